From an optimization exercise on the open Yosys and OpenROAD flow, aimed at a short achievable clock period and few clock cycles; shortcuts taken in it are not production practice. At most, simulation tests tie the RTL to the original design; equivalence was not proved. Runs are listed by start time; runs that overlapped did not see each other's results, and the first one shown may already differ from the original design. Some runs may be left out. An edit can pass the tests and still lose a function that they never use. Only the layout flow was run in runs 2 and 4; the RTL was not checked for function there. Power figures rest on the tool's default switching activity, not on a simulated workload.

`flow/design.v`:
```
module ALU (
   input wire [2:0]  ALU_control,
   input wire [31:0] ScrA,
   input wire [31:0] ScrB,
   output reg [31:0] ALUResult,
   output reg        Zero
);
always @(*) 
    begin
        Zero=1'b0;
        case (ALU_control)
            3'b000:
                begin
                 ALUResult=ScrA&ScrB;
                 Zero=(ALUResult) ? 1'b0 :1'b1;
                end    
            3'b001:
                begin
                 ALUResult=ScrA|ScrB;
                 Zero=(ALUResult) ? 1'b0 :1'b1;
                end    
            3'b010:
                begin
                 ALUResult=ScrA+ScrB;
                end   
            3'b100:
                begin
                 ALUResult=ScrA-ScrB;
                 Zero=(ALUResult) ? 1'b0 :1'b1;
                end
            3'b101:
                begin
                 ALUResult=ScrA*ScrB;
                 Zero=(ALUResult) ? 1'b0 :1'b1;
                end
            3'b110:
                begin
                 ALUResult=(ScrA<ScrB) ? 32'b1 : 32'b0;
                end
            default: 
                begin
                 ALUResult=32'b0;
                 Zero=1'b0;
                end
        endcase
    end
endmodule
module Alu_decoder (
    input wire [5:0] funct,
    input wire [1:0] Alu_op,
    output reg [2:0] Alu_control
);
always @(*)
    begin
        case (Alu_op)
            2'b00: Alu_control=3'b010;
            2'b01: Alu_control=3'b100;
            2'b10:
                begin
                    case (funct)
                        6'b100000: Alu_control=3'b010;
                        6'b100010: Alu_control=3'b100;
                        6'b101010: Alu_control=3'b110;
                        6'b011100: Alu_control=3'b101;
                        default: Alu_control=3'b010;
                    endcase
                end
            default: Alu_control=3'b010;
        endcase
    end
endmodule
module Main_decoder (
    input wire [5:0] opcode,
    output reg       jmp,
    output reg       mem_to_reg,
    output reg       mem_write,
    output reg       branch,
    output reg       Alu_src,
    output reg       reg_dst,
    output reg       reg_write,
    output reg [1:0] Alu_op
);
always @(*)
    begin
        case (opcode)
            6'b100011:
                begin
                    jmp=1'b0;
                    Alu_op=2'b0;
                    mem_write=1'b0;
                    reg_write=1'b1;
                    reg_dst=1'b0;
                    Alu_src=1'b1;
                    mem_to_reg=1'b1;
                    branch=1'b0;
                end 
            6'b101011:
                begin
                    jmp=1'b0;
                    Alu_op=2'b0;
                    mem_write=1'b1;
                    reg_write=1'b0;
                    reg_dst=1'b0;
                    Alu_src=1'b1;
                    mem_to_reg=1'b1;
                    branch=1'b0;
                end
            6'b000000:
                begin
                    jmp=1'b0;
                    Alu_op=2'b10;
                    mem_write=1'b0;
                    reg_write=1'b1;
                    reg_dst=1'b1;
                    Alu_src=1'b0;
                    mem_to_reg=1'b0;
                    branch=1'b0;
                end
            6'b001000:
                begin
                    jmp=1'b0;
                    Alu_op=2'b0;
                    mem_write=1'b0;
                    reg_write=1'b1;
                    reg_dst=1'b0;
                    Alu_src=1'b1;
                    mem_to_reg=1'b0;
                    branch=1'b0;
                end
            6'b000100:
                begin
                    jmp=1'b0;
                    Alu_op=2'b01;
                    mem_write=1'b0;
                    reg_write=1'b0;
                    reg_dst=1'b0;
                    Alu_src=1'b0;
                    mem_to_reg=1'b0;
                    branch=1'b1;
                end
            6'b000010:
                begin
                    jmp=1'b1;
                    Alu_op=2'b0;
                    mem_write=1'b0;
                    reg_write=1'b0;
                    reg_dst=1'b0;
                    Alu_src=1'b0;
                    mem_to_reg=1'b0;
                    branch=1'b0;
                end
            default:
                begin
                    jmp=1'b0;
                    Alu_op=2'b0;
                    mem_write=1'b0;
                    reg_write=1'b0;
                    reg_dst=1'b0;
                    Alu_src=1'b0;
                    mem_to_reg=1'b0;
                    branch=1'b0;
                end
        endcase
    end 
endmodule
module control_unit (
    input wire [5:0] opcode,
    input wire [5:0] funct,
    output wire       jmp,
    output wire       mem_to_reg,
    output wire       mem_write,
    output wire       branch,
    output wire       Alu_src,
    output wire       reg_dst,
    output wire       reg_write,
    output wire [2:0] Alu_control
);
wire [1:0] alu_op;
Main_decoder dec (
    .opcode(opcode),
    .jmp(jmp),
    .mem_to_reg(mem_to_reg),
    .mem_write(mem_write),
    .branch(branch),
    .Alu_src(Alu_src),
    .reg_dst(reg_dst),
    .reg_write(reg_write),
    .Alu_op(alu_op)
);
Alu_decoder alu_dec (
    .funct(funct),
    .Alu_op(alu_op),
    .Alu_control(Alu_control)
);
endmodule
module PC (
    input wire [31:0] PC_i,
    input wire        clk,
    input wire        rst,
    output reg [31:0] PC_o
);
always @(posedge clk or negedge rst) 
    begin
        if (!rst) 
            begin
               PC_o<=32'b0;   
            end
        else 
            begin
                PC_o<=PC_i;
            end  
    end
endmodule
module adder (
    input wire [31:0] A,
    input wire [31:0] B,
    output wire [31:0] C
);
assign C=A+B;    
endmodule
module mux #(
    parameter Length_in=32,
    parameter Length_out=32
 )(
    input wire [Length_in-1:0] mux_i1,
    input wire [Length_in-1:0] mux_i2,
    input wire        sel,
    output reg [Length_out-1:0] mux_o
);
always @(*)
    begin
        if (!sel)
        begin
            mux_o=mux_i1;
        end
        else
            mux_o=mux_i2;
    end
endmodule
module register_file (
    input wire [4:0]  A1,
    input wire [4:0]  A2,
    input wire [4:0]  A3,
    input wire [31:0] wd3,
    input wire        clk,
    input wire        rst,
    input wire        we3,
    output wire [31:0] rd1,
    output wire [31:0] rd2
);
reg [31:0] reg_f [0:31];
integer i;
always @(posedge clk or negedge rst)
    begin
        if (!rst)
            begin
                for (i=0; i<32; i=i+1)
                    begin
                        reg_f [i] <= { (32) {1'b0} };
                    end
            end
        else if (we3)
            begin
                reg_f [A3] <= wd3;
            end
    end
assign rd1 = reg_f[A1];
assign rd2 = reg_f[A2];
endmodule
module shift_Lft_2 #(
    parameter IN_length=32,
    parameter Out_length=32
) ( 
    input wire [IN_length-1:0] shift_i,
    output wire [Out_length-1:0] shift_o
);
assign shift_o=shift_i<<2;   
endmodule
module sign_e (
    input wire [15:0] sign_i,
    output reg [31:0] sign_o
);
reg [15:0] extra;
always @(*)
    begin
        extra={16 {sign_i[15]}};
        sign_o={extra,sign_i};   
    end    
endmodule
module mips (
    input wire clk,
    input wire rst,
    output wire [31:0] imem_addr,
    input  wire [31:0] imem_rdata,
    output wire [31:0] dmem_addr,
    output wire [31:0] dmem_wdata,
    output wire        dmem_we,
    input  wire [31:0] dmem_rdata
);
wire [31:0] instr ;
wire sel_1 ;
wire sel_2 ;
wire sel_3 ;
wire sel_4 ;
wire sel_5 ;
wire [27:0] sh1_i;
wire [27:0] sh1_o;
wire [31:0] sh2_i;
wire [31:0] sh2_o;
wire [31:0] adr1_o;
wire [31:0] adr2_o;
wire [31:0] pc_ot;
wire [31:0] PCJump;
wire [4:0] mux1_o;  
wire [31:0] mux2_o;
wire [31:0] mux3_o;
wire [31:0] mux4_o;
wire [31:0] mux5_o;
wire [31:0] R_RD1;   
wire [31:0] R_RD2;
wire Memwrite_wire;
wire Branch_wire;
wire  [2:0] Alucontrol_wire;
wire RegWrite_wire;
wire zero_wire;
wire [31:0] alu_o_wire;
wire [31:0] ReadData;  
assign sh1_i=instr[25:0];
assign PCJump={adr2_o[31:28],sh1_o};
assign sel_4=Branch_wire&zero_wire;
control_unit CU(
    .opcode(instr[31:26]),
    .funct(instr[5:0]),
    .jmp(sel_3),
    .mem_to_reg(sel_5),
    .mem_write(Memwrite_wire),
    .branch(Branch_wire), 
    .Alu_src(sel_2),
    .reg_dst(sel_1),
    .reg_write(RegWrite_wire),
    .Alu_control(Alucontrol_wire)
);
register_file RF(
    .A1(instr[25:21]),
    .A2(instr[20:16]),
    .A3(mux1_o),
    .wd3(mux5_o),
    .clk(clk),
    .rst(rst),
    .we3(RegWrite_wire),
    .rd1(R_RD1),
    .rd2(R_RD2)
);
assign imem_addr = pc_ot;
assign instr     = imem_rdata;
mux #(.Length_in(5), .Length_out(5)) M1(
    .mux_i1(instr[20:16]),
    .mux_i2(instr[15:11]),
    .sel(sel_1),
    .mux_o(mux1_o)
);
sign_e si_ex(
    .sign_i(instr[15:0]),
    .sign_o(sh2_i)
);
shift_Lft_2 #(.IN_length(28), .Out_length(28)) shift_U1 (
   .shift_i(sh1_i),
   .shift_o(sh1_o)
);
shift_Lft_2 #(.IN_length(32), .Out_length(32)) shift_U2 (
    .shift_i(sh2_i),
    .shift_o(sh2_o)
);
adder adU1(
    .A(sh2_o),
    .B(adr2_o),
    .C(adr1_o)
);
adder adU2(
    .A(pc_ot),
    .B(32'd4),
    .C(adr2_o)
);
PC pc(
    .PC_i(mux3_o),
    .clk(clk),
    .rst(rst),
    .PC_o(pc_ot)
);
mux M3(
    .mux_i1(mux4_o),
    .mux_i2(PCJump),
    .sel(sel_3),
    .mux_o(mux3_o)
);
mux M4(
    .mux_i1(adr2_o),
    .mux_i2(adr1_o),
    .sel(sel_4),
    .mux_o(mux4_o)
);
mux M2(
    .mux_i1(R_RD2),
    .mux_i2(sh2_i),  
    .sel(sel_2),  
    .mux_o(mux2_o)
);
ALU alu(
    .ALU_control(Alucontrol_wire),
    .ScrA(R_RD1),
    .ScrB(mux2_o),
    .ALUResult(alu_o_wire),
    .Zero(zero_wire)
);
assign dmem_addr  = alu_o_wire;
assign dmem_wdata = R_RD2;
assign dmem_we    = Memwrite_wire;
assign ReadData   = dmem_rdata;
mux M5(
    .mux_i1(alu_o_wire),
    .mux_i2(ReadData),  
    .sel(sel_5),  
    .mux_o(mux5_o)
);
endmodule
```
`flow/run.sh`:
```
#!/bin/bash
# synth_recipe.tcl (not shown) runs the flow's synth.tcl, then flattens the netlist and writes it again
# the make line also repeats each setting of config.mk as NAME=value (left out here)
make -C /OpenROAD-flow-scripts/flow DESIGN_CONFIG=/design/flow/config.mk WORK_HOME=/design/flow/orfs CLKGATE_MAP_FILE= SYNTH_SCRIPT=/design/flow/synth_recipe.tcl finish
```
`flow/config.mk`:
```
export PLATFORM = sky130hd
export DESIGN_NAME = mips
export DESIGN_NICKNAME = mips
export VERILOG_FILES = /design/flow/design.v
export SDC_FILE = /design/flow/constraint.sdc
export NUM_CORES = 4
export LEC_CHECK = 0
export CAP_MARGIN = 20
export CORE_MARGIN = 2
export CORE_UTILIZATION = 40
export SLEW_MARGIN = 20
```
`flow/constraint.sdc`:
```
create_clock -name core_clock -period 23.0 [get_ports {clk}]
set_input_delay 4.6000 -clock core_clock [delete_from_list [all_inputs] [get_ports {clk}]]
set_output_delay 4.6000 -clock core_clock [all_outputs]
set_load 0.01 [all_outputs]
```
==> impl_metrics.csv, run 1 <==
group,metric,value,unit
clock_network,cts.htree.levels,3,
synthesis,syn_area,0.0739,sq mm
setup_path,path_max_fanout,27,
grt,grt_first_pass_wirelength,570,mm
routing,drt_iter0_markers,13548,
timing,hold_slack,0.507,ns
clock_network,clk_latency,0.80,ns
placed_design,hpwl,284,mm
synthesis,netlist_instances,8549,
clock_network,clockBufferDepth,3,
power,clkPwrFrac,42.9,%
power,internal_power,3.23,mW
setup_path,cpMostUsedCell,"fa_1",
cells_and_area,syn2layout_area_growth,13.0,%
routing,detail-route-antenna-nets,0,
synthesis,avgSynthCellArea,8.64,sq um
synthesis,ys_ff_latch,1054,
synthesis,synth_edf_count,0,
synthesis,yosysWarnings,9,
clock_network,numCtsBuffers,111,
synthesis,ys_seq_area_share,35.7,%
routing,wl_per_cell,37.3,microns
routing,vias,74660,
worst_hold_path,hold_class,"flip-flop to flip-flop",
routing,drtPass1Iterations,15,
grt,grt-ovfl-total,0,
cells_and_area,nets,9215,
timing,tightest_slew,1.28,ns
timing,fin_tns_setup,0,ns
placed_design,gp_congestion,1.07,
timing,grt_setup_unrepaired,"no",
power,pwr-share-comb,15.1,%
synthesis,synth.distinct_cells,102,
clock_network,cts.sinks,1054,
setup_path,worstSetupPathType,"input port to output pin",
timing,slew_violations,0,
timing,fmax,0.0454,GHz
setup_path,r2r_setup_slack,10.48,ns
synthesis,ys_async_sr_fraction,100,%
clock_network,cts.reportedPaths.clkPinSlew,0.07,ns
floorplanning,num_rows,157,
routing,wirelength,413,mm
clock_network,ctsResizeCount,0,
clock_network,cts_hold_buf,0,
grt,grt_max_degree,171,
timing,hold_violations,0,
placed_design,portBuffers,160,
floorplanning,ios,163,
cells_and_area,nFillCells,17826,
cells_and_area,final_cell_mix,"nand2_1, dfrtp_1, o21ai_0, a22oi_1, inv_1",
grt,grt_pass1_vias,70774,
cells_and_area,layout_commonest_cell,"nand2_1",
setup_path,crit_required,18.40,ns
timing,fin_crit,22.01,ns
routing,viasPerCell,6.75,
routing,drc_errors,0,
synthesis,synthFlopType,"dfrtp_1",
timing,fin_skew,0.0515,ns
grt,grtUsageTotal,43.3,%
power,p_switching,1.37,mW
setup_path,slowest_delay,1.05,ns
job,maxCapViolCount,0,
timing,relSlewSlack,14.6,%
floorplanning,die-area,0.188,sq mm
timing,fin_crit_sh,95.7,%
grt,grt_antenna_before_repair,21,
setup_path,crit_path_end_kind,"output pin",
power,p_sw_share,29.8,%
clock_network,cts_root_buf,"clkbuf_16",
setup_path,start_kind,"input port",
floorplanning,dieHeight,434,microns
power,power.leakage,37.4,nW
cells_and_area,drive_above_1_share,9.50,%
floorplanning,start_util,40.3,%
outcome,status,"complete, no violations",
timing,setup_viol,0,
power,peakVddDrop,0.0515,mV
floorplanning,coreArea,0.183,sq mm
floorplanning,die_x,434,microns
clock_network,cts_tree,"built",
setup_path,arrival,17.41,ns
power,power_frac_seq,42.0,%
power,power.density,55.1,mW/mm^2
setup_path,slowest_stage,"nor2_4",
clock_network,postCtsSetupBuffers,0,
==> synthesized netlist by cell type, drive strengths merged, types with 28 or more instances <==
master	number	area share [%]
mux2i	66	0.92
and3	34	0.29
nand3	133	0.90
clkbuf	447	2.3
nor3	86	0.58
nor2	574	2.9
buf	200	1.3
a221oi	89	1.1
nand3b	29	0.32
xnor2	106	1.3
o21ai	1044	7.1
nand4	111	0.94
a21o	30	0.30
nor4	65	0.55
a22oi	732	7.4
a21oi	217	1.5
xor2	41	0.49
dfrtp	1054	36
mux2	111	1.7
fa	411	11
nand2b	36	0.30
ha	250	4.2
a22o	79	0.94
nand2	1515	7.7
inv	642	3.3
nor2b	28	0.24
==> registers in the layout (all words and copies together) (netlist names) <==
register / cells
RF.reg_f: 1024
pc.PC_o: 30
==> cells by family after synthesis <==
| family | Yosys count | share of synthesized area, % |
|---|---|---|
| compound gates | 2497 | 21.7 |
| xor+xnor | 154 | 1.96 |
| fa+ha+maj | 661 | 15.4 |
| buf+inv | 1307 | 6.96 |
| flops | 1054 | 35.7 |
| mux | 177 | 2.61 |
| other cells | 1 | 0.00508 |
| simple gates | 2698 | 15.6 |
==> power by group through the flow <==
stage	Sequential [mW]	Combinational [mW]	Clock, mW
4_1_cts	1.93	0.662	1.97
3_3_place_gp	1.96	0.652	0
5_1_grt	1.93	0.726	2.05
3_5_place_dp	1.96	0.659	0
2_1_floorplan	1.96	0.341	0
6_report	1.93	0.694	1.98
==> through the flow <==
step                cell area, sq um  power [mW]  cells  setup slack (ns)  util, %
floorplan                      73900        2.30   8550              4.56        -
finish                         83500        4.60  11055             0.992     45.6
global route                   83500        4.71  11042             0.980     45.5
CTS                            83300        4.56  11034              1.61     45.4
detailed placement             79400        2.62  10832              1.64     43.3
global placement               79400        2.62  10831              1.64     43.3
==> worst paths after layout <==
path | cells after the start | from | endpoint
max | 41 | imem_rdata[18] | dmem_addr[30]
min | 2 | RF.reg_f[19][29] | RF.reg_f[19][29]
max reg2reg | 40 | RF.reg_f[6][11] | pc.PC_o[26]
min reg2reg | 2 | RF.reg_f[19][29] | RF.reg_f[19][29]
max in group asynchronous | 4 | rst | RF.reg_f[10][23]
min in group asynchronous | 1 | rst | RF.reg_f[8][12]
==> final cells by class <==
cell class                 count  area (sq um)  area share [%]
timing repair buffer         472          4140            4.96
sequential                  1054         26400            31.6
multi-input combinational   6189         43500            52.1
tap                         2464          3080            3.69
clock inverter                50           709           0.850
inverter                     660          2480            2.97
clock buffer                 152          3180            3.81
antenna                       14          35.0          0.0420
==> critical path, delay by kind of cell <==
family          cells  cell delay [ns]
compound gates     14             2.98
mux                 2             0.82
buf+inv             9             2.18
fa+ha+maj           9             4.25
xor+xnor            1             0.30
simple gates        6             2.17
==> routing by layer <==
layer  global-route usage, %  part of all wire, %  vias up
li1                        -                    -    29525
met3                    18.8                   16     1967
met1                    56.3                   37    36519
met2                    57.8                   38     6625
met4                    28.4                  8.6       24
met5                   0.442                0.056        -
Testbench counts, summed over its fixed seeds: cycles 35,409.
==> run 2: too many edits to list; what changed since run 1 <==
flow/design.v: 425 -> 2333 lines; modules unchanged: 8
  mul_cs: new, 1931 lines, shown in part
  register_file: edited, 30 -> 28 lines
  mips: edited, 136 -> 162 lines
  removed: ALU
==> module mul_cs as of run 2, first 168 of 1931 lines <==
module mul_cs (
    input  wire [31:0] a,
    input  wire [31:0] b,
    output wire [31:0] s,
    output wire [31:0] c
);
wire w1;
wire w2;
wire w3;
wire w4;
wire w5;
wire w6;
wire w7;
wire w8;
wire w9;
wire w10;
wire w11;
wire w12;
wire w13;
wire w14;
wire w15;
wire w16;
wire w17;
wire w18;
wire w19;
wire w20;
wire w21;
wire w22;
wire w23;
wire w24;
wire w25;
wire w26;
wire w27;
wire w28;
wire w29;
wire w30;
wire w31;
wire w32;
wire w33;
wire w34;
wire w35;
wire w36;
wire w37;
wire w38;
wire w39;
wire w40;
wire w41;
wire w42;
wire w43;
wire w44;
wire w45;
wire w46;
wire w47;
wire w48;
wire w49;
wire w50;
wire w51;
wire w52;
wire w53;
wire w54;
wire w55;
wire w56;
wire w57;
wire w58;
wire w59;
wire w60;
wire w61;
wire w62;
wire w63;
wire w64;
wire w65;
wire w66;
wire w67;
wire w68;
wire w69;
wire w70;
wire w71;
wire w72;
wire w73;
wire w74;
wire w75;
wire w76;
wire w77;
wire w78;
wire w79;
wire w80;
wire w81;
wire w82;
wire w83;
wire w84;
wire w85;
wire w86;
wire w87;
wire w88;
wire w89;
wire w90;
wire w91;
wire w92;
wire w93;
wire w94;
wire w95;
wire w96;
wire w97;
wire w98;
wire w99;
wire w100;
wire w101;
wire w102;
wire w103;
wire w104;
wire w105;
wire w106;
wire w107;
wire w108;
wire w109;
wire w110;
wire w111;
wire w112;
wire w113;
wire w114;
wire w115;
wire w116;
wire w117;
wire w118;
wire w119;
wire w120;
wire w121;
wire w122;
wire w123;
wire w124;
wire w125;
wire w126;
wire w127;
wire w128;
wire w129;
wire w130;
wire w131;
wire w132;
wire w133;
wire w134;
wire w135;
wire w136;
wire w137;
wire w138;
wire w139;
wire w140;
wire w141;
wire w142;
wire w143;
wire w144;
wire w145;
wire w146;
wire w147;
wire w148;
wire w149;
wire w150;
wire w151;
wire w152;
wire w153;
wire w154;
wire w155;
wire w156;
wire w157;
wire w158;
wire w159;
wire w160;
wire w161;
wire w162;
==> module register_file as of run 2 <==
module register_file (
    input wire [4:0]  A1,
    input wire [4:0]  A2,
    input wire [4:0]  A3,
    input wire [31:0] wd3,
    input wire        clk,
    input wire        rst,
    input wire        we3,
    output wire [31:0] rd1,
    output wire [31:0] rd2
);
reg [31:0] reg_f [0:31];
reg [31:0] wv;
always @(posedge clk)
    begin
        if (we3)
            reg_f [A3] <= wd3;
    end
always @(posedge clk or negedge rst)
    begin
        if (!rst)
            wv <= 32'd0;
        else if (we3)
            wv[A3] <= 1'b1;
    end
assign rd1 = wv[A1] ? reg_f[A1] : 32'd0;
assign rd2 = wv[A2] ? reg_f[A2] : 32'd0;
endmodule
==> module mips as of run 2 <==
module mips (
    input wire clk,
    input wire rst,
    output wire [31:0] imem_addr,
    input  wire [31:0] imem_rdata,
    output wire [31:0] dmem_addr,
    output wire [31:0] dmem_wdata,
    output wire        dmem_we,
    input  wire [31:0] dmem_rdata
);
reg  [31:0] pc_f;
wire [31:0] pc4_f = pc_f + 32'd4;
wire [31:0] inst_f = imem_rdata;
wire        j_f = (inst_f[31:26] == 6'b000010);
wire [31:0] jt_f = {pc4_f[31:28], inst_f[25:0], 2'b00};
assign imem_addr = pc_f;
reg         v_d;
reg  [31:0] ir_d;
reg  [31:0] pc4_d;
wire [5:0] op_d  = ir_d[31:26];
wire [4:0] rs_d  = ir_d[25:21];
wire [4:0] rt_d  = ir_d[20:16];
wire [4:0] rd_d  = ir_d[15:11];
wire [5:0] fn_d  = ir_d[5:0];
wire [31:0] imm_d = {{16{ir_d[15]}}, ir_d[15:0]};
wire is_r_d    = (op_d == 6'b000000);
wire is_addi_d = (op_d == 6'b001000);
wire is_lw_d   = (op_d == 6'b100011);
wire is_sw_d   = (op_d == 6'b101011);
wire is_beq_d  = (op_d == 6'b000100);
wire is_mul_d  = is_r_d & (fn_d == 6'b011100);
wire is_sub_d  = is_r_d & (fn_d == 6'b100010);
wire is_slt_d  = is_r_d & (fn_d == 6'b101010);
wire wr_d      = is_r_d | is_addi_d | is_lw_d;
wire [4:0] wdst_d = is_r_d ? rd_d : rt_d;
wire use_rs_d  = is_r_d | is_addi_d | is_lw_d | is_sw_d | is_beq_d;
wire use_rt_d  = is_r_d | is_sw_d | is_beq_d;
wire isel_d    = is_addi_d | is_lw_d | is_sw_d;
reg         wr_e, ld_e, mul_e, sw_e, sub_e, slt_e;
reg  [4:0]  wdst_e;
reg  [31:0] a_e, b_e, st_e, ma_e, mb_e;
wire [31:0] alu_e;
reg         wr_m, ld_m, mul_m, we_m;
reg  [4:0]  wdst_m;
reg  [31:0] res_m, std_m, s_m, c_m;
wire [31:0] val_m;
reg         wr_w;
reg  [4:0]  wdst_w;
reg  [31:0] res_w;
wire [31:0] rf_rs, rf_rt;
register_file RF (
    .A1(rs_d), .A2(rt_d), .A3(wdst_w), .wd3(res_w),
    .clk(clk), .rst(rst), .we3(wr_w),
    .rd1(rf_rs), .rd2(rf_rt)
);
wire he_rs = wr_e & (wdst_e == rs_d);
wire hm_rs = wr_m & (wdst_m == rs_d);
wire hw_rs = wr_w & (wdst_w == rs_d);
wire he_rt = wr_e & (wdst_e == rt_d);
wire hm_rt = wr_m & (wdst_m == rt_d);
wire hw_rt = wr_w & (wdst_w == rt_d);
wire [31:0] fwd_rs = he_rs ? alu_e : hm_rs ? val_m : hw_rs ? res_w : rf_rs;
wire [31:0] fwd_rt = he_rt ? alu_e : hm_rt ? val_m : hw_rt ? res_w : rf_rt;
wire late_e = ld_e | mul_e;
wire late_m = ld_m | mul_m;
wire stall_d = v_d & (
      (use_rs_d & he_rs & late_e)
    | (use_rt_d & he_rt & late_e)
    | (is_beq_d & ~he_rs & hm_rs & late_m)
    | (is_beq_d & ~he_rt & hm_rt & late_m));
wire [31:0] cmp_rs = he_rs ? alu_e : hm_rs ? res_m : hw_rs ? res_w : rf_rs;
wire [31:0] cmp_rt = he_rt ? alu_e : hm_rt ? res_m : hw_rt ? res_w : rf_rt;
wire        taken_d = v_d & is_beq_d & ~stall_d & (cmp_rs == cmp_rt);
wire [31:0] bt_d    = pc4_d + {imm_d[29:0], 2'b00};
wire go_d = v_d & ~stall_d;
always @(posedge clk or negedge rst) begin
    if (!rst) begin
        pc_f <= 32'd0;
        v_d  <= 1'b0;
    end else begin
        if (taken_d)
            pc_f <= bt_d;
        else if (!stall_d)
            pc_f <= j_f ? jt_f : pc4_f;
        if (!stall_d)
            v_d <= ~taken_d;
    end
end
always @(posedge clk) begin
    if (!stall_d) begin
        ir_d  <= inst_f;
        pc4_d <= pc4_f;
    end
end
always @(posedge clk or negedge rst) begin
    if (!rst) begin
        wr_e  <= 1'b0;
        ld_e  <= 1'b0;
        mul_e <= 1'b0;
        sw_e  <= 1'b0;
    end else begin
        wr_e  <= go_d & wr_d;
        ld_e  <= go_d & is_lw_d;
        mul_e <= go_d & is_mul_d;
        sw_e  <= go_d & is_sw_d;
    end
end
always @(posedge clk) begin
    wdst_e <= wdst_d;
    sub_e  <= is_sub_d;
    slt_e  <= is_slt_d;
    a_e    <= fwd_rs;
    b_e    <= isel_d ? imm_d : fwd_rt;
    st_e   <= fwd_rt;
    if (go_d & is_mul_d) begin
        ma_e <= fwd_rs;
        mb_e <= fwd_rt;
    end
end
wire [31:0] add_e = a_e + b_e;
wire [32:0] sub_e33 = {1'b0, a_e} - {1'b0, b_e};
assign alu_e = slt_e ? {31'd0, sub_e33[32]} : sub_e ? sub_e33[31:0] : add_e;
wire [31:0] ms_e, mc_e;
mul_cs MUL (.a(ma_e), .b(mb_e), .s(ms_e), .c(mc_e));
always @(posedge clk or negedge rst) begin
    if (!rst) begin
        wr_m <= 1'b0;
        ld_m <= 1'b0;
        mul_m <= 1'b0;
        we_m <= 1'b0;
    end else begin
        wr_m <= wr_e;
        ld_m <= ld_e;
        mul_m <= mul_e;
        we_m <= sw_e;
    end
end
always @(posedge clk) begin
    wdst_m <= wdst_e;
    res_m  <= alu_e;
    std_m  <= st_e;
    if (mul_e) begin
        s_m <= ms_e;
        c_m <= mc_e;
    end
end
assign dmem_addr  = res_m;
assign dmem_wdata = std_m;
assign dmem_we    = we_m;
wire [31:0] mulsum_m = s_m + c_m;
assign val_m = ld_m ? dmem_rdata : mul_m ? mulsum_m : res_m;
always @(posedge clk or negedge rst) begin
    if (!rst)
        wr_w <= 1'b0;
    else
        wr_w <= wr_m;
end
always @(posedge clk) begin
    wdst_w <= wdst_m;
    res_w  <= val_m;
end
endmodule
removed: flow/run.sh
==> flow/flow/run.sh (new file) <==
#!/bin/bash
set -euo pipefail
MARGIN=${MARGIN:-17}
sed -e "s|CLKGATE_MAP_FILE= |CLKGATE_MAP_FILE= SETUP_SLACK_MARGIN=${MARGIN} |" standard.sh > standard_margin.sh
bash standard_margin.sh > make_flow.log 2>&1 || { tail -50 make_flow.log; exit 1; }
tail -5 make_flow.log
==> flow/standard.sh (new file) <==
#!/bin/bash
# synth_recipe.tcl (not shown) runs the flow's synth.tcl, then flattens the netlist and writes it again
# the make line also repeats each setting of config.mk as NAME=value (left out here)
make -C /OpenROAD-flow-scripts/flow DESIGN_CONFIG=/design/flow/config.mk WORK_HOME=/design/flow/orfs CLKGATE_MAP_FILE= SYNTH_SCRIPT=/design/flow/synth_recipe.tcl "${@:-finish}"
==> run 2 against run 1 <==
Non-clock buffer count shrank 50. Clock skew grew 0.012 ns. Cell area grew 19%. Critical path type is now flip-flop to flip-flop. Critical endpoint is now pc_f[23].
==> impl_metrics.csv, run 2 <==
group,metric,value,unit
routing,drc_errors,0,
synthesis,netlist_top_cells_area,"edfxtp_1, mux4_2, fa_1, dfxtp_1, mux2i_1",
grt,grt_antenna_before_repair,18,
cells_and_area,nFillCells,19212,
grt,grt_first_pass_wirelength,449,mm
timing,relSlewSlack,19.9,%
cells_and_area,post-route-util,45.8,%
setup_path,worstSetupPathType,"flip-flop to flip-flop",
placed_design,dp.cells,9427,
synthesis,ys_seq_area_share,48.8,%
synthesis,synthFlopType,"edfxtp_1",
timing,hold_slack,0.325,ns
setup_path,path_max_fanout,58,
cells_and_area,nets,7465,
cells_and_area,regArea,0.0429,sq mm
job,maxCapViolCount,0,
cells_and_area,largest_register,"RF.reg_f",
cells_and_area,drive_above_1_share,19.4,%
timing,fin_crit_sh,26.4,%
clock_network,cts.sinks,1508,
cells_and_area,final_cell_area,0.0997,sq mm
synthesis,netlist_instances,6639,
setup_path,crit_path_end_kind,"flip-flop",
cells_and_area,multi_input_area,0.0415,sq mm
synthesis,syn_area,0.0876,sq mm
setup_path,arrival,6.79,ns
floorplanning,die-area,0.223,sq mm
synthesis,avgSynthCellArea,13.2,sq um
synthesis,synth_compound_area_share,7.96,%
floorplanning,start_util,40.3,%
power,power.leakage,37.3,nW
clock_network,cts_root_buf,"clkbuf_16",
timing,fmax,0.164,GHz
worst_hold_path,hp-start,"st_e[17]",
setup_path,r2r_cells,15,
placed_design,hpwl,204,mm
routing,detail-route-antenna-nets,0,
worst_hold_path,hold_class,"flip-flop to flip-flop",
timing,setup_viol,0,
outcome,status,"complete, no violations",
synthesis,ys_async_sr_fraction,4.91,%
floorplanning,coreArea,0.217,sq mm
clock_network,cts.htree.levels,4,
synthesis,ys_ff_latch,1508,
routing,drtPass1Iterations,6,
clock_network,cts_tree,"built",
timing,hold_violations,0,
clock_network,cts.reportedPaths.clkPinSlew,0.06,ns
clock_network,numCtsBuffers,170,
synthesis,synth_top_area_share,41.7,%
placed_design,placed_area,0.0928,sq mm
timing,fin_crit,6.08,ns
cells_and_area,layout_commonest_cell,"edfxtp_1",
synthesis,synth_fa_ha_area_share,11.6,%
synthesis,ys_top_cells_by_count,"edfxtp_1, inv_1, nand2_1",
routing,vias,60953,
synthesis,yosysTopAreaCell,"edfxtp_1",
power,peakVddDrop,0.0781,mV
timing,fin_skew,0.0634,ns
floorplanning,num_rows,171,
cells_and_area,final_cells,9842,
timing,worst_slack,16.92,ns
grt,grt-ovfl-total,0,
synthesis,yosys-mux-area-fraction,16.6,%
synthesis,synth_simple_gate_area_share,8.78,%
cells_and_area,syn2layout_area_growth,13.8,%
synthesis,synth_top_family_by_area,"multiplexers",
floorplanning,ios,163,
placed_design,dp_slack,15.11,ns
setup_path,start_kind,"flip-flop",
timing,slew_violations,0,
routing,viasPerCell,6.19,
placed_design,portBuffers,162,
routing,wl_per_cell,32.2,microns
timing,tightest_slew,1.20,ns
cells_and_area,largest_reg_flops,1024,
floorplanning,dieHeight,472,microns
grt,grt_max_degree,71,
synthesis,synth_edf_count,1215,
synthesis,yosysWarnings,2,
grt,grt_pass1_vias,61269,
power,fin_total_pwr,6.98,mW
floorplanning,die_x,472,microns
setup_path,crit_required,23.71,ns
grt,grtUsageTotal,28.1,%
worst_hold_path,min_path_cells,0,
power,power.density,70.1,mW/mm^2
cells_and_area,final_cell_mix,"edfxtp_1, inv_1, nand2_1, mux4_2, fa_1",
clock_network,clockBufferDepth,3,
routing,drt_iter0_markers,7788,
timing,fin_tns_setup,0,ns
placed_design,gp_congestion,0.966,
routing,wirelength,317,mm
synthesis,synth_most_common_cell,"edfxtp_1",
synthesis,synth.distinct_cells,88,
timing,grt_setup_unrepaired,"yes",
clock_network,clk_latency,0.86,ns
synthesis,synth_xor_area_share,2.00,%
clock_network,cts_hold_buf,0,
run 2: changes by cell type after synthesis, moves of 195 or more:
| cell | before | now |
|---|---|---|
| edfxtp_1 | 0 | 1215 |
| dfrtp_1 | 1054 | 74 |
| nand2_1 | 1514 | 538 |
| o21ai_0 | 1030 | 204 |
| a22oi_1 | 732 | 43 |
| mux4_2 | 0 | 516 |
| and2_1 | 10 | 354 |
| nor2_1 | 571 | 302 |
| dfxtp_1 | 0 | 219 |
| clkbuf_1 | 447 | 252 |
run 2: what timing repair did:
action,CTS,global route
pin swaps,0,2
setup buffers,59,23
gates resized for setup,575,27
cloned,4,0
setup endpoints to repair,133,72
run 2: cell families after synthesis:
logic type,after synthesis
flip-flops,1508
XOR/XNOR,200
adder cells (fa/ha/maj),567
AND/OR/NAND/NOR,1580
multiplexers,800
AO/OA/AOI/OAI,1035
buffers and inverters,949
run 2: power breakdown:
| group | switching (mW) | internal [mW] | total (mW) |
|---|---|---|---|
| Sequential | 0.131 | 3.08 | 3.21 |
| Clock | 1.23 | 1.57 | 2.80 |
| Combinational | 0.563 | 0.411 | 0.975 |
| Total | 1.92 | 5.06 | 6.98 |
run 2: final timing paths:
| kind | endpoint | slack (ns) |
|---|---|---|
| worst min-delay path | std_m[17] | 0.32 |
| min in group asynchronous | pc_f[5] | 3.61 |
| max in group asynchronous | pc_f[30] | 18.17 |
| worst max register to register | pc_f[23] | 16.92 |
| worst min register to register | std_m[17] | 0.32 |
| worst max-delay path | pc_f[23] | 16.92 |
run 2: critical path, stage by stage (launching register included):
cell	delay (ns)
dfxtp_4	0.91
buf_16	0.39
mux2_2	0.39
o211ai_1	0.32
nand4_1	0.35
and3_1	0.33
o211a_1	0.21
or4_1	0.55
nor4_2	0.42
and4b_1	0.33
and4_1	0.24
nand4_1	0.24
a2111oi_4	0.32
nand4_4	0.13
buf_6	0.22
mux2_4	0.39
run 2: layer usage:
layer / track usage (%) / vias up / part of all wire [%] / wire length (microns)
met4: 18.3 / 10 / 7.7 / 24300
met3: 5.95 / 936 / 10 / 31900
met2: 42.6 / 3758 / 44 / 141000
met5: 0.346 / - / 0.050 / 159
li1: - / 24855 / - / -
met1: 36.7 / 31394 / 38 / 120000
run 2: cell type report:
class | instances | share of cell area, %
inverter | 548 | 2.08
antenna | 8 | 0.0201
clock buffer | 218 | 4.55
clock inverter | 102 | 1.20
timing repair buffer | 422 | 3.87
sequential | 1508 | 43.1
tap | 2854 | 3.58
multi-input combinational | 4182 | 41.6
==> run 3, diff against run 2 <==
--- a/flow/design.v
+++ b/flow/design.v
@@ -2184,6 +2184,14 @@
 wire [31:0] inst_f = imem_rdata;
 wire        j_f = (inst_f[31:26] == 6'b000010);
 wire [31:0] jt_f = {pc4_f[31:28], inst_f[25:0], 2'b00};
+wire        bs_f = (inst_f[31:26] == 6'b000100) & (inst_f[25:21] == inst_f[20:16]);
+wire [16:0] blo_f = {1'b0, pc4_f[17:2]} + {1'b0, inst_f[15:0]};
+wire [13:0] bhi0_f = pc4_f[31:18];
+wire [13:0] bhip_f = pc4_f[31:18] + 14'd1;
+wire [13:0] bhim_f = pc4_f[31:18] - 14'd1;
+wire [13:0] bhi_f  = (inst_f[15] == blo_f[16]) ? bhi0_f : blo_f[16] ? bhip_f : bhim_f;
+wire [31:0] bt_f = {bhi_f, blo_f[15:0], 2'b00};
+wire [31:0] pcn_f = j_f ? jt_f : bs_f ? bt_f : pc4_f;
 assign imem_addr = pc_f;
 reg         v_d;
 reg  [31:0] ir_d;
@@ -2198,7 +2206,7 @@
 wire is_addi_d = (op_d == 6'b001000);
 wire is_lw_d   = (op_d == 6'b100011);
 wire is_sw_d   = (op_d == 6'b101011);
-wire is_beq_d  = (op_d == 6'b000100);
+wire is_beq_d  = (op_d == 6'b000100) & (rs_d != rt_d);    
 wire is_mul_d  = is_r_d & (fn_d == 6'b011100);
 wire is_sub_d  = is_r_d & (fn_d == 6'b100010);
 wire is_slt_d  = is_r_d & (fn_d == 6'b101010);
@@ -2252,7 +2260,7 @@
         if (taken_d)
             pc_f <= bt_d;
         else if (!stall_d)
-            pc_f <= j_f ? jt_f : pc4_f;
+            pc_f <= pcn_f;
         if (!stall_d)
             v_d <= ~taken_d;
     end
==> run 3 against run 2 <==
Critical path depth increased by 4. Utilization up 0.13 points. Sequential power grew 2%. Fmax decreased by 23%. Worst hold slack better by 0.0015 ns. Clock skew down 0.027 ns. Cell area up 3.6%. Global-route usage down 0.14 points. Sequential cell count did not move. Wire length grew 3.4%. Largest cell class is now multi-input gates.
==> impl_metrics.csv, run 3 <==
group,metric,value,unit
outcome,status,"complete, no violations",
power,power_frac_seq,42.1,%
synthesis,synth_fa_ha_area_share,11.6,%
clock_network,cts_tree,"built",
cells_and_area,drive_above_1_share,18.7,%
worst_hold_path,hold_class,"flip-flop to flip-flop",
floorplanning,die_x,479,microns
synthesis,netlist_top_cells_area,"edfxtp_1, mux4_2, fa_1, dfxtp_1, mux2i_1",
grt,grt_first_pass_wirelength,465,mm
routing,vias,65256,
clock_network,cts_root_buf,"clkbuf_16",
routing,viasPerCell,6.20,
power,p_switching,2.34,mW
cells_and_area,largest_reg_flops,1024,
floorplanning,dieHeight,479,microns
timing,fin_skew,0.0360,ns
synthesis,synth_most_common_cell,"edfxtp_1",
timing,hold_slack,0.326,ns
clock_network,clk_latency,0.85,ns
grt,grt-ovfl-total,0,
placed_design,hpwl,213,mm
routing,wirelength,328,mm
synthesis,avgSynthCellArea,12.6,sq um
timing,fin_crit_sh,34.4,%
synthesis,synth_top_area_share,40.5,%
synthesis,ys_async_sr_fraction,4.91,%
clock_network,numCtsBuffers,169,
synthesis,synth_simple_gate_area_share,9.60,%
cells_and_area,nFillCells,19943,
synthesis,yosysTopAreaCell,"edfxtp_1",
grt,grt_antenna_before_repair,16,
routing,drt_iter0_markers,8671,
synthesis,yosysWarnings,2,
power,power.density,75.4,mW/mm^2
cells_and_area,layout_commonest_cell,"edfxtp_1",
synthesis,synth_edf_count,1215,
routing,wl_per_cell,31.2,microns
synthesis,synthFlopType,"edfxtp_1",
setup_path,path_max_fanout,4,
setup_path,crit_path_end_kind,"flip-flop",
clock_network,cts.reportedPaths.clkPinSlew,0.06,ns
grt,grtUsageMet2,43.0,%
clock_network,clockBufferDepth,3,
placed_design,gp_congestion,0.962,
power,pwr-share-comb,22.3,%
placed_design,portBuffers,162,
timing,setup_viol,0,
routing,drtPass1Iterations,6,
synthesis,ys_top_cells_by_count,"edfxtp_1, inv_1, nand2_1",
cells_and_area,syn2layout_area_growth,14.5,%
routing,drc_errors,0,
floorplanning,start_util,40.2,%
synthesis,netlist_instances,7156,
power,clkPwrFrac,35.5,%
synthesis,synth_top_family_by_area,"multiplexers",
floorplanning,die-area,0.229,sq mm
routing,detail-route-antenna-nets,0,
floorplanning,ios,163,
clock_network,cts.sinks,1508,
floorplanning,coreArea,0.224,sq mm
grt,met3_usage,6.14,%
cells_and_area,nets,8044,
floorplanning,num_rows,174,
synthesis,synth_compound_area_share,9.44,%
synthesis,syn_area,0.0902,sq mm
timing,grt_setup_unrepaired,"yes",
setup_path,worstSetupPathType,"input port to flip-flop",
cells_and_area,final_cell_mix,"edfxtp_1, inv_1, nand2_1, mux4_2, and2_1",
grt,grtUsageTotal,28.0,%
setup_path,crit_required,23.69,ns
power,internal_power,5.45,mW
timing,fin_crit,7.92,ns
job,maxCapViolCount,0,
clock_network,cts.htree.levels,4,
timing,fin_tns_setup,0,ns
timing,fmax,0.126,GHz
synthesis,yosys-mux-area-fraction,15.2,%
timing,tightest_slew,1.20,ns
setup_path,start_kind,"input port",
timing,relSlewSlack,19.4,%
grt,grt_pass1_vias,64781,
grt,use_met1,37.7,%
cells_and_area,largest_register,"RF.reg_f",
synthesis,ys_ff_latch,1508,
setup_path,arrival,8.61,ns
timing,hold_violations,0,
grt,grt_busiest_layer,"met2",
power,peakVddDrop,0.0628,mV
synthesis,synth_xor_area_share,2.19,%
synthesis,ys_seq_area_share,47.4,%
grt,grt_max_degree,111,
synthesis,synth.distinct_cells,92,
power,power.leakage,39.1,nW
power,p_sw_share,30.0,%
timing,slew_violations,0,
==> run 3: area by class of cell <==
class | count | area, sq um | share of cell area (%)
multi-input cells | 4609 | 44200 | 42.8
flip-flops and latches | 1508 | 42900 | 41.6
clock buffers | 209 | 4510 | 4.37
repair buffers | 487 | 4420 | 4.29
well taps | 2992 | 3740 | 3.63
inverters | 612 | 2310 | 2.24
clock inverters | 102 | 1070 | 1.03
diodes | 5 | 12.5 | 0.0121
==> run 3: cells by family after synthesis <==
kind of cell	after synthesis
and+or+nand+nor	1724
buffers and inverters	1039
muxes	842
DFF	1508
xor gates and xnor gates	225
adders and majority gates	591
AOI/OAI and AO/OA	1227
==> run 3: final timing paths <==
path / to / startpoint / cells after the start / slack, ns
max in group asynchronous: ld_m / rst / 2 / 18.19
hold reg to reg: std_m[0] / st_e[0] / 0 / 0.33
setup / recovery: pc_f[30] / imem_rdata[11] / 19 / 15.08
hold / removal: std_m[0] / st_e[0] / 0 / 0.33
min in group asynchronous: pc_f[8] / rst / 1 / 3.71
setup reg to reg: pc_f[17] / b_e[10] / 16 / 16.91
==> run 3: stage by stage <==
step / util (%) / setup WS (ns) / total power, mW / cell area [sq um] / cells
floorplan: - / 14.50 / 4.24 / 90400 / 7156
global route: 46.0 / 14.93 / 8.04 / 103000 / 10520
finish: 46.0 / 15.08 / 7.79 / 103000 / 10524
detailed placement: 42.6 / 13.10 / 4.80 / 95700 / 10064
global placement: 42.6 / 13.15 / 4.80 / 95700 / 10064
CTS: 45.6 / 15.16 / 7.70 / 102000 / 10467
==> run 3: metal layers <==
metal	part of all wire, %	vias to the layer above
met4	5.7	6
met3	11	753
met5	0.013	-
met2	45	3975
met1	39	33639
li1	-	26883
==> run 3: critical path, stage by stage <==
cell and delay (ns):
clkdlybuf4s50_1 0.60, ha_4 0.26, o21ai_0 0.23, a21oi_2 0.07
o211a_2 0.29, or2_4 0.28, buf_8 0.13, fa_2 0.39
inv_2 0.05, a21o_1 0.12, nor2_1 0.04, o31a_1 0.30
o21ai_2 0.14, o211a_1 0.23, o41ai_2 0.09, xnor2_1 0.14
or3_1 0.38, a31oi_1 0.17, mux2i_1 0.09
==> run 3: what timing repair did <==
action | in CTS | in global routing
endpoints found under the setup margin | 131 | 76
endpoints found under the hold margin | 0 | 0
pin swaps | 41 | 24
cloned | 1 | 2
hold buffers | 0 | 0
setup buffers | 91 | 49
resized for setup | 661 | 82
==> run 3: power groups by stage <==
stage | sequential, mW | clock (mW) | combinational, mW
after CTS | 3.28 | 2.79 | 1.63
after global routing | 3.29 | 2.90 | 1.85
after global placement | 3.35 | 0 | 1.44
after floorplan | 3.30 | 0 | 0.938
after detailed placement | 3.36 | 0 | 1.45
final | 3.28 | 2.77 | 1.74
Testbench counts for the RTL of run 3, summed over its fixed seeds: cycles 36,772.
==> run 4, diff against run 3 <==
--- a/flow/design.v
+++ b/flow/design.v
@@ -2192,7 +2192,8 @@
 wire [13:0] bhi_f  = (inst_f[15] == blo_f[16]) ? bhi0_f : blo_f[16] ? bhip_f : bhim_f;
 wire [31:0] bt_f = {bhi_f, blo_f[15:0], 2'b00};
 wire [31:0] pcn_f = j_f ? jt_f : bs_f ? bt_f : pc4_f;
-assign imem_addr = pc_f;
+reg  [31:0] pc_o;
+assign imem_addr = pc_o;
 reg         v_d;
 reg  [31:0] ir_d;
 reg  [31:0] pc4_d;
@@ -2221,7 +2222,7 @@
 wire [31:0] alu_e;
 reg         wr_m, ld_m, mul_m, we_m;
 reg  [4:0]  wdst_m;
-reg  [31:0] res_m, std_m, s_m, c_m;
+reg  [31:0] res_m, std_m, s_m, c_m, da_m;
 wire [31:0] val_m;
 reg         wr_w;
 reg  [4:0]  wdst_w;
@@ -2241,32 +2242,32 @@
 wire [31:0] fwd_rs = he_rs ? alu_e : hm_rs ? val_m : hw_rs ? res_w : rf_rs;
 wire [31:0] fwd_rt = he_rt ? alu_e : hm_rt ? val_m : hw_rt ? res_w : rf_rt;
 wire late_e = ld_e | mul_e;
-wire late_m = ld_m | mul_m;
 wire stall_d = v_d & (
       (use_rs_d & he_rs & late_e)
-    | (use_rt_d & he_rt & late_e)
-    | (is_beq_d & ~he_rs & hm_rs & late_m)
-    | (is_beq_d & ~he_rt & hm_rt & late_m));
-wire [31:0] cmp_rs = he_rs ? alu_e : hm_rs ? res_m : hw_rs ? res_w : rf_rs;
-wire [31:0] cmp_rt = he_rt ? alu_e : hm_rt ? res_m : hw_rt ? res_w : rf_rt;
-wire        taken_d = v_d & is_beq_d & ~stall_d & (cmp_rs == cmp_rt);
+    | (use_rt_d & he_rt & late_e));
+reg         beq_e;
+reg  [31:0] bt_e;
+wire        taken_e = beq_e & (a_e == b_e);
 wire [31:0] bt_d    = pc4_d + {imm_d[29:0], 2'b00};
-wire go_d = v_d & ~stall_d;
+wire stall_f = stall_d & ~taken_e;
+wire go_d = v_d & ~stall_d & ~taken_e;
+wire [31:0] pcx_f = taken_e ? bt_e : stall_d ? pc_f : pcn_f;
 always @(posedge clk or negedge rst) begin
     if (!rst) begin
         pc_f <= 32'd0;
         v_d  <= 1'b0;
     end else begin
-        if (taken_d)
-            pc_f <= bt_d;
+        pc_f <= pcx_f;
+        if (taken_e)
+            v_d <= 1'b0;
         else if (!stall_d)
-            pc_f <= pcn_f;
-        if (!stall_d)
-            v_d <= ~taken_d;
+            v_d <= 1'b1;
     end
 end
+always @(posedge clk)
+    pc_o <= rst ? pcx_f : 32'd0;
 always @(posedge clk) begin
-    if (!stall_d) begin
+    if (!stall_f) begin
         ir_d  <= inst_f;
         pc4_d <= pc4_f;
     end
@@ -2277,7 +2278,9 @@
         ld_e  <= 1'b0;
         mul_e <= 1'b0;
         sw_e  <= 1'b0;
+        beq_e <= 1'b0;
     end else begin
+        beq_e <= go_d & is_beq_d;
         wr_e  <= go_d & wr_d;
         ld_e  <= go_d & is_lw_d;
         mul_e <= go_d & is_mul_d;
@@ -2286,6 +2289,7 @@
 end
 always @(posedge clk) begin
     wdst_e <= wdst_d;
+    bt_e   <= bt_d;
     sub_e  <= is_sub_d;
     slt_e  <= is_slt_d;
     a_e    <= fwd_rs;
@@ -2317,13 +2321,16 @@
 always @(posedge clk) begin
     wdst_m <= wdst_e;
     res_m  <= alu_e;
-    std_m  <= st_e;
+    if (ld_e | sw_e)
+        da_m <= alu_e;
+    if (sw_e)
+        std_m <= st_e;
     if (mul_e) begin
         s_m <= ms_e;
         c_m <= mc_e;
     end
 end
-assign dmem_addr  = res_m;
+assign dmem_addr  = da_m;
 assign dmem_wdata = std_m;
 assign dmem_we    = we_m;
 wire [31:0] mulsum_m = s_m + c_m;
==> run 4 against run 3 <==
Critical path depth rose by 4. Area after synthesis decreased by 0.47%. Combinational power fell by about 20%. Sequential cell count is 97 higher. Count of clock-buffer cells in the layout rose by 14. Still clean. Non-clock buffer count fell by 137. Sequential share of layout area is 3.1 points higher. Fmax up 1.4%.
==> impl_metrics.csv, run 4 <==
group,metric,value,unit
outcome,status,"complete, no violations",
synthesis,netlist_instances,6334,
setup_path,slowest_delay,0.33,ns
clock_network,cts_hold_buf,0,
routing,viasPerCell,5.90,
routing,drt_iter0_markers,6071,
cells_and_area,nets,7153,
timing,slew_violations,0,
timing,fmax,0.128,GHz
timing,fin_skew,0.0477,ns
placed_design,portBuffers,162,
routing,vias,56775,
setup_path,crit_buf_inv,4,
synthesis,syn_area,0.0897,sq mm
routing,dr_wl_met2,140,mm
setup_path,cp_top_family,"compound AO/OA/AOI/OAI gates",
clock_network,numCtsBuffers,173,
grt,grt_first_pass_wirelength,418,mm
synthesis,synth_most_common_cell,"edfxtp_1",
grt,grt-ovfl-total,0,
grt,grt_pass1_vias,58443,
synthesis,ys_ff_latch,1605,
setup_path,r2r_setup_slack,17.27,ns
clock_network,clockBufferDepth,3,
power,power.density,76.2,mW/mm^2
placed_design,gp_congestion,0.948,
floorplanning,num_rows,173,
setup_path,crit_required,23.77,ns
routing,highest_layer,"met5",
cells_and_area,largest_reg_flops,1024,
synthesis,yosysWarnings,2,
job,maxCapViolCount,0,
grt,grt_antenna_before_repair,10,
synthesis,netlist_top_cells_area,"edfxtp_1, mux4_2, fa_1, dfxtp_1, and2_1",
setup_path,crit_path_end_kind,"flip-flop",
clock_network,cts_tree,"built",
cells_and_area,final_cells,9623,
cells_and_area,final_cell_mix,"edfxtp_1, mux4_2, inv_1, and2_1, fa_1",
clock_network,cts.sinks,1605,
cells_and_area,layout_commonest_cell,"edfxtp_1",
clock_network,cts_root_buf,"clkbuf_16",
floorplanning,start_util,40.3,%
routing,wirelength,290,mm
synthesis,synth.distinct_cells,99,
timing,grt_setup_unrepaired,"yes",
routing,drtPass1Iterations,6,
synthesis,synthFlopType,"edfxtp_1",
power,peakVddDrop,0.0774,mV
timing,fin_crit_sh,34.0,%
floorplanning,die_x,478,microns
synthesis,avgSynthCellArea,14.2,sq um
placed_design,dp.cells,9237,
floorplanning,ios,163,
timing,hold_violations,0,
setup_path,slowest_stage,"fa_2",
synthesis,ys_top_cells_by_count,"edfxtp_1, mux4_2, inv_1",
synthesis,ys_seq_area_share,50.5,%
setup_path,path_cells,"buf_8, ha_4, inv_2, fa_2, nand2b_4, a21oi_4, o2111ai_4, o21a_4, nor2_4, clkinv_8, ha_4, and2_4, o41a_1, a211o_1, a31oi_4, buf_6, a21oi_2, a32o_2, and3_4, o311ai_2, o21ai_1, o21ai_1, and2_1",
clock_network,cts.reportedPaths.clkPinSlew,0.06,ns
power,power.leakage,37.5,nW
setup_path,start_kind,"input port",
synthesis,yosysTopAreaCell,"edfxtp_1",
timing,setup_viol,0,
timing,relSlewSlack,12.1,%
routing,detail-route-antenna-nets,0,
grt,grt_max_degree,113,
setup_path,path_max_fanout,4,
setup_path,arrival,8.58,ns
timing,fin_tns_setup,0,ns
synthesis,synth_top_area_share,42.8,%
cells_and_area,largest_register,"RF.reg_f",
floorplanning,dieHeight,478,microns
timing,fin_crit,7.81,ns
cells_and_area,drive_above_1_share,22.2,%
routing,drc_errors,0,
grt,grtUsageTotal,25.2,%
cells_and_area,syn2layout_area_growth,13.1,%
floorplanning,coreArea,0.223,sq mm
synthesis,synth_edf_count,1279,
placed_design,hpwl,187,mm
routing,wl_met3,21.0,mm
clock_network,cts.htree.levels,4,
synthesis,ys_async_sr_fraction,4.67,%
worst_hold_path,hold_class,"flip-flop to flip-flop",
setup_path,worstSetupPathType,"input port to flip-flop",
timing,tightest_slew,1.31,ns
routing,routedLengthMet1,114,mm
clock_network,clk_latency,0.84,ns
floorplanning,die-area,0.228,sq mm
routing,wl_per_cell,30.1,microns
run 4: power by group:
part	switching (mW)	total, mW	leakage (nW)	internal [mW]
sequential	0.187	3.52	14.9	3.34
combinational	0.781	1.40	19.9	0.624
clock	1.20	2.81	2.74	1.61
total	2.16	7.74	37.5	5.57
run 4: path summary, 6_finish.rpt:
kind	endpoint	from	cells past startpoint
max	pc_o[25]	imem_rdata[0]	23
min in group asynchronous	pc_f[1]	rst	1
min	bt_e[1]	pc4_d[1]	0
max reg2reg	c_m[31]	mb_e[2]	19
min reg2reg	bt_e[1]	pc4_d[1]	0
max in group asynchronous	mul_e	rst	2
run 4: stage by stage:
| stage | instance area (sq um) | utilization (%) | power, mW | setup slack [ns] | hold slack, ns |
|---|---|---|---|---|---|
| after floorplan | 90000 | - | 4.35 | 14.74 | 0.323 |
| after global placement | 95200 | 42.8 | 4.78 | 13.16 | 0.326 |
| after detailed placement | 95200 | 42.8 | 4.79 | 13.17 | 0.330 |
| after CTS | 101000 | 45.4 | 7.67 | 15.27 | 0.335 |
| after global routing | 102000 | 45.6 | 8.00 | 15.12 | 0.343 |
| final | 102000 | 45.6 | 7.74 | 15.19 | 0.334 |
run 4: final cells by class:
type                       count  area, sq um
fill                       19738       121000
sequential                  1605        45400
multi-input combinational   3745        41700
clock buffer                 223         4650
tap                         2975         3720
timing repair buffer         350         2670
inverter                     621         2340
clock inverter                96          966
antenna                        8         20.0
run 4: cell families (layout without fill, tap and decap cells):
group,Yosys count,count (layout),synth area share (%)
and+or+nand+nor,1324,1324,7.51
adders and majority gates,592,592,11.7
xor gates and xnor gates,218,218,2.14
other,0,8,0
DFF,1605,1605,50.5
buffers and inverters,984,1290,4.19
muxes,770,770,17.8
AOI/OAI and AO/OA,841,841,6.14
run 4: what timing repair did:
item | in CTS | in global routing
pin swaps | 49 | 59
gates resized for setup | 535 | 80
setup buffers | 28 | 31
endpoints found under the setup margin | 166 | 89
run 4: metal layers:
metal	track usage [%]	vias to the layer above
met5	0	-
met4	11.6	4
met3	4.44	575
met2	41.2	2485
met1	32.9	30002
li1	-	23709
==> run 5, diff against run 4 <==
--- a/flow/design.v
+++ b/flow/design.v
@@ -2077,23 +2077,51 @@
     .Alu_control(Alu_control)
 );
 endmodule
-module PC (
-    input wire [31:0] PC_i,
-    input wire        clk,
-    input wire        rst,
-    output reg [31:0] PC_o
+module fetch_next (
+    input  wire [31:0] inst,    
+    input  wire [31:0] pc4,     
+    input  wire [23:0] hip,     
+    input  wire [23:0] him,     
+    input  wire [31:0] pcs,     
+    input  wire        hold,    
+    output wire [31:0] pcx
 );
-always @(posedge clk or negedge rst) 
-    begin
-        if (!rst) 
-            begin
-               PC_o<=32'b0;   
-            end
-        else 
-            begin
-                PC_o<=PC_i;
-            end  
-    end
+wire j  = (inst[31:26] == 6'b000010);
+wire bs = (inst[31:26] == 6'b000100) & (inst[25:21] == inst[20:16])
+        & ((inst[15:5] == {11{1'b0}}) | (inst[15:5] == {11{1'b1}}));
+wire [5:0] a = pc4[7:2];
+wire [5:0] b = inst[5:0];
+wire [5:0] p0 = a ^ b;
+wire [5:0] g0 = a & b;
+wire g1_1 = g0[1] | (p0[1] & g0[0]);
+wire g1_2 = g0[2] | (p0[2] & g0[1]);
+wire p1_2 = p0[2] & p0[1];
+wire g1_3 = g0[3] | (p0[3] & g0[2]);
+wire p1_3 = p0[3] & p0[2];
+wire g1_4 = g0[4] | (p0[4] & g0[3]);
+wire p1_4 = p0[4] & p0[3];
+wire g1_5 = g0[5] | (p0[5] & g0[4]);
+wire p1_5 = p0[5] & p0[4];
+wire g2_2 = g1_2 | (p1_2 & g0[0]);
+wire g2_3 = g1_3 | (p1_3 & g1_1);
+wire g2_4 = g1_4 | (p1_4 & g1_2);
+wire p2_4 = p1_4 & p1_2;
+wire g2_5 = g1_5 | (p1_5 & g1_3);
+wire p2_5 = p1_5 & p1_3;
+wire g3_4 = g2_4 | (p2_4 & g0[0]);
+wire g3_5 = g2_5 | (p2_5 & g1_1);
+wire [5:0] lo;
+assign lo[0] = p0[0];
+assign lo[1] = p0[1] ^ g0[0];
+assign lo[2] = p0[2] ^ g1_1;
+assign lo[3] = p0[3] ^ g2_2;
+assign lo[4] = p0[4] ^ g2_3;
+assign lo[5] = p0[5] ^ g3_4;
+wire co = g3_5;
+wire [23:0] hi = (b[5] == co) ? pc4[31:8] : co ? hip : him;
+wire [31:0] bt = {hi, lo, 2'b00};
+wire [31:0] jt = {pc4[31:28], inst[25:0], 2'b00};
+assign pcx = (j & ~hold) ? jt : (bs & ~hold) ? bt : pcs;
 endmodule
 module adder (
     input wire [31:0] A,
@@ -2182,16 +2210,6 @@
 reg  [31:0] pc_f;
 wire [31:0] pc4_f = pc_f + 32'd4;
 wire [31:0] inst_f = imem_rdata;
-wire        j_f = (inst_f[31:26] == 6'b000010);
-wire [31:0] jt_f = {pc4_f[31:28], inst_f[25:0], 2'b00};
-wire        bs_f = (inst_f[31:26] == 6'b000100) & (inst_f[25:21] == inst_f[20:16]);
-wire [16:0] blo_f = {1'b0, pc4_f[17:2]} + {1'b0, inst_f[15:0]};
-wire [13:0] bhi0_f = pc4_f[31:18];
-wire [13:0] bhip_f = pc4_f[31:18] + 14'd1;
-wire [13:0] bhim_f = pc4_f[31:18] - 14'd1;
-wire [13:0] bhi_f  = (inst_f[15] == blo_f[16]) ? bhi0_f : blo_f[16] ? bhip_f : bhim_f;
-wire [31:0] bt_f = {bhi_f, blo_f[15:0], 2'b00};
-wire [31:0] pcn_f = j_f ? jt_f : bs_f ? bt_f : pc4_f;
 reg  [31:0] pc_o;
 assign imem_addr = pc_o;
 reg         v_d;
@@ -2207,7 +2225,9 @@
 wire is_addi_d = (op_d == 6'b001000);
 wire is_lw_d   = (op_d == 6'b100011);
 wire is_sw_d   = (op_d == 6'b101011);
-wire is_beq_d  = (op_d == 6'b000100) & (rs_d != rt_d);    
+wire is_beq_d  = (op_d == 6'b000100) & (rs_d != rt_d);
+wire bsl_d     = (op_d == 6'b000100) & (rs_d == rt_d)
+               & ~((ir_d[15:5] == 11'd0) | (ir_d[15:5] == 11'h7FF));
 wire is_mul_d  = is_r_d & (fn_d == 6'b011100);
 wire is_sub_d  = is_r_d & (fn_d == 6'b100010);
 wire is_slt_d  = is_r_d & (fn_d == 6'b101010);
@@ -2251,14 +2271,22 @@
 wire [31:0] bt_d    = pc4_d + {imm_d[29:0], 2'b00};
 wire stall_f = stall_d & ~taken_e;
 wire go_d = v_d & ~stall_d & ~taken_e;
-wire [31:0] pcx_f = taken_e ? bt_e : stall_d ? pc_f : pcn_f;
+wire        tkd_d  = v_d & bsl_d;
+wire        hold_f = taken_e | tkd_d | stall_d;
+wire [31:0] pcs_f  = taken_e ? bt_e : tkd_d ? bt_d : stall_d ? pc_f : pc4_f;
+wire [31:0] pcx_f;
+fetch_next FN (
+    .inst(inst_f), .pc4(pc4_f),
+    .hip(pc4_f[31:8] + 24'd1), .him(pc4_f[31:8] - 24'd1),
+    .pcs(pcs_f), .hold(hold_f), .pcx(pcx_f)
+);
 always @(posedge clk or negedge rst) begin
     if (!rst) begin
         pc_f <= 32'd0;
         v_d  <= 1'b0;
     end else begin
         pc_f <= pcx_f;
-        if (taken_e)
+        if (taken_e | tkd_d)
             v_d <= 1'b0;
         else if (!stall_d)
             v_d <= 1'b1;
@@ -2310,21 +2338,19 @@
         wr_m <= 1'b0;
         ld_m <= 1'b0;
         mul_m <= 1'b0;
-        we_m <= 1'b0;
     end else begin
         wr_m <= wr_e;
         ld_m <= ld_e;
         mul_m <= mul_e;
-        we_m <= sw_e;
     end
 end
+always @(posedge clk)
+    we_m <= sw_e;
 always @(posedge clk) begin
     wdst_m <= wdst_e;
     res_m  <= alu_e;
-    if (ld_e | sw_e)
-        da_m <= alu_e;
-    if (sw_e)
-        std_m <= st_e;
+    da_m   <= add_e;
+    std_m  <= st_e;
     if (mul_e) begin
         s_m <= ms_e;
         c_m <= mc_e;
==> flow/flow/run.sh (replaced) <==
#!/bin/bash
set -euo pipefail
MARGIN=${MARGIN:-17}
sed -e "s|CLKGATE_MAP_FILE= |CLKGATE_MAP_FILE= SETUP_SLACK_MARGIN=${MARGIN} 'BUFFER_PORTS_ARGS=-buffer_cell sky130_fd_sc_hd__buf_4' |" standard.sh > standard_margin.sh
bash standard_margin.sh > make_flow.log 2>&1 || { tail -50 make_flow.log; exit 1; }
tail -5 make_flow.log
--- a/flow/config.mk
+++ b/flow/config.mk
@@ -9,3 +9,4 @@
 export CORE_MARGIN = 2
 export CORE_UTILIZATION = 40
 export SLEW_MARGIN = 20
+export SYNTH_HIERARCHICAL = 1
==> run 5 against run 4 <==
Via count is 15% higher. Sequential cell count is 9 lower. First-iteration DRC count grew 31%. Wire length increased by 9.4%.
==> impl_metrics.csv, run 5 <==
group,metric,value,unit
outcome,status,"complete, no violations",
floorplanning,die_x,485,microns
placed_design,gp_congestion,0.943,
routing,drc_errors,0,
cells_and_area,regArea,0.0445,sq mm
routing,drt_iter0_markers,7965,
synthesis,synth_most_common_cell,"edfxtp_1",
routing,viasPerCell,6.14,
synthesis,yosysWarnings,8,
timing,fin_tns_setup,0,ns
routing,drtPass1Iterations,5,
synthesis,synthFlopType,"edfxtp_1",
synthesis,netlist_instances,7489,
timing,fin_crit_sh,26.7,%
setup_path,cp.depth,7,
timing,slew_violations,0,
clock_network,cts_hold_buf,0,
routing,wl_per_cell,29.7,microns
routing,vias,65471,
synthesis,avgSynthCellArea,12.3,sq um
setup_path,r2r-start,"ma_e[5]",
timing,fmax,0.163,GHz
routing,detail-route-antenna-nets,0,
setup_path,reg2reg_to,"c_m[31]",
synthesis,ys_ff_latch,1596,
routing,wirelength,317,mm
floorplanning,start_util,40.2,%
setup_path,r2r_setup_slack,17.21,ns
grt,grt_antenna_before_repair,10,
clock_network,cts.htree.levels,4,
clock_network,numCtsBuffers,172,
floorplanning,ios,163,
worst_hold_path,min_to,"we_m",
clock_network,clk_latency,0.84,ns
setup_path,r2r_cells,14,
setup_path,worstSetupPathType,"input port to flip-flop",
timing,relSlewSlack,24.7,%
worst_hold_path,hp-start,"sw_e",
synthesis,yosysTopAreaCell,"edfxtp_1",
timing,hold_violations,0,
floorplanning,die-area,0.235,sq mm
synthesis,synth_top_area_share,39.5,%
clock_network,cts.sinks,1596,
setup_path,path_max_fanout,7,
timing,fin_crit,6.13,ns
setup_path,start_kind,"input port",
timing,tightest_slew,1.12,ns
cells_and_area,largest_register,"RF.reg_f",
placed_design,dp_slack,15.75,ns
grt,grt-ovfl-total,0,
synthesis,synth_edf_count,1216,
synthesis,ys_async_sr_fraction,4.64,%
synthesis,ys_seq_area_share,48.1,%
setup_path,crit_path_end_kind,"flip-flop",
setup_path,cpMostUsedCell,"or4_4",
clock_network,clockBufferDepth,3,
cells_and_area,nets,8143,
clock_network,cts_root_buf,"clkbuf_16",
timing,fin_skew,0.0517,ns
floorplanning,num_rows,176,
cells_and_area,nFillCells,20857,
floorplanning,coreArea,0.230,sq mm
setup_path,critPathLaunch,"imem_rdata[31]",
power,power.leakage,38.8,nW
timing,worst_slack,16.87,ns
grt,grt_max_degree,99,
timing,grt_setup_unrepaired,"yes",
setup_path,slowest_delay,0.55,ns
worst_hold_path,hold_class,"flip-flop to flip-flop",
worst_hold_path,min_path_cells,0,
setup_path,slowest_stage,"or4_4",
synthesis,synth.distinct_cells,109,
setup_path,arrival,6.91,ns
synthesis,netlist_top_cells_area,"edfxtp_1, fa_1, dfxtp_1, mux2i_1, mux4_2",
grt,grt_first_pass_wirelength,453,mm
grt,grtUsageTotal,26.3,%
synthesis,syn_area,0.0924,sq mm
cells_and_area,drive_above_1_share,14.6,%
clock_network,cts.reportedPaths.clkPinSlew,0.06,ns
cells_and_area,largest_reg_flops,1024,
synthesis,ys_top_cells_by_count,"edfxtp_1, mux2i_1, inv_1",
cells_and_area,layout_commonest_cell,"edfxtp_1",
grt,grt_pass1_vias,65636,
cells_and_area,final_cell_mix,"edfxtp_1, mux2i_1, inv_1, nand2_1, fa_1",
job,maxCapViolCount,0,
floorplanning,dieHeight,485,microns
setup_path,path_cells,"buf_6, or4_4, or4_4, a211o_4, buf_12, o41ai_4, buf_4",
cells_and_area,multi_input_area,0.0438,sq mm
placed_design,hpwl,200,mm
setup_path,crit_buf_inv,3,
placed_design,portBuffers,162,
setup_path,cp_top_family,"simple AND/OR/NAND/NOR gates",
timing,setup_viol,0,
clock_network,cts_tree,"built",
power,peakVddDrop,0.0845,mV
power,power.density,72.5,mW/mm^2
cells_and_area,syn2layout_area_growth,11.1,%
setup_path,crit_required,23.77,ns
[run 5: through the flow]
stage | hold WS [ns] | util (%) | power [mW] | instances | area (sq um)
floorplan | 0.310 | - | 4.19 | 7489 | 92500
global placement | 0.318 | 41.9 | 4.57 | 10319 | 96400
detailed placement | 0.314 | 41.9 | 4.59 | 10319 | 96400
CTS | 0.329 | 44.5 | 7.37 | 10645 | 102000
global route | 0.333 | 44.7 | 7.67 | 10666 | 103000
finish | 0.327 | 44.7 | 7.44 | 10668 | 103000
[run 5: worst max-delay path by stage]
stage | endpoint | slack [ns]
5_1_grt | pc_o[26] | 16.85
6_report | pc_f[18] | 16.87
3_5_place_dp | pc_o[31] | 15.75
2_1_floorplan | pc_o[8] | 16.31
4_1_cts | pc_o[16] | 16.91
3_3_place_gp | pc_o[17] | 15.64
[run 5: what timing repair did]
item / CTS / global route
gates resized for setup: 38 / 48
pin swaps: 9 / 14
setup buffers: 10 / 15
setup endpoints to repair: 65 / 64
cloned: 4 / 5
[run 5: cells by family after synthesis]
family	after synthesis	synth area share, %
adders and majority gates	576	11.1
xor gates and xnor gates	292	2.84
other	1	0.00406
AOI/OAI and AO/OA	1323	9.74
and+or+nand+nor	1708	9.29
muxes	914	13.6
buffers and inverters	1079	5.28
DFF	1596	48.1
[run 5: report_power, final]
part	switching [mW]	total, mW	internal, mW
combinational	0.784	1.24	0.457
clock	1.19	2.78	1.59
sequential	0.136	3.42	3.28
[run 5: per-layer routing]
layer  part of all wire, %  GRT usage, %  up-vias
li1                      -             -    27454
met1                    40          36.0    33734
met2                    45          40.3     3492
met3                   9.0          4.68      789
met4                   5.8          13.2        2
met5                 0.011         0.102        -
[run 5: worst register-to-register path, delay by kind of cell (launching register included)]
family | cells | cell delay (ns)
and+or+nand+nor | 1 | 0.30
DFF | 1 | 1.01
adders and majority gates | 6 | 2.83
xor gates and xnor gates | 6 | 1.28
buffers and inverters | 1 | 0.09
[run 5: area by class of cell]
class / count / share of cell area [%]
antenna: 3 / 0.00731
multi-input combinational: 4820 / 42.7
inverter: 538 / 1.97
sequential: 1596 / 43.4
clock inverter: 79 / 0.697
clock buffer: 233 / 4.69
timing repair buffer: 373 / 2.89
tap: 3026 / 3.69
[run 5: per-module statistics from Yosys (local to each module, per instance)]
module	cells inside	flip-flops and latches
fetch_next	222	0
mips	2685	540
mul_cs	1568	0
register_file	3014	1056
Testbench counts for the RTL of run 5, summed over its fixed seeds: cycles 37,594.
==> run 6, diff against run 5 <==
--- a/flow/design.v
+++ b/flow/design.v
@@ -2,7 +2,8 @@
     input  wire [31:0] a,
     input  wire [31:0] b,
     output wire [31:0] s,
-    output wire [31:0] c
+    output wire [31:0] c,
+    output wire [31:0] d
 );
 wire w1;
 wire w2;
@@ -874,66 +875,6 @@
 wire w868;
 wire w869;
 wire w870;
-wire w871;
-wire w872;
-wire w873;
-wire w874;
-wire w875;
-wire w876;
-wire w877;
-wire w878;
-wire w879;
-wire w880;
-wire w881;
-wire w882;
-wire w883;
-wire w884;
-wire w885;
-wire w886;
-wire w887;
-wire w888;
-wire w889;
-wire w890;
-wire w891;
-wire w892;
-wire w893;
-wire w894;
-wire w895;
-wire w896;
-wire w897;
-wire w898;
-wire w899;
-wire w900;
-wire w901;
-wire w902;
-wire w903;
-wire w904;
-wire w905;
-wire w906;
-wire w907;
-wire w908;
-wire w909;
-wire w910;
-wire w911;
-wire w912;
-wire w913;
-wire w914;
-wire w915;
-wire w916;
-wire w917;
-wire w918;
-wire w919;
-wire w920;
-wire w921;
-wire w922;
-wire w923;
-wire w924;
-wire w925;
-wire w926;
-wire w927;
-wire w928;
-wire w929;
-wire w930;
 assign w1 = (a[28]&b[0]) ^ (a[27]&b[1]);
 assign w2 = (a[28]&b[0]) & (a[27]&b[1]);
 assign w3 = (a[29]&b[0]) ^ (a[28]&b[1]) ^ (a[27]&b[2]);
@@ -1804,130 +1745,102 @@
 assign w868 = (w802 & w804) | (w802 & w805) | (w804 & w805);
 assign w869 = w806 ^ w808 ^ w809;
 assign w870 = (w806 & w808) | (w806 & w809) | (w808 & w809);
-assign w871 = (a[2]&b[0]) ^ (a[1]&b[1]);
-assign w872 = (a[2]&b[0]) & (a[1]&b[1]);
-assign w873 = w813 ^ (a[1]&b[2]) ^ (a[0]&b[3]);
-assign w874 = (w813 & (a[1]&b[2])) | (w813 & (a[0]&b[3])) | ((a[1]&b[2]) & (a[0]&b[3]));
-assign w875 = w814 ^ w815 ^ (a[0]&b[4]);
-assign w876 = (w814 & w815) | (w814 & (a[0]&b[4])) | (w815 & (a[0]&b[4]));
-assign w877 = w816 ^ w817 ^ (a[0]&b[5]);
-assign w878 = (w816 & w817) | (w816 & (a[0]&b[5])) | (w817 & (a[0]&b[5]));
-assign w879 = w818 ^ w819 ^ w711;
-assign w880 = (w818 & w819) | (w818 & w711) | (w819 & w711);
-assign w881 = w820 ^ w821 ^ w715;
-assign w882 = (w820 & w821) | (w820 & w715) | (w821 & w715);
-assign w883 = w822 ^ w823 ^ w719;
-assign w884 = (w822 & w823) | (w822 & w719) | (w823 & w719);
-assign w885 = w824 ^ w825 ^ w723;
-assign w886 = (w824 & w825) | (w824 & w723) | (w825 & w723);
-assign w887 = w826 ^ w827 ^ w727;
-assign w888 = (w826 & w827) | (w826 & w727) | (w827 & w727);
-assign w889 = w828 ^ w829 ^ w731;
-assign w890 = (w828 & w829) | (w828 & w731) | (w829 & w731);
-assign w891 = w830 ^ w831 ^ w735;
-assign w892 = (w830 & w831) | (w830 & w735) | (w831 & w735);
-assign w893 = w832 ^ w833 ^ w739;
-assign w894 = (w832 & w833) | (w832 & w739) | (w833 & w739);
-assign w895 = w834 ^ w835 ^ w743;
-assign w896 = (w834 & w835) | (w834 & w743) | (w835 & w743);
-assign w897 = w836 ^ w837 ^ w747;
-assign w898 = (w836 & w837) | (w836 & w747) | (w837 & w747);
-assign w899 = w838 ^ w839 ^ w751;
-assign w900 = (w838 & w839) | (w838 & w751) | (w839 & w751);
-assign w901 = w840 ^ w841 ^ w755;
-assign w902 = (w840 & w841) | (w840 & w755) | (w841 & w755);
-assign w903 = w842 ^ w843 ^ w759;
-assign w904 = (w842 & w843) | (w842 & w759) | (w843 & w759);
-assign w905 = w844 ^ w845 ^ w763;
-assign w906 = (w844 & w845) | (w844 & w763) | (w845 & w763);
-assign w907 = w846 ^ w847 ^ w767;
-assign w908 = (w846 & w847) | (w846 & w767) | (w847 & w767);
-assign w909 = w848 ^ w849 ^ w771;
-assign w910 = (w848 & w849) | (w848 & w771) | (w849 & w771);
-assign w911 = w850 ^ w851 ^ w775;
-assign w912 = (w850 & w851) | (w850 & w775) | (w851 & w775);
-assign w913 = w852 ^ w853 ^ w779;
-assign w914 = (w852 & w853) | (w852 & w779) | (w853 & w779);
-assign w915 = w854 ^ w855 ^ w783;
-assign w916 = (w854 & w855) | (w854 & w783) | (w855 & w783);
-assign w917 = w856 ^ w857 ^ w787;
-assign w918 = (w856 & w857) | (w856 & w787) | (w857 & w787);
-assign w919 = w858 ^ w859 ^ w791;
-assign w920 = (w858 & w859) | (w858 & w791) | (w859 & w791);
-assign w921 = w860 ^ w861 ^ w795;
-assign w922 = (w860 & w861) | (w860 & w795) | (w861 & w795);
-assign w923 = w862 ^ w863 ^ w799;
-assign w924 = (w862 & w863) | (w862 & w799) | (w863 & w799);
-assign w925 = w864 ^ w865 ^ w803;
-assign w926 = (w864 & w865) | (w864 & w803) | (w865 & w803);
-assign w927 = w866 ^ w867 ^ w807;
-assign w928 = (w866 & w867) | (w866 & w807) | (w867 & w807);
-assign w929 = w868 ^ w869 ^ w811;
-assign w930 = (w868 & w869) | (w868 & w811) | (w869 & w811);
 assign s[0] = (a[0]&b[0]);
 assign c[0] = 1'b0;
+assign d[0] = 1'b0;
 assign s[1] = (a[1]&b[0]);
 assign c[1] = (a[0]&b[1]);
-assign s[2] = w871;
-assign c[2] = (a[0]&b[2]);
-assign s[3] = w872;
-assign c[3] = w873;
-assign s[4] = w874;
-assign c[4] = w875;
-assign s[5] = w876;
-assign c[5] = w877;
-assign s[6] = w878;
-assign c[6] = w879;
-assign s[7] = w880;
-assign c[7] = w881;
-assign s[8] = w882;
-assign c[8] = w883;
-assign s[9] = w884;
-assign c[9] = w885;
-assign s[10] = w886;
-assign c[10] = w887;
-assign s[11] = w888;
-assign c[11] = w889;
-assign s[12] = w890;
-assign c[12] = w891;
-assign s[13] = w892;
-assign c[13] = w893;
-assign s[14] = w894;
-assign c[14] = w895;
-assign s[15] = w896;
-assign c[15] = w897;
-assign s[16] = w898;
-assign c[16] = w899;
-assign s[17] = w900;
-assign c[17] = w901;
-assign s[18] = w902;
-assign c[18] = w903;
-assign s[19] = w904;
-assign c[19] = w905;
-assign s[20] = w906;
-assign c[20] = w907;
-assign s[21] = w908;
-assign c[21] = w909;
-assign s[22] = w910;
-assign c[22] = w911;
-assign s[23] = w912;
-assign c[23] = w913;
-assign s[24] = w914;
-assign c[24] = w915;
-assign s[25] = w916;
-assign c[25] = w917;
-assign s[26] = w918;
-assign c[26] = w919;
-assign s[27] = w920;
-assign c[27] = w921;
-assign s[28] = w922;
-assign c[28] = w923;
-assign s[29] = w924;
-assign c[29] = w925;
-assign s[30] = w926;
-assign c[30] = w927;
-assign s[31] = w928;
-assign c[31] = w929;
+assign d[1] = 1'b0;
+assign s[2] = (a[2]&b[0]);
+assign c[2] = (a[1]&b[1]);
+assign d[2] = (a[0]&b[2]);
+assign s[3] = w813;
+assign c[3] = (a[1]&b[2]);
+assign d[3] = (a[0]&b[3]);
+assign s[4] = w814;
+assign c[4] = w815;
+assign d[4] = (a[0]&b[4]);
+assign s[5] = w816;
+assign c[5] = w817;
+assign d[5] = (a[0]&b[5]);
+assign s[6] = w818;
+assign c[6] = w819;
+assign d[6] = w711;
+assign s[7] = w820;
+assign c[7] = w821;
+assign d[7] = w715;
+assign s[8] = w822;
+assign c[8] = w823;
+assign d[8] = w719;
+assign s[9] = w824;
+assign c[9] = w825;
+assign d[9] = w723;
+assign s[10] = w826;
+assign c[10] = w827;
+assign d[10] = w727;
+assign s[11] = w828;
+assign c[11] = w829;
+assign d[11] = w731;
+assign s[12] = w830;
+assign c[12] = w831;
+assign d[12] = w735;
+assign s[13] = w832;
+assign c[13] = w833;
+assign d[13] = w739;
+assign s[14] = w834;
+assign c[14] = w835;
+assign d[14] = w743;
+assign s[15] = w836;
+assign c[15] = w837;
+assign d[15] = w747;
+assign s[16] = w838;
+assign c[16] = w839;
+assign d[16] = w751;
+assign s[17] = w840;
+assign c[17] = w841;
+assign d[17] = w755;
+assign s[18] = w842;
+assign c[18] = w843;
+assign d[18] = w759;
+assign s[19] = w844;
+assign c[19] = w845;
+assign d[19] = w763;
+assign s[20] = w846;
+assign c[20] = w847;
+assign d[20] = w767;
+assign s[21] = w848;
+assign c[21] = w849;
+assign d[21] = w771;
+assign s[22] = w850;
+assign c[22] = w851;
+assign d[22] = w775;
+assign s[23] = w852;
+assign c[23] = w853;
+assign d[23] = w779;
+assign s[24] = w854;
+assign c[24] = w855;
+assign d[24] = w783;
+assign s[25] = w856;
+assign c[25] = w857;
+assign d[25] = w787;
+assign s[26] = w858;
+assign c[26] = w859;
+assign d[26] = w791;
+assign s[27] = w860;
+assign c[27] = w861;
+assign d[27] = w795;
+assign s[28] = w862;
+assign c[28] = w863;
+assign d[28] = w799;
+assign s[29] = w864;
+assign c[29] = w865;
+assign d[29] = w803;
+assign s[30] = w866;
+assign c[30] = w867;
+assign d[30] = w807;
+assign s[31] = w868;
+assign c[31] = w869;
+assign d[31] = w811;
 endmodule
 module Alu_decoder (
     input wire [5:0] funct,
@@ -2118,7 +2031,9 @@
 assign lo[4] = p0[4] ^ g2_3;
 assign lo[5] = p0[5] ^ g3_4;
 wire co = g3_5;
-wire [23:0] hi = (b[5] == co) ? pc4[31:8] : co ? hip : him;
+wire [23:0] hi1 = b[5] ? pc4[31:8] : hip;
+wire [23:0] hi0 = b[5] ? him : pc4[31:8];
+wire [23:0] hi = co ? hi1 : hi0;
 wire [31:0] bt = {hi, lo, 2'b00};
 wire [31:0] jt = {pc4[31:28], inst[25:0], 2'b00};
 assign pcx = (j & ~hold) ? jt : (bs & ~hold) ? bt : pcs;
@@ -2242,7 +2157,7 @@
 wire [31:0] alu_e;
 reg         wr_m, ld_m, mul_m, we_m;
 reg  [4:0]  wdst_m;
-reg  [31:0] res_m, std_m, s_m, c_m, da_m;
+reg  [31:0] res_m, std_m, s_m, c_m, d_m, da_m;
 wire [31:0] val_m;
 reg         wr_w;
 reg  [4:0]  wdst_w;
@@ -2272,8 +2187,9 @@
 wire stall_f = stall_d & ~taken_e;
 wire go_d = v_d & ~stall_d & ~taken_e;
 wire        tkd_d  = v_d & bsl_d;
-wire        hold_f = taken_e | tkd_d | stall_d;
-wire [31:0] pcs_f  = taken_e ? bt_e : tkd_d ? bt_d : stall_d ? pc_f : pc4_f;
+reg         booted;
+wire        hold_f = taken_e | tkd_d | stall_d | ~booted;
+wire [31:0] pcs_f  = ~booted ? 32'd0 : taken_e ? bt_e : tkd_d ? bt_d : stall_d ? pc_f : pc4_f;
 wire [31:0] pcx_f;
 fetch_next FN (
     .inst(inst_f), .pc4(pc4_f),
@@ -2282,18 +2198,20 @@
 );
 always @(posedge clk or negedge rst) begin
     if (!rst) begin
-        pc_f <= 32'd0;
-        v_d  <= 1'b0;
+        pc_f   <= 32'd0;
+        v_d    <= 1'b0;
+        booted <= 1'b0;
     end else begin
+        booted <= 1'b1;
         pc_f <= pcx_f;
-        if (taken_e | tkd_d)
+        if (taken_e | tkd_d | ~booted)
             v_d <= 1'b0;
         else if (!stall_d)
             v_d <= 1'b1;
     end
 end
 always @(posedge clk)
-    pc_o <= rst ? pcx_f : 32'd0;
+    pc_o <= pcx_f;
 always @(posedge clk) begin
     if (!stall_f) begin
         ir_d  <= inst_f;
@@ -2331,8 +2249,8 @@
 wire [31:0] add_e = a_e + b_e;
 wire [32:0] sub_e33 = {1'b0, a_e} - {1'b0, b_e};
 assign alu_e = slt_e ? {31'd0, sub_e33[32]} : sub_e ? sub_e33[31:0] : add_e;
-wire [31:0] ms_e, mc_e;
-mul_cs MUL (.a(ma_e), .b(mb_e), .s(ms_e), .c(mc_e));
+wire [31:0] ms_e, mc_e, md_e;
+mul_cs MUL (.a(ma_e), .b(mb_e), .s(ms_e), .c(mc_e), .d(md_e));
 always @(posedge clk or negedge rst) begin
     if (!rst) begin
         wr_m <= 1'b0;
@@ -2354,12 +2272,15 @@
     if (mul_e) begin
         s_m <= ms_e;
         c_m <= mc_e;
+        d_m <= md_e;
     end
 end
 assign dmem_addr  = da_m;
 assign dmem_wdata = std_m;
 assign dmem_we    = we_m;
-wire [31:0] mulsum_m = s_m + c_m;
+wire [31:0] mx_m = s_m ^ c_m ^ d_m;
+wire [31:0] my_m = (s_m & c_m) | (s_m & d_m) | (c_m & d_m);
+wire [31:0] mulsum_m = mx_m + {my_m[30:0], 1'b0};
 assign val_m = ld_m ? dmem_rdata : mul_m ? mulsum_m : res_m;
 always @(posedge clk or negedge rst) begin
     if (!rst)
==> flow/flow/run.sh (replaced) <==
#!/bin/bash
set -euo pipefail
MARGIN=${MARGIN:-17.4}
sed -e "s|CLKGATE_MAP_FILE= |CLKGATE_MAP_FILE= SETUP_SLACK_MARGIN=${MARGIN} 'BUFFER_PORTS_ARGS=-buffer_cell sky130_fd_sc_hd__buf_4' |" standard.sh > standard_margin.sh
bash standard_margin.sh > make_flow.log 2>&1 || { tail -50 make_flow.log; exit 1; }
tail -5 make_flow.log
--- a/flow/config.mk
+++ b/flow/config.mk
@@ -7,6 +7,8 @@
 export LEC_CHECK = 0
 export CAP_MARGIN = 20
 export CORE_MARGIN = 2
-export CORE_UTILIZATION = 40
+export CORE_UTILIZATION = 70
+export CTS_CLUSTER_DIAMETER = 100
+export CTS_CLUSTER_SIZE = 25
 export SLEW_MARGIN = 20
 export SYNTH_HIERARCHICAL = 1
==> run 6 against run 5 <==
Synthesized cell count rose by 0.72%. Highest routed layer unchanged. Largest cell class unchanged. Global-route usage rose by 17 points. Die area shrank 42%. Area after synthesis increased by 1.5%. Largest power group unchanged.
==> impl_metrics.csv, run 6 <==
group,metric,value,unit
outcome,status,"complete, no violations",
timing,fin_crit_sh,25.8,%
synthesis,yosysTopAreaCell,"edfxtp_1",
floorplanning,ios,163,
synthesis,ys_ff_latch,1629,
timing,fin_tns_setup,0,ns
setup_path,start_kind,"input port",
floorplanning,num_rows,134,
routing,detail-route-antenna-nets,0,
floorplanning,die-area,0.137,sq mm
synthesis,synth_top_area_share,39.9,%
routing,dr_wl_met2,132,mm
synthesis,synth_most_common_cell,"edfxtp_1",
clock_network,clk_latency,0.76,ns
timing,relSlewSlack,25.2,%
clock_network,cts_tree,"built",
clock_network,cts.reportedPaths.clkPinSlew,0.10,ns
floorplanning,die_x,370,microns
setup_path,worstSetupPathType,"input port to flip-flop",
grt,grt_antenna_before_repair,8,
cells_and_area,post-route-util,74.8,%
floorplanning,coreArea,0.133,sq mm
grt,grt_max_degree,111,
clock_network,cts.htree.levels,3,
clock_network,cts.sinks,1629,
synthesis,ys_seq_area_share,48.5,%
power,power.leakage,38.3,nW
power,fin_total_pwr,5.62,mW
routing,wl_per_cell,32.4,microns
timing,hold_slack,0.371,ns
power,power.density,56.3,mW/mm^2
synthesis,synthFlopType,"edfxtp_1",
clock_network,cts_root_buf,"clkbuf_16",
grt,grt-ovfl-total,0,
cells_and_area,nets,8045,
cells_and_area,layout_commonest_cell,"edfxtp_1",
cells_and_area,drive_above_1_share,13.8,%
setup_path,cpMostUsedCell,"buf_6",
synthesis,ys_top_cells_by_count,"edfxtp_1, mux2i_1, inv_1",
floorplanning,dieHeight,370,microns
routing,vias,66822,
placed_design,dp_slack,15.56,ns
routing,drtPass1Iterations,6,
clock_network,cts_hold_buf,0,
cells_and_area,regArea,0.0456,sq mm
synthesis,avgSynthCellArea,12.4,sq um
job,maxCapViolCount,0,
setup_path,arrival,6.51,ns
routing,wl_met3,42.7,mm
timing,worst_slack,17.07,ns
timing,grt_setup_unrepaired,"yes",
timing,hold_violations,0,
placed_design,portBuffers,162,
cells_and_area,multi_input_area,0.0440,sq mm
grt,grt_first_pass_wirelength,434,mm
routing,viasPerCell,7.25,
timing,fin_skew,0.0605,ns
floorplanning,start_util,70.4,%
cells_and_area,syn2layout_area_growth,6.25,%
synthesis,syn_area,0.0938,sq mm
routing,drt_iter0_markers,10303,
placed_design,gp_congestion,0.981,
routing,routedLengthMet1,104,mm
synthesis,yosysWarnings,8,
timing,fin_crit,5.93,ns
power,peakVddDrop,0.0972,mV
timing,fmax,0.169,GHz
setup_path,crit_path_end_kind,"flip-flop",
setup_path,path_max_fanout,5,
timing,slew_violations,0,
grt,grtUsageTotal,43.6,%
synthesis,ys_async_sr_fraction,4.60,%
synthesis,synth.distinct_cells,114,
setup_path,path_cells,"buf_6, or4_4, buf_6, or4b_4, buf_8, clkbuf_16, nand3_1, o211ai_1",
cells_and_area,largest_register,"RF.reg_f",
timing,setup_viol,0,
clock_network,numCtsBuffers,78,
routing,drc_errors,0,
cells_and_area,nFillCells,8553,
synthesis,netlist_top_cells_area,"edfxtp_1, fa_1, mux2i_1, dfxtp_1, mux4_2",
timing,tightest_slew,1.12,ns
synthesis,synth_edf_count,1248,
setup_path,crit_required,23.58,ns
cells_and_area,final_cell_mix,"edfxtp_1, mux2i_1, inv_1, nand2_1, fa_1",
routing,wirelength,299,mm
placed_design,hpwl,188,mm
synthesis,netlist_instances,7543,
setup_path,r2r_setup_slack,17.31,ns
grt,grt_pass1_vias,66741,
setup_path,slowest_stage,"or4_4",
clock_network,clockBufferDepth,3,
routing,highest_layer,"met5",
cells_and_area,largest_reg_flops,1024,
worst_hold_path,hold_class,"flip-flop to flip-flop",
setup_path,slowest_delay,0.56,ns
## run 6: cell count changes after synthesis, moves of 22 or more
| cell | change |
|---|---|
| a221oi_1 | -22 |
| buf_4 | +25 |
| edfxtp_1 | +32 |
| mux2i_1 | +41 |
| nor2_1 | -29 |
| o21ai_0 | -30 |
| o2bb2ai_1 | -22 |
## run 6: per-module statistics from Yosys (local to each module, per instance)
module / cell area [sq um] / copies in the design / cells inside / flops+latches
register_file: 50100 / 1 / 3014 / 1056
mul_cs: 13500 / 1 / 1526 / 0
fetch_next: 1760 / 1 / 235 / 0
mips: 28500 / 1 / 2768 / 573
## run 6: power by group
part	switching, mW	internal, mW
clock	0.974	0.657
combinational	0.397	0.237
sequential	0.0903	3.26
## run 6: worst max-delay path: cells and delay by family
| kind | cells | cell delay [ns] |
|---|---|---|
| AND/OR/NAND/NOR | 3 | 1.19 |
| buffers and inverters | 4 | 0.60 |
| AO/OA/AOI/OAI | 1 | 0.10 |
## run 6: cells by family after synthesis
family | count (synthesis) | share of synthesized area (%)
AND/OR/NAND/NOR | 1671 | 8.91
XOR/XNOR | 296 | 2.79
flip-flops | 1629 | 48.5
multiplexers | 975 | 14.0
AO/OA/AOI/OAI | 1304 | 9.45
adder cells (fa/ha/maj) | 577 | 11.0
buffers and inverters | 1089 | 5.33
other | 2 | 0.00800
## run 6: final timing paths
path                                start      end  depth (start not counted)
max                        imem_rdata[31]  pc_o[4]                          8
min                                  sw_e     we_m                          0
max reg2reg                      ir_d[16]  pc_o[4]                         18
min reg2reg                          sw_e     we_m                          0
max in group asynchronous             rst    mul_e                          2
min in group asynchronous             rst  pc_f[6]                          1
## run 6: layer usage
| metal | vias to the layer above | track usage (%) |
|---|---|---|
| li1 | 27195 | - |
| met1 | 33168 | 59.0 |
| met2 | 5347 | 64.8 |
| met3 | 1108 | 11.7 |
| met4 | 4 | 24.2 |
| met5 | - | 0 |
## run 6: cell type report
cell class	count	share of cell area, %
multi-input combinational	4828	44.2
timing repair buffer	352	3.56
antenna	4	0.0100
clock inverter	16	0.252
tap	1768	2.22
inverter	513	1.93
sequential	1629	45.8
clock buffer	113	2.09
## run 6: through the flow
stage                     std cells  cell area [sq um]
after detailed placement       9053              95800
after CTS                      9209              99400
after global placement         9053              95800
after floorplan                7545              93900
after global routing           9219              99700
final                          9223              99700
## run 6: timing repair
action | 4_1_cts | 5_1_grt
gates resized for setup | 251 | 31
gates cloned | 14 | 3
pin swaps | 7 | 3
setup buffers | 13 | 6
setup endpoints to repair | 202 | 177
Testbench counts for the RTL of run 6, summed over its fixed seeds: cycles 37,690.
==> run 7, diff against run 6 <==
--- a/flow/config.mk
+++ b/flow/config.mk
@@ -7,7 +7,7 @@
 export LEC_CHECK = 0
 export CAP_MARGIN = 20
 export CORE_MARGIN = 2
-export CORE_UTILIZATION = 70
+export CORE_UTILIZATION = 60
 export CTS_CLUSTER_DIAMETER = 100
 export CTS_CLUSTER_SIZE = 25
 export SLEW_MARGIN = 20
==> run 7 against run 6 <==
Critical path depth did not move. Sequential power barely moved. Via count is 1.8% lower. Combinational power up 3%. Utilization down 10 points. Cell area is 0.72% higher. Count of clock-buffer cells in the layout decreased by 5. Register-to-register slack improved by 0.18 ns. First-iteration DRC count is 16% lower. Wire length increased by 4.2%. Largest power group unchanged.
==> impl_metrics.csv, run 7 <==
group,metric,value,unit
cells_and_area,post-route-util,64.4,%
timing,relSlewSlack,17.2,%
setup_path,arrival,6.55,ns
synthesis,ys_ff_latch,1629,
setup_path,crit_path_end_kind,"flip-flop",
grt,grt_max_degree,112,
timing,tightest_slew,1.24,ns
setup_path,worstSetupPathType,"input port to flip-flop",
setup_path,r2r_setup_slack,17.49,ns
floorplanning,ios,163,
placed_design,placed_area,0.0962,sq mm
clock_network,cts.sinks,1629,
routing,viasPerCell,6.90,
placed_design,hpwl,194,mm
floorplanning,die_x,399,microns
synthesis,synth_top_family_by_area,"multiplexers",
routing,wirelength,311,mm
power,fin_total_pwr,5.64,mW
cells_and_area,drive_above_1_share,14.1,%
setup_path,r2r_cells,18,
clock_network,cts_hold_buf,0,
placed_design,portBuffers,162,
synthesis,synth_top_area_share,39.9,%
synthesis,synth_compound_area_share,9.45,%
floorplanning,start_util,60.2,%
setup_path,start_kind,"input port",
setup_path,crit_required,23.63,ns
worst_hold_path,min_to,"std_m[15]",
synthesis,yosysTopAreaCell,"edfxtp_1",
timing,fin_skew,0.0521,ns
timing,hold_violations,0,
grt,grt_first_pass_wirelength,446,mm
job,maxCapViolCount,0,
synthesis,ys_top_cells_by_count,"edfxtp_1, mux2i_1, inv_1",
clock_network,numCtsBuffers,78,
cells_and_area,nets,8054,
synthesis,yosysWarnings,8,
timing,grt_setup_unrepaired,"yes",
synthesis,yosys-mux-area-fraction,14.0,%
clock_network,cts.htree.levels,3,
power,internal_power,4.17,mW
timing,setup_viol,0,
clock_network,clockBufferDepth,3,
floorplanning,dieHeight,399,microns
timing,slew_violations,0,
cells_and_area,final_cell_mix,"edfxtp_1, mux2i_1, inv_1, nand2_1, fa_1",
worst_hold_path,hold_class,"flip-flop to flip-flop",
placed_design,gp_congestion,0.956,
power,pwr-share-comb,11.6,%
power,p_switching,1.47,mW
floorplanning,num_rows,145,
synthesis,synth_simple_gate_area_share,8.91,%
clock_network,clk_latency,0.76,ns
worst_hold_path,min_path_cells,0,
synthesis,avgSynthCellArea,12.4,sq um
power,peakVddDrop,0.0675,mV
grt,grt-ovfl-total,0,
synthesis,synth.distinct_cells,114,
timing,fin_tns_setup,0,ns
setup_path,path_max_fanout,7,
worst_hold_path,hp-start,"st_e[15]",
cells_and_area,layout_commonest_cell,"edfxtp_1",
synthesis,netlist_top_cells_area,"edfxtp_1, fa_1, mux2i_1, dfxtp_1, mux4_2",
cells_and_area,syn2layout_area_growth,7.01,%
routing,detail-route-antenna-nets,0,
clock_network,cts.reportedPaths.clkPinSlew,0.11,ns
synthesis,synth_xor_area_share,2.79,%
routing,drtPass1Iterations,8,
clock_network,cts_tree,"built",
routing,vias,65606,
synthesis,ys_async_sr_fraction,4.60,%
power,p_sw_share,26.1,%
floorplanning,die-area,0.160,sq mm
routing,drt_iter0_markers,8637,
timing,fin_crit_sh,25.7,%
routing,wl_per_cell,32.7,microns
power,power.density,56.2,mW/mm^2
synthesis,synth_most_common_cell,"edfxtp_1",
routing,drc_errors,0,
floorplanning,coreArea,0.156,sq mm
synthesis,netlist_instances,7543,
cells_and_area,multi_input_area,0.0443,sq mm
power,power_frac_seq,59.2,%
power,clkPwrFrac,29.2,%
timing,fmax,0.169,GHz
setup_path,r2r-start,"ir_d[22]",
outcome,status,"complete, no violations",
cells_and_area,final_cell_area,0.100,sq mm
timing,fin_crit,5.92,ns
grt,grtUsageTotal,38.8,%
synthesis,synthFlopType,"edfxtp_1",
clock_network,cts_root_buf,"clkbuf_16",
setup_path,reg2reg_to,"pc_f[21]",
cells_and_area,nFillCells,11882,
synthesis,syn_area,0.0938,sq mm
synthesis,synth_fa_ha_area_share,11.0,%
synthesis,synth_edf_count,1248,
power,power.leakage,38.4,nW
synthesis,ys_seq_area_share,48.5,%
grt,grt_antenna_before_repair,11,
cells_and_area,regArea,0.0456,sq mm
grt,grt_pass1_vias,65009,
cells_and_area,largest_register,"RF.reg_f",
cells_and_area,largest_reg_flops,1024,
==> run 7: worst max-delay path: stages <==
cell	delay [ns]
buf_6	0.09
or4_4	0.56
nor4_4	0.35
o2111ai_4	0.16
buf_12	0.19
buf_12	0.15
or3_1	0.30
o211ai_1	0.12
==> run 7: power groups by stage <==
stage	Sequential (mW)	Clock (mW)	Combinational, mW
after detailed placement	3.40	0	0.616
final	3.34	1.65	0.652
after global placement	3.40	0	0.611
after floorplan	3.38	0	0.388
after global routing	3.35	1.75	0.687
after CTS	3.34	1.66	0.634
==> run 7: worst max-delay path by stage <==
stage	from	to	slack (ns)	depth (start not counted)
global route	imem_rdata[31]	pc_o[3]	17.07	8
finish	imem_rdata[31]	pc_o[3]	17.08	8
global placement	imem_rdata[5]	pc_f[3]	15.13	7
CTS	pc_o[2]	imem_addr[2]	17.12	1
floorplan	imem_rdata[31]	pc_f[10]	16.75	6
detailed placement	imem_rdata[5]	pc_f[3]	15.19	7
==> run 7: Yosys stat by module (local to each module, per instance) <==
module	times used	flops+latches
register_file	1	1056
mips	1	573
mul_cs	1	0
fetch_next	1	0
==> run 7: area by class of cell <==
| class | instances | area share, % |
|---|---|---|
| clock buffers | 108 | 2.12 |
| well taps | 2058 | 2.56 |
| inverters | 513 | 1.92 |
| clock inverters | 11 | 0.179 |
| repair buffers | 357 | 3.64 |
| diodes | 7 | 0.0174 |
| multi-input cells | 4832 | 44.1 |
| flip-flops and latches | 1629 | 45.4 |
==> run 7: kinds of logic after synthesis <==
logic type | Yosys count
and+or+nand+nor | 1671
DFF | 1629
AOI/OAI and AO/OA | 1304
buffers and inverters | 1089
muxes | 975
adders and majority gates | 577
xor gates and xnor gates | 296
other | 2
==> run 7: repair_timing <==
| item | 4_1_cts | 5_1_grt |
|---|---|---|
| gates resized for setup | 272 | 52 |
| pin swaps | 19 | 20 |
| gates cloned | 14 | 5 |
| endpoints found under the setup margin | 176 | 174 |
| setup buffers | 18 | 7 |
==> run 7: metrics by stage <==
| step | instances | setup WS, ns | hold WS [ns] |
|---|---|---|---|
| finish | 9515 | 17.08 | 0.332 |
| floorplan | 7545 | 16.75 | 0.310 |
| global route | 9509 | 17.07 | 0.342 |
| detailed placement | 9344 | 15.19 | 0.312 |
| CTS | 9495 | 17.12 | 0.332 |
| global placement | 9344 | 15.13 | 0.312 |
==> run 7: per-layer routing <==
| metal | wire [microns] | global-route usage, % |
|---|---|---|
| met3 | 34900 | 7.84 |
| met1 | 121000 | 54.6 |
| met5 | 38 | 0 |
| met2 | 140000 | 59.0 |
| met4 | 15700 | 16.8 |
==> run 8, diff against run 7 <==
--- a/flow/design.v
+++ b/flow/design.v
@@ -2122,11 +2122,10 @@
     output wire        dmem_we,
     input  wire [31:0] dmem_rdata
 );
-reg  [31:0] pc_f;
+reg  [31:0] pc_f;       
 wire [31:0] pc4_f = pc_f + 32'd4;
 wire [31:0] inst_f = imem_rdata;
-reg  [31:0] pc_o;
-assign imem_addr = pc_o;
+assign imem_addr = pc_f;
 reg         v_d;
 reg  [31:0] ir_d;
 reg  [31:0] pc4_d;
@@ -2198,12 +2197,10 @@
 );
 always @(posedge clk or negedge rst) begin
     if (!rst) begin
-        pc_f   <= 32'd0;
         v_d    <= 1'b0;
         booted <= 1'b0;
     end else begin
         booted <= 1'b1;
-        pc_f <= pcx_f;
         if (taken_e | tkd_d | ~booted)
             v_d <= 1'b0;
         else if (!stall_d)
@@ -2211,7 +2208,7 @@
     end
 end
 always @(posedge clk)
-    pc_o <= pcx_f;
+    pc_f <= pcx_f;
 always @(posedge clk) begin
     if (!stall_f) begin
         ir_d  <= inst_f;
--- a/flow/config.mk
+++ b/flow/config.mk
@@ -7,7 +7,7 @@
 export LEC_CHECK = 0
 export CAP_MARGIN = 20
 export CORE_MARGIN = 2
-export CORE_UTILIZATION = 60
+export CORE_UTILIZATION = 70
 export CTS_CLUSTER_DIAMETER = 100
 export CTS_CLUSTER_SIZE = 25
 export SLEW_MARGIN = 20
==> run 8 against run 7 <==
Cell count is 3.5% lower. Register-to-register slack lost 0.18 ns. First-iteration DRC count is 11% higher. Via count up 1.1%. Count of clock-buffer cells in the layout down 4. Sequential power shrank 1%. Largest cell class unchanged. Wire length fell by 4.1%. Total power decreased by 2.0%. Non-clock buffer count grew 13. Clock power decreased by 2%.
==> impl_metrics.csv, run 8 <==
group,metric,value,unit
outcome,status,"complete, no violations",
timing,fin_crit_sh,25.7,%
synthesis,syn_area,0.0931,sq mm
clock_network,cts.sinks,1597,
placed_design,dp.cells,9012,
synthesis,yosysWarnings,8,
floorplanning,die-area,0.136,sq mm
routing,wirelength,298,mm
power,p_sw_share,25.9,%
synthesis,netlist_top_cells_area,"edfxtp_1, fa_1, mux2i_1, dfxtp_1, mux4_2",
timing,relSlewSlack,21.9,%
grt,grt_first_pass_wirelength,435,mm
power,peakVddDrop,0.0606,mV
routing,drtPass1Iterations,8,
synthesis,synth_edf_count,1248,
synthesis,yosysTopAreaCell,"edfxtp_1",
clock_network,cts_hold_buf,0,
power,internal_power,4.09,mW
cells_and_area,post-route-util,74.9,%
routing,wl_per_cell,32.5,microns
setup_path,crit_required,23.65,ns
placed_design,dp_slack,15.39,ns
synthesis,netlist_instances,7513,
synthesis,ys_top_cells_by_count,"edfxtp_1, mux2i_1, inv_1",
placed_design,portBuffers,162,
setup_path,path_max_fanout,21,
grt,grt-ovfl-total,0,
cells_and_area,largest_reg_flops,1024,
floorplanning,coreArea,0.132,sq mm
worst_hold_path,min_to,"std_m[13]",
setup_path,arrival,6.56,ns
synthesis,avgSynthCellArea,12.4,sq um
cells_and_area,final_cell_area,0.0986,sq mm
clock_network,cts_root_buf,"clkbuf_16",
setup_path,worstSetupPathType,"input port to flip-flop",
placed_design,gp_congestion,0.997,
placed_design,placed_area,0.0950,sq mm
timing,grt_setup_unrepaired,"yes",
timing,worst_slack,17.09,ns
timing,hold_violations,0,
timing,fin_tns_setup,0,ns
setup_path,crit_path_end_kind,"flip-flop",
synthesis,synth_top_area_share,40.3,%
worst_hold_path,hp-start,"st_e[13]",
power,power.density,56.1,mW/mm^2
clock_network,numCtsBuffers,77,
setup_path,start_kind,"input port",
cells_and_area,final_cell_mix,"edfxtp_1, mux2i_1, inv_1, nand2_1, fa_1",
routing,drc_errors,0,
timing,slew_violations,0,
setup_path,reg2reg_to,"pc_f[3]",
synthesis,synth_most_common_cell,"edfxtp_1",
setup_path,r2r-start,"ir_d[25]",
routing,viasPerCell,7.22,
clock_network,clk_latency,0.74,ns
cells_and_area,largest_register,"RF.reg_f",
floorplanning,start_util,70.7,%
cells_and_area,syn2layout_area_growth,5.98,%
clock_network,cts.htree.levels,3,
grt,grt_pass1_vias,66707,
routing,drt_iter0_markers,9548,
grt,grt_antenna_before_repair,8,
floorplanning,num_rows,133,
grt,grtUsageTotal,44.0,%
timing,tightest_slew,1.16,ns
power,p_switching,1.43,mW
clock_network,clockBufferDepth,3,
timing,fin_crit,5.91,ns
power,clkPwrFrac,29.1,%
power,power.leakage,37.8,nW
synthesis,synthFlopType,"edfxtp_1",
floorplanning,dieHeight,369,microns
power,power_frac_seq,59.7,%
routing,detail-route-antenna-nets,0,
cells_and_area,nets,8031,
grt,grt_max_degree,114,
cells_and_area,drive_above_1_share,13.8,%
synthesis,synth.distinct_cells,114,
clock_network,cts.reportedPaths.clkPinSlew,0.10,ns
cells_and_area,layout_commonest_cell,"edfxtp_1",
setup_path,r2r_cells,16,
floorplanning,ios,163,
synthesis,ys_async_sr_fraction,2.69,%
synthesis,ys_ff_latch,1597,
timing,hold_slack,0.337,ns
routing,vias,66315,
worst_hold_path,hold_class,"flip-flop to flip-flop",
job,maxCapViolCount,0,
worst_hold_path,min_path_cells,0,
cells_and_area,final_cells,9182,
clock_network,cts_tree,"built",
timing,setup_viol,0,
power,fin_total_pwr,5.53,mW
floorplanning,die_x,369,microns
placed_design,hpwl,187,mm
setup_path,r2r_setup_slack,17.31,ns
power,pwr-share-comb,11.2,%
timing,fin_skew,0.0390,ns
timing,fmax,0.169,GHz
synthesis,ys_seq_area_share,48.0,%
==> run 8: worst max-delay path, cell delays in order <==
cell and delay, ns:
buf_6 0.09, or4_4 0.56, nor4_4 0.37, o2111ai_4 0.27
buf_12 0.24, or3_1 0.31, o211ai_1 0.09
==> run 8: logic make-up after synthesis <==
family | count (synthesis) | synth area share, %
AOI/OAI and AO/OA | 1304 | 9.53
xor gates and xnor gates | 296 | 2.81
adders and majority gates | 577 | 11.1
buffers and inverters | 1091 | 5.39
DFF | 1597 | 48.0
muxes | 975 | 14.2
other | 2 | 0.00807
and+or+nand+nor | 1671 | 8.98
==> run 8: cell type report <==
class	count	area (sq um)
clock buffers	104	2080
fillers	8468	33000
repair buffers	370	3440
multi-input cells	4829	43800
well taps	1755	2200
inverters	513	1930
flip-flops and latches	1597	44900
diodes	1	2.50
clock inverters	13	218
==> run 8: worst max path at each step <==
stage                              start        endpoint  cells past startpoint
after floorplan           imem_rdata[31]        pc_f[15]                      6
after global placement     imem_rdata[5]         pc_f[3]                      7
after detailed placement   imem_rdata[5]         pc_f[3]                      7
after CTS                      std_m[13]  dmem_wdata[13]                      1
after global routing      imem_rdata[31]         pc_f[3]                      7
final                     imem_rdata[31]         pc_f[3]                      7
==> run 8: power by group through the flow <==
stage | clock network, mW | logic, mW | registers [mW]
detailed placement | 0 | 0.583 | 3.36
global route | 1.70 | 0.649 | 3.31
CTS | 1.60 | 0.600 | 3.29
global placement | 0 | 0.576 | 3.36
finish | 1.61 | 0.619 | 3.30
floorplan | 0 | 0.388 | 3.33
==> run 8: timing repair <==
action	CTS	global route
endpoints found under the setup margin	162	137
gates resized for setup	243	29
cloned	8	0
setup buffers	41	3
pin swaps	8	3
==> run 8: Yosys stat by module, one instance, submodules excluded <==
module	times used	cells	flip-flops and latches
mips	1	2738	541
register_file	1	3014	1056
mul_cs	1	1526	0
fetch_next	1	235	0
==> run 8: per-layer routing <==
layer | GRT usage [%] | share of wire (%) | wire length [microns]
met5 | 0 | 0.025 | 76
met4 | 25.3 | 6.9 | 20500
met3 | 12.2 | 15 | 43600
met2 | 66.1 | 44 | 132000
met1 | 58.2 | 34 | 102000
Testbench counts for the RTL of run 8, summed over its fixed seeds: cycles 37,690.
==> run 9, diff against run 8 <==
--- a/flow/design.v
+++ b/flow/design.v
@@ -1995,9 +1995,7 @@
     input  wire [31:0] pc4,     
     input  wire [23:0] hip,     
     input  wire [23:0] him,     
-    input  wire [31:0] pcs,     
-    input  wire        hold,    
-    output wire [31:0] pcx
+    output wire [31:0] nf       
 );
 wire j  = (inst[31:26] == 6'b000010);
 wire bs = (inst[31:26] == 6'b000100) & (inst[25:21] == inst[20:16])
@@ -2036,7 +2034,15 @@
 wire [23:0] hi = co ? hi1 : hi0;
 wire [31:0] bt = {hi, lo, 2'b00};
 wire [31:0] jt = {pc4[31:28], inst[25:0], 2'b00};
-assign pcx = (j & ~hold) ? jt : (bs & ~hold) ? bt : pcs;
+assign nf = j ? jt : bs ? bt : pc4;
+endmodule
+module pc_mux (
+    input  wire [31:0] nf,
+    input  wire [31:0] early,
+    input  wire        use_f,
+    output wire [31:0] pcx
+);
+assign pcx = use_f ? nf : early;
 endmodule
 module adder (
     input wire [31:0] A,
@@ -2179,29 +2185,41 @@
 wire stall_d = v_d & (
       (use_rs_d & he_rs & late_e)
     | (use_rt_d & he_rt & late_e));
+wire late_m = ld_m | mul_m;
+wire [31:0] cmp_rs = hm_rs ? res_m : hw_rs ? res_w : rf_rs;
+wire [31:0] cmp_rt = hm_rt ? res_m : hw_rt ? res_w : rf_rt;
+wire        dres_d = is_beq_d & ~(hm_rs & ~he_rs & late_m) & ~(hm_rt & ~he_rt & late_m)
+                   & ~((he_rs | he_rt) & slt_e);
+wire [31:0] k_d    = he_rs ? cmp_rt : cmp_rs;
+wire [31:0] bx_e   = b_e ^ {32{sub_e}};
+wire [31:0] cfs_d  = a_e ^ bx_e ^ k_d;
+wire [31:0] cfc_d  = {(a_e[30:0] & bx_e[30:0]) | ((a_e[30:0] | bx_e[30:0]) & ~k_d[30:0]), sub_e};
+wire        eq_d   = (he_rs | he_rt) ? (cfs_d == cfc_d) : (cmp_rs == cmp_rt);
+wire        taken_d = v_d & dres_d & ~stall_d & eq_d;
 reg         beq_e;
 reg  [31:0] bt_e;
 wire        taken_e = beq_e & (a_e == b_e);
 wire [31:0] bt_d    = pc4_d + {imm_d[29:0], 2'b00};
 wire stall_f = stall_d & ~taken_e;
 wire go_d = v_d & ~stall_d & ~taken_e;
-wire        tkd_d  = v_d & bsl_d;
+wire        redir_d = (v_d & bsl_d) | taken_d;
 reg         booted;
-wire        hold_f = taken_e | tkd_d | stall_d | ~booted;
-wire [31:0] pcs_f  = ~booted ? 32'd0 : taken_e ? bt_e : tkd_d ? bt_d : stall_d ? pc_f : pc4_f;
-wire [31:0] pcx_f;
+wire        use_f   = booted & ~taken_e & ~redir_d & ~stall_d;
+wire [31:0] early_f = ~booted ? 32'd0 : taken_e ? bt_e : redir_d ? bt_d : pc_f;
+wire [31:0] nf_f, pcx_f;
 fetch_next FN (
     .inst(inst_f), .pc4(pc4_f),
     .hip(pc4_f[31:8] + 24'd1), .him(pc4_f[31:8] - 24'd1),
-    .pcs(pcs_f), .hold(hold_f), .pcx(pcx_f)
+    .nf(nf_f)
 );
+pc_mux PM (.nf(nf_f), .early(early_f), .use_f(use_f), .pcx(pcx_f));
 always @(posedge clk or negedge rst) begin
     if (!rst) begin
         v_d    <= 1'b0;
         booted <= 1'b0;
     end else begin
         booted <= 1'b1;
-        if (taken_e | tkd_d | ~booted)
+        if (taken_e | redir_d | ~booted)
             v_d <= 1'b0;
         else if (!stall_d)
             v_d <= 1'b1;
@@ -2223,7 +2241,7 @@
         sw_e  <= 1'b0;
         beq_e <= 1'b0;
     end else begin
-        beq_e <= go_d & is_beq_d;
+        beq_e <= go_d & is_beq_d & ~dres_d;
         wr_e  <= go_d & wr_d;
         ld_e  <= go_d & is_lw_d;
         mul_e <= go_d & is_mul_d;
==> run 9 against run 8 <==
Global-route usage is 4.6 points higher. Worst hold slack worse by 0.026 ns. Cell count is 5.7% higher. Via count is 12% higher. Non-clock buffer count is 171 higher. Critical path type unchanged. Largest power group unchanged.
==> impl_metrics.csv, run 9 <==
group,metric,value,unit
synthesis,ys_seq_area_share,46.5,%
cells_and_area,largest_register,"RF.reg_f",
routing,drt_iter0_markers,13091,
routing,viasPerCell,7.62,
clock_network,cts_tree,"built",
floorplanning,ios,163,
routing,wirelength,354,mm
routing,drtPass1Iterations,9,
timing,worst_slack,16.85,ns
clock_network,cts.htree.levels,3,
cells_and_area,nFillCells,7839,
synthesis,netlist_instances,7828,
setup_path,arrival,6.79,ns
placed_design,dp_slack,13.76,ns
floorplanning,die_x,374,microns
timing,relSlewSlack,14.2,%
floorplanning,num_rows,135,
timing,fin_skew,0.113,ns
setup_path,crit_path_end_kind,"flip-flop",
routing,wl_per_cell,36.5,microns
placed_design,dp.cells,9324,
setup_path,r2r-start,"ir_d[23]",
routing,vias,73984,
synthesis,synth_most_common_cell,"edfxtp_1",
grt,grtUsageTotal,48.6,%
synthesis,avgSynthCellArea,12.3,sq um
placed_design,portBuffers,162,
job,maxCapViolCount,0,
clock_network,cts.reportedPaths.clkPinSlew,0.11,ns
synthesis,yosysTopAreaCell,"edfxtp_1",
cells_and_area,syn2layout_area_growth,11.3,%
clock_network,clockBufferDepth,3,
synthesis,synthFlopType,"edfxtp_1",
floorplanning,coreArea,0.136,sq mm
setup_path,worstSetupPathType,"input port to flip-flop",
setup_path,reg2reg_to,"pc_f[12]",
timing,slew_violations,0,
floorplanning,start_util,70.7,%
setup_path,path_max_fanout,4,
setup_path,crit_required,23.65,ns
grt,grt_pass1_vias,72985,
clock_network,numCtsBuffers,78,
worst_hold_path,hp-start,"st_e[0]",
grt,grt_max_degree,74,
power,power.density,56.0,mW/mm^2
setup_path,r2r_cells,27,
floorplanning,dieHeight,374,microns
outcome,status,"complete, no violations",
cells_and_area,nets,8530,
timing,grt_setup_unrepaired,"yes",
timing,tightest_slew,1.28,ns
cells_and_area,final_cells,9705,
synthesis,ys_top_cells_by_count,"edfxtp_1, mux2i_1, inv_1",
synthesis,netlist_top_cells_area,"edfxtp_1, fa_1, mux2i_1, dfxtp_1, mux4_2",
synthesis,ys_ff_latch,1597,
worst_hold_path,min_to,"std_m[0]",
worst_hold_path,min_path_cells,0,
cells_and_area,drive_above_1_share,18.9,%
synthesis,syn_area,0.0960,sq mm
power,peakVddDrop,0.0879,mV
timing,fin_crit,6.15,ns
synthesis,synth.distinct_cells,103,
floorplanning,die-area,0.140,sq mm
timing,fmax,0.163,GHz
cells_and_area,final_cell_mix,"edfxtp_1, mux2i_1, inv_1, nand2_1, fa_1",
clock_network,clk_latency,0.84,ns
timing,fin_crit_sh,26.7,%
clock_network,cts_root_buf,"clkbuf_16",
timing,hold_violations,0,
clock_network,cts.sinks,1597,
synthesis,synth_top_area_share,39.0,%
timing,setup_viol,0,
setup_path,start_kind,"input port",
routing,detail-route-antenna-nets,0,
setup_path,r2r_setup_slack,16.95,ns
placed_design,hpwl,203,mm
power,power.leakage,41.2,nW
grt,grt_antenna_before_repair,37,
placed_design,gp_congestion,1.02,
synthesis,yosysWarnings,8,
routing,drc_errors,0,
cells_and_area,layout_commonest_cell,"edfxtp_1",
worst_hold_path,hold_class,"flip-flop to flip-flop",
synthesis,ys_async_sr_fraction,2.69,%
cells_and_area,largest_reg_flops,1024,
grt,grt-ovfl-total,0,
synthesis,synth_edf_count,1248,
timing,fin_tns_setup,0,ns
timing,hold_slack,0.311,ns
grt,grt_first_pass_wirelength,490,mm
==> run 9: cell count changes in the layout (fill, tap and decap cells not counted), sizes merged, moves of 29 or more <==
cell	previous run	this run
o221ai	2	31
xor2	96	135
nand4	35	70
mux2	55	84
a22oi	72	120
fa	414	445
buf	369	499
inv	518	552
nand3	147	184
==> run 9: cells by family (layout without fill, tap and decap cells) <==
| group | after synthesis | after routing | share of synthesized area, % |
|---|---|---|---|
| other cells | 2 | 27 | 0.00782 |
| compound gates | 1430 | 1430 | 10.3 |
| flops | 1597 | 1597 | 46.5 |
| simple gates | 1692 | 1699 | 8.76 |
| fa+ha+maj | 608 | 608 | 11.4 |
| buf+inv | 1150 | 1214 | 5.60 |
| xor+xnor | 360 | 360 | 3.31 |
| mux | 989 | 989 | 14.0 |
==> run 9: how the worst max path moves through the flow <==
stage,from,cells past startpoint,end
floorplan,imem_rdata[0],11,pc_f[17]
global placement,ir_d[16],23,pc_f[29]
detailed placement,ir_d[16],23,pc_f[31]
CTS,imem_rdata[0],12,pc_f[27]
global route,imem_rdata[0],13,pc_f[8]
finish,imem_rdata[0],13,pc_f[8]
==> run 9: power by group <==
part           switching, mW  internal [mW]
logic                  0.559          0.391
clock network           1.02          0.659
registers              0.136           3.22
total                   1.72           4.27
==> run 9: stage by stage <==
| step | util [%] | cell area, sq um | power, mW |
|---|---|---|---|
| floorplan | - | 96100 | 3.86 |
| global placement | 72.0 | 97700 | 4.13 |
| detailed placement | 72.0 | 97800 | 4.15 |
| CTS | 77.1 | 105000 | 5.83 |
| global route | 78.6 | 107000 | 6.07 |
| finish | 78.7 | 107000 | 5.98 |
==> run 9: worst max-delay path, cell delays in order <==
cell and delay [ns]:
buf_8 0.11, ha_4 0.15, inv_2 0.05, fa_2 0.20
and2b_2 0.25, o31ai_4 0.28, a21o_4 0.23, buf_6 0.11
buf_6 0.12, mux2i_1 0.19, mux2_4 0.18, o21ai_2 0.06
mux2_4 0.25
==> run 9: Yosys stat by module (local to each module, per instance) <==
module | cells inside | cell area [sq um]
fetch_next | 221 | 1770
mips | 3031 | 30100
mul_cs | 1526 | 13500
pc_mux | 36 | 544
register_file | 3014 | 50100
==> run 9: metal layers <==
layer / up-vias / track usage, % / wire [microns]
met5: - / 0 / 244
met3: 2024 / 17.6 / 62300
met2: 7375 / 70.2 / 149000
met4: 32 / 32.4 / 30600
li1: 28792 / - / -
met1: 35761 / 61.9 / 112000
==> run 9: layout make-up <==
cell class | count | area, sq um | share of cell area, %
antenna | 23 | 57.6 | 0.0539
clock buffer | 106 | 2060 | 1.93
clock inverter | 19 | 322 | 0.301
inverter | 548 | 2070 | 1.94
multi-input combinational | 5090 | 48300 | 45.2
sequential | 1597 | 44900 | 42.0
tap | 1781 | 2230 | 2.09
timing repair buffer | 541 | 6950 | 6.50
==> run 9: timing repair <==
action | in CTS | in global routing
buffers inserted | 103 | 60
gates resized for setup | 559 | 266
setup endpoints to repair | 179 | 134
hold buffers | 0 | 0
pin swaps | 33 | 47
cloned | 54 | 15
Testbench counts for the RTL of run 9, summed over its fixed seeds: cycles 36,926.
==> run 10, diff against run 9 <==
--- a/flow/design.v
+++ b/flow/design.v
@@ -1995,11 +1995,12 @@
     input  wire [31:0] pc4,     
     input  wire [23:0] hip,     
     input  wire [23:0] him,     
-    output wire [31:0] nf       
+    input  wire [31:0] pcs,     
+    input  wire        hold,    
+    output wire [31:0] pcx
 );
 wire j  = (inst[31:26] == 6'b000010);
-wire bs = (inst[31:26] == 6'b000100) & (inst[25:21] == inst[20:16])
-        & ((inst[15:5] == {11{1'b0}}) | (inst[15:5] == {11{1'b1}}));
+wire bs = (inst[31:26] == 6'b000100) & (inst[25:21] == inst[20:16]);
 wire [5:0] a = pc4[7:2];
 wire [5:0] b = inst[5:0];
 wire [5:0] p0 = a ^ b;
@@ -2034,15 +2035,7 @@
 wire [23:0] hi = co ? hi1 : hi0;
 wire [31:0] bt = {hi, lo, 2'b00};
 wire [31:0] jt = {pc4[31:28], inst[25:0], 2'b00};
-assign nf = j ? jt : bs ? bt : pc4;
-endmodule
-module pc_mux (
-    input  wire [31:0] nf,
-    input  wire [31:0] early,
-    input  wire        use_f,
-    output wire [31:0] pcx
-);
-assign pcx = use_f ? nf : early;
+assign pcx = (j & ~hold) ? jt : (bs & ~hold) ? bt : pcs;
 endmodule
 module adder (
     input wire [31:0] A,
@@ -2185,41 +2178,29 @@
 wire stall_d = v_d & (
       (use_rs_d & he_rs & late_e)
     | (use_rt_d & he_rt & late_e));
-wire late_m = ld_m | mul_m;
-wire [31:0] cmp_rs = hm_rs ? res_m : hw_rs ? res_w : rf_rs;
-wire [31:0] cmp_rt = hm_rt ? res_m : hw_rt ? res_w : rf_rt;
-wire        dres_d = is_beq_d & ~(hm_rs & ~he_rs & late_m) & ~(hm_rt & ~he_rt & late_m)
-                   & ~((he_rs | he_rt) & slt_e);
-wire [31:0] k_d    = he_rs ? cmp_rt : cmp_rs;
-wire [31:0] bx_e   = b_e ^ {32{sub_e}};
-wire [31:0] cfs_d  = a_e ^ bx_e ^ k_d;
-wire [31:0] cfc_d  = {(a_e[30:0] & bx_e[30:0]) | ((a_e[30:0] | bx_e[30:0]) & ~k_d[30:0]), sub_e};
-wire        eq_d   = (he_rs | he_rt) ? (cfs_d == cfc_d) : (cmp_rs == cmp_rt);
-wire        taken_d = v_d & dres_d & ~stall_d & eq_d;
 reg         beq_e;
 reg  [31:0] bt_e;
 wire        taken_e = beq_e & (a_e == b_e);
 wire [31:0] bt_d    = pc4_d + {imm_d[29:0], 2'b00};
 wire stall_f = stall_d & ~taken_e;
 wire go_d = v_d & ~stall_d & ~taken_e;
-wire        redir_d = (v_d & bsl_d) | taken_d;
+wire        tkd_d  = v_d & bsl_d;
 reg         booted;
-wire        use_f   = booted & ~taken_e & ~redir_d & ~stall_d;
-wire [31:0] early_f = ~booted ? 32'd0 : taken_e ? bt_e : redir_d ? bt_d : pc_f;
-wire [31:0] nf_f, pcx_f;
+wire        hold_f = taken_e | tkd_d | stall_d | ~booted;
+wire [31:0] pcs_f  = ~booted ? 32'd0 : taken_e ? bt_e : tkd_d ? bt_d : stall_d ? pc_f : pc4_f;
+wire [31:0] pcx_f;
 fetch_next FN (
     .inst(inst_f), .pc4(pc4_f),
     .hip(pc4_f[31:8] + 24'd1), .him(pc4_f[31:8] - 24'd1),
-    .nf(nf_f)
+    .pcs(pcs_f), .hold(hold_f), .pcx(pcx_f)
 );
-pc_mux PM (.nf(nf_f), .early(early_f), .use_f(use_f), .pcx(pcx_f));
 always @(posedge clk or negedge rst) begin
     if (!rst) begin
         v_d    <= 1'b0;
         booted <= 1'b0;
     end else begin
         booted <= 1'b1;
-        if (taken_e | redir_d | ~booted)
+        if (taken_e | tkd_d | ~booted)
             v_d <= 1'b0;
         else if (!stall_d)
             v_d <= 1'b1;
@@ -2241,7 +2222,7 @@
         sw_e  <= 1'b0;
         beq_e <= 1'b0;
     end else begin
-        beq_e <= go_d & is_beq_d & ~dres_d;
+        beq_e <= go_d & is_beq_d;
         wr_e  <= go_d & wr_d;
         ld_e  <= go_d & is_lw_d;
         mul_e <= go_d & is_mul_d;
--- a/flow/config.mk
+++ b/flow/config.mk
@@ -7,7 +7,7 @@
 export LEC_CHECK = 0
 export CAP_MARGIN = 20
 export CORE_MARGIN = 2
-export CORE_UTILIZATION = 70
+export CORE_UTILIZATION = 80
 export CTS_CLUSTER_DIAMETER = 100
 export CTS_CLUSTER_SIZE = 25
 export SLEW_MARGIN = 20
==> run 10 against run 9 <==
Sequential cell count unchanged. Worst hold slack better by 0.029 ns. Cell area down 8.3%. Combinational power down 33%. Largest power group unchanged. Highest routed layer unchanged.
==> impl_metrics.csv, run 10 <==
group,metric,value,unit
setup_path,crit_required,18.40,ns
cells_and_area,syn2layout_area_growth,5.49,%
power,power.density,56.6,mW/mm^2
timing,hold_slack,0.340,ns
cells_and_area,final_cell_mix,"edfxtp_1, mux2i_1, nand2_1, inv_1, fa_1",
outcome,status,"complete, no violations",
placed_design,portBuffers,162,
cells_and_area,largest_reg_flops,1024,
timing,fin_crit,5.85,ns
synthesis,synthFlopType,"edfxtp_1",
synthesis,ys_async_sr_fraction,2.69,%
power,peakVddDrop,0.118,mV
job,maxCapViolCount,0,
floorplanning,ios,163,
floorplanning,die_x,345,microns
worst_hold_path,hold_class,"flip-flop to flip-flop",
setup_path,cp_top_family,"flip-flops",
grt,grt_first_pass_wirelength,456,mm
placed_design,gp_congestion,1.01,
synthesis,avgSynthCellArea,12.4,sq um
placed_design,hpwl,194,mm
grt,grtUsageTotal,53.1,%
clock_network,cts_tree,"built",
grt,grt_antenna_before_repair,19,
timing,fin_crit_sh,25.4,%
cells_and_area,multi_input_area,0.0438,sq mm
synthesis,syn_area,0.0929,sq mm
routing,drtPass1Iterations,7,
timing,tightest_slew,1.18,ns
synthesis,netlist_instances,7479,
clock_network,cts_root_buf,"clkbuf_16",
setup_path,slowest_stage,"dfxtp_4",
synthesis,ys_seq_area_share,48.1,%
synthesis,ys_ff_latch,1597,
timing,worst_slack,17.15,ns
setup_path,crit_buf_inv,1,
setup_path,worstSetupPathType,"flip-flop to output pin",
floorplanning,num_rows,125,
placed_design,dp_slack,15.61,ns
routing,drc_errors,0,
setup_path,arrival,1.25,ns
setup_path,slowest_delay,0.42,ns
cells_and_area,largest_register,"RF.reg_f",
clock_network,cts.sinks,1597,
synthesis,ys_top_cells_by_count,"edfxtp_1, mux2i_1, nand2_1",
clock_network,cts.htree.levels,3,
timing,hold_violations,0,
timing,relSlewSlack,21.3,%
floorplanning,start_util,80.3,%
grt,grt-ovfl-total,0,
routing,drt_iter0_markers,13312,
synthesis,yosysWarnings,8,
routing,wirelength,317,mm
routing,detail-route-antenna-nets,0,
routing,viasPerCell,7.86,
cells_and_area,nets,7990,
synthesis,netlist_top_cells_area,"edfxtp_1, fa_1, mux2i_1, dfxtp_1, mux4_2",
timing,fin_skew,0.0388,ns
setup_path,path_max_fanout,2,
synthesis,synth_most_common_cell,"edfxtp_1",
setup_path,crit_path_end_kind,"output pin",
clock_network,clk_latency,0.74,ns
timing,grt_setup_unrepaired,"yes",
synthesis,synth_top_area_share,40.3,%
grt,grt_pass1_vias,71450,
clock_network,clockBufferDepth,3,
cells_and_area,drive_above_1_share,14.0,%
routing,vias,70165,
routing,wl_per_cell,35.5,microns
synthesis,synth.distinct_cells,109,
setup_path,path_cells,"buf_6",
floorplanning,die-area,0.119,sq mm
timing,slew_violations,0,
timing,fmax,0.171,GHz
floorplanning,dieHeight,345,microns
timing,fin_tns_setup,0,ns
cells_and_area,regArea,0.0449,sq mm
synthesis,synth_edf_count,1248,
cells_and_area,layout_commonest_cell,"edfxtp_1",
cells_and_area,nFillCells,5603,
grt,grt_max_degree,115,
clock_network,numCtsBuffers,75,
setup_path,start_kind,"flip-flop",
floorplanning,coreArea,0.116,sq mm
power,power.leakage,37.4,nW
synthesis,yosysTopAreaCell,"edfxtp_1",
clock_network,cts_hold_buf,0,
clock_network,cts.reportedPaths.clkPinSlew,0.10,ns
timing,setup_viol,0,
[run 10: area by class of cell]
| cell class | instances | area share (%) |
|---|---|---|
| Antenna cell | 16 | 0.0408 |
| Clock buffer | 102 | 2.04 |
| Clock inverter | 13 | 0.212 |
| Inverter | 512 | 1.96 |
| Multi-Input combinational cell | 4805 | 44.6 |
| Sequential cell | 1597 | 45.8 |
| Tap cell | 1524 | 1.95 |
| Timing Repair Buffer | 356 | 3.33 |
[run 10: what timing repair did]
action	in CTS	in global routing
setup buffers	37	9
pin swaps	5	3
gates cloned	3	2
resized for setup	240	31
setup endpoints to repair	127	133
[run 10: logic make-up after synthesis]
kind of cell | Yosys count | synth area share, %
adders and majority gates | 577 | 11.1
buffers and inverters | 1080 | 5.38
AOI/OAI and AO/OA | 1293 | 9.53
DFF | 1597 | 48.1
other | 2 | 0.00808
xor gates and xnor gates | 299 | 2.90
muxes | 975 | 14.2
and+or+nand+nor | 1656 | 8.80
[run 10: power breakdown]
group	total (mW)	switching (mW)	internal, mW	leakage, nW
sequential	3.32	0.114	3.21	14.7
clock	1.59	0.948	0.645	1.07
combinational	0.634	0.398	0.236	21.6
[run 10: per-module statistics from Yosys (local to each module, per instance)]
| module | flops+latches | area, sq um | times used |
|---|---|---|---|
| mips | 541 | 27500 | 1 |
| fetch_next | 0 | 1810 | 1 |
| register_file | 1056 | 50100 | 1 |
| mul_cs | 0 | 13500 | 1 |
[run 10: final timing paths]
path                                from             to  slack, ns  cells after the start
worst min register to register   st_e[5]       std_m[5]       0.34                      0
worst min-delay path             st_e[5]       std_m[5]       0.34                      0
worst max register to register  ir_d[21]       ma_e[23]      17.45                     12
worst max-delay path            pc_f[29]  imem_addr[29]      17.15                      1
max in group asynchronous            rst          mul_e      18.66                      1
min in group asynchronous            rst      RF.wv[17]       3.85                      1
[run 10: per-stage QoR]
step	utilization [%]	area [sq um]	power, mW	cells
detailed placement	81.6	94500	3.95	8742
floorplan	-	93000	3.72	7481
CTS	84.4	97700	5.47	8897
global route	84.7	98000	5.62	8912
finish	84.7	98000	5.55	8925
global placement	81.6	94500	3.93	8742
[run 10: routing by layer]
metal  vias to the layer above  wire length (microns)  track usage [%]
met5                         -                    101            0.881
met4                        14                  30400             37.6
met3                      2226                  58500             22.7
met2                      7659                 134000             76.9
met1                     33258                  93400             64.5
li1                      27008                      -                -
Testbench counts for the RTL of run 10, summed over its fixed seeds: cycles 37,690.
==> run 11, diff against run 10 <==
--- a/flow/design.v
+++ b/flow/design.v
@@ -2037,6 +2037,14 @@
 wire [31:0] jt = {pc4[31:28], inst[25:0], 2'b00};
 assign pcx = (j & ~hold) ? jt : (bs & ~hold) ? bt : pcs;
 endmodule
+module pc_fin (
+    input  wire [31:0] pn,
+    input  wire [31:0] bt,
+    input  wire        td,
+    output wire [31:0] pcx
+);
+assign pcx = td ? bt : pn;
+endmodule
 module adder (
     input wire [31:0] A,
     input wire [31:0] B,
@@ -2178,6 +2186,17 @@
 wire stall_d = v_d & (
       (use_rs_d & he_rs & late_e)
     | (use_rt_d & he_rt & late_e));
+wire late_m = ld_m | mul_m;
+wire [31:0] cmp_rs = hm_rs ? res_m : hw_rs ? res_w : rf_rs;
+wire [31:0] cmp_rt = hm_rt ? res_m : hw_rt ? res_w : rf_rt;
+wire        dres_d = is_beq_d & ~(hm_rs & ~he_rs & late_m) & ~(hm_rt & ~he_rt & late_m)
+                   & ~((he_rs | he_rt) & slt_e);
+wire [31:0] k_d    = he_rs ? cmp_rt : cmp_rs;
+wire [31:0] bx_e   = b_e ^ {32{sub_e}};
+wire [31:0] cfs_d  = a_e ^ bx_e ^ k_d;
+wire [31:0] cfc_d  = {(a_e[30:0] & bx_e[30:0]) | ((a_e[30:0] | bx_e[30:0]) & ~k_d[30:0]), sub_e};
+wire        eq_d   = (he_rs | he_rt) ? (cfs_d == cfc_d) : (cmp_rs == cmp_rt);
+wire        taken_d = v_d & dres_d & ~stall_d & eq_d;
 reg         beq_e;
 reg  [31:0] bt_e;
 wire        taken_e = beq_e & (a_e == b_e);
@@ -2188,19 +2207,20 @@
 reg         booted;
 wire        hold_f = taken_e | tkd_d | stall_d | ~booted;
 wire [31:0] pcs_f  = ~booted ? 32'd0 : taken_e ? bt_e : tkd_d ? bt_d : stall_d ? pc_f : pc4_f;
-wire [31:0] pcx_f;
+wire [31:0] pcn_f, pcx_f;
 fetch_next FN (
     .inst(inst_f), .pc4(pc4_f),
     .hip(pc4_f[31:8] + 24'd1), .him(pc4_f[31:8] - 24'd1),
-    .pcs(pcs_f), .hold(hold_f), .pcx(pcx_f)
+    .pcs(pcs_f), .hold(hold_f), .pcx(pcn_f)
 );
+pc_fin PF (.pn(pcn_f), .bt(bt_d), .td(taken_d & ~taken_e), .pcx(pcx_f));
 always @(posedge clk or negedge rst) begin
     if (!rst) begin
         v_d    <= 1'b0;
         booted <= 1'b0;
     end else begin
         booted <= 1'b1;
-        if (taken_e | tkd_d | ~booted)
+        if (taken_e | tkd_d | taken_d | ~booted)
             v_d <= 1'b0;
         else if (!stall_d)
             v_d <= 1'b1;
@@ -2222,7 +2242,7 @@
         sw_e  <= 1'b0;
         beq_e <= 1'b0;
     end else begin
-        beq_e <= go_d & is_beq_d;
+        beq_e <= go_d & is_beq_d & ~dres_d;
         wr_e  <= go_d & wr_d;
         ld_e  <= go_d & is_lw_d;
         mul_e <= go_d & is_mul_d;
--- a/flow/config.mk
+++ b/flow/config.mk
@@ -7,7 +7,7 @@
 export LEC_CHECK = 0
 export CAP_MARGIN = 20
 export CORE_MARGIN = 2
-export CORE_UTILIZATION = 80
+export CORE_UTILIZATION = 70
 export CTS_CLUSTER_DIAMETER = 100
 export CTS_CLUSTER_SIZE = 25
 export SLEW_MARGIN = 20
==> run 11 against run 10 <==
Cell area increased by 6.3%. Worst hold slack worse by 0.017 ns. Combinational power up 31%. Count of clock-buffer cells in the layout up 20. Largest cell class is now multi-input gates. Register-to-register slack lost 0.37 ns. Die area is 18% higher. Utilization down 7.9 points. Sequential power about the same.
==> impl_metrics.csv, run 11 <==
group,metric,value,unit
cells_and_area,final_cell_area,0.104,sq mm
synthesis,netlist_instances,7880,
timing,grt_setup_unrepaired,"yes",
floorplanning,die_x,374,microns
synthesis,yosysTopAreaCell,"edfxtp_1",
timing,fin_crit,5.92,ns
synthesis,syn_area,0.0960,sq mm
synthesis,synth.distinct_cells,114,
setup_path,crit_path_end_kind,"flip-flop",
setup_path,path_max_fanout,6,
synthesis,synth_most_common_cell,"edfxtp_1",
grt,grt_max_degree,73,
routing,wl_per_cell,34.5,microns
cells_and_area,final_cell_mix,"edfxtp_1, mux2i_1, nand2_1, inv_1, fa_1",
synthesis,ys_seq_area_share,46.5,%
setup_path,arrival,6.62,ns
grt,grt_antenna_before_repair,12,
floorplanning,die-area,0.140,sq mm
timing,tightest_slew,1.19,ns
cells_and_area,largest_register,"RF.reg_f",
timing,relSlewSlack,20.1,%
timing,fin_skew,0.0415,ns
routing,drc_errors,0,
setup_path,start_kind,"input port",
synthesis,avgSynthCellArea,12.2,sq um
timing,slew_violations,0,
synthesis,netlist_top_cells_area,"edfxtp_1, fa_1, mux2i_1, dfxtp_1, mux4_2",
routing,viasPerCell,7.41,
worst_hold_path,min_path_cells,0,
grt,grtUsageTotal,46.4,%
setup_path,worstSetupPathType,"input port to flip-flop",
grt,grt_pass1_vias,71156,
floorplanning,coreArea,0.136,sq mm
power,peakVddDrop,0.0726,mV
placed_design,portBuffers,162,
synthesis,yosysWarnings,8,
synthesis,synthFlopType,"edfxtp_1",
synthesis,synth_top_area_share,39.0,%
timing,fin_crit_sh,25.8,%
timing,fmax,0.169,GHz
routing,detail-route-antenna-nets,0,
clock_network,numCtsBuffers,76,
power,power.density,55.6,mW/mm^2
clock_network,cts_tree,"built",
cells_and_area,syn2layout_area_growth,8.58,%
power,power.leakage,40.5,nW
cells_and_area,nets,8511,
clock_network,cts.htree.levels,3,
timing,hold_violations,0,
routing,drt_iter0_markers,12256,
placed_design,hpwl,197,mm
floorplanning,ios,163,
clock_network,cts_hold_buf,0,
cells_and_area,drive_above_1_share,15.9,%
outcome,status,"complete, no violations",
cells_and_area,regArea,0.0449,sq mm
synthesis,ys_ff_latch,1597,
clock_network,cts_root_buf,"clkbuf_16",
synthesis,ys_top_cells_by_count,"edfxtp_1, mux2i_1, nand2_1",
floorplanning,dieHeight,374,microns
setup_path,crit_required,23.70,ns
placed_design,gp_congestion,1.02,
floorplanning,num_rows,135,
setup_path,r2r_cells,20,
clock_network,cts.reportedPaths.clkPinSlew,0.10,ns
routing,wirelength,334,mm
timing,hold_slack,0.323,ns
clock_network,clk_latency,0.75,ns
synthesis,synth_edf_count,1248,
cells_and_area,nFillCells,8346,
job,maxCapViolCount,0,
clock_network,cts.sinks,1597,
synthesis,ys_async_sr_fraction,2.69,%
routing,drtPass1Iterations,8,
cells_and_area,multi_input_area,0.0473,sq mm
clock_network,clockBufferDepth,3,
routing,vias,71764,
timing,fin_tns_setup,0,ns
cells_and_area,largest_reg_flops,1024,
placed_design,placed_area,0.0979,sq mm
cells_and_area,layout_commonest_cell,"edfxtp_1",
grt,grt_first_pass_wirelength,470,mm
grt,grt-ovfl-total,0,
timing,setup_viol,0,
floorplanning,start_util,70.7,%
worst_hold_path,hold_class,"flip-flop to flip-flop",
-- run 11: critical path, cell delays in order --
cell,delay (ns)
buf_8,0.08
ha_4,0.12
inv_2,0.04
fa_2,0.34
nand2b_4,0.16
a21oi_4,0.17
a31oi_4,0.12
buf_12,0.16
clkbuf_16,0.17
mux2_4,0.31
o21ai_2,0.16
mux2_4,0.17
-- run 11: final timing paths --
check	start	to	slack [ns]
worst max-delay path	imem_rdata[0]	pc_f[27]	17.08
worst min-delay path	st_e[16]	std_m[16]	0.32
worst max register to register	ir_d[18]	pc_f[27]	17.08
worst min register to register	st_e[16]	std_m[16]	0.32
max in group asynchronous	rst	mul_e	18.65
min in group asynchronous	rst	sw_e	3.84
-- run 11: power breakdown --
group / switching [mW] / internal, mW
combinational: 0.511 / 0.319
clock: 0.969 / 0.669
sequential: 0.114 / 3.22
total: 1.59 / 4.21
-- run 11: what timing repair did --
item / CTS / global route
pin swaps: 6 / 18
endpoints found under the setup margin: 138 / 133
gates resized for setup: 332 / 157
setup buffers: 59 / 45
cloned: 36 / 17
-- run 11: cell families after synthesis --
family,share of synthesized area [%]
xor+xnor,3.63
fa+ha+maj,11.4
simple gates,9.23
other cells,0.00782
compound gates,9.73
mux,14.0
buf+inv,5.40
flops,46.5
-- run 11: layer usage --
| metal | part of all wire (%) | GRT usage, % | wire length [microns] | up-vias |
|---|---|---|---|---|
| met2 | 44 | 68.7 | 146000 | 6648 |
| met4 | 7.4 | 27.7 | 24800 | 8 |
| li1 | - | - | - | 28551 |
| met5 | 0.019 | 0 | 62 | - |
| met3 | 16 | 14.6 | 53700 | 1577 |
| met1 | 33 | 60.3 | 110000 | 34980 |
-- run 11: stage by stage --
step                      setup WS (ns)  total power [mW]  utilization, %  std cells
final                             17.08              5.80            76.7       9685
after detailed placement          14.90              4.09            72.1       9381
after global placement            14.95              4.08            72.1       9381
after CTS                         17.11              5.70            75.7       9610
after global routing              17.08              5.90            76.7       9675
after floorplan                   16.63              3.81               -       7882
-- run 11: modules after synthesis (local to each module, per instance) --
module | copies in the design | flops+latches | cells inside
mips | 1 | 541 | 3074
fetch_next | 1 | 0 | 230
mul_cs | 1 | 0 | 1526
register_file | 1 | 1056 | 3014
pc_fin | 1 | 0 | 36
-- run 11: area by class of cell --
class | count | area share, %
antenna | 11 | 0.0264
clock buffer | 122 | 2.07
clock inverter | 12 | 0.181
inverter | 516 | 1.86
multi-input combinational | 5185 | 45.4
sequential | 1597 | 43.1
tap | 1781 | 2.14
timing repair buffer | 461 | 5.25
Testbench counts for the RTL of run 11, summed over its fixed seeds: cycles 36,926.
==> run 12, diff against run 11 <==
--- a/flow/config.mk
+++ b/flow/config.mk
@@ -7,7 +7,7 @@
 export LEC_CHECK = 0
 export CAP_MARGIN = 20
 export CORE_MARGIN = 2
-export CORE_UTILIZATION = 70
+export CORE_UTILIZATION = 80
 export CTS_CLUSTER_DIAMETER = 100
 export CTS_CLUSTER_SIZE = 25
 export SLEW_MARGIN = 20
==> run 12 against run 11 <==
The flow now stops in global routing (5_1_grt). Synthesized cell count stayed put. Area after synthesis stayed put.
==> impl_metrics.csv, run 12 <==
group,metric,value,unit
outcome,status,"did not finish",
outcome,haltStage,"global routing (5_1_grt)",
outcome,firstError,"[ERROR GRT-0232] Routing congestion too high. Check the congestion heatmap in the GUI.",
synthesis,synthFlopType,"edfxtp_1",
synthesis,synth.distinct_cells,114,
synthesis,ys_async_sr_fraction,2.69,%
grt,grt_max_degree,68,
placed_design,portBuffers,162,
grt,grt-ovfl-total,192,
clock_network,cts_root_buf,"clkbuf_16",
clock_network,cts.htree.levels,3,
clock_network,numCtsBuffers,76,
placed_design,dp_slack,14.95,ns
timing,grt-worst-endpoint,"pc_f[26]$_DFF_P_/D",
placed_design,gp_congestion,1.05,
clock_network,cts_hold_buf,0,
synthesis,syn_area,0.0960,sq mm
synthesis,synth_most_common_cell,"edfxtp_1",
synthesis,ys_seq_area_share,46.5,%
grt,grt_antenna_before_repair,59,
placed_design,hpwl,206,mm
grt,grtUsageTotal,79.2,%
synthesis,ys_ff_latch,1597,
placed_design,placed_area,0.0977,sq mm
synthesis,synth_top_area_share,39.0,%
synthesis,netlist_top_cells_area,"edfxtp_1, fa_1, mux2i_1, dfxtp_1, mux4_2",
synthesis,yosysWarnings,8,
floorplanning,num_rows,127,
floorplanning,start_util,80.3,%
synthesis,avgSynthCellArea,12.2,sq um
synthesis,netlist_instances,7880,
timing,worstEpCategory,"register input",
floorplanning,die_x,350,microns
clock_network,cts.sinks,1597,
synthesis,yosysTopAreaCell,"edfxtp_1",
clock_network,clockBufferDepth,3,
placed_design,dp.cells,9213,
synthesis,ys_top_cells_by_count,"edfxtp_1, mux2i_1, nand2_1",
floorplanning,ios,163,
synthesis,synth_edf_count,1248,
floorplanning,dieHeight,350,microns
## run 12: cell counts after synthesis
No cell type changed its count.
## run 12: cell families after synthesis
| group | Yosys count | share of synthesized area [%] |
|---|---|---|
| and+or+nand+nor | 1815 | 9.23 |
| DFF | 1597 | 46.5 |
| AOI/OAI and AO/OA | 1369 | 9.73 |
| buffers and inverters | 1107 | 5.40 |
| muxes | 988 | 14.0 |
| adders and majority gates | 608 | 11.4 |
| xor gates and xnor gates | 394 | 3.63 |
| other | 2 | 0.00782 |
## run 12: power by group through the flow
stage	registers, mW	clock network, mW	logic [mW]
detailed placement	3.40	0	0.686
global placement	3.39	0	0.669
CTS	3.34	1.59	0.770
floorplan	3.35	0	0.455
## run 12: worst max-delay path by stage
stage	end	slack [ns]	startpoint
CTS	imem_addr[30]	17.15	pc_f[30]
detailed placement	pc_f[29]	14.95	ir_d[21]
global placement	pc_f[31]	15.09	ir_d[21]
floorplan	pc_f[28]	16.63	imem_rdata[0]
## run 12: per-stage QoR
step                util, %  hold WS (ns)
CTS                    86.6         0.323
detailed placement     81.7         0.313
global placement       81.7         0.314
floorplan                 -         0.310
## run 12: Yosys stat by module, one instance, submodules excluded
module / cell area, sq um / times used / cells / flops+latches
fetch_next: 1810 / 1 / 230 / 0
mips: 30100 / 1 / 3074 / 541
mul_cs: 13400 / 1 / 1526 / 0
pc_fin: 544 / 1 / 36 / 0
register_file: 50100 / 1 / 3014 / 1056
## run 12: repair_timing
action	CTS
gates cloned	37
setup buffers	71
gates resized for setup	538
pin swaps	23
endpoints found under the setup margin	136
## run 12: metal layers
| metal | GRT overflow | global-route usage, % |
|---|---|---|
| met2 | 82 | 92.3 |
| met1 | 9 | 80.8 |
| met4 | 99 | 75.6 |
| met3 | 2 | 67.4 |
| met5 | 0 | 38.2 |
==> run 13, diff against run 12 <==
--- a/flow/design.v
+++ b/flow/design.v
@@ -2037,14 +2037,6 @@
 wire [31:0] jt = {pc4[31:28], inst[25:0], 2'b00};
 assign pcx = (j & ~hold) ? jt : (bs & ~hold) ? bt : pcs;
 endmodule
-module pc_fin (
-    input  wire [31:0] pn,
-    input  wire [31:0] bt,
-    input  wire        td,
-    output wire [31:0] pcx
-);
-assign pcx = td ? bt : pn;
-endmodule
 module adder (
     input wire [31:0] A,
     input wire [31:0] B,
@@ -2186,17 +2178,6 @@
 wire stall_d = v_d & (
       (use_rs_d & he_rs & late_e)
     | (use_rt_d & he_rt & late_e));
-wire late_m = ld_m | mul_m;
-wire [31:0] cmp_rs = hm_rs ? res_m : hw_rs ? res_w : rf_rs;
-wire [31:0] cmp_rt = hm_rt ? res_m : hw_rt ? res_w : rf_rt;
-wire        dres_d = is_beq_d & ~(hm_rs & ~he_rs & late_m) & ~(hm_rt & ~he_rt & late_m)
-                   & ~((he_rs | he_rt) & slt_e);
-wire [31:0] k_d    = he_rs ? cmp_rt : cmp_rs;
-wire [31:0] bx_e   = b_e ^ {32{sub_e}};
-wire [31:0] cfs_d  = a_e ^ bx_e ^ k_d;
-wire [31:0] cfc_d  = {(a_e[30:0] & bx_e[30:0]) | ((a_e[30:0] | bx_e[30:0]) & ~k_d[30:0]), sub_e};
-wire        eq_d   = (he_rs | he_rt) ? (cfs_d == cfc_d) : (cmp_rs == cmp_rt);
-wire        taken_d = v_d & dres_d & ~stall_d & eq_d;
 reg         beq_e;
 reg  [31:0] bt_e;
 wire        taken_e = beq_e & (a_e == b_e);
@@ -2207,20 +2188,19 @@
 reg         booted;
 wire        hold_f = taken_e | tkd_d | stall_d | ~booted;
 wire [31:0] pcs_f  = ~booted ? 32'd0 : taken_e ? bt_e : tkd_d ? bt_d : stall_d ? pc_f : pc4_f;
-wire [31:0] pcn_f, pcx_f;
+wire [31:0] pcx_f;
 fetch_next FN (
     .inst(inst_f), .pc4(pc4_f),
     .hip(pc4_f[31:8] + 24'd1), .him(pc4_f[31:8] - 24'd1),
-    .pcs(pcs_f), .hold(hold_f), .pcx(pcn_f)
+    .pcs(pcs_f), .hold(hold_f), .pcx(pcx_f)
 );
-pc_fin PF (.pn(pcn_f), .bt(bt_d), .td(taken_d & ~taken_e), .pcx(pcx_f));
 always @(posedge clk or negedge rst) begin
     if (!rst) begin
         v_d    <= 1'b0;
         booted <= 1'b0;
     end else begin
         booted <= 1'b1;
-        if (taken_e | tkd_d | taken_d | ~booted)
+        if (taken_e | tkd_d | ~booted)
             v_d <= 1'b0;
         else if (!stall_d)
             v_d <= 1'b1;
@@ -2242,7 +2222,7 @@
         sw_e  <= 1'b0;
         beq_e <= 1'b0;
     end else begin
-        beq_e <= go_d & is_beq_d & ~dres_d;
+        beq_e <= go_d & is_beq_d;
         wr_e  <= go_d & wr_d;
         ld_e  <= go_d & is_lw_d;
         mul_e <= go_d & is_mul_d;
--- a/flow/config.mk
+++ b/flow/config.mk
@@ -7,7 +7,7 @@
 export LEC_CHECK = 0
 export CAP_MARGIN = 20
 export CORE_MARGIN = 2
-export CORE_UTILIZATION = 80
+export CORE_UTILIZATION = 85
 export CTS_CLUSTER_DIAMETER = 100
 export CTS_CLUSTER_SIZE = 25
 export SLEW_MARGIN = 20
==> run 13 against run 12 <==
The flow again stops in global routing (5_1_grt). Synthesized cell count shrank 5.1%. Area after synthesis shrank 3.2%.
==> impl_metrics.csv, run 13 <==
group,metric,value,unit
synthesis,yosys-mux-area-fraction,14.2,%
floorplanning,die_x,335,microns
clock_network,cts.htree.levels,3,
synthesis,ys_top_cells_by_count,"edfxtp_1, mux2i_1, nand2_1",
synthesis,synth.distinct_cells,109,
synthesis,synth_top_family_by_area,"multiplexers",
synthesis,yosysTopAreaCell,"edfxtp_1",
clock_network,numCtsBuffers,76,
grt,grt_max_degree,114,
outcome,status,"did not finish",
grt,grtUsageTotal,78.2,%
timing,worstEpCategory,"top-level output",
outcome,firstError,"[ERROR GRT-0232] Routing congestion too high. Check the congestion heatmap in the GUI.",
timing,grt-worst-endpoint,"imem_addr[30]",
synthesis,ys_async_sr_fraction,2.69,%
synthesis,netlist_instances,7479,
placed_design,hpwl,211,mm
synthesis,synth_most_common_cell,"edfxtp_1",
placed_design,gp_congestion,1.03,
synthesis,yosysWarnings,8,
grt,grt-ovfl-total,7,
synthesis,synth_simple_gate_area_share,8.80,%
placed_design,placed_area,0.0944,sq mm
floorplanning,start_util,85.5,%
synthesis,synth_xor_area_share,2.90,%
synthesis,syn_area,0.0929,sq mm
synthesis,synth_compound_area_share,9.53,%
floorplanning,dieHeight,335,microns
synthesis,netlist_top_cells_area,"edfxtp_1, fa_1, mux2i_1, dfxtp_1, mux4_2",
clock_network,cts.sinks,1597,
floorplanning,num_rows,121,
synthesis,synth_edf_count,1248,
synthesis,avgSynthCellArea,12.4,sq um
placed_design,dp.cells,8626,
synthesis,ys_ff_latch,1597,
synthesis,synth_top_area_share,40.3,%
synthesis,synth_fa_ha_area_share,11.1,%
placed_design,portBuffers,162,
floorplanning,ios,163,
synthesis,ys_seq_area_share,48.1,%
synthesis,synthFlopType,"edfxtp_1",
clock_network,clockBufferDepth,3,
outcome,haltStage,"global routing (5_1_grt)",
clock_network,cts_root_buf,"clkbuf_16",
## run 13: cell count changes after synthesis, sizes merged, moves of 12 or more
cell / before / now
nand2: 593 / 508
xor2: 163 / 93
a21oi: 281 / 230
fa: 445 / 414
mux2: 81 / 50
buf: 305 / 275
xnor2: 230 / 205
nand3: 168 / 144
o21a: 47 / 24
nor2: 330 / 309
mux2i: 639 / 657
nor3: 129 / 114
a211oi: 31 / 43
## run 13: cell families after synthesis
family	count (synthesis)
flops	1597
buf+inv	1080
other cells	2
compound gates	1293
fa+ha+maj	577
xor+xnor	299
simple gates	1656
mux	975
## run 13: power groups by stage
stage	Combinational, mW	Sequential, mW	Clock (mW)
global placement	0.556	3.37	0
detailed placement	0.584	3.38	0
floorplan	0.386	3.33	0
CTS	0.625	3.32	1.60
## run 13: per-module statistics from Yosys (local to each module, per instance)
module | flops+latches | copies in the design
fetch_next | 0 | 1
mips | 541 | 1
mul_cs | 0 | 1
register_file | 1056 | 1
## run 13: stage by stage
| stage | util, % | power [mW] | hold slack (ns) | worst slack [ns] |
|---|---|---|---|---|
| after detailed placement | 86.8 | 3.96 | 0.313 | 15.61 |
| after CTS | 89.9 | 5.55 | 0.332 | 17.17 |
| after global placement | 86.8 | 3.92 | 0.313 | 15.69 |
| after floorplan | - | 3.72 | 0.310 | 16.86 |
## run 13: how the worst max path moves through the flow
stage | slack (ns) | start | cells after the start | end
2_1_floorplan | 16.86 | imem_rdata[0] | 9 | pc_f[10]
4_1_cts | 17.17 | pc_f[29] | 1 | imem_addr[29]
3_3_place_gp | 15.69 | imem_rdata[5] | 6 | pc_f[31]
3_5_place_dp | 15.61 | imem_rdata[5] | 6 | pc_f[31]
## run 13: routing by layer
metal | GRT overflow | global-route usage [%]
met5 | 0 | 38.6
met1 | 0 | 78.3
met3 | 2 | 66.5
met4 | 4 | 73.6
met2 | 1 | 93.0
## run 13: repair_timing
action | in CTS
hold buffers | 0
buffers inserted | 42
pin swaps | 3
gates cloned | 4
gates resized for setup | 249
endpoints found under the setup margin | 162
Testbench counts for the RTL of run 13, summed over its fixed seeds: cycles 37,690.
==> run 14, diff against run 13 <==
--- a/flow/design.v
+++ b/flow/design.v
@@ -2037,6 +2037,14 @@
 wire [31:0] jt = {pc4[31:28], inst[25:0], 2'b00};
 assign pcx = (j & ~hold) ? jt : (bs & ~hold) ? bt : pcs;
 endmodule
+module pc_fin (
+    input  wire [31:0] pn,
+    input  wire [31:0] bt,
+    input  wire        td,
+    output wire [31:0] pcx
+);
+assign pcx = td ? bt : pn;
+endmodule
 module adder (
     input wire [31:0] A,
     input wire [31:0] B,
@@ -2178,6 +2186,17 @@
 wire stall_d = v_d & (
       (use_rs_d & he_rs & late_e)
     | (use_rt_d & he_rt & late_e));
+wire late_m = ld_m | mul_m;
+wire [31:0] cmp_rs = hm_rs ? res_m : hw_rs ? res_w : rf_rs;
+wire [31:0] cmp_rt = hm_rt ? res_m : hw_rt ? res_w : rf_rt;
+wire        dres_d = is_beq_d & ~(hm_rs & ~he_rs & late_m) & ~(hm_rt & ~he_rt & late_m)
+                   & ~((he_rs | he_rt) & slt_e);
+wire [31:0] k_d    = he_rs ? cmp_rt : cmp_rs;
+wire [31:0] bx_e   = b_e ^ {32{sub_e}};
+wire [31:0] cfs_d  = a_e ^ bx_e ^ k_d;
+wire [31:0] cfc_d  = {(a_e[30:0] & bx_e[30:0]) | ((a_e[30:0] | bx_e[30:0]) & ~k_d[30:0]), sub_e};
+wire        eq_d   = (he_rs | he_rt) ? (cfs_d == cfc_d) : (cmp_rs == cmp_rt);
+wire        taken_d = v_d & dres_d & ~stall_d & eq_d;
 reg         beq_e;
 reg  [31:0] bt_e;
 wire        taken_e = beq_e & (a_e == b_e);
@@ -2188,19 +2207,20 @@
 reg         booted;
 wire        hold_f = taken_e | tkd_d | stall_d | ~booted;
 wire [31:0] pcs_f  = ~booted ? 32'd0 : taken_e ? bt_e : tkd_d ? bt_d : stall_d ? pc_f : pc4_f;
-wire [31:0] pcx_f;
+wire [31:0] pcn_f, pcx_f;
 fetch_next FN (
     .inst(inst_f), .pc4(pc4_f),
     .hip(pc4_f[31:8] + 24'd1), .him(pc4_f[31:8] - 24'd1),
-    .pcs(pcs_f), .hold(hold_f), .pcx(pcx_f)
+    .pcs(pcs_f), .hold(hold_f), .pcx(pcn_f)
 );
+pc_fin PF (.pn(pcn_f), .bt(bt_d), .td(taken_d & ~taken_e), .pcx(pcx_f));
 always @(posedge clk or negedge rst) begin
     if (!rst) begin
         v_d    <= 1'b0;
         booted <= 1'b0;
     end else begin
         booted <= 1'b1;
-        if (taken_e | tkd_d | ~booted)
+        if (taken_e | tkd_d | taken_d | ~booted)
             v_d <= 1'b0;
         else if (!stall_d)
             v_d <= 1'b1;
@@ -2222,7 +2242,7 @@
         sw_e  <= 1'b0;
         beq_e <= 1'b0;
     end else begin
-        beq_e <= go_d & is_beq_d;
+        beq_e <= go_d & is_beq_d & ~dres_d;
         wr_e  <= go_d & wr_d;
         ld_e  <= go_d & is_lw_d;
         mul_e <= go_d & is_mul_d;
--- a/flow/config.mk
+++ b/flow/config.mk
@@ -7,7 +7,7 @@
 export LEC_CHECK = 0
 export CAP_MARGIN = 20
 export CORE_MARGIN = 2
-export CORE_UTILIZATION = 85
+export CORE_UTILIZATION = 75
 export CTS_CLUSTER_DIAMETER = 100
 export CTS_CLUSTER_SIZE = 25
 export SLEW_MARGIN = 20
==> run 14 against run 13 <==
Now clean on timing, DRC and antenna. Area after synthesis up 3.3%. Synthesized cell count grew 5.4%.
==> impl_metrics.csv, run 14 <==
group,metric,value,unit
setup_path,path_max_fanout,6,
floorplanning,die_x,362,microns
timing,grt_setup_unrepaired,"yes",
setup_path,worstSetupPathType,"input port to flip-flop",
cells_and_area,largest_register,"RF.reg_f",
synthesis,yosys-mux-area-fraction,14.0,%
placed_design,gp_congestion,1.07,
power,fin_total_pwr,5.81,mW
cells_and_area,nets,8526,
synthesis,yosysWarnings,8,
synthesis,ys_async_sr_fraction,2.69,%
timing,tightest_slew,1.21,ns
cells_and_area,regArea,0.0449,sq mm
floorplanning,num_rows,131,
synthesis,synth_compound_area_share,9.73,%
cells_and_area,multi_input_area,0.0475,sq mm
power,peakVddDrop,0.110,mV
synthesis,ys_top_cells_by_count,"edfxtp_1, mux2i_1, nand2_1",
placed_design,hpwl,198,mm
synthesis,synth_top_family_by_area,"multiplexers",
setup_path,reg2reg_to,"pc_f[29]",
cells_and_area,final_cell_mix,"edfxtp_1, mux2i_1, nand2_1, inv_1, fa_1",
grt,grtUsageTotal,50.3,%
floorplanning,coreArea,0.127,sq mm
routing,wl_per_cell,35.8,microns
cells_and_area,layout_commonest_cell,"edfxtp_1",
synthesis,netlist_instances,7880,
cells_and_area,nFillCells,6829,
grt,grt_max_degree,70,
timing,fin_tns_setup,0,ns
power,power.density,55.6,mW/mm^2
setup_path,worstSetupEndpoint,"pc_f[27]",
timing,fin_crit,5.92,ns
setup_path,critPathLaunch,"imem_rdata[0]",
timing,hold_violations,0,
placed_design,portBuffers,162,
routing,drtPass1Iterations,17,
synthesis,synth_edf_count,1248,
cells_and_area,largest_reg_flops,1024,
floorplanning,start_util,75.4,%
timing,slew_violations,0,
synthesis,synth_top_area_share,39.0,%
grt,grt_antenna_before_repair,25,
routing,vias,73507,
clock_network,clk_latency,0.80,ns
job,maxCapViolCount,0,
clock_network,numCtsBuffers,76,
routing,drt_iter0_markers,14167,
grt,grt-ovfl-total,0,
power,power.leakage,40.6,nW
clock_network,cts_tree,"built",
setup_path,crit_path_end_kind,"flip-flop",
clock_network,cts.sinks,1597,
setup_path,r2r_setup_slack,17.27,ns
setup_path,r2r-start,"ir_d[23]",
synthesis,synth_fa_ha_area_share,11.4,%
clock_network,clockBufferDepth,3,
setup_path,start_kind,"input port",
timing,relSlewSlack,19.5,%
routing,wirelength,343,mm
cells_and_area,syn2layout_area_growth,8.86,%
routing,drc_errors,0,
setup_path,r2r_cells,21,
cells_and_area,drive_above_1_share,16.4,%
synthesis,ys_ff_latch,1597,
synthesis,yosysTopAreaCell,"edfxtp_1",
floorplanning,die-area,0.131,sq mm
clock_network,cts.reportedPaths.clkPinSlew,0.10,ns
clock_network,cts_hold_buf,0,
synthesis,syn_area,0.0960,sq mm
timing,fin_crit_sh,25.8,%
timing,fmax,0.169,GHz
synthesis,avgSynthCellArea,12.2,sq um
synthesis,synthFlopType,"edfxtp_1",
synthesis,synth_simple_gate_area_share,9.23,%
timing,setup_viol,0,
synthesis,netlist_top_cells_area,"edfxtp_1, fa_1, mux2i_1, dfxtp_1, mux4_2",
clock_network,cts.htree.levels,3,
setup_path,crit_required,23.69,ns
synthesis,synth_most_common_cell,"edfxtp_1",
setup_path,arrival,6.61,ns
clock_network,cts_root_buf,"clkbuf_16",
routing,viasPerCell,7.68,
outcome,status,"complete, no violations",
grt,grt_first_pass_wirelength,473,mm
synthesis,ys_seq_area_share,46.5,%
synthesis,synth_xor_area_share,3.63,%
synthesis,synth.distinct_cells,114,
worst_hold_path,hold_class,"flip-flop to flip-flop",
routing,detail-route-antenna-nets,0,
floorplanning,dieHeight,362,microns
floorplanning,ios,163,
timing,fin_skew,0.0662,ns
grt,grt_pass1_vias,71991,
[run 14: metrics by stage]
step | util [%] | instances | setup slack [ns] | cell area (sq um) | hold WS, ns
6_report | 82.0 | 9566 | 17.08 | 104000 | 0.329
5_1_grt | 82.0 | 9559 | 17.08 | 104000 | 0.334
4_1_cts | 80.7 | 9478 | 17.09 | 103000 | 0.331
3_5_place_dp | 76.8 | 9271 | 15.01 | 97800 | 0.312
3_3_place_gp | 76.8 | 9271 | 15.04 | 97800 | 0.312
2_1_floorplan | - | 7882 | 16.63 | 96100 | 0.310
[run 14: timing repair]
| action | 4_1_cts | 5_1_grt |
|---|---|---|
| setup endpoints to repair | 146 | 134 |
| gates cloned | 31 | 22 |
| setup buffers | 54 | 54 |
| pin swaps | 13 | 16 |
| gates resized for setup | 420 | 160 |
[run 14: cell families (layout without fill, tap and decap cells)]
kind of cell	Yosys count	after routing
other	2	12
AO/OA/AOI/OAI	1369	1369
XOR/XNOR	394	394
adder cells (fa/ha/maj)	608	608
AND/OR/NAND/NOR	1815	1820
buffers and inverters	1107	1116
multiplexers	988	988
flip-flops	1597	1597
[run 14: routing by layer]
layer	vias to the layer above	part of all wire (%)	global-route usage [%]
li1	28563	-	-
met1	35231	31	63.0
met2	7500	41	72.7
met3	2182	19	19.7
met4	31	9.2	33.8
met5	-	0.13	0
[run 14: power by group]
group,total (mW),internal (mW),leakage (nW),switching (mW)
sequential,3.34,3.22,14.7,0.121
clock,1.63,0.647,1.09,0.983
combinational,0.845,0.327,24.8,0.518
[run 14: per-module statistics from Yosys (local to each module, per instance)]
| module | flops+latches | cells | copies in the design |
|---|---|---|---|
| fetch_next | 0 | 230 | 1 |
| mips | 541 | 3074 | 1 |
| mul_cs | 0 | 1526 | 1 |
| pc_fin | 0 | 36 | 1 |
| register_file | 1056 | 3014 | 1 |
[run 14: how the worst min path moves through the flow]
stage,startpoint,endpoint,slack (ns),cells after the start
after floorplan,st_e[0],std_m[0],0.31,0
after global placement,st_e[22],std_m[22],0.31,0
after detailed placement,st_e[23],std_m[23],0.31,0
after CTS,st_e[23],std_m[23],0.33,0
after global routing,st_e[21],std_m[21],0.33,0
final,st_e[9],std_m[9],0.33,0
[run 14: cell type report]
| type | instances | area share [%] |
|---|---|---|
| antenna | 8 | 0.0192 |
| timing repair buffer | 478 | 5.55 |
| tap | 1662 | 1.99 |
| multi-input combinational | 5183 | 45.4 |
| inverter | 516 | 1.86 |
| clock inverter | 15 | 0.189 |
| clock buffer | 107 | 1.97 |
| sequential | 1597 | 43.0 |
[run 14: critical path: stages]
cell and delay, ns:
buf_8 0.08, ha_4 0.12, inv_2 0.04, fa_2 0.35, nand2b_4 0.17, a21oi_4 0.17, a31oi_4 0.17, buf_6 0.17
buf_16 0.15, mux2_4 0.32, o21ai_2 0.12, mux2_4 0.16
Testbench counts for the RTL of run 14, summed over its fixed seeds: cycles 36,926.

==> static timing again, ports no longer ideal <==
No port has a modelled driver above. Below, the same layouts with a new extraction and two added sets of constraints.
Step 1: set_driving_cell puts a clkbuf_16 on clk and a buf_2 on each other input, an assumption about the parent block.
Step 2 also shifts input and output timing later by t, the mid clock arrival at the registers, as if the neighbouring blocks saw the same clock.
Three values: no drivers, after step 1, after step 2; two values: the first two.
| run | t, ns | slack for setup (ns) | worst setup path at the end | latest minus earliest clock arrival (ns) |
|---|---|---|---|---|
| run 1 | 0.867 | 0.992 / 0.940 / 0.940 | input to output | 0.051 / 0.052 |
| run 2 | 0.925 | 16.918 / 16.866 / 16.139 | input to register | 0.064 / 0.064 |
| run 3 | 0.916 | 15.079 / 15.146 / 14.230 | input to register | 0.045 / 0.046 |
| run 4 | 0.907 | 15.189 / 15.218 / 14.311 | input to register | 0.048 / 0.048 |
| run 5 | 0.902 | 16.866 / 16.906 / 16.015 | input to register | 0.063 / 0.064 |
| run 6 | 0.817 | 17.073 / 17.043 / 16.315 | input to register | 0.062 / 0.062 |
| run 7 | 0.815 | 17.080 / 17.055 / 16.319 | input to register | 0.064 / 0.063 |
| run 8 | 0.805 | 17.091 / 17.054 / 16.336 | input to register | 0.042 / 0.042 |
| run 9 | 0.875 | 16.852 / 16.896 / 16.022 | input to register | 0.114 / 0.113 |
| run 10 | 0.803 | 17.148 / 17.064 / 16.376 | input to register | 0.042 / 0.042 |
| run 11 | 0.821 | 17.076 / 17.055 / 16.291 | input to register | 0.044 / 0.044 |
| run 14 | 0.853 | 17.075 / 17.024 / 16.228 | input to register | 0.082 / 0.082 |
After both steps setup and hold are still met in every run listed. The setup slack of run 4, which loses most, moves by +0.029 ns with the drivers and by -0.878 ns with both steps.
